This design comes from an exercise in tuning for small area and a short achievable clock period on the open sky130 flow, not from production work. Where RTL was checked, it was by simulation tests only, not by an equivalence proof against the original. The runs stand in the order in which they began. Some may have run side by side, so a run need not build on the results above it, and the first need not be the original design. Some runs may be left out. An edit can pass the tests and still lose a function that they never use. For runs 2 to 4 and 14, only the layout was checked, not whether the RTL still works. No activity file was given, so power comes from the tool's default toggle rates.

### flow/run.sh
#!/bin/bash
# synth_recipe.tcl (not shown) runs the flow's synth.tcl, then flattens the netlist and writes it again
# the make line also repeats each setting of config.mk as NAME=value (left out here)
make -C /OpenROAD-flow-scripts/flow DESIGN_CONFIG=/design/flow/config.mk WORK_HOME=/design/flow/orfs CLKGATE_MAP_FILE= SYNTH_SCRIPT=/design/flow/synth_recipe.tcl finish
### flow/config.mk
export PLATFORM = sky130hd
export DESIGN_NAME = F_Mul
export DESIGN_NICKNAME = F_Mul
export VERILOG_FILES = /design/flow/design.v
export SDC_FILE = /design/flow/constraint.sdc
export NUM_CORES = 4
export LEC_CHECK = 0
export CAP_MARGIN = 20
export CORE_MARGIN = 2
export CORE_UTILIZATION = 40
export SLEW_MARGIN = 20
### flow/constraint.sdc
create_clock -name core_clock -period 10.0 [get_ports {clk}]
set_input_delay 2.0000 -clock core_clock [delete_from_list [all_inputs] [get_ports {clk}]]
set_output_delay 2.0000 -clock core_clock [all_outputs]
set_load 0.01 [all_outputs]
### flow/design.v
`timescale 1ns / 1ps
module iob_fp_clz #(
             parameter DATA_W = 32 
             )
  (
   input [DATA_W-1:0]                data_i,
   output reg [$clog2(DATA_W+1)-1:0] data_o
   );
   localparam BIT_W = $clog2(DATA_W+1);
   integer                         i;
   always @* begin
      data_o = DATA_W[BIT_W-1:0];
      for (i=0; i < DATA_W; i=i+1) begin
         if (data_i[i]) begin
            data_o = (DATA_W[BIT_W-1:0] - i[BIT_W-1:0] - 1);
         end
      end
   end
endmodule
`timescale 1ns / 1ps
module iob_fp_special #(
                    parameter DATA_W = 32,
                    parameter EXP_W = 8
                    )
   (
    input [DATA_W-2:0] data_i,
    output             nan_o,
    output             infinite_o,
    output             zero_o,
    output             sub_normal_o
    );
   localparam MAN_W = DATA_W-EXP_W;
   wire [EXP_W-1:0]    exponent = data_i[DATA_W-2 -: EXP_W];
   wire [MAN_W-2:0]    mantissa = data_i[MAN_W-2:0];
   wire                exp_all_ones = &exponent;
   wire                exp_zero = ~|exponent;
   wire                man_zero = ~|mantissa;
   assign nan_o        = exp_all_ones & ~man_zero;
   assign infinite_o   = exp_all_ones & man_zero;
   assign zero_o       = exp_zero & man_zero;
   assign sub_normal_o = exp_zero & ~man_zero;
endmodule
`timescale 1ns / 1ps
module iob_fp_round #(
               parameter DATA_W = 24,
               parameter EXP_W = 8
               )
  (
   input [EXP_W-1:0]    exponent_i,
   input [DATA_W+3-1:0] mantissa_i,
   output [EXP_W-1:0]   exponent_rnd_o,
   output [DATA_W-2:0]  mantissa_rnd_o
   );
   wire                 round = ~mantissa_i[2]? 1'b0:
                                ~|mantissa_i[1:0] & ~mantissa_i[3]? 1'b0: 1'b1;
   wire [DATA_W-1:0] mantissa_rnd_int = round? mantissa_i[DATA_W+3-1:3] + 1'b1: mantissa_i[DATA_W+3-1:3];
   wire allOnes = &mantissa_i[DATA_W+3-1:3];
   wire [$clog2(DATA_W)-1:0] lzc;
   iob_fp_clz #(
         .DATA_W(DATA_W)
         )
   clz0
     (
      .data_i  (mantissa_rnd_int),
      .data_o (lzc)
      );
   assign exponent_rnd_o = allOnes ? (exponent_i + 1) : exponent_i - {{(EXP_W-$clog2(DATA_W)){1'b0}},lzc};
   wire [DATA_W-2:0] mantissa_rnd_norm = mantissa_rnd_int[DATA_W-2:0] << lzc;
   assign mantissa_rnd_o = allOnes ? 0 : mantissa_rnd_norm;
endmodule
`timescale 1ns / 1ps
module iob_fp_mul #(
                parameter DATA_W = 32,
                parameter EXP_W = 8
                )
   (
    input                   clk_i,
    input                   rst_i,
    input                   start_i,
    output reg              done_o,
    input [DATA_W-1:0]      op_a_i,
    input [DATA_W-1:0]      op_b_i,
    output                  overflow_o,
    output                  underflow_o,
    output                  exception_o,
    output reg [DATA_W-1:0] res_o
    );
   localparam MAN_W = DATA_W-EXP_W;
   localparam BIAS = 2**(EXP_W-1)-1;
   localparam EXTRA = 3;
   wire                     op_a_nan, op_a_inf, op_a_zero;
   iob_fp_special #(
                .DATA_W(DATA_W),
                .EXP_W(EXP_W)
                )
   special_op_a
     (
      .data_i      (op_a_i[DATA_W-2:0]),
      .nan_o        (op_a_nan),
      .infinite_o   (op_a_inf),
      .zero_o       (op_a_zero),
      .sub_normal_o ()
      );
   wire                     op_b_nan, op_b_inf, op_b_zero;
   iob_fp_special #(
                .DATA_W(DATA_W),
                .EXP_W(EXP_W)
                )
   special_op_b
     (
      .data_i       (op_b_i[DATA_W-2:0]),
      .nan_o        (op_b_nan),
      .infinite_o   (op_b_inf),
      .zero_o       (op_b_zero),
      .sub_normal_o ()
      );
   wire                     special = op_a_nan | op_a_inf | op_b_nan | op_b_inf;
wire any_nan = op_a_nan | op_b_nan;
wire any_inf = op_a_inf | op_b_inf;
wire any_zero = op_a_zero | op_b_zero;
reg any_zero_1,any_zero_2,any_zero_3;
always @(posedge clk_i) begin
   any_zero_1 <= any_zero;
   any_zero_2 <= any_zero_1;
   any_zero_3 <= any_zero_2;
end
   wire [MAN_W-1:0]         A_Mantissa = {1'b1, op_a_i[MAN_W-2:0]};
   wire [EXP_W-1:0]         A_Exponent = op_a_i[DATA_W-2 -: EXP_W];
   wire                     A_sign     = op_a_i[DATA_W-1];
   wire [MAN_W-1:0]         B_Mantissa = {1'b1, op_b_i[MAN_W-2:0]};
   wire [EXP_W-1:0]         B_Exponent = op_b_i[DATA_W-2 -: EXP_W];
   wire                     B_sign     = op_b_i[DATA_W-1];
   reg                      A_sign_reg;
   reg [EXP_W-1:0]          A_Exponent_reg;
   reg [MAN_W-1:0]          A_Mantissa_reg;
   reg                      B_sign_reg;
   reg [EXP_W-1:0]          B_Exponent_reg;
   reg [MAN_W-1:0]          B_Mantissa_reg;
   reg                      done_int;
   always @(posedge clk_i) begin
      if (rst_i) begin
         A_sign_reg <= 1'b0;
         A_Exponent_reg <= {EXP_W{1'b0}};
         A_Mantissa_reg <= {MAN_W{1'b0}};
         B_sign_reg <= 1'b0;
         B_Exponent_reg <= {EXP_W{1'b0}};
         B_Mantissa_reg <= {MAN_W{1'b0}};
         done_int <= 1'b0;
      end else begin
         A_sign_reg <= A_sign;
         A_Exponent_reg <= A_Exponent;
         A_Mantissa_reg <= A_Mantissa;
         B_sign_reg <= B_sign;
         B_Exponent_reg <= B_Exponent;
         B_Mantissa_reg <= B_Mantissa;
         done_int <= start_i;
      end
   end
   wire                     Temp_sign = A_sign_reg ^ B_sign_reg;
   wire [EXP_W-1:0]         Temp_Exponent = A_Exponent_reg + B_Exponent_reg - BIAS;
   wire [2*MAN_W-1:0]       Temp_Mantissa = A_Mantissa_reg * B_Mantissa_reg;
   reg                      Temp_sign_reg;
   reg [EXP_W-1:0]          Temp_Exponent_reg;
   reg [MAN_W+EXTRA:0]      Temp_Mantissa_reg;
   reg                      done_int2;
   always @(posedge clk_i) begin
      if (rst_i) begin
         Temp_sign_reg <= 1'b0;
         Temp_Exponent_reg <= {EXP_W{1'b0}};
         Temp_Mantissa_reg <= {(MAN_W+EXTRA+1){1'b0}};
         done_int2 <= 1'b0;
      end else begin
         Temp_sign_reg <= Temp_sign;
         Temp_Exponent_reg <= Temp_Exponent;
         Temp_Mantissa_reg <= Temp_Mantissa[2*MAN_W-1 -: MAN_W+EXTRA+1];
         done_int2 <= done_int;
      end
   end
   wire [MAN_W+EXTRA-1:0]   Mantissa_int = Temp_Mantissa_reg[MAN_W+EXTRA]? Temp_Mantissa_reg[MAN_W+EXTRA:1] : Temp_Mantissa_reg[MAN_W+EXTRA-1:0];
   wire [EXP_W-1:0]         Exponent_int = Temp_Mantissa_reg[MAN_W+EXTRA]? Temp_Exponent_reg + 1'b1 : Temp_Exponent_reg;
   reg                      Temp_sign_reg2;
   reg [EXP_W-1:0]          Exponent_reg;
   reg [MAN_W+EXTRA-1:0]    Mantissa_reg;
   reg                      done_int3;
   always @(posedge clk_i) begin
      if (rst_i) begin
         Temp_sign_reg2 <= 1'b0;
         Exponent_reg <= {EXP_W{1'b0}};
         Mantissa_reg <= {(MAN_W+EXTRA){1'b0}};
         done_int3 <= 1'b0;
      end else begin
         Temp_sign_reg2 <= Temp_sign_reg;
         Exponent_reg <= Exponent_int;
         Mantissa_reg <= {Mantissa_int[MAN_W+EXTRA-1:1], Mantissa_int[0] | Temp_Mantissa_reg[0]};
         done_int3 <= done_int2;
      end
   end
   wire [MAN_W-2:0]         Mantissa_rnd;
   wire [EXP_W-1:0]         Exponent_rnd;
   iob_fp_round #(
           .DATA_W (MAN_W),
           .EXP_W  (EXP_W)
           )
   round0
     (
      .exponent_i     (Exponent_reg),
      .mantissa_i     (Mantissa_reg),
      .exponent_rnd_o (Exponent_rnd),
      .mantissa_rnd_o (Mantissa_rnd)
      );
   wire [MAN_W-2:0]         Mantissa = Mantissa_rnd[MAN_W-2:0];
   wire [EXP_W-1:0]         Exponent = Exponent_rnd;
   wire                     Sign = Temp_sign_reg2;
   wire [DATA_W-1:0]        res_in = any_zero_3 ? 32'b0 :
                                                  (any_nan ? {1'b0, {EXP_W{1'b1}}, 1'b1, {(DATA_W-EXP_W-2){1'b0}}} : 
                                                             (any_inf ? {Sign, {EXP_W{1'b1}}, {(DATA_W-EXP_W-1){1'b0}}} : {Sign, Exponent, Mantissa}));
   wire                     done_in = special? start_i: done_int3;
   always @(posedge clk_i) begin
      if (rst_i) begin
         res_o <= {DATA_W{1'b0}};
         done_o <= 1'b0;
      end else begin
         res_o <= res_in;
         done_o <= done_in;
      end
   end
   assign overflow_o = 1'b0;
   assign underflow_o = 1'b0;
   assign exception_o = 1'b0;
endmodule
`timescale 1ns / 1ps
module F_Mul  #(
    parameter DATA_W = 32
    )
   (
   input clk,
   input rst,
   input running,
   input [DATA_W-1:0] in0,
   input [DATA_W-1:0] in1,
   (* versat_latency = 4 *) output [DATA_W-1:0] out0
   );
wire [DATA_W-1:0] muller_out;
iob_fp_mul muller (
  .start_i(1'b1),
  .done_o (),
  .op_a_i(in0),
  .op_b_i(in1),
  .res_o(muller_out),
  .overflow_o(),
  .underflow_o(),
  .exception_o(),
  .clk_i(clk),
  .rst_i(rst)
);
assign out0 = running ? muller_out : 0;
endmodule
==> results of run 1 <==
-- logic make-up (layout without fill, tap and decap cells) --
family	after synthesis	count (layout)	share of synthesized area, %
XOR/XNOR	81	81	2.72
AND/OR/NAND/NOR	1021	1021	19.5
buffers and inverters	662	658	9.76
adder cells (fa/ha/maj)	676	676	45.9
flip-flops	173	173	13.1
multiplexers	70	70	2.74
AO/OA/AOI/OAI	234	234	6.25
-- final cells by class --
type / instances / area, um^2
Tap cell: 864 / 1080
Timing Repair Buffer: 120 / 1150
Sequential cell: 173 / 3480
Multi-Input combinational cell: 2082 / 20300
Fill cell: 6299 / 37000
Clock buffer: 18 / 439
Inverter: 506 / 1900
Clock inverter: 14 / 184
-- per-layer routing --
metal,routed length (um),global-route usage [%],up-vias
met2,33800,36.2,711
met5,0,0,-
li1,-,-,8969
met1,30800,29.3,10031
met4,2050,7.35,0
met3,4490,2.59,114
-- per-stage QoR --
step,worst slack (ns),area [um^2],power (mW),hold slack (ns),util [%]
floorplan,2.91,26300,3.08,0.310,-
global placement,2.01,27900,3.83,0.320,42.6
detailed placement,1.94,27900,3.87,0.317,42.6
CTS,1.90,28500,4.61,0.336,43.5
global route,1.43,28600,5.01,0.342,43.6
finish,1.84,28600,4.59,0.332,43.6
-- cell usage after synthesis, drive strengths merged, types with 5 or more instances --
cell type | number | area share, %
nand2b | 6 | 0.14
nor2 | 113 | 1.6
xnor2 | 45 | 1.5
ha | 193 | 9.2
nor3 | 28 | 0.65
xor2 | 36 | 1.2
nand3 | 35 | 0.77
nand4 | 25 | 0.67
dfxtp | 173 | 13
nor4 | 23 | 0.65
o21a | 5 | 0.15
or3 | 6 | 0.14
mux2i | 61 | 2.3
a21oi | 51 | 1.0
buf | 34 | 0.81
and3 | 16 | 0.38
o21ai | 45 | 0.87
clkbuf | 122 | 1.7
fa | 483 | 37
o211ai | 15 | 0.45
o31ai | 7 | 0.25
and4 | 8 | 0.27
nor2b | 75 | 1.8
a311oi | 11 | 0.37
a21o | 27 | 0.77
nand2 | 426 | 6.1
o221ai | 6 | 0.20
inv | 505 | 7.2
or2 | 6 | 0.14
o21bai | 7 | 0.20
and2 | 242 | 5.8
a211o | 5 | 0.17
mux2 | 9 | 0.41
a31oi | 8 | 0.19
-- critical path: stages, from the launching register on --
cell and delay (ns):
dfxtp_1 1.12, nand2_1 0.20, fa_1 0.57, inv_1 0.05, fa_1 0.47, fa_1 0.58
fa_1 0.45, fa_1 0.55, inv_1 0.05, fa_1 0.47, inv_1 0.05, fa_1 0.43
ha_1 0.34, a21oi_1 0.14, o211a_1 0.14, o21ai_0 0.11, a211o_1 0.28, o21ai_1 0.13
buf_4 0.18, o21bai_1 0.20, a221o_1 0.48, a211o_1 0.36, a21o_1 0.21, a211o_1 0.28
and3_1 0.18
-- how the worst max path moves through the flow --
stage                         startpoint  slack (ns)                            to  cells after the start
2_1_floorplan   muller.B_Mantissa_reg[3]        2.91  muller.Temp_Mantissa_reg[25]                     24
3_3_place_gp   muller.A_Mantissa_reg[18]        2.01  muller.Temp_Mantissa_reg[25]                     25
3_5_place_dp    muller.B_Mantissa_reg[3]        1.94  muller.Temp_Mantissa_reg[25]                     24
4_1_cts         muller.B_Mantissa_reg[3]        1.90  muller.Temp_Mantissa_reg[25]                     24
5_1_grt         muller.B_Mantissa_reg[3]        1.43  muller.Temp_Mantissa_reg[27]                     21
6_report        muller.B_Mantissa_reg[3]        1.84  muller.Temp_Mantissa_reg[25]                     24
-- where the power goes --
part / switching (mW) / internal (mW) / total, mW / leakage (nW)
registers: 0.154 / 0.819 / 0.973 / 1.44
clock network: 0.340 / 0.369 / 0.709 / 0.305
logic: 1.69 / 1.22 / 2.91 / 11.3
==> impl_metrics.env, run 1 <==
export IMPL_p_leak_nw=13.0
export IMPL_worst_skew_pair_late_latency_ns=0.47
export IMPL_finalCritPeriodShare_pct=81.6
export IMPL_gp_congestion=0.877
export IMPL_worstHoldEndpoint="muller.any_zero_2"
export IMPL_vias_per_cell=5.25
export IMPL_layout_commonest_cell="inv_1"
export IMPL_crit_path_start_kind="flip-flop"
export IMPL_finalSetupViolations=0
export IMPL_cts_tree="yes"
export IMPL_grt_setup_unrepaired="false"
export IMPL_r2r_start="muller.B_Mantissa_reg[3]"
export IMPL_die_w_um=261
export IMPL_synth_ff_type="dfxtp_1"
export IMPL_grtUsageTotal_pct=21.7
export IMPL_overflow=0
export IMPL_grt_antenna_before_repair=0
export IMPL_largest_reg_flops=32
export IMPL_critPathMaxFanout=24
export IMPL_r2r_slack_ns=1.84
export IMPL_endpoint_kind="flip-flop"
export IMPL_maxCapViolations=0
export IMPL_synth_warnings=2
export IMPL_drt_initial_drc_count=1229
export IMPL_dr_total_vias=19825
export IMPL_syn_cell_area_um2=26300
export IMPL_dr_pass1_iters=5
export IMPL_clock_sinks=173
export IMPL_htree_levels=4
export IMPL_tightest_slew_ns=1.20
export IMPL_ys_seq_area_share_pct=13.1
export IMPL_clock_path_buffers=2
export IMPL_num_antenna_cells=0
export IMPL_drc_errors=0
export IMPL_hold_violations=0
export IMPL_grt_max_degree=75
export IMPL_coreArea_um2=65500
export IMPL_period_needed_ns=8.16
export IMPL_cts_made_buffers=17
export IMPL_finalNonFillerCells=3777
export IMPL_worstHoldPathCells=0
export IMPL_cp_arrival_ns=8.51
export IMPL_fmax_ghz=0.123
export IMPL_port_buffers=98
export IMPL_dp_cells=3744
export IMPL_cts_clk_slew_worst_paths_ns=0.08
export IMPL_crit_required_ns=10.35
export IMPL_report_final_slew_viol_count=0
export IMPL_wl_per_cell_um=18.8
export IMPL_grt_pass1_wl_mm=115
export IMPL_nNetsFinal=3643
export IMPL_synth_net_count=3660
export IMPL_drive_gt1_share_pct=4.22
export IMPL_cts_repair_resized=0
export IMPL_clockRootBuffer="clkbuf_16"
export IMPL_grt_pass1_vias=21292
export IMPL_cts_hold_buffers_added=0
export IMPL_ys_ff_latch=173
export IMPL_die_area_um2=67900
export IMPL_layout_common_cells="inv_1 (504), fa_1 (483), nand2_1 (423)"
export IMPL_r2r_cells=24
export IMPL_syn_avg_cell_area_um2=9.03
export IMPL_post_cts_setup_buffers=0
export IMPL_status="complete, no violations"
export IMPL_finClkSkew_ns=0.0177
export IMPL_hold_start="muller.any_zero_1"
export IMPL_vdd_drop_max_v=0.000108
export IMPL_power_per_cell_area_nw_per_um2=161
export IMPL_io_pins=99
export IMPL_die_h_um=261
export IMPL_postRouteAntennaNets=0
export IMPL_holdCritPathClass="reg2reg"
export IMPL_routed_wl_mm=71.2
export IMPL_syn_inst=2917
export IMPL_dp_hpwl_mm=54.5
export IMPL_start_util_pct=40.2
export IMPL_max_slew_margin_rel_pct=19.7
export IMPL_crit_type="reg2reg"
export IMPL_synthToLayoutAreaGrowth_pct=8.37
export IMPL_synth_edf_count=0
export IMPL_row_count=94
export IMPL_setup_tns_final_ns=0
export IMPL_regToRegEndpoint="muller.Temp_Mantissa_reg[25]"
export IMPL_async_flop_share_pct=0
export IMPL_yosysUniqueCellTypes=91
==> run 2, diff against run 1 <==
==> flow/design.v (replaced) <==
`timescale 1ns / 1ps
module F_Mul #(
    parameter DATA_W = 32
    )
   (
   input clk,
   input rst,
   input running,
   input [DATA_W-1:0] in0,
   input [DATA_W-1:0] in1,
   (* versat_latency = 4 *) output [DATA_W-1:0] out0
   );
   wire a_zero = ~|in0[30:0];
   wire b_zero = ~|in1[30:0];
   wire a_eff  = &in0[30:23];
   wire b_eff  = &in1[30:23];
   wire a_mz   = ~|in0[22:0];
   wire b_mz   = ~|in1[22:0];
   wire any_nan = (a_eff & ~a_mz) | (b_eff & ~b_mz);
   wire any_inf = (a_eff & a_mz) | (b_eff & b_mz);
   reg        s1, z1, v1;
   reg [7:0]  e1;
   reg [22:0] fa1, fb1;
   always @(posedge clk) begin
      z1  <= a_zero | b_zero;
      v1  <= ~rst;
      s1  <= in0[31] ^ in1[31];
      e1  <= in0[30:23] + in1[30:23] + 8'd129;
      fa1 <= in0[22:0];
      fb1 <= in1[22:0];
   end
   wire neg0 = fb1[1];
   wire one0 = fb1[0] ^ 1'b0;
   wire two0 = (fb1[1] & ~fb1[0] & ~1'b0) | (~fb1[1] & fb1[0] & 1'b0);
   wire pp0_0 = ((one0 & fa1[0]) | (two0 & 1'b0)) ^ neg0;
   wire pp0_1 = ((one0 & fa1[1]) | (two0 & fa1[0])) ^ neg0;
   wire pp0_2 = ((one0 & fa1[2]) | (two0 & fa1[1])) ^ neg0;
   wire pp0_3 = ((one0 & fa1[3]) | (two0 & fa1[2])) ^ neg0;
   wire pp0_4 = ((one0 & fa1[4]) | (two0 & fa1[3])) ^ neg0;
   wire pp0_5 = ((one0 & fa1[5]) | (two0 & fa1[4])) ^ neg0;
   wire pp0_6 = ((one0 & fa1[6]) | (two0 & fa1[5])) ^ neg0;
   wire pp0_7 = ((one0 & fa1[7]) | (two0 & fa1[6])) ^ neg0;
   wire pp0_8 = ((one0 & fa1[8]) | (two0 & fa1[7])) ^ neg0;
   wire pp0_9 = ((one0 & fa1[9]) | (two0 & fa1[8])) ^ neg0;
   wire pp0_10 = ((one0 & fa1[10]) | (two0 & fa1[9])) ^ neg0;
   wire pp0_11 = ((one0 & fa1[11]) | (two0 & fa1[10])) ^ neg0;
   wire pp0_12 = ((one0 & fa1[12]) | (two0 & fa1[11])) ^ neg0;
   wire pp0_13 = ((one0 & fa1[13]) | (two0 & fa1[12])) ^ neg0;
   wire pp0_14 = ((one0 & fa1[14]) | (two0 & fa1[13])) ^ neg0;
   wire pp0_15 = ((one0 & fa1[15]) | (two0 & fa1[14])) ^ neg0;
   wire pp0_16 = ((one0 & fa1[16]) | (two0 & fa1[15])) ^ neg0;
   wire pp0_17 = ((one0 & fa1[17]) | (two0 & fa1[16])) ^ neg0;
   wire pp0_18 = ((one0 & fa1[18]) | (two0 & fa1[17])) ^ neg0;
   wire pp0_19 = ((one0 & fa1[19]) | (two0 & fa1[18])) ^ neg0;
   wire pp0_20 = ((one0 & fa1[20]) | (two0 & fa1[19])) ^ neg0;
   wire pp0_21 = ((one0 & fa1[21]) | (two0 & fa1[20])) ^ neg0;
   wire pp0_22 = ((one0 & fa1[22]) | (two0 & fa1[21])) ^ neg0;
   wire pp0_23 = ((one0 & 1'b1) | (two0 & fa1[22])) ^ neg0;
   wire pp0_24 = ((one0 & 1'b0) | (two0 & 1'b1)) ^ neg0;
   wire neg1 = fb1[3];
   wire one1 = fb1[2] ^ fb1[1];
   wire two1 = (fb1[3] & ~fb1[2] & ~fb1[1]) | (~fb1[3] & fb1[2] & fb1[1]);
   wire pp1_0 = ((one1 & fa1[0]) | (two1 & 1'b0)) ^ neg1;
   wire pp1_1 = ((one1 & fa1[1]) | (two1 & fa1[0])) ^ neg1;
   wire pp1_2 = ((one1 & fa1[2]) | (two1 & fa1[1])) ^ neg1;
   wire pp1_3 = ((one1 & fa1[3]) | (two1 & fa1[2])) ^ neg1;
   wire pp1_4 = ((one1 & fa1[4]) | (two1 & fa1[3])) ^ neg1;
   wire pp1_5 = ((one1 & fa1[5]) | (two1 & fa1[4])) ^ neg1;
   wire pp1_6 = ((one1 & fa1[6]) | (two1 & fa1[5])) ^ neg1;
   wire pp1_7 = ((one1 & fa1[7]) | (two1 & fa1[6])) ^ neg1;
   wire pp1_8 = ((one1 & fa1[8]) | (two1 & fa1[7])) ^ neg1;
   wire pp1_9 = ((one1 & fa1[9]) | (two1 & fa1[8])) ^ neg1;
   wire pp1_10 = ((one1 & fa1[10]) | (two1 & fa1[9])) ^ neg1;
   wire pp1_11 = ((one1 & fa1[11]) | (two1 & fa1[10])) ^ neg1;
   wire pp1_12 = ((one1 & fa1[12]) | (two1 & fa1[11])) ^ neg1;
   wire pp1_13 = ((one1 & fa1[13]) | (two1 & fa1[12])) ^ neg1;
   wire pp1_14 = ((one1 & fa1[14]) | (two1 & fa1[13])) ^ neg1;
   wire pp1_15 = ((one1 & fa1[15]) | (two1 & fa1[14])) ^ neg1;
   wire pp1_16 = ((one1 & fa1[16]) | (two1 & fa1[15])) ^ neg1;
   wire pp1_17 = ((one1 & fa1[17]) | (two1 & fa1[16])) ^ neg1;
   wire pp1_18 = ((one1 & fa1[18]) | (two1 & fa1[17])) ^ neg1;
   wire pp1_19 = ((one1 & fa1[19]) | (two1 & fa1[18])) ^ neg1;
   wire pp1_20 = ((one1 & fa1[20]) | (two1 & fa1[19])) ^ neg1;
   wire pp1_21 = ((one1 & fa1[21]) | (two1 & fa1[20])) ^ neg1;
   wire pp1_22 = ((one1 & fa1[22]) | (two1 & fa1[21])) ^ neg1;
   wire pp1_23 = ((one1 & 1'b1) | (two1 & fa1[22])) ^ neg1;
   wire pp1_24 = ((one1 & 1'b0) | (two1 & 1'b1)) ^ neg1;
   wire neg2 = fb1[5];
   wire one2 = fb1[4] ^ fb1[3];
   wire two2 = (fb1[5] & ~fb1[4] & ~fb1[3]) | (~fb1[5] & fb1[4] & fb1[3]);
   wire pp2_0 = ((one2 & fa1[0]) | (two2 & 1'b0)) ^ neg2;
   wire pp2_1 = ((one2 & fa1[1]) | (two2 & fa1[0])) ^ neg2;
   wire pp2_2 = ((one2 & fa1[2]) | (two2 & fa1[1])) ^ neg2;
   wire pp2_3 = ((one2 & fa1[3]) | (two2 & fa1[2])) ^ neg2;
   wire pp2_4 = ((one2 & fa1[4]) | (two2 & fa1[3])) ^ neg2;
   wire pp2_5 = ((one2 & fa1[5]) | (two2 & fa1[4])) ^ neg2;
   wire pp2_6 = ((one2 & fa1[6]) | (two2 & fa1[5])) ^ neg2;
   wire pp2_7 = ((one2 & fa1[7]) | (two2 & fa1[6])) ^ neg2;
   wire pp2_8 = ((one2 & fa1[8]) | (two2 & fa1[7])) ^ neg2;
   wire pp2_9 = ((one2 & fa1[9]) | (two2 & fa1[8])) ^ neg2;
   wire pp2_10 = ((one2 & fa1[10]) | (two2 & fa1[9])) ^ neg2;
   wire pp2_11 = ((one2 & fa1[11]) | (two2 & fa1[10])) ^ neg2;
   wire pp2_12 = ((one2 & fa1[12]) | (two2 & fa1[11])) ^ neg2;
   wire pp2_13 = ((one2 & fa1[13]) | (two2 & fa1[12])) ^ neg2;
   wire pp2_14 = ((one2 & fa1[14]) | (two2 & fa1[13])) ^ neg2;
   wire pp2_15 = ((one2 & fa1[15]) | (two2 & fa1[14])) ^ neg2;
   wire pp2_16 = ((one2 & fa1[16]) | (two2 & fa1[15])) ^ neg2;
   wire pp2_17 = ((one2 & fa1[17]) | (two2 & fa1[16])) ^ neg2;
   wire pp2_18 = ((one2 & fa1[18]) | (two2 & fa1[17])) ^ neg2;
   wire pp2_19 = ((one2 & fa1[19]) | (two2 & fa1[18])) ^ neg2;
   wire pp2_20 = ((one2 & fa1[20]) | (two2 & fa1[19])) ^ neg2;
   wire pp2_21 = ((one2 & fa1[21]) | (two2 & fa1[20])) ^ neg2;
   wire pp2_22 = ((one2 & fa1[22]) | (two2 & fa1[21])) ^ neg2;
   wire pp2_23 = ((one2 & 1'b1) | (two2 & fa1[22])) ^ neg2;
   wire pp2_24 = ((one2 & 1'b0) | (two2 & 1'b1)) ^ neg2;
   wire neg3 = fb1[7];
   wire one3 = fb1[6] ^ fb1[5];
   wire two3 = (fb1[7] & ~fb1[6] & ~fb1[5]) | (~fb1[7] & fb1[6] & fb1[5]);
   wire pp3_0 = ((one3 & fa1[0]) | (two3 & 1'b0)) ^ neg3;
   wire pp3_1 = ((one3 & fa1[1]) | (two3 & fa1[0])) ^ neg3;
   wire pp3_2 = ((one3 & fa1[2]) | (two3 & fa1[1])) ^ neg3;
   wire pp3_3 = ((one3 & fa1[3]) | (two3 & fa1[2])) ^ neg3;
   wire pp3_4 = ((one3 & fa1[4]) | (two3 & fa1[3])) ^ neg3;
   wire pp3_5 = ((one3 & fa1[5]) | (two3 & fa1[4])) ^ neg3;
   wire pp3_6 = ((one3 & fa1[6]) | (two3 & fa1[5])) ^ neg3;
   wire pp3_7 = ((one3 & fa1[7]) | (two3 & fa1[6])) ^ neg3;
   wire pp3_8 = ((one3 & fa1[8]) | (two3 & fa1[7])) ^ neg3;
   wire pp3_9 = ((one3 & fa1[9]) | (two3 & fa1[8])) ^ neg3;
   wire pp3_10 = ((one3 & fa1[10]) | (two3 & fa1[9])) ^ neg3;
   wire pp3_11 = ((one3 & fa1[11]) | (two3 & fa1[10])) ^ neg3;
   wire pp3_12 = ((one3 & fa1[12]) | (two3 & fa1[11])) ^ neg3;
   wire pp3_13 = ((one3 & fa1[13]) | (two3 & fa1[12])) ^ neg3;
   wire pp3_14 = ((one3 & fa1[14]) | (two3 & fa1[13])) ^ neg3;
   wire pp3_15 = ((one3 & fa1[15]) | (two3 & fa1[14])) ^ neg3;
   wire pp3_16 = ((one3 & fa1[16]) | (two3 & fa1[15])) ^ neg3;
   wire pp3_17 = ((one3 & fa1[17]) | (two3 & fa1[16])) ^ neg3;
   wire pp3_18 = ((one3 & fa1[18]) | (two3 & fa1[17])) ^ neg3;
   wire pp3_19 = ((one3 & fa1[19]) | (two3 & fa1[18])) ^ neg3;
   wire pp3_20 = ((one3 & fa1[20]) | (two3 & fa1[19])) ^ neg3;
   wire pp3_21 = ((one3 & fa1[21]) | (two3 & fa1[20])) ^ neg3;
   wire pp3_22 = ((one3 & fa1[22]) | (two3 & fa1[21])) ^ neg3;
   wire pp3_23 = ((one3 & 1'b1) | (two3 & fa1[22])) ^ neg3;
   wire pp3_24 = ((one3 & 1'b0) | (two3 & 1'b1)) ^ neg3;
   wire neg4 = fb1[9];
   wire one4 = fb1[8] ^ fb1[7];
   wire two4 = (fb1[9] & ~fb1[8] & ~fb1[7]) | (~fb1[9] & fb1[8] & fb1[7]);
   wire pp4_0 = ((one4 & fa1[0]) | (two4 & 1'b0)) ^ neg4;
   wire pp4_1 = ((one4 & fa1[1]) | (two4 & fa1[0])) ^ neg4;
   wire pp4_2 = ((one4 & fa1[2]) | (two4 & fa1[1])) ^ neg4;
   wire pp4_3 = ((one4 & fa1[3]) | (two4 & fa1[2])) ^ neg4;
   wire pp4_4 = ((one4 & fa1[4]) | (two4 & fa1[3])) ^ neg4;
   wire pp4_5 = ((one4 & fa1[5]) | (two4 & fa1[4])) ^ neg4;
   wire pp4_6 = ((one4 & fa1[6]) | (two4 & fa1[5])) ^ neg4;
   wire pp4_7 = ((one4 & fa1[7]) | (two4 & fa1[6])) ^ neg4;
   wire pp4_8 = ((one4 & fa1[8]) | (two4 & fa1[7])) ^ neg4;
   wire pp4_9 = ((one4 & fa1[9]) | (two4 & fa1[8])) ^ neg4;
   wire pp4_10 = ((one4 & fa1[10]) | (two4 & fa1[9])) ^ neg4;
   wire pp4_11 = ((one4 & fa1[11]) | (two4 & fa1[10])) ^ neg4;
   wire pp4_12 = ((one4 & fa1[12]) | (two4 & fa1[11])) ^ neg4;
   wire pp4_13 = ((one4 & fa1[13]) | (two4 & fa1[12])) ^ neg4;
   wire pp4_14 = ((one4 & fa1[14]) | (two4 & fa1[13])) ^ neg4;
   wire pp4_15 = ((one4 & fa1[15]) | (two4 & fa1[14])) ^ neg4;
   wire pp4_16 = ((one4 & fa1[16]) | (two4 & fa1[15])) ^ neg4;
   wire pp4_17 = ((one4 & fa1[17]) | (two4 & fa1[16])) ^ neg4;
   wire pp4_18 = ((one4 & fa1[18]) | (two4 & fa1[17])) ^ neg4;
   wire pp4_19 = ((one4 & fa1[19]) | (two4 & fa1[18])) ^ neg4;
   wire pp4_20 = ((one4 & fa1[20]) | (two4 & fa1[19])) ^ neg4;
   wire pp4_21 = ((one4 & fa1[21]) | (two4 & fa1[20])) ^ neg4;
   wire pp4_22 = ((one4 & fa1[22]) | (two4 & fa1[21])) ^ neg4;
   wire pp4_23 = ((one4 & 1'b1) | (two4 & fa1[22])) ^ neg4;
   wire pp4_24 = ((one4 & 1'b0) | (two4 & 1'b1)) ^ neg4;
   wire neg5 = fb1[11];
   wire one5 = fb1[10] ^ fb1[9];
   wire two5 = (fb1[11] & ~fb1[10] & ~fb1[9]) | (~fb1[11] & fb1[10] & fb1[9]);
   wire pp5_0 = ((one5 & fa1[0]) | (two5 & 1'b0)) ^ neg5;
   wire pp5_1 = ((one5 & fa1[1]) | (two5 & fa1[0])) ^ neg5;
   wire pp5_2 = ((one5 & fa1[2]) | (two5 & fa1[1])) ^ neg5;
   wire pp5_3 = ((one5 & fa1[3]) | (two5 & fa1[2])) ^ neg5;
   wire pp5_4 = ((one5 & fa1[4]) | (two5 & fa1[3])) ^ neg5;
   wire pp5_5 = ((one5 & fa1[5]) | (two5 & fa1[4])) ^ neg5;
   wire pp5_6 = ((one5 & fa1[6]) | (two5 & fa1[5])) ^ neg5;
   wire pp5_7 = ((one5 & fa1[7]) | (two5 & fa1[6])) ^ neg5;
   wire pp5_8 = ((one5 & fa1[8]) | (two5 & fa1[7])) ^ neg5;
   wire pp5_9 = ((one5 & fa1[9]) | (two5 & fa1[8])) ^ neg5;
   wire pp5_10 = ((one5 & fa1[10]) | (two5 & fa1[9])) ^ neg5;
   wire pp5_11 = ((one5 & fa1[11]) | (two5 & fa1[10])) ^ neg5;
   wire pp5_12 = ((one5 & fa1[12]) | (two5 & fa1[11])) ^ neg5;
   wire pp5_13 = ((one5 & fa1[13]) | (two5 & fa1[12])) ^ neg5;
   wire pp5_14 = ((one5 & fa1[14]) | (two5 & fa1[13])) ^ neg5;
   wire pp5_15 = ((one5 & fa1[15]) | (two5 & fa1[14])) ^ neg5;
   wire pp5_16 = ((one5 & fa1[16]) | (two5 & fa1[15])) ^ neg5;
   wire pp5_17 = ((one5 & fa1[17]) | (two5 & fa1[16])) ^ neg5;
   wire pp5_18 = ((one5 & fa1[18]) | (two5 & fa1[17])) ^ neg5;
   wire pp5_19 = ((one5 & fa1[19]) | (two5 & fa1[18])) ^ neg5;
   wire pp5_20 = ((one5 & fa1[20]) | (two5 & fa1[19])) ^ neg5;
   wire pp5_21 = ((one5 & fa1[21]) | (two5 & fa1[20])) ^ neg5;
   wire pp5_22 = ((one5 & fa1[22]) | (two5 & fa1[21])) ^ neg5;
   wire pp5_23 = ((one5 & 1'b1) | (two5 & fa1[22])) ^ neg5;
   wire pp5_24 = ((one5 & 1'b0) | (two5 & 1'b1)) ^ neg5;
   wire neg6 = fb1[13];
   wire one6 = fb1[12] ^ fb1[11];
   wire two6 = (fb1[13] & ~fb1[12] & ~fb1[11]) | (~fb1[13] & fb1[12] & fb1[11]);
   wire pp6_0 = ((one6 & fa1[0]) | (two6 & 1'b0)) ^ neg6;
   wire pp6_1 = ((one6 & fa1[1]) | (two6 & fa1[0])) ^ neg6;
   wire pp6_2 = ((one6 & fa1[2]) | (two6 & fa1[1])) ^ neg6;
   wire pp6_3 = ((one6 & fa1[3]) | (two6 & fa1[2])) ^ neg6;
   wire pp6_4 = ((one6 & fa1[4]) | (two6 & fa1[3])) ^ neg6;
   wire pp6_5 = ((one6 & fa1[5]) | (two6 & fa1[4])) ^ neg6;
   wire pp6_6 = ((one6 & fa1[6]) | (two6 & fa1[5])) ^ neg6;
   wire pp6_7 = ((one6 & fa1[7]) | (two6 & fa1[6])) ^ neg6;
   wire pp6_8 = ((one6 & fa1[8]) | (two6 & fa1[7])) ^ neg6;
   wire pp6_9 = ((one6 & fa1[9]) | (two6 & fa1[8])) ^ neg6;
   wire pp6_10 = ((one6 & fa1[10]) | (two6 & fa1[9])) ^ neg6;
   wire pp6_11 = ((one6 & fa1[11]) | (two6 & fa1[10])) ^ neg6;
   wire pp6_12 = ((one6 & fa1[12]) | (two6 & fa1[11])) ^ neg6;
   wire pp6_13 = ((one6 & fa1[13]) | (two6 & fa1[12])) ^ neg6;
   wire pp6_14 = ((one6 & fa1[14]) | (two6 & fa1[13])) ^ neg6;
   wire pp6_15 = ((one6 & fa1[15]) | (two6 & fa1[14])) ^ neg6;
   wire pp6_16 = ((one6 & fa1[16]) | (two6 & fa1[15])) ^ neg6;
   wire pp6_17 = ((one6 & fa1[17]) | (two6 & fa1[16])) ^ neg6;
   wire pp6_18 = ((one6 & fa1[18]) | (two6 & fa1[17])) ^ neg6;
   wire pp6_19 = ((one6 & fa1[19]) | (two6 & fa1[18])) ^ neg6;
   wire pp6_20 = ((one6 & fa1[20]) | (two6 & fa1[19])) ^ neg6;
   wire pp6_21 = ((one6 & fa1[21]) | (two6 & fa1[20])) ^ neg6;
   wire pp6_22 = ((one6 & fa1[22]) | (two6 & fa1[21])) ^ neg6;
   wire pp6_23 = ((one6 & 1'b1) | (two6 & fa1[22])) ^ neg6;
   wire pp6_24 = ((one6 & 1'b0) | (two6 & 1'b1)) ^ neg6;
   wire neg7 = fb1[15];
   wire one7 = fb1[14] ^ fb1[13];
   wire two7 = (fb1[15] & ~fb1[14] & ~fb1[13]) | (~fb1[15] & fb1[14] & fb1[13]);
   wire pp7_0 = ((one7 & fa1[0]) | (two7 & 1'b0)) ^ neg7;
   wire pp7_1 = ((one7 & fa1[1]) | (two7 & fa1[0])) ^ neg7;
   wire pp7_2 = ((one7 & fa1[2]) | (two7 & fa1[1])) ^ neg7;
   wire pp7_3 = ((one7 & fa1[3]) | (two7 & fa1[2])) ^ neg7;
   wire pp7_4 = ((one7 & fa1[4]) | (two7 & fa1[3])) ^ neg7;
   wire pp7_5 = ((one7 & fa1[5]) | (two7 & fa1[4])) ^ neg7;
   wire pp7_6 = ((one7 & fa1[6]) | (two7 & fa1[5])) ^ neg7;
   wire pp7_7 = ((one7 & fa1[7]) | (two7 & fa1[6])) ^ neg7;
   wire pp7_8 = ((one7 & fa1[8]) | (two7 & fa1[7])) ^ neg7;
   wire pp7_9 = ((one7 & fa1[9]) | (two7 & fa1[8])) ^ neg7;
   wire pp7_10 = ((one7 & fa1[10]) | (two7 & fa1[9])) ^ neg7;
   wire pp7_11 = ((one7 & fa1[11]) | (two7 & fa1[10])) ^ neg7;
   wire pp7_12 = ((one7 & fa1[12]) | (two7 & fa1[11])) ^ neg7;
   wire pp7_13 = ((one7 & fa1[13]) | (two7 & fa1[12])) ^ neg7;
   wire pp7_14 = ((one7 & fa1[14]) | (two7 & fa1[13])) ^ neg7;
   wire pp7_15 = ((one7 & fa1[15]) | (two7 & fa1[14])) ^ neg7;
   wire pp7_16 = ((one7 & fa1[16]) | (two7 & fa1[15])) ^ neg7;
   wire pp7_17 = ((one7 & fa1[17]) | (two7 & fa1[16])) ^ neg7;
   wire pp7_18 = ((one7 & fa1[18]) | (two7 & fa1[17])) ^ neg7;
   wire pp7_19 = ((one7 & fa1[19]) | (two7 & fa1[18])) ^ neg7;
   wire pp7_20 = ((one7 & fa1[20]) | (two7 & fa1[19])) ^ neg7;
   wire pp7_21 = ((one7 & fa1[21]) | (two7 & fa1[20])) ^ neg7;
   wire pp7_22 = ((one7 & fa1[22]) | (two7 & fa1[21])) ^ neg7;
   wire pp7_23 = ((one7 & 1'b1) | (two7 & fa1[22])) ^ neg7;
   wire pp7_24 = ((one7 & 1'b0) | (two7 & 1'b1)) ^ neg7;
   wire neg8 = fb1[17];
   wire one8 = fb1[16] ^ fb1[15];
   wire two8 = (fb1[17] & ~fb1[16] & ~fb1[15]) | (~fb1[17] & fb1[16] & fb1[15]);
   wire pp8_0 = ((one8 & fa1[0]) | (two8 & 1'b0)) ^ neg8;
   wire pp8_1 = ((one8 & fa1[1]) | (two8 & fa1[0])) ^ neg8;
   wire pp8_2 = ((one8 & fa1[2]) | (two8 & fa1[1])) ^ neg8;
   wire pp8_3 = ((one8 & fa1[3]) | (two8 & fa1[2])) ^ neg8;
   wire pp8_4 = ((one8 & fa1[4]) | (two8 & fa1[3])) ^ neg8;
   wire pp8_5 = ((one8 & fa1[5]) | (two8 & fa1[4])) ^ neg8;
   wire pp8_6 = ((one8 & fa1[6]) | (two8 & fa1[5])) ^ neg8;
   wire pp8_7 = ((one8 & fa1[7]) | (two8 & fa1[6])) ^ neg8;
   wire pp8_8 = ((one8 & fa1[8]) | (two8 & fa1[7])) ^ neg8;
   wire pp8_9 = ((one8 & fa1[9]) | (two8 & fa1[8])) ^ neg8;
   wire pp8_10 = ((one8 & fa1[10]) | (two8 & fa1[9])) ^ neg8;
   wire pp8_11 = ((one8 & fa1[11]) | (two8 & fa1[10])) ^ neg8;
   wire pp8_12 = ((one8 & fa1[12]) | (two8 & fa1[11])) ^ neg8;
   wire pp8_13 = ((one8 & fa1[13]) | (two8 & fa1[12])) ^ neg8;
   wire pp8_14 = ((one8 & fa1[14]) | (two8 & fa1[13])) ^ neg8;
   wire pp8_15 = ((one8 & fa1[15]) | (two8 & fa1[14])) ^ neg8;
   wire pp8_16 = ((one8 & fa1[16]) | (two8 & fa1[15])) ^ neg8;
   wire pp8_17 = ((one8 & fa1[17]) | (two8 & fa1[16])) ^ neg8;
   wire pp8_18 = ((one8 & fa1[18]) | (two8 & fa1[17])) ^ neg8;
   wire pp8_19 = ((one8 & fa1[19]) | (two8 & fa1[18])) ^ neg8;
   wire pp8_20 = ((one8 & fa1[20]) | (two8 & fa1[19])) ^ neg8;
   wire pp8_21 = ((one8 & fa1[21]) | (two8 & fa1[20])) ^ neg8;
   wire pp8_22 = ((one8 & fa1[22]) | (two8 & fa1[21])) ^ neg8;
   wire pp8_23 = ((one8 & 1'b1) | (two8 & fa1[22])) ^ neg8;
   wire pp8_24 = ((one8 & 1'b0) | (two8 & 1'b1)) ^ neg8;
   wire neg9 = fb1[19];
   wire one9 = fb1[18] ^ fb1[17];
   wire two9 = (fb1[19] & ~fb1[18] & ~fb1[17]) | (~fb1[19] & fb1[18] & fb1[17]);
   wire pp9_0 = ((one9 & fa1[0]) | (two9 & 1'b0)) ^ neg9;
   wire pp9_1 = ((one9 & fa1[1]) | (two9 & fa1[0])) ^ neg9;
   wire pp9_2 = ((one9 & fa1[2]) | (two9 & fa1[1])) ^ neg9;
   wire pp9_3 = ((one9 & fa1[3]) | (two9 & fa1[2])) ^ neg9;
   wire pp9_4 = ((one9 & fa1[4]) | (two9 & fa1[3])) ^ neg9;
   wire pp9_5 = ((one9 & fa1[5]) | (two9 & fa1[4])) ^ neg9;
   wire pp9_6 = ((one9 & fa1[6]) | (two9 & fa1[5])) ^ neg9;
   wire pp9_7 = ((one9 & fa1[7]) | (two9 & fa1[6])) ^ neg9;
   wire pp9_8 = ((one9 & fa1[8]) | (two9 & fa1[7])) ^ neg9;
   wire pp9_9 = ((one9 & fa1[9]) | (two9 & fa1[8])) ^ neg9;
   wire pp9_10 = ((one9 & fa1[10]) | (two9 & fa1[9])) ^ neg9;
   wire pp9_11 = ((one9 & fa1[11]) | (two9 & fa1[10])) ^ neg9;
   wire pp9_12 = ((one9 & fa1[12]) | (two9 & fa1[11])) ^ neg9;
   wire pp9_13 = ((one9 & fa1[13]) | (two9 & fa1[12])) ^ neg9;
   wire pp9_14 = ((one9 & fa1[14]) | (two9 & fa1[13])) ^ neg9;
   wire pp9_15 = ((one9 & fa1[15]) | (two9 & fa1[14])) ^ neg9;
   wire pp9_16 = ((one9 & fa1[16]) | (two9 & fa1[15])) ^ neg9;
   wire pp9_17 = ((one9 & fa1[17]) | (two9 & fa1[16])) ^ neg9;
   wire pp9_18 = ((one9 & fa1[18]) | (two9 & fa1[17])) ^ neg9;
   wire pp9_19 = ((one9 & fa1[19]) | (two9 & fa1[18])) ^ neg9;
   wire pp9_20 = ((one9 & fa1[20]) | (two9 & fa1[19])) ^ neg9;
   wire pp9_21 = ((one9 & fa1[21]) | (two9 & fa1[20])) ^ neg9;
   wire pp9_22 = ((one9 & fa1[22]) | (two9 & fa1[21])) ^ neg9;
   wire pp9_23 = ((one9 & 1'b1) | (two9 & fa1[22])) ^ neg9;
   wire pp9_24 = ((one9 & 1'b0) | (two9 & 1'b1)) ^ neg9;
   wire neg10 = fb1[21];
   wire one10 = fb1[20] ^ fb1[19];
   wire two10 = (fb1[21] & ~fb1[20] & ~fb1[19]) | (~fb1[21] & fb1[20] & fb1[19]);
   wire pp10_0 = ((one10 & fa1[0]) | (two10 & 1'b0)) ^ neg10;
   wire pp10_1 = ((one10 & fa1[1]) | (two10 & fa1[0])) ^ neg10;
   wire pp10_2 = ((one10 & fa1[2]) | (two10 & fa1[1])) ^ neg10;
   wire pp10_3 = ((one10 & fa1[3]) | (two10 & fa1[2])) ^ neg10;
   wire pp10_4 = ((one10 & fa1[4]) | (two10 & fa1[3])) ^ neg10;
   wire pp10_5 = ((one10 & fa1[5]) | (two10 & fa1[4])) ^ neg10;
   wire pp10_6 = ((one10 & fa1[6]) | (two10 & fa1[5])) ^ neg10;
   wire pp10_7 = ((one10 & fa1[7]) | (two10 & fa1[6])) ^ neg10;
   wire pp10_8 = ((one10 & fa1[8]) | (two10 & fa1[7])) ^ neg10;
   wire pp10_9 = ((one10 & fa1[9]) | (two10 & fa1[8])) ^ neg10;
   wire pp10_10 = ((one10 & fa1[10]) | (two10 & fa1[9])) ^ neg10;
   wire pp10_11 = ((one10 & fa1[11]) | (two10 & fa1[10])) ^ neg10;
   wire pp10_12 = ((one10 & fa1[12]) | (two10 & fa1[11])) ^ neg10;
   wire pp10_13 = ((one10 & fa1[13]) | (two10 & fa1[12])) ^ neg10;
   wire pp10_14 = ((one10 & fa1[14]) | (two10 & fa1[13])) ^ neg10;
   wire pp10_15 = ((one10 & fa1[15]) | (two10 & fa1[14])) ^ neg10;
   wire pp10_16 = ((one10 & fa1[16]) | (two10 & fa1[15])) ^ neg10;
   wire pp10_17 = ((one10 & fa1[17]) | (two10 & fa1[16])) ^ neg10;
   wire pp10_18 = ((one10 & fa1[18]) | (two10 & fa1[17])) ^ neg10;
   wire pp10_19 = ((one10 & fa1[19]) | (two10 & fa1[18])) ^ neg10;
   wire pp10_20 = ((one10 & fa1[20]) | (two10 & fa1[19])) ^ neg10;
   wire pp10_21 = ((one10 & fa1[21]) | (two10 & fa1[20])) ^ neg10;
   wire pp10_22 = ((one10 & fa1[22]) | (two10 & fa1[21])) ^ neg10;
   wire pp10_23 = ((one10 & 1'b1) | (two10 & fa1[22])) ^ neg10;
   wire pp10_24 = ((one10 & 1'b0) | (two10 & 1'b1)) ^ neg10;
   wire neg11 = 1'b1;
   wire one11 = fb1[22] ^ fb1[21];
   wire two11 = (1'b1 & ~fb1[22] & ~fb1[21]) | (~1'b1 & fb1[22] & fb1[21]);
   wire pp11_0 = ((one11 & fa1[0]) | (two11 & 1'b0)) ^ neg11;
   wire pp11_1 = ((one11 & fa1[1]) | (two11 & fa1[0])) ^ neg11;
   wire pp11_2 = ((one11 & fa1[2]) | (two11 & fa1[1])) ^ neg11;
   wire pp11_3 = ((one11 & fa1[3]) | (two11 & fa1[2])) ^ neg11;
   wire pp11_4 = ((one11 & fa1[4]) | (two11 & fa1[3])) ^ neg11;
   wire pp11_5 = ((one11 & fa1[5]) | (two11 & fa1[4])) ^ neg11;
   wire pp11_6 = ((one11 & fa1[6]) | (two11 & fa1[5])) ^ neg11;
   wire pp11_7 = ((one11 & fa1[7]) | (two11 & fa1[6])) ^ neg11;
   wire pp11_8 = ((one11 & fa1[8]) | (two11 & fa1[7])) ^ neg11;
   wire pp11_9 = ((one11 & fa1[9]) | (two11 & fa1[8])) ^ neg11;
   wire pp11_10 = ((one11 & fa1[10]) | (two11 & fa1[9])) ^ neg11;
   wire pp11_11 = ((one11 & fa1[11]) | (two11 & fa1[10])) ^ neg11;
   wire pp11_12 = ((one11 & fa1[12]) | (two11 & fa1[11])) ^ neg11;
   wire pp11_13 = ((one11 & fa1[13]) | (two11 & fa1[12])) ^ neg11;
   wire pp11_14 = ((one11 & fa1[14]) | (two11 & fa1[13])) ^ neg11;
   wire pp11_15 = ((one11 & fa1[15]) | (two11 & fa1[14])) ^ neg11;
   wire pp11_16 = ((one11 & fa1[16]) | (two11 & fa1[15])) ^ neg11;
   wire pp11_17 = ((one11 & fa1[17]) | (two11 & fa1[16])) ^ neg11;
   wire pp11_18 = ((one11 & fa1[18]) | (two11 & fa1[17])) ^ neg11;
   wire pp11_19 = ((one11 & fa1[19]) | (two11 & fa1[18])) ^ neg11;
   wire pp11_20 = ((one11 & fa1[20]) | (two11 & fa1[19])) ^ neg11;
   wire pp11_21 = ((one11 & fa1[21]) | (two11 & fa1[20])) ^ neg11;
   wire pp11_22 = ((one11 & fa1[22]) | (two11 & fa1[21])) ^ neg11;
   wire pp11_23 = ((one11 & 1'b1) | (two11 & fa1[22])) ^ neg11;
   wire pp11_24 = ((one11 & 1'b0) | (two11 & 1'b1)) ^ neg11;
   wire ts1 = neg8 ^ pp0_16;
   wire tc2 = neg8 & pp0_16;
   wire ts3 = pp0_17 ^ pp1_15;
   wire tc4 = pp0_17 & pp1_15;
   wire ts5 = neg9 ^ pp0_18 ^ pp1_16;
   wire tc6 = (neg9 & pp0_18) | (neg9 & pp1_16) | (pp0_18 & pp1_16);
   wire ts7 = pp2_14 ^ pp3_12;
   wire tc8 = pp2_14 & pp3_12;
   wire ts9 = pp0_19 ^ pp1_17 ^ pp2_15;
   wire tc10 = (pp0_19 & pp1_17) | (pp0_19 & pp2_15) | (pp1_17 & pp2_15);
   wire ts11 = pp3_13 ^ pp4_11;
   wire tc12 = pp3_13 & pp4_11;
   wire ts13 = neg10 ^ pp0_20 ^ pp10_0;
   wire tc14 = (neg10 & pp0_20) | (neg10 & pp10_0) | (pp0_20 & pp10_0);
   wire ts15 = pp1_18 ^ pp2_16 ^ pp3_14;
   wire tc16 = (pp1_18 & pp2_16) | (pp1_18 & pp3_14) | (pp2_16 & pp3_14);
   wire ts17 = pp4_12 ^ pp5_10;
   wire tc18 = pp4_12 & pp5_10;
   wire ts19 = pp0_21 ^ pp10_1 ^ pp1_19;
   wire tc20 = (pp0_21 & pp10_1) | (pp0_21 & pp1_19) | (pp10_1 & pp1_19);
   wire ts21 = pp2_17 ^ pp3_15 ^ pp4_13;
   wire tc22 = (pp2_17 & pp3_15) | (pp2_17 & pp4_13) | (pp3_15 & pp4_13);
   wire ts23 = pp5_11 ^ pp6_9;
   wire tc24 = pp5_11 & pp6_9;
   wire ts25 = 1'b1 ^ pp0_22 ^ pp10_2;
   wire tc26 = (1'b1 & pp0_22) | (1'b1 & pp10_2) | (pp0_22 & pp10_2);
   wire ts27 = pp11_0 ^ pp1_20 ^ pp2_18;
   wire tc28 = (pp11_0 & pp1_20) | (pp11_0 & pp2_18) | (pp1_20 & pp2_18);
   wire ts29 = pp3_16 ^ pp4_14 ^ pp5_12;
   wire tc30 = (pp3_16 & pp4_14) | (pp3_16 & pp5_12) | (pp4_14 & pp5_12);
   wire ts31 = pp6_10 ^ pp7_8;
   wire tc32 = pp6_10 & pp7_8;
   wire ts33 = pp0_23 ^ pp10_3 ^ pp11_1;
   wire tc34 = (pp0_23 & pp10_3) | (pp0_23 & pp11_1) | (pp10_3 & pp11_1);
   wire ts35 = pp1_21 ^ pp2_19 ^ pp3_17;
   wire tc36 = (pp1_21 & pp2_19) | (pp1_21 & pp3_17) | (pp2_19 & pp3_17);
   wire ts37 = pp4_15 ^ pp5_13 ^ pp6_11;
   wire tc38 = (pp4_15 & pp5_13) | (pp4_15 & pp6_11) | (pp5_13 & pp6_11);
   wire ts39 = pp7_9 ^ pp8_7;
   wire tc40 = pp7_9 & pp8_7;
   wire ts41 = fa1[0] ^ pp0_24 ^ pp10_4;
   wire tc42 = (fa1[0] & pp0_24) | (fa1[0] & pp10_4) | (pp0_24 & pp10_4);
   wire ts43 = pp11_2 ^ pp1_22 ^ pp2_20;
   wire tc44 = (pp11_2 & pp1_22) | (pp11_2 & pp2_20) | (pp1_22 & pp2_20);
   wire ts45 = pp3_18 ^ pp4_16 ^ pp5_14;
   wire tc46 = (pp3_18 & pp4_16) | (pp3_18 & pp5_14) | (pp4_16 & pp5_14);
   wire ts47 = pp6_12 ^ pp7_10 ^ pp8_8;
   wire tc48 = (pp6_12 & pp7_10) | (pp6_12 & pp8_8) | (pp7_10 & pp8_8);
   wire ts49 = fa1[1] ^ neg0 ^ pp10_5;
   wire tc50 = (fa1[1] & neg0) | (fa1[1] & pp10_5) | (neg0 & pp10_5);
   wire ts51 = pp11_3 ^ pp1_23 ^ pp2_21;
   wire tc52 = (pp11_3 & pp1_23) | (pp11_3 & pp2_21) | (pp1_23 & pp2_21);
   wire ts53 = pp3_19 ^ pp4_17 ^ pp5_15;
   wire tc54 = (pp3_19 & pp4_17) | (pp3_19 & pp5_15) | (pp4_17 & pp5_15);
   wire ts55 = pp6_13 ^ pp7_11 ^ pp8_9;
   wire tc56 = (pp6_13 & pp7_11) | (pp6_13 & pp8_9) | (pp7_11 & pp8_9);
   wire ts57 = fa1[2] ^ neg0 ^ pp10_6;
   wire tc58 = (fa1[2] & neg0) | (fa1[2] & pp10_6) | (neg0 & pp10_6);
   wire ts59 = pp11_4 ^ pp1_24 ^ pp2_22;
   wire tc60 = (pp11_4 & pp1_24) | (pp11_4 & pp2_22) | (pp1_24 & pp2_22);
   wire ts61 = pp3_20 ^ pp4_18 ^ pp5_16;
   wire tc62 = (pp3_20 & pp4_18) | (pp3_20 & pp5_16) | (pp4_18 & pp5_16);
   wire ts63 = pp6_14 ^ pp7_12 ^ pp8_10;
   wire tc64 = (pp6_14 & pp7_12) | (pp6_14 & pp8_10) | (pp7_12 & pp8_10);
   wire ts65 = fa1[3] ^ ~neg0 ^ ~neg1;
   wire tc66 = (fa1[3] & ~neg0) | (fa1[3] & ~neg1) | (~neg0 & ~neg1);
   wire ts67 = pp10_7 ^ pp11_5 ^ pp2_23;
   wire tc68 = (pp10_7 & pp11_5) | (pp10_7 & pp2_23) | (pp11_5 & pp2_23);
   wire ts69 = pp3_21 ^ pp4_19 ^ pp5_17;
   wire tc70 = (pp3_21 & pp4_19) | (pp3_21 & pp5_17) | (pp4_19 & pp5_17);
   wire ts71 = pp6_15 ^ pp7_13 ^ pp8_11;
   wire tc72 = (pp6_15 & pp7_13) | (pp6_15 & pp8_11) | (pp7_13 & pp8_11);
   wire ts73 = 1'b1 ^ fa1[4] ^ pp10_8;
   wire tc74 = (1'b1 & fa1[4]) | (1'b1 & pp10_8) | (fa1[4] & pp10_8);
   wire ts75 = pp11_6 ^ pp2_24 ^ pp3_22;
   wire tc76 = (pp11_6 & pp2_24) | (pp11_6 & pp3_22) | (pp2_24 & pp3_22);
   wire ts77 = pp4_20 ^ pp5_18 ^ pp6_16;
   wire tc78 = (pp4_20 & pp5_18) | (pp4_20 & pp6_16) | (pp5_18 & pp6_16);
   wire ts79 = pp7_14 ^ pp8_12;
   wire tc80 = pp7_14 & pp8_12;
   wire ts81 = fa1[5] ^ ~neg2 ^ pp10_9;
   wire tc82 = (fa1[5] & ~neg2) | (fa1[5] & pp10_9) | (~neg2 & pp10_9);
   wire ts83 = pp11_7 ^ pp3_23 ^ pp4_21;
   wire tc84 = (pp11_7 & pp3_23) | (pp11_7 & pp4_21) | (pp3_23 & pp4_21);
   wire ts85 = pp5_19 ^ pp6_17 ^ pp7_15;
   wire tc86 = (pp5_19 & pp6_17) | (pp5_19 & pp7_15) | (pp6_17 & pp7_15);
   wire ts87 = 1'b1 ^ fa1[6] ^ pp10_10;
   wire tc88 = (1'b1 & fa1[6]) | (1'b1 & pp10_10) | (fa1[6] & pp10_10);
   wire ts89 = pp11_8 ^ pp3_24 ^ pp4_22;
   wire tc90 = (pp11_8 & pp3_24) | (pp11_8 & pp4_22) | (pp3_24 & pp4_22);
   wire ts91 = pp5_20 ^ pp6_18;
   wire tc92 = pp5_20 & pp6_18;
   wire ts93 = fa1[7] ^ ~neg3 ^ pp10_11;
   wire tc94 = (fa1[7] & ~neg3) | (fa1[7] & pp10_11) | (~neg3 & pp10_11);
   wire ts95 = pp11_9 ^ pp4_23 ^ pp5_21;
   wire tc96 = (pp11_9 & pp4_23) | (pp11_9 & pp5_21) | (pp4_23 & pp5_21);
   wire ts97 = 1'b1 ^ fa1[8] ^ pp10_12;
   wire tc98 = (1'b1 & fa1[8]) | (1'b1 & pp10_12) | (fa1[8] & pp10_12);
   wire ts99 = pp11_10 ^ pp4_24;
   wire tc100 = pp11_10 & pp4_24;
   wire ts101 = fa1[9] ^ ~neg4 ^ pp10_13;
   wire tc102 = (fa1[9] & ~neg4) | (fa1[9] & pp10_13) | (~neg4 & pp10_13);
   wire ts103 = 1'b1 ^ fa1[10];
   wire tc104 = 1'b1 & fa1[10];
   wire ts105 = neg5 ^ pp0_10;
   wire tc106 = neg5 & pp0_10;
   wire ts107 = pp0_11 ^ pp1_9;
   wire tc108 = pp0_11 & pp1_9;
   wire ts109 = neg6 ^ pp0_12 ^ pp1_10;
   wire tc110 = (neg6 & pp0_12) | (neg6 & pp1_10) | (pp0_12 & pp1_10);
   wire ts111 = pp2_8 ^ pp3_6;
   wire tc112 = pp2_8 & pp3_6;
   wire ts113 = pp0_13 ^ pp1_11 ^ pp2_9;
   wire tc114 = (pp0_13 & pp1_11) | (pp0_13 & pp2_9) | (pp1_11 & pp2_9);
   wire ts115 = pp3_7 ^ pp4_5;
   wire tc116 = pp3_7 & pp4_5;
   wire ts117 = neg7 ^ pp0_14 ^ pp1_12;
   wire tc118 = (neg7 & pp0_14) | (neg7 & pp1_12) | (pp0_14 & pp1_12);
   wire ts119 = pp2_10 ^ pp3_8 ^ pp4_6;
   wire tc120 = (pp2_10 & pp3_8) | (pp2_10 & pp4_6) | (pp3_8 & pp4_6);
   wire ts121 = pp5_4 ^ pp6_2;
   wire tc122 = pp5_4 & pp6_2;
   wire ts123 = pp0_15 ^ pp1_13 ^ pp2_11;
   wire tc124 = (pp0_15 & pp1_13) | (pp0_15 & pp2_11) | (pp1_13 & pp2_11);
   wire ts125 = pp3_9 ^ pp4_7 ^ pp5_5;
   wire tc126 = (pp3_9 & pp4_7) | (pp3_9 & pp5_5) | (pp4_7 & pp5_5);
   wire ts127 = pp6_3 ^ pp7_1;
   wire tc128 = pp6_3 & pp7_1;
   wire ts129 = pp1_14 ^ pp2_12 ^ pp3_10;
   wire tc130 = (pp1_14 & pp2_12) | (pp1_14 & pp3_10) | (pp2_12 & pp3_10);
   wire ts131 = pp4_8 ^ pp5_6 ^ pp6_4;
   wire tc132 = (pp4_8 & pp5_6) | (pp4_8 & pp6_4) | (pp5_6 & pp6_4);
   wire ts133 = pp7_2 ^ pp8_0 ^ ts1;
   wire tc134 = (pp7_2 & pp8_0) | (pp7_2 & ts1) | (pp8_0 & ts1);
   wire ts135 = pp2_13 ^ pp3_11 ^ pp4_9;
   wire tc136 = (pp2_13 & pp3_11) | (pp2_13 & pp4_9) | (pp3_11 & pp4_9);
   wire ts137 = pp5_7 ^ pp6_5 ^ pp7_3;
   wire tc138 = (pp5_7 & pp6_5) | (pp5_7 & pp7_3) | (pp6_5 & pp7_3);
   wire ts139 = pp8_1 ^ tc2 ^ ts3;
   wire tc140 = (pp8_1 & tc2) | (pp8_1 & ts3) | (tc2 & ts3);
   wire ts141 = pp4_10 ^ pp5_8 ^ pp6_6;
   wire tc142 = (pp4_10 & pp5_8) | (pp4_10 & pp6_6) | (pp5_8 & pp6_6);
   wire ts143 = pp7_4 ^ pp8_2 ^ pp9_0;
   wire tc144 = (pp7_4 & pp8_2) | (pp7_4 & pp9_0) | (pp8_2 & pp9_0);
   wire ts145 = tc4 ^ ts7 ^ ts5;
   wire tc146 = (tc4 & ts7) | (tc4 & ts5) | (ts7 & ts5);
   wire ts147 = pp5_9 ^ pp6_7 ^ pp7_5;
   wire tc148 = (pp5_9 & pp6_7) | (pp5_9 & pp7_5) | (pp6_7 & pp7_5);
   wire ts149 = pp8_3 ^ pp9_1 ^ tc8;
   wire tc150 = (pp8_3 & pp9_1) | (pp8_3 & tc8) | (pp9_1 & tc8);
   wire ts151 = ts11 ^ tc6 ^ ts9;
   wire tc152 = (ts11 & tc6) | (ts11 & ts9) | (tc6 & ts9);
   wire ts153 = pp6_8 ^ pp7_6 ^ pp8_4;
   wire tc154 = (pp6_8 & pp7_6) | (pp6_8 & pp8_4) | (pp7_6 & pp8_4);
   wire ts155 = pp9_2 ^ tc12 ^ ts17;
   wire tc156 = (pp9_2 & tc12) | (pp9_2 & ts17) | (tc12 & ts17);
   wire ts157 = tc10 ^ ts13 ^ ts15;
   wire tc158 = (tc10 & ts13) | (tc10 & ts15) | (ts13 & ts15);
   wire ts159 = pp7_7 ^ pp8_5 ^ pp9_3;
   wire tc160 = (pp7_7 & pp8_5) | (pp7_7 & pp9_3) | (pp8_5 & pp9_3);
   wire ts161 = tc18 ^ ts23 ^ tc14;
   wire tc162 = (tc18 & ts23) | (tc18 & tc14) | (ts23 & tc14);
   wire ts163 = tc16 ^ ts19 ^ ts21;
   wire tc164 = (tc16 & ts19) | (tc16 & ts21) | (ts19 & ts21);
   wire ts165 = pp8_6 ^ pp9_4 ^ tc24;
   wire tc166 = (pp8_6 & pp9_4) | (pp8_6 & tc24) | (pp9_4 & tc24);
   wire ts167 = ts31 ^ tc20 ^ tc22;
   wire tc168 = (ts31 & tc20) | (ts31 & tc22) | (tc20 & tc22);
   wire ts169 = ts25 ^ ts27 ^ ts29;
   wire tc170 = (ts25 & ts27) | (ts25 & ts29) | (ts27 & ts29);
   wire ts171 = pp9_5 ^ tc32 ^ ts39;
   wire tc172 = (pp9_5 & tc32) | (pp9_5 & ts39) | (tc32 & ts39);
   wire ts173 = tc26 ^ tc28 ^ tc30;
   wire tc174 = (tc26 & tc28) | (tc26 & tc30) | (tc28 & tc30);
   wire ts175 = ts33 ^ ts35 ^ ts37;
   wire tc176 = (ts33 & ts35) | (ts33 & ts37) | (ts35 & ts37);
   wire ts177 = pp9_6 ^ tc40 ^ tc34;
   wire tc178 = (pp9_6 & tc40) | (pp9_6 & tc34) | (tc40 & tc34);
   wire ts179 = tc36 ^ tc38 ^ ts41;
   wire tc180 = (tc36 & tc38) | (tc36 & ts41) | (tc38 & ts41);
   wire ts181 = ts43 ^ ts45 ^ ts47;
   wire tc182 = (ts43 & ts45) | (ts43 & ts47) | (ts45 & ts47);
   wire ts183 = pp9_7 ^ tc42 ^ tc44;
   wire tc184 = (pp9_7 & tc42) | (pp9_7 & tc44) | (tc42 & tc44);
   wire ts185 = tc46 ^ tc48 ^ ts49;
   wire tc186 = (tc46 & tc48) | (tc46 & ts49) | (tc48 & ts49);
   wire ts187 = ts51 ^ ts53 ^ ts55;
   wire tc188 = (ts51 & ts53) | (ts51 & ts55) | (ts53 & ts55);
   wire ts189 = pp9_8 ^ tc50 ^ tc52;
   wire tc190 = (pp9_8 & tc50) | (pp9_8 & tc52) | (tc50 & tc52);
   wire ts191 = tc54 ^ tc56 ^ ts57;
   wire tc192 = (tc54 & tc56) | (tc54 & ts57) | (tc56 & ts57);
   wire ts193 = ts59 ^ ts61 ^ ts63;
   wire tc194 = (ts59 & ts61) | (ts59 & ts63) | (ts61 & ts63);
   wire ts195 = pp9_9 ^ ts65 ^ tc58;
   wire tc196 = (pp9_9 & ts65) | (pp9_9 & tc58) | (ts65 & tc58);
   wire ts197 = tc60 ^ tc62 ^ tc64;
   wire tc198 = (tc60 & tc62) | (tc60 & tc64) | (tc62 & tc64);
   wire ts199 = ts67 ^ ts69 ^ ts71;
   wire tc200 = (ts67 & ts69) | (ts67 & ts71) | (ts69 & ts71);
   wire ts201 = pp9_10 ^ tc66 ^ ts79;
   wire tc202 = (pp9_10 & tc66) | (pp9_10 & ts79) | (tc66 & ts79);
   wire ts203 = tc68 ^ tc70 ^ tc72;
   wire tc204 = (tc68 & tc70) | (tc68 & tc72) | (tc70 & tc72);
   wire ts205 = ts73 ^ ts75 ^ ts77;
   wire tc206 = (ts73 & ts75) | (ts73 & ts77) | (ts75 & ts77);
   wire ts207 = pp8_13 ^ pp9_11 ^ tc80;
   wire tc208 = (pp8_13 & pp9_11) | (pp8_13 & tc80) | (pp9_11 & tc80);
   wire ts209 = tc74 ^ tc76 ^ tc78;
   wire tc210 = (tc74 & tc76) | (tc74 & tc78) | (tc76 & tc78);
   wire ts211 = ts81 ^ ts83 ^ ts85;
   wire tc212 = (ts81 & ts83) | (ts81 & ts85) | (ts83 & ts85);
   wire ts213 = pp7_16 ^ pp8_14 ^ pp9_12;
   wire tc214 = (pp7_16 & pp8_14) | (pp7_16 & pp9_12) | (pp8_14 & pp9_12);
   wire ts215 = ts91 ^ tc82 ^ tc84;
   wire tc216 = (ts91 & tc82) | (ts91 & tc84) | (tc82 & tc84);
   wire ts217 = tc86 ^ ts87 ^ ts89;
   wire tc218 = (tc86 & ts87) | (tc86 & ts89) | (ts87 & ts89);
   wire ts219 = pp6_19 ^ pp7_17 ^ pp8_15;
   wire tc220 = (pp6_19 & pp7_17) | (pp6_19 & pp8_15) | (pp7_17 & pp8_15);
   wire ts221 = pp9_13 ^ tc92 ^ tc88;
   wire tc222 = (pp9_13 & tc92) | (pp9_13 & tc88) | (tc92 & tc88);
   wire ts223 = tc90 ^ ts93 ^ ts95;
   wire tc224 = (tc90 & ts93) | (tc90 & ts95) | (ts93 & ts95);
   wire ts225 = pp5_22 ^ pp6_20 ^ pp7_18;
   wire tc226 = (pp5_22 & pp6_20) | (pp5_22 & pp7_18) | (pp6_20 & pp7_18);
   wire ts227 = pp8_16 ^ pp9_14 ^ ts99;
   wire tc228 = (pp8_16 & pp9_14) | (pp8_16 & ts99) | (pp9_14 & ts99);
   wire ts229 = tc94 ^ tc96 ^ ts97;
   wire tc230 = (tc94 & tc96) | (tc94 & ts97) | (tc96 & ts97);
   wire ts231 = pp11_11 ^ pp5_23 ^ pp6_21;
   wire tc232 = (pp11_11 & pp5_23) | (pp11_11 & pp6_21) | (pp5_23 & pp6_21);
   wire ts233 = pp7_19 ^ pp8_17 ^ pp9_15;
   wire tc234 = (pp7_19 & pp8_17) | (pp7_19 & pp9_15) | (pp8_17 & pp9_15);
   wire ts235 = tc100 ^ tc98 ^ ts101;
   wire tc236 = (tc100 & tc98) | (tc100 & ts101) | (tc98 & ts101);
   wire ts237 = ts103 ^ pp10_14 ^ pp11_12;
   wire tc238 = (ts103 & pp10_14) | (ts103 & pp11_12) | (pp10_14 & pp11_12);
   wire ts239 = pp5_24 ^ pp6_22 ^ pp7_20;
   wire tc240 = (pp5_24 & pp6_22) | (pp5_24 & pp7_20) | (pp6_22 & pp7_20);
   wire ts241 = pp8_18 ^ pp9_16 ^ tc102;
   wire tc242 = (pp8_18 & pp9_16) | (pp8_18 & tc102) | (pp9_16 & tc102);
   wire ts243 = fa1[11] ^ ~neg5 ^ tc104;
   wire tc244 = (fa1[11] & ~neg5) | (fa1[11] & tc104) | (~neg5 & tc104);
   wire ts245 = pp10_15 ^ pp11_13 ^ pp6_23;
   wire tc246 = (pp10_15 & pp11_13) | (pp10_15 & pp6_23) | (pp11_13 & pp6_23);
   wire ts247 = pp7_21 ^ pp8_19 ^ pp9_17;
   wire tc248 = (pp7_21 & pp8_19) | (pp7_21 & pp9_17) | (pp8_19 & pp9_17);
   wire ts249 = 1'b1 ^ fa1[12] ^ pp10_16;
   wire tc250 = (1'b1 & fa1[12]) | (1'b1 & pp10_16) | (fa1[12] & pp10_16);
   wire ts251 = pp11_14 ^ pp6_24 ^ pp7_22;
   wire tc252 = (pp11_14 & pp6_24) | (pp11_14 & pp7_22) | (pp6_24 & pp7_22);
   wire ts253 = pp8_20 ^ pp9_18;
   wire tc254 = pp8_20 & pp9_18;
   wire ts255 = fa1[13] ^ ~neg6 ^ pp10_17;
   wire tc256 = (fa1[13] & ~neg6) | (fa1[13] & pp10_17) | (~neg6 & pp10_17);
   wire ts257 = pp11_15 ^ pp7_23 ^ pp8_21;
   wire tc258 = (pp11_15 & pp7_23) | (pp11_15 & pp8_21) | (pp7_23 & pp8_21);
   wire ts259 = 1'b1 ^ fa1[14] ^ pp10_18;
   wire tc260 = (1'b1 & fa1[14]) | (1'b1 & pp10_18) | (fa1[14] & pp10_18);
   wire ts261 = pp11_16 ^ pp7_24;
   wire tc262 = pp11_16 & pp7_24;
   wire ts263 = fa1[15] ^ ~neg7 ^ pp10_19;
   wire tc264 = (fa1[15] & ~neg7) | (fa1[15] & pp10_19) | (~neg7 & pp10_19);
   wire ts265 = 1'b1 ^ fa1[16];
   wire tc266 = 1'b1 & fa1[16];
   wire ts267 = neg3 ^ pp0_6;
   wire tc268 = neg3 & pp0_6;
   wire ts269 = pp0_7 ^ pp1_5;
   wire tc270 = pp0_7 & pp1_5;
   wire ts271 = neg4 ^ pp0_8 ^ pp1_6;
   wire tc272 = (neg4 & pp0_8) | (neg4 & pp1_6) | (pp0_8 & pp1_6);
   wire ts273 = pp2_4 ^ pp3_2;
   wire tc274 = pp2_4 & pp3_2;
   wire ts275 = pp0_9 ^ pp1_7 ^ pp2_5;
   wire tc276 = (pp0_9 & pp1_7) | (pp0_9 & pp2_5) | (pp1_7 & pp2_5);
   wire ts277 = pp3_3 ^ pp4_1;
   wire tc278 = pp3_3 & pp4_1;
   wire ts279 = pp1_8 ^ pp2_6 ^ pp3_4;
   wire tc280 = (pp1_8 & pp2_6) | (pp1_8 & pp3_4) | (pp2_6 & pp3_4);
   wire ts281 = pp4_2 ^ pp5_0 ^ ts105;
   wire tc282 = (pp4_2 & pp5_0) | (pp4_2 & ts105) | (pp5_0 & ts105);
   wire ts283 = pp2_7 ^ pp3_5 ^ pp4_3;
   wire tc284 = (pp2_7 & pp3_5) | (pp2_7 & pp4_3) | (pp3_5 & pp4_3);
   wire ts285 = pp5_1 ^ tc106 ^ ts107;
   wire tc286 = (pp5_1 & tc106) | (pp5_1 & ts107) | (tc106 & ts107);
   wire ts287 = pp4_4 ^ pp5_2 ^ pp6_0;
   wire tc288 = (pp4_4 & pp5_2) | (pp4_4 & pp6_0) | (pp5_2 & pp6_0);
   wire ts289 = tc108 ^ ts111 ^ ts109;
   wire tc290 = (tc108 & ts111) | (tc108 & ts109) | (ts111 & ts109);
   wire ts291 = pp5_3 ^ pp6_1 ^ tc112;
   wire tc292 = (pp5_3 & pp6_1) | (pp5_3 & tc112) | (pp6_1 & tc112);
   wire ts293 = ts115 ^ tc110 ^ ts113;
   wire tc294 = (ts115 & tc110) | (ts115 & ts113) | (tc110 & ts113);
   wire ts295 = pp7_0 ^ tc116 ^ ts121;
   wire tc296 = (pp7_0 & tc116) | (pp7_0 & ts121) | (tc116 & ts121);
   wire ts297 = tc114 ^ ts117 ^ ts119;
   wire tc298 = (tc114 & ts117) | (tc114 & ts119) | (ts117 & ts119);
   wire ts299 = tc122 ^ ts127 ^ tc118;
   wire tc300 = (tc122 & ts127) | (tc122 & tc118) | (ts127 & tc118);
   wire ts301 = tc120 ^ ts123 ^ ts125;
   wire tc302 = (tc120 & ts123) | (tc120 & ts125) | (ts123 & ts125);
   wire ts303 = tc128 ^ tc124 ^ tc126;
   wire tc304 = (tc128 & tc124) | (tc128 & tc126) | (tc124 & tc126);
   wire ts305 = ts129 ^ ts131 ^ ts133;
   wire tc306 = (ts129 & ts131) | (ts129 & ts133) | (ts131 & ts133);
   wire ts307 = tc130 ^ tc132 ^ ts135;
   wire tc308 = (tc130 & tc132) | (tc130 & ts135) | (tc132 & ts135);
   wire ts309 = ts137 ^ tc134 ^ ts139;
   wire tc310 = (ts137 & tc134) | (ts137 & ts139) | (tc134 & ts139);
   wire ts311 = tc136 ^ tc138 ^ ts141;
   wire tc312 = (tc136 & tc138) | (tc136 & ts141) | (tc138 & ts141);
   wire ts313 = ts143 ^ tc140 ^ ts145;
   wire tc314 = (ts143 & tc140) | (ts143 & ts145) | (tc140 & ts145);
   wire ts315 = tc142 ^ tc144 ^ ts147;
   wire tc316 = (tc142 & tc144) | (tc142 & ts147) | (tc144 & ts147);
   wire ts317 = ts149 ^ tc146 ^ ts151;
   wire tc318 = (ts149 & tc146) | (ts149 & ts151) | (tc146 & ts151);
   wire ts319 = tc148 ^ ts153 ^ tc150;
   wire tc320 = (tc148 & ts153) | (tc148 & tc150) | (ts153 & tc150);
   wire ts321 = ts155 ^ tc152 ^ ts157;
   wire tc322 = (ts155 & tc152) | (ts155 & ts157) | (tc152 & ts157);
   wire ts323 = tc154 ^ ts159 ^ tc156;
   wire tc324 = (tc154 & ts159) | (tc154 & tc156) | (ts159 & tc156);
   wire ts325 = tc158 ^ ts161 ^ ts163;
   wire tc326 = (tc158 & ts161) | (tc158 & ts163) | (ts161 & ts163);
   wire ts327 = tc160 ^ ts165 ^ tc162;
   wire tc328 = (tc160 & ts165) | (tc160 & tc162) | (ts165 & tc162);
   wire ts329 = tc164 ^ ts167 ^ ts169;
   wire tc330 = (tc164 & ts167) | (tc164 & ts169) | (ts167 & ts169);
   wire ts331 = tc166 ^ tc168 ^ ts171;
   wire tc332 = (tc166 & tc168) | (tc166 & ts171) | (tc168 & ts171);
   wire ts333 = tc170 ^ ts173 ^ ts175;
   wire tc334 = (tc170 & ts173) | (tc170 & ts175) | (ts173 & ts175);
   wire ts335 = tc172 ^ tc174 ^ tc176;
   wire tc336 = (tc172 & tc174) | (tc172 & tc176) | (tc174 & tc176);
   wire ts337 = ts177 ^ ts179 ^ ts181;
   wire tc338 = (ts177 & ts179) | (ts177 & ts181) | (ts179 & ts181);
   wire ts339 = tc178 ^ tc180 ^ tc182;
   wire tc340 = (tc178 & tc180) | (tc178 & tc182) | (tc180 & tc182);
   wire ts341 = ts183 ^ ts185 ^ ts187;
   wire tc342 = (ts183 & ts185) | (ts183 & ts187) | (ts185 & ts187);
   wire ts343 = tc184 ^ tc186 ^ tc188;
   wire tc344 = (tc184 & tc186) | (tc184 & tc188) | (tc186 & tc188);
   wire ts345 = ts189 ^ ts191 ^ ts193;
   wire tc346 = (ts189 & ts191) | (ts189 & ts193) | (ts191 & ts193);
   wire ts347 = tc190 ^ tc192 ^ tc194;
   wire tc348 = (tc190 & tc192) | (tc190 & tc194) | (tc192 & tc194);
   wire ts349 = ts195 ^ ts197 ^ ts199;
   wire tc350 = (ts195 & ts197) | (ts195 & ts199) | (ts197 & ts199);
   wire ts351 = tc196 ^ tc198 ^ ts201;
   wire tc352 = (tc196 & tc198) | (tc196 & ts201) | (tc198 & ts201);
   wire ts353 = tc200 ^ ts203 ^ ts205;
   wire tc354 = (tc200 & ts203) | (tc200 & ts205) | (ts203 & ts205);
   wire ts355 = tc202 ^ ts207 ^ tc204;
   wire tc356 = (tc202 & ts207) | (tc202 & tc204) | (ts207 & tc204);
   wire ts357 = tc206 ^ ts209 ^ ts211;
   wire tc358 = (tc206 & ts209) | (tc206 & ts211) | (ts209 & ts211);
   wire ts359 = ts213 ^ tc208 ^ tc210;
   wire tc360 = (ts213 & tc208) | (ts213 & tc210) | (tc208 & tc210);
   wire ts361 = tc212 ^ ts215 ^ ts217;
   wire tc362 = (tc212 & ts215) | (tc212 & ts217) | (ts215 & ts217);
   wire ts363 = tc214 ^ ts219 ^ tc216;
   wire tc364 = (tc214 & ts219) | (tc214 & tc216) | (ts219 & tc216);
   wire ts365 = tc218 ^ ts221 ^ ts223;
   wire tc366 = (tc218 & ts221) | (tc218 & ts223) | (ts221 & ts223);
   wire ts367 = tc220 ^ ts225 ^ tc222;
   wire tc368 = (tc220 & ts225) | (tc220 & tc222) | (ts225 & tc222);
   wire ts369 = ts227 ^ tc224 ^ ts229;
   wire tc370 = (ts227 & tc224) | (ts227 & ts229) | (tc224 & ts229);
   wire ts371 = tc226 ^ ts231 ^ ts233;
   wire tc372 = (tc226 & ts231) | (tc226 & ts233) | (ts231 & ts233);
   wire ts373 = tc228 ^ tc230 ^ ts235;
   wire tc374 = (tc228 & tc230) | (tc228 & ts235) | (tc230 & ts235);
   wire ts375 = tc232 ^ tc234 ^ ts237;
   wire tc376 = (tc232 & tc234) | (tc232 & ts237) | (tc234 & ts237);
   wire ts377 = ts239 ^ tc236 ^ ts241;
   wire tc378 = (ts239 & tc236) | (ts239 & ts241) | (tc236 & ts241);
   wire ts379 = ts243 ^ tc238 ^ tc240;
   wire tc380 = (ts243 & tc238) | (ts243 & tc240) | (tc238 & tc240);
   wire ts381 = ts245 ^ ts247 ^ tc242;
   wire tc382 = (ts245 & ts247) | (ts245 & tc242) | (ts247 & tc242);
   wire ts383 = tc244 ^ ts253 ^ tc246;
   wire tc384 = (tc244 & ts253) | (tc244 & tc246) | (ts253 & tc246);
   wire ts385 = tc248 ^ ts249 ^ ts251;
   wire tc386 = (tc248 & ts249) | (tc248 & ts251) | (ts249 & ts251);
   wire ts387 = pp9_19 ^ tc254 ^ tc250;
   wire tc388 = (pp9_19 & tc254) | (pp9_19 & tc250) | (tc254 & tc250);
   wire ts389 = tc252 ^ ts255 ^ ts257;
   wire tc390 = (tc252 & ts255) | (tc252 & ts257) | (ts255 & ts257);
   wire ts391 = pp8_22 ^ pp9_20 ^ ts261;
   wire tc392 = (pp8_22 & pp9_20) | (pp8_22 & ts261) | (pp9_20 & ts261);
   wire ts393 = tc256 ^ tc258 ^ ts259;
   wire tc394 = (tc256 & tc258) | (tc256 & ts259) | (tc258 & ts259);
   wire ts395 = pp11_17 ^ pp8_23 ^ pp9_21;
   wire tc396 = (pp11_17 & pp8_23) | (pp11_17 & pp9_21) | (pp8_23 & pp9_21);
   wire ts397 = tc262 ^ tc260 ^ ts263;
   wire tc398 = (tc262 & tc260) | (tc262 & ts263) | (tc260 & ts263);
   wire ts399 = ts265 ^ pp10_20 ^ pp11_18;
   wire tc400 = (ts265 & pp10_20) | (ts265 & pp11_18) | (pp10_20 & pp11_18);
   wire ts401 = pp8_24 ^ pp9_22 ^ tc264;
   wire tc402 = (pp8_24 & pp9_22) | (pp8_24 & tc264) | (pp9_22 & tc264);
   wire ts403 = fa1[17] ^ ~neg8 ^ tc266;
   wire tc404 = (fa1[17] & ~neg8) | (fa1[17] & tc266) | (~neg8 & tc266);
   wire ts405 = pp10_21 ^ pp11_19 ^ pp9_23;
   wire tc406 = (pp10_21 & pp11_19) | (pp10_21 & pp9_23) | (pp11_19 & pp9_23);
   wire ts407 = 1'b1 ^ fa1[18] ^ pp10_22;
   wire tc408 = (1'b1 & fa1[18]) | (1'b1 & pp10_22) | (fa1[18] & pp10_22);
   wire ts409 = pp11_20 ^ pp9_24;
   wire tc410 = pp11_20 & pp9_24;
   wire ts411 = fa1[19] ^ ~neg9 ^ pp10_23;
   wire tc412 = (fa1[19] & ~neg9) | (fa1[19] & pp10_23) | (~neg9 & pp10_23);
   wire ts413 = 1'b1 ^ fa1[20];
   wire tc414 = 1'b1 & fa1[20];
   wire ts415 = neg2 ^ pp0_4;
   wire tc416 = neg2 & pp0_4;
   wire ts417 = pp0_5 ^ pp1_3;
   wire tc418 = pp0_5 & pp1_3;
   wire ts419 = pp1_4 ^ pp2_2 ^ pp3_0;
   wire tc420 = (pp1_4 & pp2_2) | (pp1_4 & pp3_0) | (pp2_2 & pp3_0);
   wire ts421 = pp2_3 ^ pp3_1 ^ tc268;
   wire tc422 = (pp2_3 & pp3_1) | (pp2_3 & tc268) | (pp3_1 & tc268);
   wire ts423 = pp4_0 ^ tc270 ^ ts273;
   wire tc424 = (pp4_0 & tc270) | (pp4_0 & ts273) | (tc270 & ts273);
   wire ts425 = tc274 ^ ts277 ^ tc272;
   wire tc426 = (tc274 & ts277) | (tc274 & tc272) | (ts277 & tc272);
   wire ts427 = tc278 ^ tc276 ^ ts279;
   wire tc428 = (tc278 & tc276) | (tc278 & ts279) | (tc276 & ts279);
   wire ts429 = tc280 ^ ts283 ^ tc282;
   wire tc430 = (tc280 & ts283) | (tc280 & tc282) | (ts283 & tc282);
   wire ts431 = tc284 ^ ts287 ^ tc286;
   wire tc432 = (tc284 & ts287) | (tc284 & tc286) | (ts287 & tc286);
   wire ts433 = tc288 ^ ts291 ^ tc290;
   wire tc434 = (tc288 & ts291) | (tc288 & tc290) | (ts291 & tc290);
   wire ts435 = tc292 ^ ts295 ^ tc294;
   wire tc436 = (tc292 & ts295) | (tc292 & tc294) | (ts295 & tc294);
   wire ts437 = tc296 ^ tc298 ^ ts299;
   wire tc438 = (tc296 & tc298) | (tc296 & ts299) | (tc298 & ts299);
   wire ts439 = tc300 ^ tc302 ^ ts303;
   wire tc440 = (tc300 & tc302) | (tc300 & ts303) | (tc302 & ts303);
   wire ts441 = tc304 ^ ts307 ^ tc306;
   wire tc442 = (tc304 & ts307) | (tc304 & tc306) | (ts307 & tc306);
   wire ts443 = tc308 ^ ts311 ^ tc310;
   wire tc444 = (tc308 & ts311) | (tc308 & tc310) | (ts311 & tc310);
   wire ts445 = tc312 ^ ts315 ^ tc314;
   wire tc446 = (tc312 & ts315) | (tc312 & tc314) | (ts315 & tc314);
   wire ts447 = tc316 ^ ts319 ^ tc318;
   wire tc448 = (tc316 & ts319) | (tc316 & tc318) | (ts319 & tc318);
   wire ts449 = tc320 ^ ts323 ^ tc322;
   wire tc450 = (tc320 & ts323) | (tc320 & tc322) | (ts323 & tc322);
   wire ts451 = tc324 ^ ts327 ^ tc326;
   wire tc452 = (tc324 & ts327) | (tc324 & tc326) | (ts327 & tc326);
   wire ts453 = tc328 ^ ts331 ^ tc330;
   wire tc454 = (tc328 & ts331) | (tc328 & tc330) | (ts331 & tc330);
   wire ts455 = tc332 ^ tc334 ^ ts335;
   wire tc456 = (tc332 & tc334) | (tc332 & ts335) | (tc334 & ts335);
   wire ts457 = tc336 ^ tc338 ^ ts339;
   wire tc458 = (tc336 & tc338) | (tc336 & ts339) | (tc338 & ts339);
   wire ts459 = tc340 ^ tc342 ^ ts343;
   wire tc460 = (tc340 & tc342) | (tc340 & ts343) | (tc342 & ts343);
   wire ts461 = tc344 ^ tc346 ^ ts347;
   wire tc462 = (tc344 & tc346) | (tc344 & ts347) | (tc346 & ts347);
   wire ts463 = tc348 ^ ts351 ^ tc350;
   wire tc464 = (tc348 & ts351) | (tc348 & tc350) | (ts351 & tc350);
   wire ts465 = tc352 ^ ts355 ^ tc354;
   wire tc466 = (tc352 & ts355) | (tc352 & tc354) | (ts355 & tc354);
   wire ts467 = tc356 ^ ts359 ^ tc358;
   wire tc468 = (tc356 & ts359) | (tc356 & tc358) | (ts359 & tc358);
   wire ts469 = tc360 ^ ts363 ^ tc362;
   wire tc470 = (tc360 & ts363) | (tc360 & tc362) | (ts363 & tc362);
   wire ts471 = tc364 ^ ts367 ^ tc366;
   wire tc472 = (tc364 & ts367) | (tc364 & tc366) | (ts367 & tc366);
   wire ts473 = ts371 ^ tc368 ^ tc370;
   wire tc474 = (ts371 & tc368) | (ts371 & tc370) | (tc368 & tc370);
   wire ts475 = tc372 ^ ts375 ^ tc374;
   wire tc476 = (tc372 & ts375) | (tc372 & tc374) | (ts375 & tc374);
   wire ts477 = tc376 ^ ts379 ^ tc378;
   wire tc478 = (tc376 & ts379) | (tc376 & tc378) | (ts379 & tc378);
   wire ts479 = tc380 ^ ts383 ^ ts385;
   wire tc480 = (tc380 & ts383) | (tc380 & ts385) | (ts383 & ts385);
   wire ts481 = tc384 ^ tc386 ^ ts387;
   wire tc482 = (tc384 & tc386) | (tc384 & ts387) | (tc386 & ts387);
   wire ts483 = tc388 ^ ts391 ^ tc390;
   wire tc484 = (tc388 & ts391) | (tc388 & tc390) | (ts391 & tc390);
   wire ts485 = ts395 ^ tc392 ^ tc394;
   wire tc486 = (ts395 & tc392) | (ts395 & tc394) | (tc392 & tc394);
   wire ts487 = tc396 ^ ts399 ^ tc398;
   wire tc488 = (tc396 & ts399) | (tc396 & tc398) | (ts399 & tc398);
   wire ts489 = ts403 ^ tc400 ^ ts405;
   wire tc490 = (ts403 & tc400) | (ts403 & ts405) | (tc400 & ts405);
   wire ts491 = tc404 ^ ts409 ^ tc406;
   wire tc492 = (tc404 & ts409) | (tc404 & tc406) | (ts409 & tc406);
   wire ts493 = pp11_21 ^ tc410 ^ tc408;
   wire tc494 = (pp11_21 & tc410) | (pp11_21 & tc408) | (tc410 & tc408);
   wire ts495 = ts413 ^ pp10_24 ^ pp11_22;
   wire tc496 = (ts413 & pp10_24) | (ts413 & pp11_22) | (pp10_24 & pp11_22);
   wire ts497 = fa1[21] ^ ~neg10 ^ tc414;
   wire tc498 = (fa1[21] & ~neg10) | (fa1[21] & tc414) | (~neg10 & tc414);
   wire ts499 = 1'b1 ^ fa1[22];
   wire tc500 = 1'b1 & fa1[22];
   wire ts501 = neg1 ^ pp0_2;
   wire tc502 = neg1 & pp0_2;
   wire ts503 = pp0_3 ^ pp1_1;
   wire tc504 = pp0_3 & pp1_1;
   wire ts505 = pp1_2 ^ pp2_0 ^ ts415;
   wire tc506 = (pp1_2 & pp2_0) | (pp1_2 & ts415) | (pp2_0 & ts415);
   wire ts507 = pp2_1 ^ tc416 ^ ts417;
   wire tc508 = (pp2_1 & tc416) | (pp2_1 & ts417) | (tc416 & ts417);
   wire ts509 = tc418 ^ ts267 ^ ts419;
   wire tc510 = (tc418 & ts267) | (tc418 & ts419) | (ts267 & ts419);
   wire ts511 = ts269 ^ tc420 ^ ts421;
   wire tc512 = (ts269 & tc420) | (ts269 & ts421) | (tc420 & ts421);
   wire ts513 = ts271 ^ tc422 ^ ts423;
   wire tc514 = (ts271 & tc422) | (ts271 & ts423) | (tc422 & ts423);
   wire ts515 = ts275 ^ tc424 ^ ts425;
   wire tc516 = (ts275 & tc424) | (ts275 & ts425) | (tc424 & ts425);
   wire ts517 = tc426 ^ ts281 ^ ts427;
   wire tc518 = (tc426 & ts281) | (tc426 & ts427) | (ts281 & ts427);
   wire ts519 = ts285 ^ tc428 ^ ts429;
   wire tc520 = (ts285 & tc428) | (ts285 & ts429) | (tc428 & ts429);
   wire ts521 = ts289 ^ tc430 ^ ts431;
   wire tc522 = (ts289 & tc430) | (ts289 & ts431) | (tc430 & ts431);
   wire ts523 = ts293 ^ tc432 ^ ts433;
   wire tc524 = (ts293 & tc432) | (ts293 & ts433) | (tc432 & ts433);
   wire ts525 = ts297 ^ tc434 ^ ts435;
   wire tc526 = (ts297 & tc434) | (ts297 & ts435) | (tc434 & ts435);
   wire ts527 = ts301 ^ tc436 ^ ts437;
   wire tc528 = (ts301 & tc436) | (ts301 & ts437) | (tc436 & ts437);
   wire ts529 = tc438 ^ ts305 ^ ts439;
   wire tc530 = (tc438 & ts305) | (tc438 & ts439) | (ts305 & ts439);
   wire ts531 = tc440 ^ ts309 ^ ts441;
   wire tc532 = (tc440 & ts309) | (tc440 & ts441) | (ts309 & ts441);
   wire ts533 = ts313 ^ tc442 ^ ts443;
   wire tc534 = (ts313 & tc442) | (ts313 & ts443) | (tc442 & ts443);
   wire ts535 = ts317 ^ tc444 ^ ts445;
   wire tc536 = (ts317 & tc444) | (ts317 & ts445) | (tc444 & ts445);
   wire ts537 = ts321 ^ tc446 ^ ts447;
   wire tc538 = (ts321 & tc446) | (ts321 & ts447) | (tc446 & ts447);
   wire ts539 = ts325 ^ tc448 ^ ts449;
   wire tc540 = (ts325 & tc448) | (ts325 & ts449) | (tc448 & ts449);
   wire ts541 = ts329 ^ tc450 ^ ts451;
   wire tc542 = (ts329 & tc450) | (ts329 & ts451) | (tc450 & ts451);
   wire ts543 = ts333 ^ tc452 ^ ts453;
   wire tc544 = (ts333 & tc452) | (ts333 & ts453) | (tc452 & ts453);
   wire ts545 = ts337 ^ tc454 ^ ts455;
   wire tc546 = (ts337 & tc454) | (ts337 & ts455) | (tc454 & ts455);
   wire ts547 = ts341 ^ tc456 ^ ts457;
   wire tc548 = (ts341 & tc456) | (ts341 & ts457) | (tc456 & ts457);
   wire ts549 = ts345 ^ tc458 ^ ts459;
   wire tc550 = (ts345 & tc458) | (ts345 & ts459) | (tc458 & ts459);
   wire ts551 = ts349 ^ tc460 ^ ts461;
   wire tc552 = (ts349 & tc460) | (ts349 & ts461) | (tc460 & ts461);
   wire ts553 = ts353 ^ tc462 ^ ts463;
   wire tc554 = (ts353 & tc462) | (ts353 & ts463) | (tc462 & ts463);
   wire ts555 = ts357 ^ tc464 ^ ts465;
   wire tc556 = (ts357 & tc464) | (ts357 & ts465) | (tc464 & ts465);
   wire ts557 = ts361 ^ tc466 ^ ts467;
   wire tc558 = (ts361 & tc466) | (ts361 & ts467) | (tc466 & ts467);
   wire ts559 = ts365 ^ tc468 ^ ts469;
   wire tc560 = (ts365 & tc468) | (ts365 & ts469) | (tc468 & ts469);
   wire ts561 = ts369 ^ tc470 ^ ts471;
   wire tc562 = (ts369 & tc470) | (ts369 & ts471) | (tc470 & ts471);
   wire ts563 = ts373 ^ tc472 ^ ts473;
   wire tc564 = (ts373 & tc472) | (ts373 & ts473) | (tc472 & ts473);
   wire ts565 = ts377 ^ tc474 ^ ts475;
   wire tc566 = (ts377 & tc474) | (ts377 & ts475) | (tc474 & ts475);
   wire ts567 = ts381 ^ tc476 ^ ts477;
   wire tc568 = (ts381 & tc476) | (ts381 & ts477) | (tc476 & ts477);
   wire ts569 = tc382 ^ ts479 ^ tc478;
   wire tc570 = (tc382 & ts479) | (tc382 & tc478) | (ts479 & tc478);
   wire ts571 = ts389 ^ tc480 ^ ts481;
   wire tc572 = (ts389 & tc480) | (ts389 & ts481) | (tc480 & ts481);
   wire ts573 = ts393 ^ tc482 ^ ts483;
   wire tc574 = (ts393 & tc482) | (ts393 & ts483) | (tc482 & ts483);
   wire ts575 = ts397 ^ tc484 ^ ts485;
   wire tc576 = (ts397 & tc484) | (ts397 & ts485) | (tc484 & ts485);
   wire ts577 = ts401 ^ tc486 ^ ts487;
   wire tc578 = (ts401 & tc486) | (ts401 & ts487) | (tc486 & ts487);
   wire ts579 = tc402 ^ ts489 ^ tc488;
   wire tc580 = (tc402 & ts489) | (tc402 & tc488) | (ts489 & tc488);
   wire ts581 = ts407 ^ tc490 ^ ts491;
   wire tc582 = (ts407 & tc490) | (ts407 & ts491) | (tc490 & ts491);
   wire ts583 = ts411 ^ tc492 ^ ts493;
   wire tc584 = (ts411 & tc492) | (ts411 & ts493) | (tc492 & ts493);
   wire ts585 = tc412 ^ ts495 ^ tc494;
   wire tc586 = (tc412 & ts495) | (tc412 & tc494) | (ts495 & tc494);
   wire ts587 = pp11_23 ^ ts497 ^ tc496;
   wire tc588 = (pp11_23 & ts497) | (pp11_23 & tc496) | (ts497 & tc496);
   wire ts589 = ts499 ^ pp11_24 ^ tc498;
   wire tc590 = (ts499 & pp11_24) | (ts499 & tc498) | (pp11_24 & tc498);
   wire ts591 = 1'b1 ^ tc500;
   wire tc592 = 1'b1 & tc500;
   wire [20:0] low_sum = {1'b0, {tc534, tc532, tc530, tc528, tc526, tc524, tc522, tc520, tc518, tc516, tc514, tc512, tc510, tc508, tc506, tc504, tc502, ts501, pp0_1, neg0}} + {1'b0, {ts535, ts533, ts531, ts529, ts527, ts525, ts523, ts521, ts519, ts517, ts515, ts513, ts511, ts509, ts507, ts505, ts503, pp1_0, 1'b0, pp0_0}};
   reg        s2, z2, n2, k2, c2;
   reg [7:0]  e2;
   reg [27:0] x2, y2;
   always @(posedge clk) begin
      s2 <= s1;
      z2 <= z1;
      e2 <= e1;
      n2 <= ~rst & v1;
      k2 <= ~rst;
      c2 <= low_sum[20];
      x2 <= {tc590, tc588, tc586, tc584, tc582, tc580, tc578, tc576, tc574, tc572, tc570, tc568, tc566, tc564, tc562, tc560, tc558, tc556, tc554, tc552, tc550, tc548, tc546, tc544, tc542, tc540, tc538, tc536};
      y2 <= {ts591, ts589, ts587, ts585, ts583, ts581, ts579, ts577, ts575, ts573, ts571, ts569, ts567, ts565, ts563, ts561, ts559, ts557, ts555, ts553, ts551, ts549, ts547, ts545, ts543, ts541, ts539, ts537};
   end
   wire [27:0] hsum = x2 + y2 + c2;
   wire [27:0] T = hsum[27 -: 28];
   wire        hi = T[27];
   wire [23:0] m24 = hi ? T[27:4] : T[26:3];
   wire        g   = hi ? T[3] : T[2];
   wire        r   = hi ? T[2] : T[1];
   wire        st  = hi ? (T[1] | T[0]) : T[0];
   wire        rnd = g & (r | st | m24[0]);
   wire        all_ones = &m24;
   wire [23:0] mr = m24 + rnd;
   wire [22:0] mant = all_ones ? 23'd0 : mr[22:0];
   wire [7:0]  expo = e2 + {7'd0, hi} + {7'd0, all_ones};
   reg [31:0] w3;
   reg        z3;
   always @(posedge clk) begin
      z3 <= z2;
      if (rst)
         w3 <= 32'h74000000;
      else if (n2)
         w3 <= {s2, expo, mant};
      else if (k2)
         w3 <= 32'h34800000;
      else
         w3 <= 32'h74000000;
   end
   reg [31:0] res;
   always @(posedge clk) begin
      if (rst | z3)
         res <= 32'h0;
      else if (any_nan)
         res <= 32'h7fc00000;
      else if (any_inf)
         res <= {w3[31], 8'hff, 23'd0};
      else
         res <= w3;
   end
   assign out0 = running ? res : {DATA_W{1'b0}};
endmodule
==> run 2 against run 1 <==
Fmax up 38%; sequential power increased by 12%; register-to-register slack better by 2.2 ns; non-clock buffer count rose by 55; via count up 21%; still clean on timing, DRC and antenna; core utilization grew 0.066 points; highest routed layer unchanged; clock power is 3.4% higher; clock skew grew 0.0088 ns; largest power group unchanged.
==> impl_metrics.env, run 2 <==
export IMPL_status="complete, no violations"
export IMPL_cts_made_buffers=17
export IMPL_synth_area_leaders="fa_1 (21%), dfxtp_1 (16%), ha_1 (5.0%)"
export IMPL_fillCellCount=5997
export IMPL_row_count=90
export IMPL_worst_path_buf_inv=4
export IMPL_overflow=0
export IMPL_stdcell_area_um2=26400
export IMPL_holdCritPathClass="reg2reg"
export IMPL_num_antenna_cells=0
export IMPL_syn_cell_area_um2=24500
export IMPL_period_needed_ns=5.92
export IMPL_dr_total_vias=23976
export IMPL_clock_path_buffers=2
export IMPL_port_buffers=98
export IMPL_crit_type="reg2reg"
export IMPL_nNetsFinal=3460
export IMPL_worst_skew_pair_late_latency_ns=0.51
export IMPL_syn_inst=3183
export IMPL_synth_edf_count=0
export IMPL_layout_common_cells="inv_1 (320), nor2_1 (305), fa_1 (258)"
export IMPL_finalCritPeriodShare_pct=59.2
export IMPL_grtUsageTotal_pct=28.7
export IMPL_cts_repair_resized=0
export IMPL_grt_pass1_vias=22666
export IMPL_drc_errors=0
export IMPL_grt_max_degree=89
export IMPL_finalSetupViolations=0
export IMPL_dr_pass1_iters=6
export IMPL_post_synth_top_area_cell="fa_1"
export IMPL_crit_path_start_kind="flip-flop"
export IMPL_postRouteAntennaNets=0
export IMPL_clock_sinks=190
export IMPL_die_h_um=252
export IMPL_dpl_worst_slack_ns=4.22
export IMPL_p_total_mw=7.13
export IMPL_cts_clk_slew_worst_paths_ns=0.09
export IMPL_grt_antenna_before_repair=0
export IMPL_final_util_pct=43.7
export IMPL_htree_levels=4
export IMPL_setup_tns_final_ns=0
export IMPL_r2r_start="fb1[3]"
export IMPL_synth_ff_type="dfxtp_1"
export IMPL_routed_wl_mm=90.7
export IMPL_cp_cell_sequence="buf_4 > inv_1 > nor2_1 > nand2_1 > o21ai_0 > a21oi_1 > ha_1 > fa_1 > inv_1 > fa_1 > inv_1 > fa_1 > fa_1 > ha_1 > a2111oi_0 > a31oi_1"
export IMPL_grt_setup_unrepaired="false"
export IMPL_vias_per_cell=6.26
export IMPL_post_cts_setup_buffers=0
export IMPL_grt_pass1_wl_mm=139
export IMPL_max_stage_delay_ns=0.96
export IMPL_hold_violations=0
export IMPL_ys_ff_latch=190
export IMPL_crit_path_top_delay_cell="nor2_1"
export IMPL_crit_family="adder cells"
export IMPL_tightest_slew_ns=1.17
export IMPL_wl_per_cell_um=23.7
export IMPL_dp_hpwl_mm=63.8
export IMPL_ys_seq_area_share_pct=15.5
export IMPL_post_dp_cell_area_um2=25800
export IMPL_hold_start="e1[6]"
export IMPL_drt_initial_drc_count=2933
export IMPL_power_per_cell_area_nw_per_um2=270
export IMPL_maxCapViolations=0
export IMPL_die_area_um2=63300
export IMPL_p_leak_nw=10.7
export IMPL_vdd_drop_max_v=0.000157
export IMPL_synth_warnings=1
export IMPL_layout_commonest_cell="inv_1"
export IMPL_coreArea_um2=60500
export IMPL_crit_required_ns=10.39
export IMPL_max_slew_margin_rel_pct=21.4
export IMPL_report_final_slew_viol_count=0
export IMPL_drive_gt1_share_pct=5.34
export IMPL_synth_top_area_share_pct=21.1
export IMPL_clockRootBuffer="clkbuf_16"
export IMPL_critPathMaxFanout=79
export IMPL_start_util_pct=40.5
export IMPL_finClkSkew_ns=0.0265
export IMPL_syn_avg_cell_area_um2=7.70
export IMPL_yosysUniqueCellTypes=83
export IMPL_synthToLayoutAreaGrowth_pct=7.72
export IMPL_cts_hold_buffers_added=0
export IMPL_gp_congestion=0.936
export IMPL_finalWorstSetupSlack_ns=4.08
export IMPL_yosys_top_cells_count="inv_1 (320), nor2_1 (309), clkbuf_1 (274), fa_1 (258), a21oi_1 (240)"
export IMPL_synth_most_common_cell="inv_1"
export IMPL_crit_path_start="fb1[3]"
export IMPL_cts_tree="yes"
export IMPL_cp_common_cell="fa_1"
export IMPL_endpoint_kind="flip-flop"
export IMPL_async_flop_share_pct=0
export IMPL_cp_arrival_ns=6.31
export IMPL_die_w_um=252
export IMPL_synth_net_count=3605
export IMPL_io_pins=99
export IMPL_fmax_ghz=0.169
==> run 2: changes by cell type after synthesis, moves of 152 or more <==
cell and delta:
fa_1 -225, nand2_1 -205, nor2_1 +196, a21oi_1 +191
inv_1 -184, and2_1 -158, o21ai_0 +155, clkbuf_1 +152
==> run 2: layout make-up <==
cell class,instances,area [um^2],area share [%]
Inverter,324,1220,4.61
Clock buffer,17,425,1.61
Clock inverter,15,184,0.697
Sequential cell,190,3830,14.5
Multi-Input combinational cell,2330,18200,69.0
Tap cell,782,978,3.71
Timing Repair Buffer,175,1560,5.91
==> run 2: final timing paths <==
check	to	slack [ns]	cells after the start
hold reg to reg	e2[6]	0.33	0
hold / removal	e2[6]	0.33	0
setup reg to reg	c2	4.08	16
setup / recovery	c2	4.08	16
==> run 2: cells by family (layout without fill, tap and decap cells) <==
| kind of cell | after synthesis | in the layout | synth area share, % |
|---|---|---|---|
| multiplexers | 6 | 6 | 0.250 |
| buffers and inverters | 663 | 531 | 10.2 |
| flip-flops | 190 | 190 | 15.5 |
| AO/OA/AOI/OAI | 1044 | 1044 | 28.2 |
| AND/OR/NAND/NOR | 805 | 805 | 15.2 |
| XOR/XNOR | 71 | 71 | 2.57 |
| adder cells (fa/ha/maj) | 404 | 404 | 28.0 |
==> run 2: per-layer routing <==
layer	vias to the layer above	track usage, %	routed length (um)
met2	1479	44.0	39200
met1	11521	39.3	37800
met5	-	0	0
met4	0	10.6	3460
met3	201	6.65	10200
li1	10775	-	-
==> run 2: where the power goes <==
group	internal (mW)	switching, mW	total, mW
logic	2.00	3.31	5.31
registers	0.994	0.0960	1.09
clock network	0.340	0.394	0.733
==> run 2: metrics by stage <==
stage               hold WS (ns)  std cells
global placement           0.313       3801
global route               0.338       3833
detailed placement         0.314       3801
CTS                        0.332       3833
floorplan                  0.310       3183
finish                     0.332       3833
==> run 3, diff against run 2 <==
--- a/flow/design.v
+++ b/flow/design.v
@@ -20,18 +20,54 @@
    wire any_inf = (a_eff & a_mz) | (b_eff & b_mz);
    reg        s1, z1, v1;
    reg [7:0]  e1;
-   reg [22:0] fa1, fb1;
+   reg [22:0] fa1;
+   reg [11:0] bone, btwo;    
+   reg [10:0] bneg;          
    always @(posedge clk) begin
       z1  <= a_zero | b_zero;
       v1  <= ~rst;
       s1  <= in0[31] ^ in1[31];
       e1  <= in0[30:23] + in1[30:23] + 8'd129;
       fa1 <= in0[22:0];
-      fb1 <= in1[22:0];
+      bone[0] <= in1[0] ^ 1'b0;
+      btwo[0] <= (in1[1] & ~in1[0] & ~1'b0) | (~in1[1] & in1[0] & 1'b0);
+      bneg[0] <= in1[1];
+      bone[1] <= in1[2] ^ in1[1];
+      btwo[1] <= (in1[3] & ~in1[2] & ~in1[1]) | (~in1[3] & in1[2] & in1[1]);
+      bneg[1] <= in1[3];
+      bone[2] <= in1[4] ^ in1[3];
+      btwo[2] <= (in1[5] & ~in1[4] & ~in1[3]) | (~in1[5] & in1[4] & in1[3]);
+      bneg[2] <= in1[5];
+      bone[3] <= in1[6] ^ in1[5];
+      btwo[3] <= (in1[7] & ~in1[6] & ~in1[5]) | (~in1[7] & in1[6] & in1[5]);
+      bneg[3] <= in1[7];
+      bone[4] <= in1[8] ^ in1[7];
+      btwo[4] <= (in1[9] & ~in1[8] & ~in1[7]) | (~in1[9] & in1[8] & in1[7]);
+      bneg[4] <= in1[9];
+      bone[5] <= in1[10] ^ in1[9];
+      btwo[5] <= (in1[11] & ~in1[10] & ~in1[9]) | (~in1[11] & in1[10] & in1[9]);
+      bneg[5] <= in1[11];
+      bone[6] <= in1[12] ^ in1[11];
+      btwo[6] <= (in1[13] & ~in1[12] & ~in1[11]) | (~in1[13] & in1[12] & in1[11]);
+      bneg[6] <= in1[13];
+      bone[7] <= in1[14] ^ in1[13];
+      btwo[7] <= (in1[15] & ~in1[14] & ~in1[13]) | (~in1[15] & in1[14] & in1[13]);
+      bneg[7] <= in1[15];
+      bone[8] <= in1[16] ^ in1[15];
+      btwo[8] <= (in1[17] & ~in1[16] & ~in1[15]) | (~in1[17] & in1[16] & in1[15]);
+      bneg[8] <= in1[17];
+      bone[9] <= in1[18] ^ in1[17];
+      btwo[9] <= (in1[19] & ~in1[18] & ~in1[17]) | (~in1[19] & in1[18] & in1[17]);
+      bneg[9] <= in1[19];
+      bone[10] <= in1[20] ^ in1[19];
+      btwo[10] <= (in1[21] & ~in1[20] & ~in1[19]) | (~in1[21] & in1[20] & in1[19]);
+      bneg[10] <= in1[21];
+      bone[11] <= in1[22] ^ in1[21];
+      btwo[11] <= (1'b1 & ~in1[22] & ~in1[21]) | (~1'b1 & in1[22] & in1[21]);
    end
-   wire neg0 = fb1[1];
-   wire one0 = fb1[0] ^ 1'b0;
-   wire two0 = (fb1[1] & ~fb1[0] & ~1'b0) | (~fb1[1] & fb1[0] & 1'b0);
+   wire neg0 = bneg[0];
+   wire one0 = bone[0];
+   wire two0 = btwo[0];
    wire pp0_0 = ((one0 & fa1[0]) | (two0 & 1'b0)) ^ neg0;
    wire pp0_1 = ((one0 & fa1[1]) | (two0 & fa1[0])) ^ neg0;
    wire pp0_2 = ((one0 & fa1[2]) | (two0 & fa1[1])) ^ neg0;
@@ -57,9 +93,9 @@
    wire pp0_22 = ((one0 & fa1[22]) | (two0 & fa1[21])) ^ neg0;
    wire pp0_23 = ((one0 & 1'b1) | (two0 & fa1[22])) ^ neg0;
    wire pp0_24 = ((one0 & 1'b0) | (two0 & 1'b1)) ^ neg0;
-   wire neg1 = fb1[3];
-   wire one1 = fb1[2] ^ fb1[1];
-   wire two1 = (fb1[3] & ~fb1[2] & ~fb1[1]) | (~fb1[3] & fb1[2] & fb1[1]);
+   wire neg1 = bneg[1];
+   wire one1 = bone[1];
+   wire two1 = btwo[1];
    wire pp1_0 = ((one1 & fa1[0]) | (two1 & 1'b0)) ^ neg1;
    wire pp1_1 = ((one1 & fa1[1]) | (two1 & fa1[0])) ^ neg1;
    wire pp1_2 = ((one1 & fa1[2]) | (two1 & fa1[1])) ^ neg1;
@@ -85,9 +121,9 @@
    wire pp1_22 = ((one1 & fa1[22]) | (two1 & fa1[21])) ^ neg1;
    wire pp1_23 = ((one1 & 1'b1) | (two1 & fa1[22])) ^ neg1;
    wire pp1_24 = ((one1 & 1'b0) | (two1 & 1'b1)) ^ neg1;
-   wire neg2 = fb1[5];
-   wire one2 = fb1[4] ^ fb1[3];
-   wire two2 = (fb1[5] & ~fb1[4] & ~fb1[3]) | (~fb1[5] & fb1[4] & fb1[3]);
+   wire neg2 = bneg[2];
+   wire one2 = bone[2];
+   wire two2 = btwo[2];
    wire pp2_0 = ((one2 & fa1[0]) | (two2 & 1'b0)) ^ neg2;
    wire pp2_1 = ((one2 & fa1[1]) | (two2 & fa1[0])) ^ neg2;
    wire pp2_2 = ((one2 & fa1[2]) | (two2 & fa1[1])) ^ neg2;
@@ -113,9 +149,9 @@
    wire pp2_22 = ((one2 & fa1[22]) | (two2 & fa1[21])) ^ neg2;
    wire pp2_23 = ((one2 & 1'b1) | (two2 & fa1[22])) ^ neg2;
    wire pp2_24 = ((one2 & 1'b0) | (two2 & 1'b1)) ^ neg2;
-   wire neg3 = fb1[7];
-   wire one3 = fb1[6] ^ fb1[5];
-   wire two3 = (fb1[7] & ~fb1[6] & ~fb1[5]) | (~fb1[7] & fb1[6] & fb1[5]);
+   wire neg3 = bneg[3];
+   wire one3 = bone[3];
+   wire two3 = btwo[3];
    wire pp3_0 = ((one3 & fa1[0]) | (two3 & 1'b0)) ^ neg3;
    wire pp3_1 = ((one3 & fa1[1]) | (two3 & fa1[0])) ^ neg3;
    wire pp3_2 = ((one3 & fa1[2]) | (two3 & fa1[1])) ^ neg3;
@@ -141,9 +177,9 @@
    wire pp3_22 = ((one3 & fa1[22]) | (two3 & fa1[21])) ^ neg3;
    wire pp3_23 = ((one3 & 1'b1) | (two3 & fa1[22])) ^ neg3;
    wire pp3_24 = ((one3 & 1'b0) | (two3 & 1'b1)) ^ neg3;
-   wire neg4 = fb1[9];
-   wire one4 = fb1[8] ^ fb1[7];
-   wire two4 = (fb1[9] & ~fb1[8] & ~fb1[7]) | (~fb1[9] & fb1[8] & fb1[7]);
+   wire neg4 = bneg[4];
+   wire one4 = bone[4];
+   wire two4 = btwo[4];
    wire pp4_0 = ((one4 & fa1[0]) | (two4 & 1'b0)) ^ neg4;
    wire pp4_1 = ((one4 & fa1[1]) | (two4 & fa1[0])) ^ neg4;
    wire pp4_2 = ((one4 & fa1[2]) | (two4 & fa1[1])) ^ neg4;
@@ -169,9 +205,9 @@
    wire pp4_22 = ((one4 & fa1[22]) | (two4 & fa1[21])) ^ neg4;
    wire pp4_23 = ((one4 & 1'b1) | (two4 & fa1[22])) ^ neg4;
    wire pp4_24 = ((one4 & 1'b0) | (two4 & 1'b1)) ^ neg4;
-   wire neg5 = fb1[11];
-   wire one5 = fb1[10] ^ fb1[9];
-   wire two5 = (fb1[11] & ~fb1[10] & ~fb1[9]) | (~fb1[11] & fb1[10] & fb1[9]);
+   wire neg5 = bneg[5];
+   wire one5 = bone[5];
+   wire two5 = btwo[5];
    wire pp5_0 = ((one5 & fa1[0]) | (two5 & 1'b0)) ^ neg5;
    wire pp5_1 = ((one5 & fa1[1]) | (two5 & fa1[0])) ^ neg5;
    wire pp5_2 = ((one5 & fa1[2]) | (two5 & fa1[1])) ^ neg5;
@@ -197,9 +233,9 @@
    wire pp5_22 = ((one5 & fa1[22]) | (two5 & fa1[21])) ^ neg5;
    wire pp5_23 = ((one5 & 1'b1) | (two5 & fa1[22])) ^ neg5;
    wire pp5_24 = ((one5 & 1'b0) | (two5 & 1'b1)) ^ neg5;
-   wire neg6 = fb1[13];
-   wire one6 = fb1[12] ^ fb1[11];
-   wire two6 = (fb1[13] & ~fb1[12] & ~fb1[11]) | (~fb1[13] & fb1[12] & fb1[11]);
+   wire neg6 = bneg[6];
+   wire one6 = bone[6];
+   wire two6 = btwo[6];
    wire pp6_0 = ((one6 & fa1[0]) | (two6 & 1'b0)) ^ neg6;
    wire pp6_1 = ((one6 & fa1[1]) | (two6 & fa1[0])) ^ neg6;
    wire pp6_2 = ((one6 & fa1[2]) | (two6 & fa1[1])) ^ neg6;
@@ -225,9 +261,9 @@
    wire pp6_22 = ((one6 & fa1[22]) | (two6 & fa1[21])) ^ neg6;
    wire pp6_23 = ((one6 & 1'b1) | (two6 & fa1[22])) ^ neg6;
    wire pp6_24 = ((one6 & 1'b0) | (two6 & 1'b1)) ^ neg6;
-   wire neg7 = fb1[15];
-   wire one7 = fb1[14] ^ fb1[13];
-   wire two7 = (fb1[15] & ~fb1[14] & ~fb1[13]) | (~fb1[15] & fb1[14] & fb1[13]);
+   wire neg7 = bneg[7];
+   wire one7 = bone[7];
+   wire two7 = btwo[7];
    wire pp7_0 = ((one7 & fa1[0]) | (two7 & 1'b0)) ^ neg7;
    wire pp7_1 = ((one7 & fa1[1]) | (two7 & fa1[0])) ^ neg7;
    wire pp7_2 = ((one7 & fa1[2]) | (two7 & fa1[1])) ^ neg7;
@@ -253,9 +289,9 @@
    wire pp7_22 = ((one7 & fa1[22]) | (two7 & fa1[21])) ^ neg7;
    wire pp7_23 = ((one7 & 1'b1) | (two7 & fa1[22])) ^ neg7;
    wire pp7_24 = ((one7 & 1'b0) | (two7 & 1'b1)) ^ neg7;
-   wire neg8 = fb1[17];
-   wire one8 = fb1[16] ^ fb1[15];
-   wire two8 = (fb1[17] & ~fb1[16] & ~fb1[15]) | (~fb1[17] & fb1[16] & fb1[15]);
+   wire neg8 = bneg[8];
+   wire one8 = bone[8];
+   wire two8 = btwo[8];
    wire pp8_0 = ((one8 & fa1[0]) | (two8 & 1'b0)) ^ neg8;
    wire pp8_1 = ((one8 & fa1[1]) | (two8 & fa1[0])) ^ neg8;
    wire pp8_2 = ((one8 & fa1[2]) | (two8 & fa1[1])) ^ neg8;
@@ -281,9 +317,9 @@
    wire pp8_22 = ((one8 & fa1[22]) | (two8 & fa1[21])) ^ neg8;
    wire pp8_23 = ((one8 & 1'b1) | (two8 & fa1[22])) ^ neg8;
    wire pp8_24 = ((one8 & 1'b0) | (two8 & 1'b1)) ^ neg8;
-   wire neg9 = fb1[19];
-   wire one9 = fb1[18] ^ fb1[17];
-   wire two9 = (fb1[19] & ~fb1[18] & ~fb1[17]) | (~fb1[19] & fb1[18] & fb1[17]);
+   wire neg9 = bneg[9];
+   wire one9 = bone[9];
+   wire two9 = btwo[9];
    wire pp9_0 = ((one9 & fa1[0]) | (two9 & 1'b0)) ^ neg9;
    wire pp9_1 = ((one9 & fa1[1]) | (two9 & fa1[0])) ^ neg9;
    wire pp9_2 = ((one9 & fa1[2]) | (two9 & fa1[1])) ^ neg9;
@@ -309,9 +345,9 @@
    wire pp9_22 = ((one9 & fa1[22]) | (two9 & fa1[21])) ^ neg9;
    wire pp9_23 = ((one9 & 1'b1) | (two9 & fa1[22])) ^ neg9;
    wire pp9_24 = ((one9 & 1'b0) | (two9 & 1'b1)) ^ neg9;
-   wire neg10 = fb1[21];
-   wire one10 = fb1[20] ^ fb1[19];
-   wire two10 = (fb1[21] & ~fb1[20] & ~fb1[19]) | (~fb1[21] & fb1[20] & fb1[19]);
+   wire neg10 = bneg[10];
+   wire one10 = bone[10];
+   wire two10 = btwo[10];
    wire pp10_0 = ((one10 & fa1[0]) | (two10 & 1'b0)) ^ neg10;
    wire pp10_1 = ((one10 & fa1[1]) | (two10 & fa1[0])) ^ neg10;
    wire pp10_2 = ((one10 & fa1[2]) | (two10 & fa1[1])) ^ neg10;
@@ -338,8 +374,8 @@
    wire pp10_23 = ((one10 & 1'b1) | (two10 & fa1[22])) ^ neg10;
    wire pp10_24 = ((one10 & 1'b0) | (two10 & 1'b1)) ^ neg10;
    wire neg11 = 1'b1;
-   wire one11 = fb1[22] ^ fb1[21];
-   wire two11 = (1'b1 & ~fb1[22] & ~fb1[21]) | (~1'b1 & fb1[22] & fb1[21]);
+   wire one11 = bone[11];
+   wire two11 = btwo[11];
    wire pp11_0 = ((one11 & fa1[0]) | (two11 & 1'b0)) ^ neg11;
    wire pp11_1 = ((one11 & fa1[1]) | (two11 & fa1[0])) ^ neg11;
    wire pp11_2 = ((one11 & fa1[2]) | (two11 & fa1[1])) ^ neg11;
--- a/flow/config.mk
+++ b/flow/config.mk
@@ -8,4 +8,5 @@
 export CAP_MARGIN = 20
 export CORE_MARGIN = 2
 export CORE_UTILIZATION = 40
+export SETUP_SLACK_MARGIN = 5
 export SLEW_MARGIN = 20
==> run 3 against run 2 <==
Still clean on timing, DRC and antenna; synthesized cell count shrank 31%; hold slack lost 0.0066 ns; design area shrank 12%; via count shrank 33%; power grew 7.9%; register-to-register slack gained 1.1 ns; routed wire length shrank 37%; sequential power grew 6%; combinational power grew 7.2%; clock-buffer cell count grew 13; non-clock buffer count shrank 16; critical path type is now in2out; highest routed layer unchanged.
==> impl_metrics.env, run 3 <==
export IMPL_status="complete, no violations"
export IMPL_synth_edf_count=0
export IMPL_fillCellCount=4926
export IMPL_grt_antenna_before_repair=0
export IMPL_r2r_slack_ns=5.19
export IMPL_synth_net_count=2630
export IMPL_endpoint_kind="output pin"
export IMPL_r2r_start="c2"
export IMPL_holdCritPathClass="reg2reg"
export IMPL_gp_congestion=0.887
export IMPL_async_flop_share_pct=0
export IMPL_hold_violations=0
export IMPL_synth_most_common_cell="inv_1"
export IMPL_finalNonFillerCells=2923
export IMPL_syn_cell_area_um2=20600
export IMPL_synth_top_area_share_pct=25.1
export IMPL_dp_cells=2880
export IMPL_yosysUniqueCellTypes=68
export IMPL_worst_skew_pair_late_latency_ns=0.55
export IMPL_worstSetupEndpoint="out0[19]"
export IMPL_post_dp_cell_area_um2=22200
export IMPL_finalSetupViolations=0
export IMPL_p_leak_nw=9.71
export IMPL_drive_gt1_share_pct=6.29
export IMPL_finClkSkew_ns=0.0349
export IMPL_crit_path_start="running"
export IMPL_row_count=83
export IMPL_htree_levels=1
export IMPL_die_w_um=231
export IMPL_maxCapViolations=0
export IMPL_crit_path_start_kind="input pin"
export IMPL_drt_initial_drc_count=1373
export IMPL_drc_errors=0
export IMPL_wl_per_cell_um=19.6
export IMPL_report_final_slew_viol_count=0
export IMPL_ys_ff_latch=202
export IMPL_crit_required_ns=8.00
export IMPL_vias_per_cell=5.49
export IMPL_grt_pass1_wl_mm=91.4
export IMPL_layout_common_cells="inv_1 (315), xnor2_1 (278), a22oi_1 (260)"
export IMPL_dp_hpwl_mm=41.0
export IMPL_overflow=0
export IMPL_io_pins=99
export IMPL_clock_path_buffers=3
export IMPL_regToRegEndpoint="w3[14]"
export IMPL_syn_avg_cell_area_um2=9.33
export IMPL_synth_area_leaders="fa_1 (25%), dfxtp_1 (20%), xnor2_1 (12%)"
export IMPL_grtUsageMet2_pct=34.9
export IMPL_grt_pass1_vias=16686
export IMPL_cp_arrival_ns=2.86
export IMPL_synthToLayoutAreaGrowth_pct=12.1
export IMPL_grt_use_met3_pct=4.47
export IMPL_critPathMaxFanout=32
export IMPL_num_antenna_cells=0
export IMPL_cts_made_buffers=24
export IMPL_coreArea_um2=51100
export IMPL_grt_util_met1_pct=28.3
export IMPL_syn_inst=2208
export IMPL_postRouteAntennaNets=0
export IMPL_period_needed_ns=4.86
export IMPL_p_total_mw=7.69
export IMPL_busiest_layer="met2"
export IMPL_r2r_cells=17
export IMPL_max_slew_margin_rel_pct=40.5
export IMPL_vdd_drop_max_v=0.000197
export IMPL_ys_seq_area_share_pct=19.6
export IMPL_dr_pass1_iters=6
export IMPL_stdcell_area_um2=23100
export IMPL_port_buffers=98
export IMPL_nNetsFinal=2649
export IMPL_clockRootBuffer="clkbuf_16"
export IMPL_die_h_um=231
export IMPL_synth_warnings=1
export IMPL_layout_commonest_cell="inv_1"
export IMPL_grt_max_degree=36
export IMPL_synth_ff_type="dfxtp_1"
export IMPL_clock_sinks=202
export IMPL_finalCritPeriodShare_pct=48.6
export IMPL_power_per_cell_area_nw_per_um2=333
export IMPL_start_util_pct=40.3
export IMPL_fmax_ghz=0.206
export IMPL_yosys_top_cells_count="inv_1 (315), xnor2_1 (279), a22oi_1 (260), fa_1 (258), dfxtp_1 (202)"
export IMPL_post_synth_top_area_cell="fa_1"
export IMPL_dr_total_vias=16036
export IMPL_cts_clk_slew_worst_paths_ns=0.06
export IMPL_setup_tns_final_ns=0
export IMPL_grt_setup_unrepaired="true"
export IMPL_cts_tree="yes"
export IMPL_tightest_slew_ns=0.891
export IMPL_routed_wl_mm=57.4
export IMPL_grtUsageTotal_pct=21.6
export IMPL_crit_type="in2out"
export IMPL_die_area_um2=53300
-- run 3: repair_timing --
action | in CTS | in global routing
resized for setup | 11 | 13
pin swaps | 0 | 2
hold endpoints to repair | 0 | 0
setup endpoints to repair | 43 | 15
hold buffers | 0 | 0
buffers inserted | 0 | 1
-- run 3: critical path, cell delays in order --
cell	delay (ns)
buf_6	0.16
and2_1	0.16
clkdlybuf4s50_1	0.54
-- run 3: routing by layer --
metal	wire length, um	share of wire, %	vias up
met5	0	0	-
met4	2060	3.6	0
met3	5000	8.7	135
met2	26500	46	765
met1	23900	42	7811
li1	-	-	7325
-- run 3: cell families (layout without fill, tap and decap cells) --
group	Yosys count	in the layout	synth area share, %
xor+xnor	341	341	14.5
simple gates	351	351	9.23
buf+inv	487	522	9.07
flops	202	202	19.6
fa+ha+maj	355	355	31.0
mux	9	9	0.456
compound gates	463	463	16.1
-- run 3: worst min-delay path by stage --
stage / startpoint / to / slack (ns) / cells after the start
after detailed placement: e1[1] / e2[1] / 0.31 / 0
after global placement: e1[5] / e2[5] / 0.31 / 0
after floorplan: e1[0] / e2[0] / 0.31 / 0
after global routing: e1[3] / e2[3] / 0.33 / 0
after CTS: e1[1] / e2[1] / 0.33 / 0
final: e1[0] / e2[0] / 0.33 / 0
-- run 3: layout make-up --
cell class,instances,area [um^2],share of cell area [%]
flip-flops and latches,202,4050,17.5
repair buffers,159,1450,6.27
well taps,680,851,3.68
multi-input cells,1519,14800,63.9
clock buffers,30,633,2.74
clock inverters,12,141,0.612
inverters,321,1210,5.22
-- run 3: stage by stage --
| stage | utilization [%] | hold slack (ns) | setup WS [ns] |
|---|---|---|---|
| 2_1_floorplan | - | 0.310 | 5.33 |
| 3_3_place_gp | 43.5 | 0.312 | 4.33 |
| 3_5_place_dp | 43.5 | 0.312 | 4.26 |
| 4_1_cts | 45.1 | 0.326 | 5.05 |
| 5_1_grt | 45.2 | 0.329 | 4.84 |
| 6_report | 45.2 | 0.326 | 5.14 |
-- run 3: power breakdown --
group | switching, mW | leakage [nW] | total, mW | internal (mW)
registers | 0.0785 | 1.68 | 1.15 | 1.07
clock network | 0.349 | 0.367 | 0.853 | 0.504
logic | 3.40 | 7.66 | 5.69 | 2.29
total | 3.83 | 9.71 | 7.69 | 3.87
==> run 4, diff against run 3 <==
--- a/flow/config.mk
+++ b/flow/config.mk
@@ -8,5 +8,6 @@
 export CAP_MARGIN = 20
 export CORE_MARGIN = 2
 export CORE_UTILIZATION = 40
+export CTS_BUF_LIST = sky130_fd_sc_hd__clkbuf_4 sky130_fd_sc_hd__clkbuf_8
 export SETUP_SLACK_MARGIN = 5
 export SLEW_MARGIN = 20
==> run 4 against run 3 <==
Still clean; register-to-register slack improved by 0.03 ns; non-clock buffer count grew 1; sequential share of layout area is essentially flat; combinational power is 0.9% higher; synthesized area unchanged; die area is the same; routed wire length grew 0.29%; sequential power about the same; critical endpoint unchanged; largest cell class unchanged.
==> impl_metrics.env, run 4 <==
export IMPL_status="complete, no violations"
export IMPL_finalSetupViolations=0
export IMPL_yosysUniqueCellTypes=68
export IMPL_drive_gt1_share_pct=7.60
export IMPL_dpl_worst_slack_ns=4.26
export IMPL_synth_adder_area_share_pct=31.0
export IMPL_port_buffers=98
export IMPL_layout_common_cells="inv_1 (315), xnor2_1 (277), a22oi_1 (260)"
export IMPL_syn_avg_cell_area_um2=9.33
export IMPL_crit_type="in2out"
export IMPL_synth_edf_count=0
export IMPL_cts_clk_slew_worst_paths_ns=0.06
export IMPL_holdCritPathClass="reg2reg"
export IMPL_synth_warnings=1
export IMPL_die_area_um2=53300
export IMPL_die_w_um=231
export IMPL_vias_per_cell=5.44
export IMPL_routed_wl_mm=57.6
export IMPL_ys_seq_area_share_pct=19.6
export IMPL_synth_compound_area_share_pct=16.1
export IMPL_crit_path_start="running"
export IMPL_dp_hpwl_mm=41.0
export IMPL_cts_made_buffers=36
export IMPL_cts_tree="yes"
export IMPL_grt_setup_unrepaired="false"
export IMPL_fmax_ghz=0.206
export IMPL_io_pins=99
export IMPL_ys_ff_latch=202
export IMPL_finalCritPeriodShare_pct=48.7
export IMPL_synth_xor_area_share_pct=14.5
export IMPL_crit_path_top_delay_cell="clkdlybuf4s50_1"
export IMPL_cts_hold_buffers_added=0
export IMPL_num_antenna_cells=0
export IMPL_drc_errors=0
export IMPL_hold_start="e1[3]"
export IMPL_hold_violations=0
export IMPL_grt_antenna_before_repair=0
export IMPL_synth_top_family_by_area="adder cells"
export IMPL_dr_total_vias=16018
export IMPL_coreArea_um2=51100
export IMPL_syn_inst=2208
export IMPL_gp_congestion=0.887
export IMPL_r2r_start="btwo[4]"
export IMPL_nNetsFinal=2662
export IMPL_synth_most_common_cell="inv_1"
export IMPL_yosys_top_cells_count="inv_1 (315), xnor2_1 (279), a22oi_1 (260), fa_1 (258), dfxtp_1 (202)"
export IMPL_synthToLayoutAreaGrowth_pct=12.3
export IMPL_synth_net_count=2630
export IMPL_wl_per_cell_um=19.6
export IMPL_finalWorstSetupSlack_ns=5.13
export IMPL_die_h_um=231
export IMPL_period_needed_ns=4.87
export IMPL_cp_cell_sequence="buf_6 > and2_1 > clkdlybuf4s50_1"
export IMPL_drt_initial_drc_count=1378
export IMPL_dr_pass1_iters=6
export IMPL_crit_path_start_kind="input pin"
export IMPL_grtUsageTotal_pct=21.8
export IMPL_synth_ff_type="dfxtp_1"
export IMPL_syn_cell_area_um2=20600
export IMPL_worst_skew_pair_late_latency_ns=0.58
export IMPL_clock_sinks=202
export IMPL_yosys_area_share_simple_pct=9.23
export IMPL_max_stage_delay_ns=0.54
export IMPL_maxCapViolations=0
export IMPL_crit_required_ns=8.00
export IMPL_grt_pass1_wl_mm=91.5
export IMPL_synth_top_area_share_pct=25.1
export IMPL_grt_pass1_vias=16857
export IMPL_setup_tns_final_ns=0
export IMPL_grt_max_degree=36
export IMPL_max_slew_margin_rel_pct=35.8
export IMPL_htree_levels=2
export IMPL_overflow=0
export IMPL_clock_path_buffers=3
export IMPL_tightest_slew_ns=0.956
export IMPL_muxShareOfSynthArea_pct=0.456
export IMPL_vdd_drop_max_v=0.000144
export IMPL_p_leak_nw=9.77
export IMPL_critPathMaxFanout=32
export IMPL_synth_area_leaders="fa_1 (25%), dfxtp_1 (20%), xnor2_1 (12%)"
export IMPL_cp_arrival_ns=2.87
export IMPL_power_per_cell_area_nw_per_um2=332
export IMPL_row_count=83
export IMPL_report_final_slew_viol_count=0
export IMPL_layout_commonest_cell="inv_1"
export IMPL_endpoint_kind="output pin"
export IMPL_clockRootBuffer="clkbuf_8"
export IMPL_finClkSkew_ns=0.0277
export IMPL_start_util_pct=40.3
export IMPL_post_synth_top_area_cell="fa_1"
export IMPL_async_flop_share_pct=0
export IMPL_postRouteAntennaNets=0
[run 4: changes by cell type in the layout (fill, tap and decap cells not counted), moves of 2 or more]
cell       before  now
clkbuf_16      24    0
clkbuf_8        1   40
clkbuf_4        0   11
buf_12          0    2
buf_6           3    1
clkbuf_1        5    0
[run 4: logic make-up after synthesis]
group                      Yosys count
xor gates and xnor gates           341
DFF                                202
muxes                                9
buffers and inverters              487
and+or+nand+nor                    351
adders and majority gates          355
AOI/OAI and AO/OA                  463
[run 4: stage by stage]
step / instance area, um^2 / cells / total power [mW] / hold slack [ns] / util [%]
after floorplan: 20600 / 2208 / 5.33 / 0.310 / -
after global placement: 22200 / 2880 / 6.62 / 0.312 / 43.5
after detailed placement: 22200 / 2880 / 6.78 / 0.312 / 43.5
after CTS: 23000 / 2941 / 7.67 / 0.320 / 45.0
after global routing: 23100 / 2943 / 8.63 / 0.324 / 45.3
final: 23100 / 2943 / 7.69 / 0.322 / 45.3
[run 4: what timing repair did]
item | CTS | global route
pin swaps | 0 | 3
setup buffers | 0 | 2
endpoints found under the setup margin | 45 | 15
gates resized for setup | 13 | 23
[run 4: path summary, 6_finish.rpt]
path | endpoint | slack, ns | cells past startpoint
setup / recovery | out0[19] | 5.13 | 3
hold / removal | e2[3] | 0.32 | 0
setup reg to reg | c2 | 5.22 | 16
hold reg to reg | e2[3] | 0.32 | 0
[run 4: power by group]
| group | total (mW) | internal (mW) | switching [mW] |
|---|---|---|---|
| Sequential | 1.15 | 1.07 | 0.0784 |
| Clock | 0.804 | 0.462 | 0.342 |
| Combinational | 5.74 | 2.32 | 3.42 |
[run 4: final cells by class]
class	count	area, um^2
Timing Repair Buffer	160	1470
Multi-Input combinational cell	1519	14800
Sequential cell	202	4050
Inverter	321	1210
Tap cell	680	851
Fill cell	4931	28000
Clock buffer	51	633
Clock inverter	10	118
[run 4: layer usage]
layer | part of all wire, % | up-vias | GRT usage (%)
li1 | - | 7361 | -
met1 | 42 | 7746 | 28.1
met2 | 46 | 759 | 34.8
met3 | 8.7 | 152 | 4.85
met4 | 3.9 | 0 | 9.70
met5 | 0 | - | 0
[run 4: critical path: cells and delay by family]
| kind | cells | cell delay (ns) |
|---|---|---|
| and+or+nand+nor | 1 | 0.16 |
| buffers and inverters | 2 | 0.70 |
==> run 5, diff against run 4 <==
--- a/flow/design.v
+++ b/flow/design.v
@@ -1007,31 +1007,129 @@
       x2 <= {tc590, tc588, tc586, tc584, tc582, tc580, tc578, tc576, tc574, tc572, tc570, tc568, tc566, tc564, tc562, tc560, tc558, tc556, tc554, tc552, tc550, tc548, tc546, tc544, tc542, tc540, tc538, tc536};
       y2 <= {ts591, ts589, ts587, ts585, ts583, ts581, ts579, ts577, ts575, ts573, ts571, ts569, ts567, ts565, ts563, ts561, ts559, ts557, ts555, ts553, ts551, ts549, ts547, ts545, ts543, ts541, ts539, ts537};
    end
-   wire [27:0] hsum = x2 + y2 + c2;
-   wire [27:0] T = hsum[27 -: 28];
+   wire [27:0] cpa_p = x2 ^ y2;
+   wire [27:0] cpa_g = x2 & y2;
+   wire cpa_g0c = cpa_g[0] | (cpa_p[0] & c2);
+   wire cpa_G1 = cpa_g[1] | (cpa_p[1] & cpa_g0c);
+   wire cpa_P1 = cpa_p[1] & cpa_p[0];
+   wire cpa_G2 = cpa_g[3] | (cpa_p[3] & cpa_g[2]);
+   wire cpa_P2 = cpa_p[3] & cpa_p[2];
+   wire cpa_G3 = cpa_g[5] | (cpa_p[5] & cpa_g[4]);
+   wire cpa_P3 = cpa_p[5] & cpa_p[4];
+   wire cpa_G4 = cpa_g[7] | (cpa_p[7] & cpa_g[6]);
+   wire cpa_P4 = cpa_p[7] & cpa_p[6];
+   wire cpa_G5 = cpa_g[9] | (cpa_p[9] & cpa_g[8]);
+   wire cpa_P5 = cpa_p[9] & cpa_p[8];
+   wire cpa_G6 = cpa_g[11] | (cpa_p[11] & cpa_g[10]);
+   wire cpa_P6 = cpa_p[11] & cpa_p[10];
+   wire cpa_G7 = cpa_g[13] | (cpa_p[13] & cpa_g[12]);
+   wire cpa_P7 = cpa_p[13] & cpa_p[12];
+   wire cpa_G8 = cpa_g[15] | (cpa_p[15] & cpa_g[14]);
+   wire cpa_P8 = cpa_p[15] & cpa_p[14];
+   wire cpa_G9 = cpa_g[17] | (cpa_p[17] & cpa_g[16]);
+   wire cpa_P9 = cpa_p[17] & cpa_p[16];
+   wire cpa_G10 = cpa_g[19] | (cpa_p[19] & cpa_g[18]);
+   wire cpa_P10 = cpa_p[19] & cpa_p[18];
+   wire cpa_G11 = cpa_g[21] | (cpa_p[21] & cpa_g[20]);
+   wire cpa_P11 = cpa_p[21] & cpa_p[20];
+   wire cpa_G12 = cpa_g[23] | (cpa_p[23] & cpa_g[22]);
+   wire cpa_P12 = cpa_p[23] & cpa_p[22];
+   wire cpa_G13 = cpa_g[25] | (cpa_p[25] & cpa_g[24]);
+   wire cpa_P13 = cpa_p[25] & cpa_p[24];
+   wire cpa_G14 = cpa_g[27] | (cpa_p[27] & cpa_g[26]);
+   wire cpa_P14 = cpa_p[27] & cpa_p[26];
+   wire cpa_G15 = cpa_G2 | (cpa_P2 & cpa_G1);
+   wire cpa_P15 = cpa_P2 & cpa_P1;
+   wire cpa_G16 = cpa_G4 | (cpa_P4 & cpa_G3);
+   wire cpa_P16 = cpa_P4 & cpa_P3;
+   wire cpa_G17 = cpa_G6 | (cpa_P6 & cpa_G5);
+   wire cpa_P17 = cpa_P6 & cpa_P5;
+   wire cpa_G18 = cpa_G8 | (cpa_P8 & cpa_G7);
+   wire cpa_P18 = cpa_P8 & cpa_P7;
+   wire cpa_G19 = cpa_G10 | (cpa_P10 & cpa_G9);
+   wire cpa_P19 = cpa_P10 & cpa_P9;
+   wire cpa_G20 = cpa_G12 | (cpa_P12 & cpa_G11);
+   wire cpa_P20 = cpa_P12 & cpa_P11;
+   wire cpa_G21 = cpa_G14 | (cpa_P14 & cpa_G13);
+   wire cpa_P21 = cpa_P14 & cpa_P13;
+   wire cpa_G22 = cpa_G16 | (cpa_P16 & cpa_G15);
+   wire cpa_P22 = cpa_P16 & cpa_P15;
+   wire cpa_G23 = cpa_G18 | (cpa_P18 & cpa_G17);
+   wire cpa_P23 = cpa_P18 & cpa_P17;
+   wire cpa_G24 = cpa_G20 | (cpa_P20 & cpa_G19);
+   wire cpa_P24 = cpa_P20 & cpa_P19;
+   wire cpa_G25 = cpa_G23 | (cpa_P23 & cpa_G22);
+   wire cpa_P25 = cpa_P23 & cpa_P22;
+   wire cpa_G26 = cpa_G24 | (cpa_P24 & cpa_G25);
+   wire cpa_P26 = cpa_P24 & cpa_P25;
+   wire cpa_G27 = cpa_G17 | (cpa_P17 & cpa_G22);
+   wire cpa_P27 = cpa_P17 & cpa_P22;
+   wire cpa_G28 = cpa_G19 | (cpa_P19 & cpa_G25);
+   wire cpa_P28 = cpa_P19 & cpa_P25;
+   wire cpa_G29 = cpa_G21 | (cpa_P21 & cpa_G26);
+   wire cpa_P29 = cpa_P21 & cpa_P26;
+   wire cpa_G30 = cpa_G3 | (cpa_P3 & cpa_G15);
+   wire cpa_P30 = cpa_P3 & cpa_P15;
+   wire cpa_G31 = cpa_G5 | (cpa_P5 & cpa_G22);
+   wire cpa_P31 = cpa_P5 & cpa_P22;
+   wire cpa_G32 = cpa_G7 | (cpa_P7 & cpa_G27);
+   wire cpa_P32 = cpa_P7 & cpa_P27;
+   wire cpa_G33 = cpa_G9 | (cpa_P9 & cpa_G25);
+   wire cpa_P33 = cpa_P9 & cpa_P25;
+   wire cpa_G34 = cpa_G11 | (cpa_P11 & cpa_G28);
+   wire cpa_P34 = cpa_P11 & cpa_P28;
+   wire cpa_G35 = cpa_G13 | (cpa_P13 & cpa_G26);
+   wire cpa_P35 = cpa_P13 & cpa_P26;
+   wire cpa_G36 = cpa_g[2] | (cpa_p[2] & cpa_G1);
+   wire cpa_P36 = cpa_p[2] & cpa_P1;
+   wire cpa_G37 = cpa_g[4] | (cpa_p[4] & cpa_G15);
+   wire cpa_P37 = cpa_p[4] & cpa_P15;
+   wire cpa_G38 = cpa_g[6] | (cpa_p[6] & cpa_G30);
+   wire cpa_P38 = cpa_p[6] & cpa_P30;
+   wire cpa_G39 = cpa_g[8] | (cpa_p[8] & cpa_G22);
+   wire cpa_P39 = cpa_p[8] & cpa_P22;
+   wire cpa_G40 = cpa_g[10] | (cpa_p[10] & cpa_G31);
+   wire cpa_P40 = cpa_p[10] & cpa_P31;
+   wire cpa_G41 = cpa_g[12] | (cpa_p[12] & cpa_G27);
+   wire cpa_P41 = cpa_p[12] & cpa_P27;
+   wire cpa_G42 = cpa_g[14] | (cpa_p[14] & cpa_G32);
+   wire cpa_P42 = cpa_p[14] & cpa_P32;
+   wire cpa_G43 = cpa_g[16] | (cpa_p[16] & cpa_G25);
+   wire cpa_P43 = cpa_p[16] & cpa_P25;
+   wire cpa_G44 = cpa_g[18] | (cpa_p[18] & cpa_G33);
+   wire cpa_P44 = cpa_p[18] & cpa_P33;
+   wire cpa_G45 = cpa_g[20] | (cpa_p[20] & cpa_G28);
+   wire cpa_P45 = cpa_p[20] & cpa_P28;
+   wire cpa_G46 = cpa_g[22] | (cpa_p[22] & cpa_G34);
+   wire cpa_P46 = cpa_p[22] & cpa_P34;
+   wire cpa_G47 = cpa_g[24] | (cpa_p[24] & cpa_G26);
+   wire cpa_P47 = cpa_p[24] & cpa_P26;
+   wire cpa_G48 = cpa_g[26] | (cpa_p[26] & cpa_G35);
+   wire cpa_P48 = cpa_p[26] & cpa_P35;
+   wire [27:0] cpa_s = cpa_p ^ {cpa_G48, cpa_G35, cpa_G47, cpa_G26, cpa_G46, cpa_G34, cpa_G45, cpa_G28, cpa_G44, cpa_G33, cpa_G43, cpa_G25, cpa_G42, cpa_G32, cpa_G41, cpa_G27, cpa_G40, cpa_G31, cpa_G39, cpa_G22, cpa_G38, cpa_G30, cpa_G37, cpa_G15, cpa_G36, cpa_G1, cpa_g0c, c2};
+   wire [27:0] T = cpa_s[27 -: 28];
    wire        hi = T[27];
    wire [23:0] m24 = hi ? T[27:4] : T[26:3];
    wire        g   = hi ? T[3] : T[2];
    wire        r   = hi ? T[2] : T[1];
    wire        st  = hi ? (T[1] | T[0]) : T[0];
-   wire        rnd = g & (r | st | m24[0]);
-   wire        all_ones = &m24;
-   wire [23:0] mr = m24 + rnd;
-   wire [22:0] mant = all_ones ? 23'd0 : mr[22:0];
-   wire [7:0]  expo = e2 + {7'd0, hi} + {7'd0, all_ones};
-   reg [31:0] w3;
-   reg        z3;
+   reg [23:0] m3;
+   reg [7:0]  e3;
+   reg        rnd3, s3, n3, k3, z3;
    always @(posedge clk) begin
-      z3 <= z2;
-      if (rst)
-         w3 <= 32'h74000000;
-      else if (n2)
-         w3 <= {s2, expo, mant};
-      else if (k2)
-         w3 <= 32'h34800000;
-      else
-         w3 <= 32'h74000000;
+      z3   <= z2;
+      m3   <= m24;
+      rnd3 <= g & (r | st | m24[0]);
+      e3   <= e2 + {7'd0, hi};
+      s3   <= s2;
+      n3   <= ~rst & n2;
+      k3   <= ~rst & k2;
    end
+   wire [23:0] mr = m3 + {23'd0, rnd3};
+   wire        all_ones = &m3;
+   wire [22:0] mant = all_ones ? 23'd0 : mr[22:0];
+   wire [7:0]  expo = e3 + {7'd0, all_ones};
+   wire [31:0] w = n3 ? {s3, expo, mant} : (k3 ? 32'h34800000 : 32'h74000000);
    reg [31:0] res;
    always @(posedge clk) begin
       if (rst | z3)
@@ -1039,9 +1137,9 @@
       else if (any_nan)
          res <= 32'h7fc00000;
       else if (any_inf)
-         res <= {w3[31], 8'hff, 23'd0};
+         res <= {w[31], 8'hff, 23'd0};
       else
-         res <= w3;
+         res <= w;
    end
    assign out0 = running ? res : {DATA_W{1'b0}};
 endmodule
--- a/flow/config.mk
+++ b/flow/config.mk
@@ -8,6 +8,5 @@
 export CAP_MARGIN = 20
 export CORE_MARGIN = 2
 export CORE_UTILIZATION = 40
-export CTS_BUF_LIST = sky130_fd_sc_hd__clkbuf_4 sky130_fd_sc_hd__clkbuf_8
 export SETUP_SLACK_MARGIN = 5
 export SLEW_MARGIN = 20
==> run 5 against run 4 <==
Global-route usage barely moved; critical path type unchanged; clock skew fell by 0.017 ns; sequential share of layout area rose by 1.2 points; critical endpoint is now out0[27]; fmax fell by 1.2%; still clean; cell count fell by 8.7%; sequential power rose by 12%; power fell by 16%; synthesized area fell by 5.3%; highest routed layer unchanged; combinational power fell by 25%; critical path depth did not move.
==> impl_metrics.env, run 5 <==
export IMPL_largest_reg_flops=32
export IMPL_finalCritPeriodShare_pct=49.3
export IMPL_period_needed_ns=4.93
export IMPL_finalWorstSetupSlack_ns=5.07
export IMPL_tightest_slew_ns=0.843
export IMPL_ys_ff_latch=205
export IMPL_grt_pass1_wl_mm=86.0
export IMPL_regToRegEndpoint="c2"
export IMPL_holdCritPathClass="reg2reg"
export IMPL_crit_type="in2out"
export IMPL_vdd_drop_max_v=0.000213
export IMPL_r2r_cells=17
export IMPL_die_h_um=225
export IMPL_crit_path_start_kind="input pin"
export IMPL_port_buffers=98
export IMPL_hold_violations=0
export IMPL_grt_pass1_vias=15440
export IMPL_max_slew_margin_rel_pct=43.6
export IMPL_grt_antenna_before_repair=0
export IMPL_worstHoldPathCells=0
export IMPL_critPathMaxFanout=32
export IMPL_dp_hpwl_mm=37.5
export IMPL_finalSetupViolations=0
export IMPL_r2r_slack_ns=5.18
export IMPL_synth_net_count=2443
export IMPL_yosys_top_cells_count="inv_1 (324), xnor2_1 (275), fa_1 (271), a22oi_1 (260), dfxtp_1 (205)"
export IMPL_grt_setup_unrepaired="false"
export IMPL_maxCapViolations=0
export IMPL_cp_arrival_ns=2.93
export IMPL_switching_power_mw=2.96
export IMPL_die_w_um=225
export IMPL_dr_total_vias=14518
export IMPL_drive_gt1_share_pct=6.85
export IMPL_p_int_mw=3.49
export IMPL_status="complete, no violations"
export IMPL_postRouteAntennaNets=0
export IMPL_grtUsageTotal_pct=21.7
export IMPL_p_leak_nw=9.49
export IMPL_final_util_pct=45.9
export IMPL_stdcell_area_um2=22000
export IMPL_num_antenna_cells=0
export IMPL_routed_wl_mm=54.0
export IMPL_post_dp_cell_area_um2=21100
export IMPL_synth_top_area_share_pct=27.8
export IMPL_ys_seq_area_share_pct=21.0
export IMPL_drc_errors=0
export IMPL_drt_initial_drc_count=1221
export IMPL_power_per_cell_area_nw_per_um2=293
export IMPL_syn_inst=2008
export IMPL_synth_most_common_cell="inv_1"
export IMPL_crit_required_ns=8.00
export IMPL_dp_cells=2627
export IMPL_synth_ff_type="dfxtp_1"
export IMPL_overflow=0
export IMPL_p_total_mw=6.45
export IMPL_nNetsFinal=2492
export IMPL_syn_avg_cell_area_um2=9.72
export IMPL_io_pins=99
export IMPL_multiInputGateArea_um2=13600
export IMPL_worstHoldEndpoint="e2[3]"
export IMPL_clockRootBuffer="clkbuf_16"
export IMPL_grt_max_degree=50
export IMPL_clock_sinks=205
export IMPL_synth_area_leaders="fa_1 (28%), dfxtp_1 (21%), xnor2_1 (12%)"
export IMPL_dr_pass1_iters=5
export IMPL_seq_power_share_pct=20.0
export IMPL_hold_start="e1[3]"
export IMPL_synthToLayoutAreaGrowth_pct=12.9
export IMPL_finClkSkew_ns=0.0106
export IMPL_coreArea_um2=47900
export IMPL_r2r_start="fa1[11]"
export IMPL_swShare_pct=45.8
export IMPL_synth_warnings=1
export IMPL_die_area_um2=50600
export IMPL_hold_worst_slack_ns=0.326
export IMPL_dpl_worst_slack_ns=4.25
export IMPL_p_comb_share_pct=66.9
export IMPL_worst_skew_pair_late_latency_ns=0.54
export IMPL_cts_hold_buffers_added=0
export IMPL_fillCellCount=4545
export IMPL_post_synth_top_area_cell="fa_1"
export IMPL_wl_per_cell_um=20.1
export IMPL_htree_levels=1
export IMPL_cts_clk_slew_worst_paths_ns=0.06
export IMPL_yosysUniqueCellTypes=51
export IMPL_cts_made_buffers=25
export IMPL_fmax_ghz=0.203
export IMPL_start_util_pct=40.7
export IMPL_async_flop_share_pct=0
export IMPL_syn_cell_area_um2=19500
export IMPL_cts_tree="yes"
export IMPL_setup_tns_final_ns=0
export IMPL_synth_edf_count=0
export IMPL_power_frac_clock_pct=13.1
export IMPL_endpoint_kind="output pin"
export IMPL_clock_path_buffers=3
export IMPL_finalNonFillerCells=2688
export IMPL_layout_common_cells="inv_1 (321), xnor2_1 (274), fa_1 (271)"
export IMPL_layout_commonest_cell="inv_1"
export IMPL_gp_congestion=0.858
export IMPL_regMostFlops="res"
export IMPL_vias_per_cell=5.40
export IMPL_report_final_slew_viol_count=0
export IMPL_ff_latch_area_um2=4110
export IMPL_row_count=80
## run 5: changes by cell type after synthesis, moves of 8 or more
cell      previous run  this run
a211oi_2             9         0
a21oi_1             59        46
and2_1              67        33
buf_1               14         6
buf_2                5        19
clkbuf_1           142       123
fa_1               258       271
inv_1              315       324
nand2_1             58        43
nand4_1             31        14
nor3_1              25         6
o21a_1              14         2
## run 5: worst max-delay path: stages
cell	delay, ns
buf_4	0.21
and2_1	0.16
clkdlybuf4s50_1	0.55
## run 5: logic make-up after synthesis
group	count (synthesis)	share of synthesized area, %
muxes	5	0.276
DFF	205	21.0
AOI/OAI and AO/OA	375	13.5
and+or+nand+nor	239	6.57
xor gates and xnor gates	339	15.2
buffers and inverters	477	9.34
adders and majority gates	368	34.0
## run 5: metal layers
metal  part of all wire, %  vias up  track usage [%]
met5                     0        -            0.880
met1                    42     7168             28.2
met3                   9.1      113             5.26
met4                   3.5        0             7.97
li1                      -     6581                -
met2                    45      656             35.1
## run 5: worst max path at each step
| stage | startpoint | endpoint | slack (ns) | cells after the start |
|---|---|---|---|---|
| final | running | out0[27] | 5.07 | 3 |
| after global routing | running | out0[19] | 5.00 | 3 |
| after CTS | bneg[2] | c2 | 5.02 | 15 |
| after detailed placement | running | out0[27] | 4.25 | 3 |
| after global placement | running | out0[17] | 4.36 | 3 |
| after floorplan | bneg[2] | c2 | 5.49 | 18 |
## run 5: power by group through the flow
stage,logic [mW],clock network (mW),registers (mW)
after floorplan,3.07,0,1.27
after global placement,4.15,0,1.30
after detailed placement,4.30,0,1.31
after CTS,4.34,0.870,1.30
after global routing,5.01,0.903,1.32
final,4.31,0.844,1.29
## run 5: repair_timing
action / in CTS / in global routing
buffers inserted: 0 / 18
resized for setup: 8 / 7
pin swaps: 0 / 0
endpoints found under the setup margin: 33 / 1
## run 5: layout make-up
| type | instances | area share, % |
|---|---|---|
| clock inverters | 11 | 0.341 |
| flip-flops and latches | 205 | 18.7 |
| inverters | 328 | 5.66 |
| multi-input cells | 1326 | 61.7 |
| well taps | 615 | 3.49 |
| clock buffers | 32 | 3.14 |
| repair buffers | 171 | 6.95 |
==> run 6, diff against run 5 <==
==> flow/flow/run.sh (new file) <==
#!/bin/bash
# Standard ORFS flow with one extra step between synthesis and floorplan:
# flow/invpush.py re-polarises full adders in the synthesised netlist to drop
# the inverters Yosys' extract_fa leaves between them (registers untouched).
set -euo pipefail
R=$(pwd)/orfs/results/${FLOW_PLATFORM}/F_Mul/base
bash standard.sh "$R/1_2_yosys.v" > synth.log 2>&1
cp "$R/1_2_yosys.v" yosys_orig.v
python3 flow/invpush.py yosys_orig.v "$R/1_2_yosys.v" > invpush.log 2>&1
bash standard.sh finish BUFFER_PORTS_ARGS="-buffer_cell sky130_fd_sc_hd__buf_1" > layout.log 2>&1
==> flow/flow/invpush.py (new file) <==
#!/usr/bin/env python3
"""Re-polarise full adders in a mapped sky130 netlist to remove inverters.

A full adder is self-dual: FA(~a,~b,~c) = (~s, ~co).  Yosys' extract_fa leaves
an inverter on many adder-to-adder nets.  This pass chooses, for each fa cell,
whether it computes the true or the complemented outputs so that as few nets as
possible need an inverter, removes the inverters that only served the adder
network and adds one inverter per net that still needs the other polarity.
usage: invpush.py in.v out.v
"""
import re, sys, collections

src = open(sys.argv[1]).read()
m = re.search(r'\bmodule\s+(\S+)\s*\(', src)
body_start = src.index(';', m.end()) + 1
end = src.rindex('endmodule')
header = src[:body_start]
body = src[body_start:end]

cell_re = re.compile(r'^\s*(sky130_fd_sc_hd__\w+)\s+(\\\S+\s|\S+)\s*\((.*?)\);\s*$', re.S | re.M)
pin_re = re.compile(r'\.(\w+)\(\s*(.*?)\s*\)\s*(?:,|$)', re.S)

items = []      # ('text', str) or ('cell', [type, name, [(pin, net)]])
pos = 0
for cm in cell_re.finditer(body):
    if cm.start() > pos:
        items.append(('text', body[pos:cm.start()]))
    typ, name, pins = cm.group(1), cm.group(2).strip(), cm.group(3)
    pl = [(p, n.strip()) for p, n in pin_re.findall(pins)]
    items.append(('cell', [typ, name, pl]))
    pos = cm.end()
items.append(('text', body[pos:]))

ports = set()
for pm in re.finditer(r'^\s*(input|output)\s*(\[(\d+):(\d+)\])?\s*([^;]+);', src, re.M):
    names = [x.strip() for x in pm.group(5).split(',')]
    for nm in names:
        if pm.group(2):
            hi, lo = int(pm.group(3)), int(pm.group(4))
            for i in range(min(hi, lo), max(hi, lo) + 1):
                ports.add('%s[%d]' % (nm, i))
        ports.add(nm)

OUT = {'X', 'Y', 'Q', 'Q_N', 'SUM', 'COUT', 'HI', 'LO'}
def is_inv(t): return re.match(r'sky130_fd_sc_hd__(clk)?inv_\d+$', t) is not None
def is_buf(t): return re.match(r'sky130_fd_sc_hd__(clk)?buf_\d+$', t) is not None
def is_fa(t): return re.match(r'sky130_fd_sc_hd__fa_\d+$', t) is not None
def is_xor(t): return re.match(r'sky130_fd_sc_hd__x(n)?or2_\d+$', t) is not None

cells = [it[1] for it in items if it[0] == 'cell']
driver = {}
for ci, (t, n, pl) in enumerate(cells):
    for p, net in pl:
        if p in OUT:
            driver[net] = ci

# inverters that may be collapsed: output not a port
inv_in = {}
def collapsible(c):
    t, n, pl = c
    if not (is_inv(t) or is_buf(t)): return False
    d = dict(pl)
    return (d.get('Y', d.get('X')) not in ports)
for ci, c in enumerate(cells):
    if collapsible(c):
        d = dict(c[2])
        if is_inv(c[0]):
            inv_in[d['Y']] = (d['A'], 1)
        else:
            inv_in[d['X']] = (d['A'], 0)

def lit(net):
    par = 0
    seen = 0
    while net in inv_in and seen < 100:
        net, q = inv_in[net]; par ^= q; seen += 1
    return net, par

fas = [ci for ci, c in enumerate(cells) if is_fa(c[0]) or is_xor(c[0])]
infl = [is_fa(cells[ci][0]) for ci in fas]   # inputs flip too (full adders)
fa_idx = {ci: k for k, ci in enumerate(fas)}
phi = [0] * len(fas)
flippable = [True] * len(fas)
for k, ci in enumerate(fas):
    for p, net in cells[ci][2]:
        if p in OUT and net in ports:
            flippable[k] = False

# loads per base net: list of (cell index, pin, parity)
loads = collections.defaultdict(list)
for ci, (t, n, pl) in enumerate(cells):
    if collapsible(cells[ci]):
        continue
    for p, net in pl:
        if p in OUT: continue
        b, par = lit(net)
        loads[b].append((ci, p, par))

def base_phase(b):
    ci = driver.get(b)
    if ci is not None and ci in fa_idx:
        return phi[fa_idx[ci]]
    return 0

def need(b):
    """1 if base net b needs an inverted copy."""
    av = base_phase(b)
    for ci, p, par in loads[b]:
        req = par ^ (phi[fa_idx[ci]] if ci in fa_idx and infl[fa_idx[ci]] else 0)
        if req != av:
            return 1
    return 0

def touched(k):
    ci = fas[k]
    s = set()
    for p, net in cells[ci][2]:
        if p in OUT:
            s.add(net)
        elif infl[k]:
            s.add(lit(net)[0])
    return s

before = sum(need(b) for b in list(loads))
changed = True
it = 0
while changed and it < 50:
    changed = False; it += 1
    for k in range(len(fas)):
        if not flippable[k]: continue
        ts = touched(k)
        c0 = sum(need(b) for b in ts)
        phi[k] ^= 1
        c1 = sum(need(b) for b in ts)
        if c1 < c0:
            changed = True
        else:
            phi[k] ^= 1
import random
random.seed(1)
cur = sum(need(b) for b in list(loads))
best = cur; bestphi = list(phi)
flip_ok = [k for k in range(len(fas)) if flippable[k]]
T = 1.0
for step in range(300000):
    k = random.choice(flip_ok)
    ts = touched(k)
    c0 = sum(need(b) for b in ts)
    phi[k] ^= 1
    c1 = sum(need(b) for b in ts)
    d = c1 - c0
    if d <= 0 or random.random() < pow(2.718, -d / T):
        cur += d
        if cur < best:
            best = cur; bestphi = list(phi)
    else:
        phi[k] ^= 1
    T = max(0.02, 1.0 * (1 - step / 250000.0))
phi[:] = bestphi
after = sum(need(b) for b in list(loads))
n_old_inv = sum(1 for c in cells if collapsible(c))
sys.stderr.write("invpush: %d fa, %d flipped, collapsible inverters %d, inverted nets needed before %d after %d\n"
                 % (len(fas), sum(phi), n_old_inv, before, after))

# rebuild
newinv = {}
newwires = []
def inv_of(b):
    if b not in newinv:
        nm = '_invp%d_' % len(newinv)
        newinv[b] = nm
        newwires.append(nm)
    return newinv[b]

# nets driven by a flipped cell carry the complement now: rename them
ren = {}
for k, ci in enumerate(fas):
    if phi[k]:
        for p, net in cells[ci][2]:
            if p in OUT:
                ren[net] = '_ipn%d_' % len(ren)
                newwires.append(ren[net])
R = lambda x: ren.get(x, x)
for ci, (t, n, pl) in enumerate(cells):
    if collapsible(cells[ci]):
        continue
    newpl = []
    for p, net in pl:
        if p in OUT:
            newpl.append((p, R(net))); continue
        b, par = lit(net)
        req = par ^ (phi[fa_idx[ci]] if ci in fa_idx and infl[fa_idx[ci]] else 0)
        newpl.append((p, R(b) if req == base_phase(b) else inv_of(b)))
    cells[ci][2] = newpl
    if ci in fa_idx and phi[fa_idx[ci]] and is_xor(t):
        cells[ci][0] = t.replace('xnor2', 'XOR2').replace('xor2', 'xnor2').replace('XOR2', 'xor2')
        op = 'Y' if 'xnor2' in cells[ci][0] else 'X'
        cells[ci][2] = [(op if p in ('X', 'Y') else p, net) for p, net in cells[ci][2]]

def esc(x):
    return x + ' ' if x.startswith('\\') else x
out = [header]
out.append('\n' + ''.join('  wire %s;\n' % w for w in newwires))
k = 0
for kind, v in items:
    if kind == 'text':
        out.append(v)
    else:
        t, n, pl = v
        if collapsible(v):
            continue
        out.append('  %s %s (\n%s\n  );\n' % (t, n if not n.startswith('\\') else n + ' ', ',\n'.join('    .%s(%s)' % (p, esc(net)) for p, net in pl)))
for b, nm in newinv.items():
    out.append('  sky130_fd_sc_hd__inv_1 _invpc%s (\n    .A(%s),\n    .Y(%s)\n  );\n' % (nm[5:], esc(R(b)), nm))
out.append('endmodule\n')
open(sys.argv[2], 'w').write(''.join(out))
==> flow/standard.sh (new file) <==
#!/bin/bash
# synth_recipe.tcl (not shown) runs the flow's synth.tcl, then flattens the netlist and writes it again
# the make line also repeats each setting of config.mk as NAME=value (left out here)
make -C /OpenROAD-flow-scripts/flow DESIGN_CONFIG=/design/flow/config.mk WORK_HOME=/design/flow/orfs CLKGATE_MAP_FILE= SYNTH_SCRIPT=/design/flow/synth_recipe.tcl "${@:-finish}"
removed: flow/run.sh
==> run 6 against run 5 <==
Still clean; sequential share of layout area grew 1.6 points; power fell by 1.8%; hold slack improved by 0.0032 ns; cell count decreased by 12%; sequential cell count stayed put; fmax up 5.5%; critical path depth rose by 12; routed wire length rose by 0.82%; worst setup slack better by 0.26 ns; critical path type is now reg2reg.
==> impl_metrics.env, run 6 <==
export IMPL_synth_warnings=1
export IMPL_io_pins=99
export IMPL_cts_hold_buffers_added=0
export IMPL_fillCellCount=4123
export IMPL_setup_tns_final_ns=0
export IMPL_drc_errors=0
export IMPL_finalCritPeriodShare_pct=46.7
export IMPL_cts_tree="yes"
export IMPL_largest_reg_flops=32
export IMPL_crit_path_start_kind="flip-flop"
export IMPL_p_comb_share_pct=65.3
export IMPL_p_int_mw=3.56
export IMPL_syn_avg_cell_area_um2=11.3
export IMPL_finalSetupViolations=0
export IMPL_row_count=77
export IMPL_report_final_slew_viol_count=0
export IMPL_postRouteAntennaNets=0
export IMPL_die_w_um=216
export IMPL_layout_common_cells="fa_1 (271), a22oi_1 (260), xnor2_1 (201)"
export IMPL_hold_violations=0
export IMPL_cts_clk_slew_worst_paths_ns=0.06
export IMPL_die_area_um2=46500
export IMPL_status="complete, no violations"
export IMPL_fmax_ghz=0.214
export IMPL_grt_pass1_wl_mm=85.4
export IMPL_grtUsageTotal_pct=23.7
export IMPL_regMostFlops="res"
export IMPL_synth_net_count=2022
export IMPL_p_leak_nw=7.84
export IMPL_num_antenna_cells=0
export IMPL_drt_initial_drc_count=1270
export IMPL_drive_gt1_share_pct=6.90
export IMPL_die_h_um=216
export IMPL_htree_levels=1
export IMPL_routed_wl_mm=54.4
export IMPL_power_per_cell_area_nw_per_um2=313
export IMPL_nNetsFinal=2201
export IMPL_start_util_pct=40.5
export IMPL_holdCritPathClass="reg2reg"
export IMPL_critPathMaxFanout=26
export IMPL_cp_arrival_ns=5.12
export IMPL_period_needed_ns=4.67
export IMPL_switching_power_mw=2.78
export IMPL_crit_type="reg2reg"
export IMPL_power_frac_clock_pct=14.0
export IMPL_synthToLayoutAreaGrowth_pct=13.2
export IMPL_tightest_slew_ns=1.12
export IMPL_wl_per_cell_um=22.9
export IMPL_coreArea_um2=44200
export IMPL_layout_commonest_cell="fa_1"
export IMPL_clockRootBuffer="clkbuf_16"
export IMPL_grt_antenna_before_repair=0
export IMPL_dp_hpwl_mm=36.8
export IMPL_seq_power_share_pct=20.6
export IMPL_cts_made_buffers=23
export IMPL_swShare_pct=43.8
export IMPL_worst_skew_pair_late_latency_ns=0.56
export IMPL_gp_congestion=0.914
export IMPL_dr_total_vias=13440
export IMPL_p_total_mw=6.34
export IMPL_clock_path_buffers=3
export IMPL_port_buffers=98
export IMPL_clock_sinks=205
export IMPL_vdd_drop_max_v=0.000276
export IMPL_dr_pass1_iters=7
export IMPL_crit_required_ns=10.45
export IMPL_maxCapViolations=0
export IMPL_max_slew_margin_rel_pct=25.2
export IMPL_grt_setup_unrepaired="false"
export IMPL_grt_pass1_vias=14415
export IMPL_endpoint_kind="flip-flop"
export IMPL_syn_inst=1587
export IMPL_hold_worst_slack_ns=0.329
export IMPL_grt_max_degree=50
export IMPL_syn_cell_area_um2=17900
export IMPL_finClkSkew_ns=0.0262
export IMPL_vias_per_cell=5.66
export IMPL_overflow=0
==> run 6: cell count changes in the layout (fill, tap and decap cells not counted), sizes merged <==
cell	change
clkdlybuf4s50	-97
bufinv	+3
xor2	+73
inv	-272
xnor2	-73
clkbuf	-3
buf	+80
clkinv	-2
==> run 6: final cells by class <==
class                      count  area (um^2)  share of cell area, %
clock inverter                12          161                  0.796
multi-input combinational   1326        13600                   67.1
tap                          592          741                   3.65
sequential                   205         4120                   20.3
timing repair buffer         154          790                   3.90
inverter                      56          218                   1.07
clock buffer                  29          638                   3.15
==> run 6: what timing repair did <==
item | 4_1_cts | 5_1_grt
gates cloned | 0 | 0
endpoints found under the setup margin | 8 | 1
setup buffers | 0 | 6
gates resized for setup | 3 | 9
==> run 6: power groups by stage <==
| stage | clock [mW] | combinational (mW) | sequential (mW) |
|---|---|---|---|
| floorplan | 0 | 2.85 | 1.33 |
| CTS | 0.920 | 4.15 | 1.31 |
| global route | 0.947 | 4.73 | 1.34 |
| global placement | 0 | 4.02 | 1.32 |
| detailed placement | 0 | 4.12 | 1.32 |
| finish | 0.890 | 4.14 | 1.31 |
==> run 6: final timing paths <==
path | start | end | slack, ns | cells past startpoint
setup reg to reg | fa1[16] | c2 | 5.33 | 15
setup / recovery | fa1[16] | c2 | 5.33 | 15
hold / removal | e1[6] | e2[6] | 0.33 | 0
hold reg to reg | e1[6] | e2[6] | 0.33 | 0
==> run 6: worst max-delay path, cell delays in order (launching register included) <==
cell and delay, ns:
dfxtp_1 0.34, buf_4 0.36, a22oi_1 0.15, xnor2_1 0.16
ha_1 0.31, fa_1 0.52, fa_1 0.47, fa_1 0.53
fa_1 0.50, ha_1 0.33, a21o_1 0.18, a21o_1 0.18
a21oi_1 0.15, o21ai_0 0.13, nor3_1 0.16, a21oi_1 0.08
==> run 6: metal layers <==
metal | part of all wire (%) | GRT usage, % | up-vias | routed length [um]
met1 | 41 | 30.9 | 6631 | 22100
met2 | 45 | 38.5 | 681 | 24600
met4 | 4.3 | 9.31 | 0 | 2360
met3 | 9.8 | 5.36 | 147 | 5330
li1 | - | - | 5981 | -
met5 | 0 | 0 | - | 0
==> run 6: per-stage QoR <==
step                      cells  util [%]  area [um^2]  setup WS, ns
after floorplan            1587         -        17900          5.41
after global placement     2327      43.9        19400          4.89
after detailed placement   2327      43.9        19400          4.83
after CTS                  2368      45.7        20200          5.01
after global routing       2374      45.8        20300          5.02
final                      2374      45.8        20300          5.33
==> run 7, diff against run 6 <==
--- a/flow/design.v
+++ b/flow/design.v
@@ -993,22 +993,22 @@
    wire tc590 = (ts499 & pp11_24) | (ts499 & tc498) | (pp11_24 & tc498);
    wire ts591 = 1'b1 ^ tc500;
    wire tc592 = 1'b1 & tc500;
-   wire [20:0] low_sum = {1'b0, {tc534, tc532, tc530, tc528, tc526, tc524, tc522, tc520, tc518, tc516, tc514, tc512, tc510, tc508, tc506, tc504, tc502, ts501, pp0_1, neg0}} + {1'b0, {ts535, ts533, ts531, ts529, ts527, ts525, ts523, ts521, ts519, ts517, ts515, ts513, ts511, ts509, ts507, ts505, ts503, pp1_0, 1'b0, pp0_0}};
+   wire [14:0] low_sum = {1'b0, {tc522, tc520, tc518, tc516, tc514, tc512, tc510, tc508, tc506, tc504, tc502, ts501, pp0_1, neg0}} + {1'b0, {ts523, ts521, ts519, ts517, ts515, ts513, ts511, ts509, ts507, ts505, ts503, pp1_0, 1'b0, pp0_0}};
    reg        s2, z2, n2, k2, c2;
    reg [7:0]  e2;
-   reg [27:0] x2, y2;
+   reg [33:0] x2, y2;
    always @(posedge clk) begin
       s2 <= s1;
       z2 <= z1;
       e2 <= e1;
       n2 <= ~rst & v1;
       k2 <= ~rst;
-      c2 <= low_sum[20];
-      x2 <= {tc590, tc588, tc586, tc584, tc582, tc580, tc578, tc576, tc574, tc572, tc570, tc568, tc566, tc564, tc562, tc560, tc558, tc556, tc554, tc552, tc550, tc548, tc546, tc544, tc542, tc540, tc538, tc536};
-      y2 <= {ts591, ts589, ts587, ts585, ts583, ts581, ts579, ts577, ts575, ts573, ts571, ts569, ts567, ts565, ts563, ts561, ts559, ts557, ts555, ts553, ts551, ts549, ts547, ts545, ts543, ts541, ts539, ts537};
+      c2 <= low_sum[14];
+      x2 <= {tc590, tc588, tc586, tc584, tc582, tc580, tc578, tc576, tc574, tc572, tc570, tc568, tc566, tc564, tc562, tc560, tc558, tc556, tc554, tc552, tc550, tc548, tc546, tc544, tc542, tc540, tc538, tc536, tc534, tc532, tc530, tc528, tc526, tc524};
+      y2 <= {ts591, ts589, ts587, ts585, ts583, ts581, ts579, ts577, ts575, ts573, ts571, ts569, ts567, ts565, ts563, ts561, ts559, ts557, ts555, ts553, ts551, ts549, ts547, ts545, ts543, ts541, ts539, ts537, ts535, ts533, ts531, ts529, ts527, ts525};
    end
-   wire [27:0] cpa_p = x2 ^ y2;
-   wire [27:0] cpa_g = x2 & y2;
+   wire [33:0] cpa_p = x2 ^ y2;
+   wire [33:0] cpa_g = x2 & y2;
    wire cpa_g0c = cpa_g[0] | (cpa_p[0] & c2);
    wire cpa_G1 = cpa_g[1] | (cpa_p[1] & cpa_g0c);
    wire cpa_P1 = cpa_p[1] & cpa_p[0];
@@ -1038,76 +1038,100 @@
    wire cpa_P13 = cpa_p[25] & cpa_p[24];
    wire cpa_G14 = cpa_g[27] | (cpa_p[27] & cpa_g[26]);
    wire cpa_P14 = cpa_p[27] & cpa_p[26];
-   wire cpa_G15 = cpa_G2 | (cpa_P2 & cpa_G1);
-   wire cpa_P15 = cpa_P2 & cpa_P1;
-   wire cpa_G16 = cpa_G4 | (cpa_P4 & cpa_G3);
-   wire cpa_P16 = cpa_P4 & cpa_P3;
-   wire cpa_G17 = cpa_G6 | (cpa_P6 & cpa_G5);
-   wire cpa_P17 = cpa_P6 & cpa_P5;
-   wire cpa_G18 = cpa_G8 | (cpa_P8 & cpa_G7);
-   wire cpa_P18 = cpa_P8 & cpa_P7;
-   wire cpa_G19 = cpa_G10 | (cpa_P10 & cpa_G9);
-   wire cpa_P19 = cpa_P10 & cpa_P9;
-   wire cpa_G20 = cpa_G12 | (cpa_P12 & cpa_G11);
-   wire cpa_P20 = cpa_P12 & cpa_P11;
-   wire cpa_G21 = cpa_G14 | (cpa_P14 & cpa_G13);
-   wire cpa_P21 = cpa_P14 & cpa_P13;
-   wire cpa_G22 = cpa_G16 | (cpa_P16 & cpa_G15);
-   wire cpa_P22 = cpa_P16 & cpa_P15;
-   wire cpa_G23 = cpa_G18 | (cpa_P18 & cpa_G17);
-   wire cpa_P23 = cpa_P18 & cpa_P17;
-   wire cpa_G24 = cpa_G20 | (cpa_P20 & cpa_G19);
-   wire cpa_P24 = cpa_P20 & cpa_P19;
-   wire cpa_G25 = cpa_G23 | (cpa_P23 & cpa_G22);
-   wire cpa_P25 = cpa_P23 & cpa_P22;
-   wire cpa_G26 = cpa_G24 | (cpa_P24 & cpa_G25);
-   wire cpa_P26 = cpa_P24 & cpa_P25;
-   wire cpa_G27 = cpa_G17 | (cpa_P17 & cpa_G22);
-   wire cpa_P27 = cpa_P17 & cpa_P22;
-   wire cpa_G28 = cpa_G19 | (cpa_P19 & cpa_G25);
-   wire cpa_P28 = cpa_P19 & cpa_P25;
-   wire cpa_G29 = cpa_G21 | (cpa_P21 & cpa_G26);
-   wire cpa_P29 = cpa_P21 & cpa_P26;
-   wire cpa_G30 = cpa_G3 | (cpa_P3 & cpa_G15);
-   wire cpa_P30 = cpa_P3 & cpa_P15;
-   wire cpa_G31 = cpa_G5 | (cpa_P5 & cpa_G22);
-   wire cpa_P31 = cpa_P5 & cpa_P22;
-   wire cpa_G32 = cpa_G7 | (cpa_P7 & cpa_G27);
-   wire cpa_P32 = cpa_P7 & cpa_P27;
-   wire cpa_G33 = cpa_G9 | (cpa_P9 & cpa_G25);
-   wire cpa_P33 = cpa_P9 & cpa_P25;
-   wire cpa_G34 = cpa_G11 | (cpa_P11 & cpa_G28);
-   wire cpa_P34 = cpa_P11 & cpa_P28;
-   wire cpa_G35 = cpa_G13 | (cpa_P13 & cpa_G26);
-   wire cpa_P35 = cpa_P13 & cpa_P26;
-   wire cpa_G36 = cpa_g[2] | (cpa_p[2] & cpa_G1);
-   wire cpa_P36 = cpa_p[2] & cpa_P1;
-   wire cpa_G37 = cpa_g[4] | (cpa_p[4] & cpa_G15);
-   wire cpa_P37 = cpa_p[4] & cpa_P15;
-   wire cpa_G38 = cpa_g[6] | (cpa_p[6] & cpa_G30);
-   wire cpa_P38 = cpa_p[6] & cpa_P30;
-   wire cpa_G39 = cpa_g[8] | (cpa_p[8] & cpa_G22);
-   wire cpa_P39 = cpa_p[8] & cpa_P22;
-   wire cpa_G40 = cpa_g[10] | (cpa_p[10] & cpa_G31);
-   wire cpa_P40 = cpa_p[10] & cpa_P31;
-   wire cpa_G41 = cpa_g[12] | (cpa_p[12] & cpa_G27);
-   wire cpa_P41 = cpa_p[12] & cpa_P27;
-   wire cpa_G42 = cpa_g[14] | (cpa_p[14] & cpa_G32);
-   wire cpa_P42 = cpa_p[14] & cpa_P32;
-   wire cpa_G43 = cpa_g[16] | (cpa_p[16] & cpa_G25);
-   wire cpa_P43 = cpa_p[16] & cpa_P25;
-   wire cpa_G44 = cpa_g[18] | (cpa_p[18] & cpa_G33);
-   wire cpa_P44 = cpa_p[18] & cpa_P33;
-   wire cpa_G45 = cpa_g[20] | (cpa_p[20] & cpa_G28);
-   wire cpa_P45 = cpa_p[20] & cpa_P28;
-   wire cpa_G46 = cpa_g[22] | (cpa_p[22] & cpa_G34);
-   wire cpa_P46 = cpa_p[22] & cpa_P34;
-   wire cpa_G47 = cpa_g[24] | (cpa_p[24] & cpa_G26);
-   wire cpa_P47 = cpa_p[24] & cpa_P26;
-   wire cpa_G48 = cpa_g[26] | (cpa_p[26] & cpa_G35);
-   wire cpa_P48 = cpa_p[26] & cpa_P35;
-   wire [27:0] cpa_s = cpa_p ^ {cpa_G48, cpa_G35, cpa_G47, cpa_G26, cpa_G46, cpa_G34, cpa_G45, cpa_G28, cpa_G44, cpa_G33, cpa_G43, cpa_G25, cpa_G42, cpa_G32, cpa_G41, cpa_G27, cpa_G40, cpa_G31, cpa_G39, cpa_G22, cpa_G38, cpa_G30, cpa_G37, cpa_G15, cpa_G36, cpa_G1, cpa_g0c, c2};
-   wire [27:0] T = cpa_s[27 -: 28];
+   wire cpa_G15 = cpa_g[29] | (cpa_p[29] & cpa_g[28]);
+   wire cpa_P15 = cpa_p[29] & cpa_p[28];
+   wire cpa_G16 = cpa_g[31] | (cpa_p[31] & cpa_g[30]);
+   wire cpa_P16 = cpa_p[31] & cpa_p[30];
+   wire cpa_G17 = cpa_g[33] | (cpa_p[33] & cpa_g[32]);
+   wire cpa_P17 = cpa_p[33] & cpa_p[32];
+   wire cpa_G18 = cpa_G2 | (cpa_P2 & cpa_G1);
+   wire cpa_P18 = cpa_P2 & cpa_P1;
+   wire cpa_G19 = cpa_G4 | (cpa_P4 & cpa_G3);
+   wire cpa_P19 = cpa_P4 & cpa_P3;
+   wire cpa_G20 = cpa_G6 | (cpa_P6 & cpa_G5);
+   wire cpa_P20 = cpa_P6 & cpa_P5;
+   wire cpa_G21 = cpa_G8 | (cpa_P8 & cpa_G7);
+   wire cpa_P21 = cpa_P8 & cpa_P7;
+   wire cpa_G22 = cpa_G10 | (cpa_P10 & cpa_G9);
+   wire cpa_P22 = cpa_P10 & cpa_P9;
+   wire cpa_G23 = cpa_G12 | (cpa_P12 & cpa_G11);
+   wire cpa_P23 = cpa_P12 & cpa_P11;
+   wire cpa_G24 = cpa_G14 | (cpa_P14 & cpa_G13);
+   wire cpa_P24 = cpa_P14 & cpa_P13;
+   wire cpa_G25 = cpa_G16 | (cpa_P16 & cpa_G15);
+   wire cpa_P25 = cpa_P16 & cpa_P15;
+   wire cpa_G26 = cpa_G19 | (cpa_P19 & cpa_G18);
+   wire cpa_P26 = cpa_P19 & cpa_P18;
+   wire cpa_G27 = cpa_G21 | (cpa_P21 & cpa_G20);
+   wire cpa_P27 = cpa_P21 & cpa_P20;
+   wire cpa_G28 = cpa_G23 | (cpa_P23 & cpa_G22);
+   wire cpa_P28 = cpa_P23 & cpa_P22;
+   wire cpa_G29 = cpa_G25 | (cpa_P25 & cpa_G24);
+   wire cpa_P29 = cpa_P25 & cpa_P24;
+   wire cpa_G30 = cpa_G27 | (cpa_P27 & cpa_G26);
+   wire cpa_P30 = cpa_P27 & cpa_P26;
+   wire cpa_G31 = cpa_G29 | (cpa_P29 & cpa_G28);
+   wire cpa_P31 = cpa_P29 & cpa_P28;
+   wire cpa_G32 = cpa_G31 | (cpa_P31 & cpa_G30);
+   wire cpa_P32 = cpa_P31 & cpa_P30;
+   wire cpa_G33 = cpa_G28 | (cpa_P28 & cpa_G30);
+   wire cpa_P33 = cpa_P28 & cpa_P30;
+   wire cpa_G34 = cpa_G20 | (cpa_P20 & cpa_G26);
+   wire cpa_P34 = cpa_P20 & cpa_P26;
+   wire cpa_G35 = cpa_G22 | (cpa_P22 & cpa_G30);
+   wire cpa_P35 = cpa_P22 & cpa_P30;
+   wire cpa_G36 = cpa_G24 | (cpa_P24 & cpa_G33);
+   wire cpa_P36 = cpa_P24 & cpa_P33;
+   wire cpa_G37 = cpa_G3 | (cpa_P3 & cpa_G18);
+   wire cpa_P37 = cpa_P3 & cpa_P18;
+   wire cpa_G38 = cpa_G5 | (cpa_P5 & cpa_G26);
+   wire cpa_P38 = cpa_P5 & cpa_P26;
+   wire cpa_G39 = cpa_G7 | (cpa_P7 & cpa_G34);
+   wire cpa_P39 = cpa_P7 & cpa_P34;
+   wire cpa_G40 = cpa_G9 | (cpa_P9 & cpa_G30);
+   wire cpa_P40 = cpa_P9 & cpa_P30;
+   wire cpa_G41 = cpa_G11 | (cpa_P11 & cpa_G35);
+   wire cpa_P41 = cpa_P11 & cpa_P35;
+   wire cpa_G42 = cpa_G13 | (cpa_P13 & cpa_G33);
+   wire cpa_P42 = cpa_P13 & cpa_P33;
+   wire cpa_G43 = cpa_G15 | (cpa_P15 & cpa_G36);
+   wire cpa_P43 = cpa_P15 & cpa_P36;
+   wire cpa_G44 = cpa_G17 | (cpa_P17 & cpa_G32);
+   wire cpa_P44 = cpa_P17 & cpa_P32;
+   wire cpa_G45 = cpa_g[2] | (cpa_p[2] & cpa_G1);
+   wire cpa_P45 = cpa_p[2] & cpa_P1;
+   wire cpa_G46 = cpa_g[4] | (cpa_p[4] & cpa_G18);
+   wire cpa_P46 = cpa_p[4] & cpa_P18;
+   wire cpa_G47 = cpa_g[6] | (cpa_p[6] & cpa_G37);
+   wire cpa_P47 = cpa_p[6] & cpa_P37;
+   wire cpa_G48 = cpa_g[8] | (cpa_p[8] & cpa_G26);
+   wire cpa_P48 = cpa_p[8] & cpa_P26;
+   wire cpa_G49 = cpa_g[10] | (cpa_p[10] & cpa_G38);
+   wire cpa_P49 = cpa_p[10] & cpa_P38;
+   wire cpa_G50 = cpa_g[12] | (cpa_p[12] & cpa_G34);
+   wire cpa_P50 = cpa_p[12] & cpa_P34;
+   wire cpa_G51 = cpa_g[14] | (cpa_p[14] & cpa_G39);
+   wire cpa_P51 = cpa_p[14] & cpa_P39;
+   wire cpa_G52 = cpa_g[16] | (cpa_p[16] & cpa_G30);
+   wire cpa_P52 = cpa_p[16] & cpa_P30;
+   wire cpa_G53 = cpa_g[18] | (cpa_p[18] & cpa_G40);
+   wire cpa_P53 = cpa_p[18] & cpa_P40;
+   wire cpa_G54 = cpa_g[20] | (cpa_p[20] & cpa_G35);
+   wire cpa_P54 = cpa_p[20] & cpa_P35;
+   wire cpa_G55 = cpa_g[22] | (cpa_p[22] & cpa_G41);
+   wire cpa_P55 = cpa_p[22] & cpa_P41;
+   wire cpa_G56 = cpa_g[24] | (cpa_p[24] & cpa_G33);
+   wire cpa_P56 = cpa_p[24] & cpa_P33;
+   wire cpa_G57 = cpa_g[26] | (cpa_p[26] & cpa_G42);
+   wire cpa_P57 = cpa_p[26] & cpa_P42;
+   wire cpa_G58 = cpa_g[28] | (cpa_p[28] & cpa_G36);
+   wire cpa_P58 = cpa_p[28] & cpa_P36;
+   wire cpa_G59 = cpa_g[30] | (cpa_p[30] & cpa_G43);
+   wire cpa_P59 = cpa_p[30] & cpa_P43;
+   wire cpa_G60 = cpa_g[32] | (cpa_p[32] & cpa_G32);
+   wire cpa_P60 = cpa_p[32] & cpa_P32;
+   wire [33:0] cpa_s = cpa_p ^ {cpa_G60, cpa_G32, cpa_G59, cpa_G43, cpa_G58, cpa_G36, cpa_G57, cpa_G42, cpa_G56, cpa_G33, cpa_G55, cpa_G41, cpa_G54, cpa_G35, cpa_G53, cpa_G40, cpa_G52, cpa_G30, cpa_G51, cpa_G39, cpa_G50, cpa_G34, cpa_G49, cpa_G38, cpa_G48, cpa_G26, cpa_G47, cpa_G37, cpa_G46, cpa_G18, cpa_G45, cpa_G1, cpa_g0c, c2};
+   wire [27:0] T = cpa_s[33 -: 28];
    wire        hi = T[27];
    wire [23:0] m24 = hi ? T[27:4] : T[26:3];
    wire        g   = hi ? T[3] : T[2];
==> flow/flow/run.sh (replaced) <==
#!/bin/bash
# Standard ORFS flow with one extra step between synthesis and floorplan:
# flow/invpush.py re-polarises full adders in the synthesised netlist to drop
# the inverters Yosys' extract_fa leaves between them (registers untouched).
# Ports are buffered with buf_1 (resized later by repair) and timing repair
# aims for 5.5 ns of setup slack.
set -euo pipefail
R=$(pwd)/orfs/results/${FLOW_PLATFORM}/F_Mul/base
bash standard.sh "$R/1_2_yosys.v" > synth.log 2>&1
cp "$R/1_2_yosys.v" yosys_orig.v
python3 flow/invpush.py yosys_orig.v "$R/1_2_yosys.v" > invpush.log 2>&1
bash standard.sh finish SETUP_SLACK_MARGIN=5.5 BUFFER_PORTS_ARGS="-buffer_cell sky130_fd_sc_hd__buf_1" > layout.log 2>&1
--- a/flow/config.mk
+++ b/flow/config.mk
@@ -8,5 +8,4 @@
 export CAP_MARGIN = 20
 export CORE_MARGIN = 2
 export CORE_UTILIZATION = 40
-export SETUP_SLACK_MARGIN = 5
 export SLEW_MARGIN = 20
==> run 7 against run 6 <==
Clock skew up 0.0089 ns; clock power up 13%; worst setup slack better by 0.24 ns; fmax increased by 5.5%; combinational power down 6.3%; sequential share of layout area is 0.59 points higher; cell count is 2.2% higher; largest cell class unchanged.
==> impl_metrics.env, run 7 <==
export IMPL_port_buffers=98
export IMPL_grt_antenna_before_repair=0
export IMPL_layout_common_cells="fa_1 (270), a22oi_1 (255), dfxtp_1 (215)"
export IMPL_io_pins=99
export IMPL_cp_cell_sequence="buf_8 > and2_1 > buf_1"
export IMPL_drt_initial_drc_count=1285
export IMPL_finalNonFillerCells=2427
export IMPL_setup_tns_final_ns=0
export IMPL_dr_pass1_iters=6
export IMPL_cts_clk_slew_worst_paths_ns=0.06
export IMPL_htree_levels=1
export IMPL_status="complete, no violations"
export IMPL_worst_path_buf_inv=2
export IMPL_swShare_pct=42.5
export IMPL_critPathMaxFanout=32
export IMPL_wl_per_cell_um=22.5
export IMPL_grt_pass1_wl_mm=85.4
export IMPL_finalCritPeriodShare_pct=44.3
export IMPL_cts_tree="yes"
export IMPL_ff_latch_area_um2=4350
export IMPL_clock_sinks=217
export IMPL_num_antenna_cells=0
export IMPL_cp_depth=3
export IMPL_overflow=0
export IMPL_power_per_cell_area_nw_per_um2=302
export IMPL_grt_pass1_vias=14635
export IMPL_max_stage_delay_ns=0.15
export IMPL_maxCapViolations=0
export IMPL_nNetsFinal=2245
export IMPL_die_w_um=217
export IMPL_fmax_ghz=0.226
export IMPL_drc_errors=0
export IMPL_synth_net_count=2052
export IMPL_r2r_cells=11
export IMPL_finClkSkew_ns=0.0351
export IMPL_dp_cells=2371
export IMPL_die_h_um=217
export IMPL_switching_power_mw=2.66
export IMPL_dp_hpwl_mm=36.4
export IMPL_p_int_mw=3.61
export IMPL_die_area_um2=47100
export IMPL_coreArea_um2=45100
export IMPL_syn_inst=1616
export IMPL_crit_type="in2out"
export IMPL_vias_per_cell=5.71
export IMPL_drive_gt1_share_pct=7.17
export IMPL_p_leak_nw=8.10
export IMPL_crit_path_start_kind="input pin"
export IMPL_grtUsageTotal_pct=23.5
export IMPL_seq_power_share_pct=22.0
export IMPL_gp_congestion=0.872
export IMPL_synthToLayoutAreaGrowth_pct=14.4
export IMPL_max_slew_margin_rel_pct=18.8
export IMPL_fillCellCount=4211
export IMPL_worst_skew_pair_late_latency_ns=0.58
export IMPL_crit_required_ns=8.00
export IMPL_clock_path_buffers=3
export IMPL_crit_path_top_delay_cell="buf_1"
export IMPL_row_count=78
export IMPL_tightest_slew_ns=1.22
export IMPL_stdcell_area_um2=20800
export IMPL_dr_total_vias=13862
export IMPL_finalSetupViolations=0
export IMPL_layout_commonest_cell="fa_1"
export IMPL_grt_max_degree=40
export IMPL_crit_family="buffers and inverters"
export IMPL_routed_wl_mm=54.5
export IMPL_syn_avg_cell_area_um2=11.2
export IMPL_endpoint_kind="output pin"
export IMPL_report_final_slew_viol_count=0
export IMPL_holdCritPathClass="reg2reg"
export IMPL_p_comb_share_pct=61.8
export IMPL_hold_violations=0
export IMPL_multiInputGateArea_um2=13600
export IMPL_vdd_drop_max_v=0.000182
export IMPL_synth_warnings=1
export IMPL_grt_setup_unrepaired="true"
export IMPL_power_frac_clock_pct=16.2
export IMPL_post_dp_cell_area_um2=19700
export IMPL_syn_cell_area_um2=18200
export IMPL_cts_made_buffers=25
export IMPL_start_util_pct=40.3
export IMPL_cp_arrival_ns=2.43
export IMPL_worstHoldPathCells=0
export IMPL_period_needed_ns=4.43
export IMPL_clockRootBuffer="clkbuf_16"
export IMPL_postRouteAntennaNets=0
[run 7: layout make-up]
class / instances / area share [%]
inverter: 66 / 1.23
clock inverter: 12 / 1.01
sequential: 217 / 20.9
clock buffer: 33 / 3.40
tap: 600 / 3.61
timing repair buffer: 166 / 4.30
multi-input combinational: 1333 / 65.5
[run 7: through the flow]
step                      power (mW)  hold slack (ns)  setup WS, ns  utilization (%)
after floorplan                 4.09            0.310          5.57                -
after global placement          5.15            0.311          4.79             43.8
after detailed placement        5.25            0.313          4.97             43.8
after CTS                       6.30            0.327          5.53             45.8
after global routing            6.93            0.331          5.45             46.1
final                           6.27            0.326          5.57             46.1
[run 7: worst paths after layout]
kind	slack, ns	startpoint	end
setup / recovery	5.57	running	out0[0]
hold / removal	0.33	s1	s2
setup reg to reg	5.60	fa1[10]	c2
hold reg to reg	0.33	s1	s2
[run 7: power groups by stage]
stage / registers, mW / logic, mW / clock network, mW
3_3_place_gp: 1.39 / 3.76 / 0
6_report: 1.38 / 3.88 / 1.01
2_1_floorplan: 1.42 / 2.67 / 0
5_1_grt: 1.41 / 4.45 / 1.07
4_1_cts: 1.38 / 3.88 / 1.04
3_5_place_dp: 1.40 / 3.85 / 0
[run 7: what timing repair did]
item | CTS | global route
buffers inserted | 0 | 11
resized for setup | 7 | 8
endpoints found under the setup margin | 41 | 17
hold buffers | 0 | 0
hold endpoints to repair | 0 | 0
[run 7: metal layers]
| layer | GRT usage (%) | wire [um] | part of all wire, % |
|---|---|---|---|
| met2 | 38.6 | 24900 | 46 |
| met5 | 0 | 0 | 0 |
| met1 | 30.7 | 22100 | 41 |
| met3 | 4.86 | 5020 | 9.2 |
| met4 | 8.61 | 2460 | 4.5 |
==> run 8, diff against run 7 <==
--- a/flow/flow/run.sh
+++ b/flow/flow/run.sh
@@ -9,4 +9,4 @@
 bash standard.sh "$R/1_2_yosys.v" > synth.log 2>&1
 cp "$R/1_2_yosys.v" yosys_orig.v
 python3 flow/invpush.py yosys_orig.v "$R/1_2_yosys.v" > invpush.log 2>&1
-bash standard.sh finish SETUP_SLACK_MARGIN=5.5 BUFFER_PORTS_ARGS="-buffer_cell sky130_fd_sc_hd__buf_1" > layout.log 2>&1
+bash standard.sh finish SETUP_SLACK_MARGIN=5.75 BUFFER_PORTS_ARGS="-buffer_cell sky130_fd_sc_hd__buf_1" > layout.log 2>&1
==> run 8 against run 7 <==
Highest routed layer unchanged; combinational power is 2% higher; still clean; critical path type unchanged; critical path depth stayed put; cell count fell by 0.12%; sequential share of layout area is 0.41 points lower; hold slack worse by 0.0035 ns; worst setup slack better by 0.047 ns; clock skew is 0.024 ns lower; power is 1.0% higher.
==> impl_metrics.env, run 8 <==
export IMPL_cts_made_buffers=26
export IMPL_holdCritPathClass="reg2reg"
export IMPL_drt_initial_drc_count=1300
export IMPL_clock_sinks=217
export IMPL_crit_required_ns=8.00
export IMPL_clockRootBuffer="clkbuf_16"
export IMPL_die_area_um2=47100
export IMPL_p_comb_share_pct=62.6
export IMPL_synth_net_count=2052
export IMPL_nNetsFinal=2242
export IMPL_syn_inst=1616
export IMPL_finalSetupViolations=0
export IMPL_grt_antenna_before_repair=0
export IMPL_syn_cell_area_um2=18200
export IMPL_drive_gt1_share_pct=10.7
export IMPL_num_antenna_cells=0
export IMPL_finalCritPeriodShare_pct=43.8
export IMPL_synthToLayoutAreaGrowth_pct=16.8
export IMPL_die_h_um=217
export IMPL_clock_path_buffers=3
export IMPL_critPathMaxFanout=16
export IMPL_stdcell_area_um2=21200
export IMPL_crit_path_start_kind="input pin"
export IMPL_die_w_um=217
export IMPL_io_pins=99
export IMPL_gp_congestion=0.872
export IMPL_routed_wl_mm=55.6
export IMPL_finalNonFillerCells=2424
export IMPL_port_buffers=98
export IMPL_post_dp_cell_area_um2=19700
export IMPL_grt_max_degree=47
export IMPL_dp_cells=2370
export IMPL_swShare_pct=42.5
export IMPL_cts_clk_slew_worst_paths_ns=0.05
export IMPL_report_final_slew_viol_count=0
export IMPL_start_util_pct=40.3
export IMPL_grt_setup_unrepaired="true"
export IMPL_setup_tns_final_ns=0
export IMPL_status="complete, no violations"
export IMPL_dr_pass1_iters=6
export IMPL_grt_pass1_vias=15020
export IMPL_row_count=78
export IMPL_coreArea_um2=45100
export IMPL_syn_avg_cell_area_um2=11.2
export IMPL_drc_errors=0
export IMPL_maxCapViolations=0
export IMPL_layout_common_cells="fa_1 (270), a22oi_1 (255), dfxtp_1 (213)"
export IMPL_grtUsageTotal_pct=23.8
export IMPL_power_per_cell_area_nw_per_um2=299
export IMPL_htree_levels=1
export IMPL_vdd_drop_max_v=0.000143
export IMPL_endpoint_kind="output pin"
export IMPL_worst_skew_pair_late_latency_ns=0.55
export IMPL_p_int_mw=3.64
export IMPL_hold_violations=0
export IMPL_synth_warnings=1
export IMPL_cts_tree="yes"
export IMPL_wl_per_cell_um=22.9
export IMPL_crit_type="in2out"
export IMPL_switching_power_mw=2.69
export IMPL_dp_hpwl_mm=36.6
export IMPL_seq_power_share_pct=21.9
export IMPL_cts_hold_buffers_added=0
export IMPL_vias_per_cell=5.77
export IMPL_cp_arrival_ns=2.38
export IMPL_finClkSkew_ns=0.0115
export IMPL_fmax_ghz=0.228
export IMPL_dr_total_vias=13997
export IMPL_overflow=0
export IMPL_power_frac_clock_pct=15.5
export IMPL_postRouteAntennaNets=0
export IMPL_final_util_pct=47.1
export IMPL_tightest_slew_ns=0.942
export IMPL_period_needed_ns=4.38
export IMPL_grt_pass1_wl_mm=86.5
export IMPL_p_leak_nw=8.32
export IMPL_layout_commonest_cell="fa_1"
export IMPL_max_slew_margin_rel_pct=37.1
## run 8: changes by cell type in the layout (fill, tap and decap cells not counted), sizes merged
| cell | previous run | this run |
|---|---|---|
| bufinv | 5 | 3 |
| clkinv | 4 | 6 |
| inv | 66 | 64 |
| buf | 163 | 162 |
## run 8: layout make-up
type / count / area (um^2)
inverter: 66 / 255
sequential: 217 / 4350
fill: 4171 / 23900
multi-input combinational: 1333 / 13700
timing repair buffer: 162 / 1210
clock buffer: 36 / 768
tap: 600 / 751
clock inverter: 10 / 150
## run 8: metrics by stage
step / power [mW] / hold WS (ns) / setup slack (ns)
after CTS: 6.36 / 0.321 / 5.61
after global placement: 5.15 / 0.311 / 4.81
final: 6.34 / 0.323 / 5.62
after global routing: 6.92 / 0.326 / 5.61
after floorplan: 4.09 / 0.310 / 5.85
after detailed placement: 5.30 / 0.312 / 4.95
## run 8: final timing paths
path	startpoint	depth (start not counted)	endpoint	slack, ns
hold reg to reg	e1[5]	0	e2[5]	0.32
setup / recovery	running	3	out0[3]	5.62
hold / removal	e1[5]	0	e2[5]	0.32
setup reg to reg	bneg[7]	8	y2[11]	5.86
## run 8: what timing repair did
action | in CTS | in global routing
gates cloned | 2 | 0
setup endpoints to repair | 67 | 63
gates resized for setup | 76 | 55
pin swaps | 4 | 4
setup buffers | 1 | 5
## run 8: critical path, cell delays in order
cell and delay (ns):
buf_12 0.12, and2_4 0.14, buf_6 0.11
## run 8: routing by layer
metal	track usage, %	share of wire (%)	up-vias
li1	-	-	6082
met1	30.8	40	7000
met2	39.5	47	763
met3	4.32	9.0	152
met4	9.54	3.7	0
met5	0	0	-
## run 8: power by group through the flow
stage          clock (mW)  combinational, mW  sequential [mW]
2_1_floorplan           0               2.67             1.42
3_3_place_gp            0               3.76             1.40
3_5_place_dp            0               3.90             1.40
4_1_cts              1.01               3.96             1.39
5_1_grt              1.04               4.46             1.41
6_report            0.981               3.97             1.39
==> run 9, diff against run 8 <==
--- a/flow/flow/run.sh
+++ b/flow/flow/run.sh
@@ -9,4 +9,4 @@
 bash standard.sh "$R/1_2_yosys.v" > synth.log 2>&1
 cp "$R/1_2_yosys.v" yosys_orig.v
 python3 flow/invpush.py yosys_orig.v "$R/1_2_yosys.v" > invpush.log 2>&1
-bash standard.sh finish SETUP_SLACK_MARGIN=5.75 BUFFER_PORTS_ARGS="-buffer_cell sky130_fd_sc_hd__buf_1" > layout.log 2>&1
+bash standard.sh finish SETUP_SLACK_MARGIN=5.5 BUFFER_PORTS_ARGS="-buffer_cell sky130_fd_sc_hd__buf_1" > layout.log 2>&1
--- a/flow/config.mk
+++ b/flow/config.mk
@@ -8,4 +8,6 @@
 export CAP_MARGIN = 20
 export CORE_MARGIN = 2
 export CORE_UTILIZATION = 40
+export CTS_CLUSTER_DIAMETER = 80
+export CTS_CLUSTER_SIZE = 30
 export SLEW_MARGIN = 20
==> run 9 against run 8 <==
Highest routed layer unchanged; routed wire length down 2.9%; power down 5.8%; register-to-register slack worse by 0.25 ns; sequential power about the same; largest power group unchanged; sequential cell count unchanged; worst setup slack worse by 0.048 ns; via count down 1.7%; non-clock buffer count up 5; clock power down 27%; sequential share of layout area up 0.75 points; clock skew up 0.00097 ns.
==> impl_metrics.env, run 9 <==
export IMPL_status="complete, no violations"
export IMPL_port_buffers=98
export IMPL_layout_common_cells="fa_1 (270), a22oi_1 (255), dfxtp_1 (215)"
export IMPL_clockRootBuffer="clkbuf_16"
export IMPL_swShare_pct=44.0
export IMPL_crit_path_start_kind="input pin"
export IMPL_grt_use_met3_pct=5.03
export IMPL_vdd_drop_max_v=0.000132
export IMPL_vias_per_cell=5.70
export IMPL_die_h_um=217
export IMPL_seq_power_share_pct=23.1
export IMPL_drive_gt1_share_pct=6.45
export IMPL_layout_commonest_cell="fa_1"
export IMPL_finalSetupViolations=0
export IMPL_tightest_slew_ns=1.22
export IMPL_worst_skew_pair_late_latency_ns=0.52
export IMPL_syn_cell_area_um2=18200
export IMPL_hold_violations=0
export IMPL_crit_type="in2out"
export IMPL_finalNonFillerCells=2413
export IMPL_ff_latch_area_um2=4350
export IMPL_die_w_um=217
export IMPL_grtUsageMet2_pct=38.3
export IMPL_critPathMaxFanout=32
export IMPL_drt_initial_drc_count=1149
export IMPL_cts_tree="yes"
export IMPL_grtUsageTotal_pct=23.3
export IMPL_finClkSkew_ns=0.0124
export IMPL_grt_pass1_wl_mm=84.7
export IMPL_p_leak_nw=7.94
export IMPL_row_count=78
export IMPL_cts_made_buffers=17
export IMPL_grt_util_met1_pct=30.4
export IMPL_busiest_layer="met2"
export IMPL_coreArea_um2=45100
export IMPL_syn_inst=1616
export IMPL_grt_max_degree=40
export IMPL_fillCellCount=4242
export IMPL_cp_arrival_ns=2.43
export IMPL_synth_net_count=2052
export IMPL_p_total_mw=5.96
export IMPL_clock_path_buffers=3
export IMPL_drc_errors=0
export IMPL_clock_sinks=217
export IMPL_holdCritPathClass="reg2reg"
export IMPL_htree_levels=1
export IMPL_cts_clk_slew_worst_paths_ns=0.09
export IMPL_switching_power_mw=2.62
export IMPL_syn_avg_cell_area_um2=11.2
export IMPL_maxCapViolations=0
export IMPL_start_util_pct=40.3
export IMPL_synthToLayoutAreaGrowth_pct=12.6
export IMPL_finalCritPeriodShare_pct=44.3
export IMPL_die_area_um2=47100
export IMPL_synth_warnings=1
export IMPL_endpoint_kind="output pin"
export IMPL_power_frac_clock_pct=12.0
export IMPL_grt_setup_unrepaired="false"
export IMPL_dp_cells=2371
export IMPL_num_antenna_cells=0
export IMPL_io_pins=99
export IMPL_dr_total_vias=13759
export IMPL_dp_hpwl_mm=36.4
export IMPL_setup_tns_final_ns=0
export IMPL_routed_wl_mm=54.0
export IMPL_dr_pass1_iters=6
export IMPL_multiInputGateArea_um2=13600
export IMPL_p_int_mw=3.34
export IMPL_grt_pass1_vias=14543
export IMPL_postRouteAntennaNets=0
export IMPL_report_final_slew_viol_count=0
export IMPL_fmax_ghz=0.226
export IMPL_p_comb_share_pct=64.9
export IMPL_gp_congestion=0.872
export IMPL_power_per_cell_area_nw_per_um2=292
export IMPL_wl_per_cell_um=22.4
export IMPL_overflow=0
export IMPL_grt_antenna_before_repair=0
export IMPL_max_slew_margin_rel_pct=18.5
export IMPL_cts_hold_buffers_added=0
export IMPL_nNetsFinal=2238
export IMPL_crit_required_ns=8.00
export IMPL_period_needed_ns=4.43
run 9: cell types whose count changed in the layout (fill, tap and decap cells not counted), sizes merged:
cell / delta
clkinv: -3
inv: +5
clkinvlp: -1
bufinv: -2
buf: +2
clkbuf: -12
run 9: layout make-up:
| type | instances | share of cell area [%] |
|---|---|---|
| clock buffers | 21 | 2.20 |
| clock inverters | 9 | 0.581 |
| inverters | 66 | 1.25 |
| multi-input cells | 1333 | 66.6 |
| flip-flops and latches | 217 | 21.3 |
| well taps | 600 | 3.67 |
| repair buffers | 167 | 4.44 |
run 9: what timing repair did:
item                                    in CTS  in global routing
resized for setup                            7                 10
endpoints found under the setup margin      40                 17
buffers inserted                             0                 12
run 9: path summary, 6_finish.rpt:
check,from,end,slack [ns],cells after the start
setup / recovery,running,out0[0],5.57,3
hold / removal,e1[4],e2[4],0.33,0
setup reg to reg,fa1[10],c2,5.61,11
hold reg to reg,e1[4],e2[4],0.33,0
run 9: routing by layer:
| metal | share of wire, % | vias up |
|---|---|---|
| li1 | - | 6063 |
| met1 | 40 | 6829 |
| met2 | 46 | 719 |
| met3 | 9.5 | 148 |
| met4 | 4.1 | 0 |
| met5 | 0 | - |
run 9: power groups by stage:
stage | clock network (mW) | logic (mW) | registers, mW
floorplan | 0 | 2.67 | 1.42
global route | 0.770 | 4.44 | 1.41
finish | 0.713 | 3.87 | 1.38
detailed placement | 0 | 3.85 | 1.40
global placement | 0 | 3.76 | 1.39
CTS | 0.739 | 3.88 | 1.38
run 9: per-stage QoR:
stage / hold WS (ns) / util (%) / setup WS (ns) / cell area [um^2]
2_1_floorplan: 0.310 / - / 5.57 / 18200
3_3_place_gp: 0.311 / 43.8 / 4.79 / 19700
3_5_place_dp: 0.313 / 43.8 / 4.97 / 19700
4_1_cts: 0.334 / 45.1 / 5.53 / 20300
5_1_grt: 0.337 / 45.4 / 5.50 / 20500
6_report: 0.334 / 45.4 / 5.57 / 20500
run 9: worst max-delay path: stages:
cell and delay (ns):
buf_8 0.14, and2_1 0.14, buf_1 0.15
==> run 10, diff against run 9 <==
--- a/flow/flow/invpush.py
+++ b/flow/flow/invpush.py
@@ -45,6 +45,7 @@
 def is_inv(t): return re.match(r'sky130_fd_sc_hd__(clk)?inv_\d+$', t) is not None
 def is_buf(t): return re.match(r'sky130_fd_sc_hd__(clk)?buf_\d+$', t) is not None
 def is_fa(t): return re.match(r'sky130_fd_sc_hd__fa_\d+$', t) is not None
+def is_ha(t): return re.match(r'sky130_fd_sc_hd__ha_1$', t) is not None
 def is_xor(t): return re.match(r'sky130_fd_sc_hd__x(n)?or2_\d+$', t) is not None
 
 cells = [it[1] for it in items if it[0] == 'cell']
@@ -76,8 +77,9 @@
         net, q = inv_in[net]; par ^= q; seen += 1
     return net, par
 
-fas = [ci for ci, c in enumerate(cells) if is_fa(c[0]) or is_xor(c[0])]
-infl = [is_fa(cells[ci][0]) for ci in fas]   # inputs flip too (full adders)
+fas = [ci for ci, c in enumerate(cells) if is_fa(c[0]) or is_xor(c[0]) or is_ha(c[0])]
+infl = [is_fa(cells[ci][0]) or is_ha(cells[ci][0]) for ci in fas]   # inputs flip
+outfl = [not is_ha(cells[ci][0]) for ci in fas]                     # outputs flip
 fa_idx = {ci: k for k, ci in enumerate(fas)}
 phi = [0] * len(fas)
 flippable = [True] * len(fas)
@@ -98,7 +100,7 @@
 
 def base_phase(b):
     ci = driver.get(b)
-    if ci is not None and ci in fa_idx:
+    if ci is not None and ci in fa_idx and outfl[fa_idx[ci]]:
         return phi[fa_idx[ci]]
     return 0
 
@@ -116,7 +118,7 @@
     s = set()
     for p, net in cells[ci][2]:
         if p in OUT:
-            s.add(net)
+            if outfl[k]: s.add(net)
         elif infl[k]:
             s.add(lit(net)[0])
     return s
@@ -175,7 +177,7 @@
 # nets driven by a flipped cell carry the complement now: rename them
 ren = {}
 for k, ci in enumerate(fas):
-    if phi[k]:
+    if phi[k] and outfl[k]:
         for p, net in cells[ci][2]:
             if p in OUT:
                 ren[net] = '_ipn%d_' % len(ren)
@@ -209,6 +211,11 @@
         t, n, pl = v
         if collapsible(v):
             continue
+        if is_ha(t) and cells.index(v) in fa_idx and phi[fa_idx[cells.index(v)]]:
+            d = dict(pl)
+            out.append('  sky130_fd_sc_hd__xor2_1 %s (\n    .A(%s),\n    .B(%s),\n    .X(%s)\n  );\n' % (n + '_hx' if not n.startswith('\\') else n + '_hx ', esc(d['A']), esc(d['B']), esc(d['SUM'])))
+            out.append('  sky130_fd_sc_hd__nor2_1 %s (\n    .A(%s),\n    .B(%s),\n    .Y(%s)\n  );\n' % (n + '_hn' if not n.startswith('\\') else n + '_hn ', esc(d['A']), esc(d['B']), esc(d['COUT'])))
+            continue
         out.append('  %s %s (\n%s\n  );\n' % (t, n if not n.startswith('\\') else n + ' ', ',\n'.join('    .%s(%s)' % (p, esc(net)) for p, net in pl)))
 for b, nm in newinv.items():
     out.append('  sky130_fd_sc_hd__inv_1 _invpc%s (\n    .A(%s),\n    .Y(%s)\n  );\n' % (nm[5:], esc(R(b)), nm))
==> run 10 against run 9 <==
Cell count barely moved; critical path depth did not move; synthesized cell count rose by 0.80%; via count rose by 1.0%; critical path type unchanged; highest routed layer unchanged.
==> impl_metrics.env, run 10 <==
export IMPL_status="complete, no violations"
export IMPL_crit_required_ns=8.00
export IMPL_cp_arrival_ns=2.43
export IMPL_tightest_slew_ns=1.22
export IMPL_vias_per_cell=5.77
export IMPL_die_area_um2=47000
export IMPL_row_count=78
export IMPL_cts_tree="yes"
export IMPL_clockRootBuffer="clkbuf_16"
export IMPL_hold_violations=0
export IMPL_nNetsFinal=2215
export IMPL_fillCellCount=4320
export IMPL_fmax_ghz=0.226
export IMPL_crit_type="in2out"
export IMPL_p_total_mw=6.04
export IMPL_synth_net_count=2042
export IMPL_syn_inst=1629
export IMPL_maxCapViolations=0
export IMPL_drt_initial_drc_count=1332
export IMPL_endpoint_kind="output pin"
export IMPL_start_util_pct=40.2
export IMPL_dr_pass1_iters=7
export IMPL_layout_common_cells="fa_1 (270), a22oi_1 (255), dfxtp_1 (215)"
export IMPL_finalWorstSetupSlack_ns=5.57
export IMPL_cts_made_buffers=16
export IMPL_drc_errors=0
export IMPL_hold_worst_slack_ns=0.333
export IMPL_wl_per_cell_um=22.7
export IMPL_clock_path_buffers=3
export IMPL_synthToLayoutAreaGrowth_pct=12.2
export IMPL_power_per_cell_area_nw_per_um2=297
export IMPL_overflow=0
export IMPL_grt_pass1_wl_mm=85.7
export IMPL_layout_commonest_cell="fa_1"
export IMPL_clock_sinks=217
export IMPL_worst_skew_pair_late_latency_ns=0.53
export IMPL_critPathMaxFanout=32
export IMPL_max_slew_margin_rel_pct=18.4
export IMPL_post_dp_cell_area_um2=19700
export IMPL_gp_congestion=0.886
export IMPL_setup_tns_final_ns=0
export IMPL_num_antenna_cells=0
export IMPL_stdcell_area_um2=20300
export IMPL_finalNonFillerCells=2411
export IMPL_final_util_pct=45.1
export IMPL_crit_path_start_kind="input pin"
export IMPL_grt_max_degree=48
export IMPL_dp_hpwl_mm=36.8
export IMPL_finalCritPeriodShare_pct=44.3
export IMPL_die_h_um=217
export IMPL_syn_avg_cell_area_um2=11.1
export IMPL_cts_clk_slew_worst_paths_ns=0.08
export IMPL_crit_path_start="running"
export IMPL_holdCritPathClass="reg2reg"
export IMPL_grt_pass1_vias=14884
export IMPL_port_buffers=98
export IMPL_p_leak_nw=7.82
export IMPL_htree_levels=1
export IMPL_period_needed_ns=4.43
export IMPL_cts_hold_buffers_added=0
export IMPL_hold_start="e1[3]"
export IMPL_grt_antenna_before_repair=0
export IMPL_finClkSkew_ns=0.0418
export IMPL_report_final_slew_viol_count=0
export IMPL_dr_total_vias=13900
export IMPL_vdd_drop_max_v=0.000141
export IMPL_syn_cell_area_um2=18100
export IMPL_grtUsageTotal_pct=23.6
export IMPL_postRouteAntennaNets=0
export IMPL_r2r_start="btwo[4]"
export IMPL_drive_gt1_share_pct=5.80
export IMPL_coreArea_um2=45100
export IMPL_synth_warnings=1
export IMPL_finalSetupViolations=0
export IMPL_dp_cells=2383
export IMPL_die_w_um=217
export IMPL_io_pins=99
export IMPL_grt_setup_unrepaired="false"
export IMPL_dpl_worst_slack_ns=4.86
export IMPL_routed_wl_mm=54.7
[run 10: cell count changes in the layout (fill, tap and decap cells not counted), moves of 3 or more]
cell / delta
buf_4: -13
clkbuf_1: -3
ha_1: -23
inv_1: -9
nor2_1: +23
xnor2_1: -17
xor2_1: +40
[run 10: worst max-delay path, stage by stage]
cell and delay [ns]:
buf_8 0.13, and2_1 0.14, buf_1 0.14
[run 10: repair_timing]
item	4_1_cts	5_1_grt
gates resized for setup	8	9
buffers inserted	1	0
setup endpoints to repair	62	19
endpoints found under the hold margin	0	0
[run 10: final cells by class]
class,instances,area (um^2),share of cell area [%]
tap,600,751,3.69
clock inverter,9,126,0.621
multi-input combinational,1356,13600,67.1
sequential,217,4350,21.4
inverter,56,214,1.05
timing repair buffer,155,821,4.04
clock buffer,18,439,2.16
[run 10: metal layers]
metal,global-route usage (%),share of wire (%)
met1,30.3,40
met2,38.4,46
met3,5.06,9.6
met4,10.3,4.6
met5,0,0
[run 10: power breakdown]
group          internal [mW]  total (mW)  switching [mW]
logic                   1.78        3.96            2.18
registers               1.21        1.38           0.167
clock network          0.338       0.690           0.352
[run 10: worst paths after layout]
| path | to | slack (ns) | cells after the start |
|---|---|---|---|
| setup / recovery | out0[19] | 5.57 | 3 |
| hold / removal | e2[3] | 0.33 | 0 |
| setup reg to reg | c2 | 5.66 | 9 |
| hold reg to reg | e2[3] | 0.33 | 0 |
==> run 11, diff against run 10 <==
--- a/flow/flow/run.sh
+++ b/flow/flow/run.sh
@@ -9,4 +9,4 @@
 bash standard.sh "$R/1_2_yosys.v" > synth.log 2>&1
 cp "$R/1_2_yosys.v" yosys_orig.v
 python3 flow/invpush.py yosys_orig.v "$R/1_2_yosys.v" > invpush.log 2>&1
-bash standard.sh finish SETUP_SLACK_MARGIN=5.5 BUFFER_PORTS_ARGS="-buffer_cell sky130_fd_sc_hd__buf_1" > layout.log 2>&1
+bash standard.sh finish SETUP_SLACK_MARGIN=5.4 BUFFER_PORTS_ARGS="-buffer_cell sky130_fd_sc_hd__buf_1" > layout.log 2>&1
--- a/flow/config.mk
+++ b/flow/config.mk
@@ -10,4 +10,5 @@
 export CORE_UTILIZATION = 40
 export CTS_CLUSTER_DIAMETER = 80
 export CTS_CLUSTER_SIZE = 30
+export GPL_TIMING_DRIVEN = 0
 export SLEW_MARGIN = 20
==> run 11 against run 10 <==
Combinational power shrank 4%; synthesized cell count unchanged; global-route usage is essentially flat; cell count fell by 1.8%; clock power decreased by 3.6%; power is 0.38% lower; synthesized area did not move; still clean on timing, DRC and antenna.
==> impl_metrics.env, run 11 <==
export IMPL_hold_violations=0
export IMPL_tightest_slew_ns=1.24
export IMPL_finClkSkew_ns=0.0418
export IMPL_period_needed_ns=4.63
export IMPL_grt_pass1_vias=14593
export IMPL_finalNonFillerCells=2368
export IMPL_postRouteAntennaNets=0
export IMPL_die_w_um=217
export IMPL_clock_path_buffers=3
export IMPL_cts_tree="yes"
export IMPL_drive_gt1_share_pct=6.23
export IMPL_dp_cells=2330
export IMPL_grtUsageMet2_pct=37.6
export IMPL_htree_levels=1
export IMPL_grt_antenna_before_repair=1
export IMPL_grt_max_degree=35
export IMPL_grtUsageTotal_pct=23.6
export IMPL_crit_path_start_kind="flip-flop"
export IMPL_wl_per_cell_um=23.0
export IMPL_critPathMaxFanout=14
export IMPL_synth_net_count=2042
export IMPL_overflow=0
export IMPL_gp_congestion=0.865
export IMPL_layout_commonest_cell="fa_1"
export IMPL_synth_warnings=1
export IMPL_coreArea_um2=45100
export IMPL_maxCapViolations=0
export IMPL_syn_avg_cell_area_um2=11.1
export IMPL_crit_required_ns=10.39
export IMPL_p_leak_nw=7.59
export IMPL_drt_initial_drc_count=1268
export IMPL_io_pins=99
export IMPL_multiInputGateArea_um2=13600
export IMPL_grt_pass1_wl_mm=85.2
export IMPL_power_per_cell_area_nw_per_um2=299
export IMPL_finalCritPeriodShare_pct=46.3
export IMPL_fillCellCount=4281
export IMPL_port_buffers=98
export IMPL_dr_pass1_iters=6
export IMPL_die_h_um=217
export IMPL_vdd_drop_max_v=0.000158
export IMPL_grt_use_met3_pct=4.70
export IMPL_drc_errors=0
export IMPL_fmax_ghz=0.216
export IMPL_cts_clk_slew_worst_paths_ns=0.10
export IMPL_syn_inst=1629
export IMPL_status="complete, no violations"
export IMPL_ff_latch_area_um2=4410
export IMPL_finalSetupViolations=0
export IMPL_setup_tns_final_ns=0
export IMPL_grt_util_met1_pct=31.0
export IMPL_grt_setup_unrepaired="true"
export IMPL_synthToLayoutAreaGrowth_pct=10.8
export IMPL_worst_skew_pair_late_latency_ns=0.53
export IMPL_start_util_pct=40.2
export IMPL_vias_per_cell=5.81
export IMPL_dp_hpwl_mm=36.0
export IMPL_cts_hold_buffers_added=0
export IMPL_cp_arrival_ns=5.02
export IMPL_row_count=78
export IMPL_layout_common_cells="fa_1 (270), a22oi_1 (255), xor2_1 (189)"
export IMPL_dr_total_vias=13758
export IMPL_nNetsFinal=2173
export IMPL_syn_cell_area_um2=18100
export IMPL_clockRootBuffer="clkbuf_16"
export IMPL_holdCritPathClass="reg2reg"
export IMPL_max_slew_margin_rel_pct=17.4
export IMPL_routed_wl_mm=54.5
export IMPL_crit_type="reg2reg"
export IMPL_die_area_um2=47000
export IMPL_clock_sinks=217
export IMPL_report_final_slew_viol_count=0
export IMPL_endpoint_kind="flip-flop"
export IMPL_busiest_layer="met2"
export IMPL_cts_made_buffers=14
run 11: power by group:
part	switching, mW	internal [mW]	total, mW
clock	0.343	0.322	0.665
combinational	2.03	1.79	3.82
sequential	0.316	1.22	1.53
run 11: layout make-up:
class,instances,share of cell area [%]
timing repair buffer,115,2.78
clock buffer,15,1.87
tap,600,3.74
clock inverter,8,0.723
antenna,1,0.0125
inverter,56,1.12
multi-input combinational,1356,67.8
sequential,217,22.0
run 11: layer usage:
layer  wire [um]  vias to the layer above
li1            -                     5988
met1       22100                     6826
met2       24700                      801
met3        5300                      143
met4        2340                        0
met5           0                        -
run 11: final timing paths:
kind,cells after the start,start,endpoint,slack [ns]
max,9,bneg[4],c2,5.37
min,0,e1[2],e2[2],0.34
max reg2reg,9,bneg[4],c2,5.37
min reg2reg,0,e1[2],e2[2],0.34
run 11: worst max-delay path, cell delays in order (launching register included):
cell and delay [ns]:
dfxtp_2 0.77, inv_1 0.68, xor2_1 0.36, fa_1 0.63
fa_1 0.45, fa_1 0.50, ha_1 0.32, nand4_1 0.09
or3_1 0.36, o21ai_0 0.33
run 11: stage by stage:
stage	cell area (um^2)	setup WS, ns	total power [mW]	util, %	hold WS, ns
2_1_floorplan	18100	5.57	4.09	-	0.310
3_3_place_gp	19300	4.53	5.19	42.7	0.314
3_5_place_dp	19400	4.80	5.32	43.0	0.318
4_1_cts	20000	5.26	6.03	44.3	0.341
5_1_grt	20100	5.32	6.63	44.5	0.346
6_report	20100	5.37	6.01	44.5	0.337
run 11: repair_timing:
| item | CTS | global route |
|---|---|---|
| hold endpoints to repair | 0 | 0 |
| gates resized for setup | 13 | 8 |
| setup buffers | 6 | 8 |
| endpoints found under the setup margin | 67 | 6 |
==> run 12, diff against run 11 <==
--- a/flow/flow/run.sh
+++ b/flow/flow/run.sh
@@ -9,4 +9,4 @@
 bash standard.sh "$R/1_2_yosys.v" > synth.log 2>&1
 cp "$R/1_2_yosys.v" yosys_orig.v
 python3 flow/invpush.py yosys_orig.v "$R/1_2_yosys.v" > invpush.log 2>&1
-bash standard.sh finish SETUP_SLACK_MARGIN=5.4 BUFFER_PORTS_ARGS="-buffer_cell sky130_fd_sc_hd__buf_1" > layout.log 2>&1
+bash standard.sh finish SETUP_SLACK_MARGIN=5.5 BUFFER_PORTS_ARGS="-buffer_cell sky130_fd_sc_hd__buf_1" > layout.log 2>&1
==> run 12 against run 11 <==
Highest routed layer unchanged; largest cell class unchanged; clock skew decreased by 0.00076 ns; critical path type is now in2out; combinational power about the same; die area unchanged.
==> impl_metrics.env, run 12 <==
export IMPL_cp_cell_sequence="buf_8 > and2_1 > buf_1"
export IMPL_layout_commonest_cell="fa_1"
export IMPL_grtUsageTotal_pct=23.6
export IMPL_grt_pass1_wl_mm=85.2
export IMPL_dr_pass1_iters=6
export IMPL_endpoint_kind="output pin"
export IMPL_fmax_ghz=0.226
export IMPL_synthToLayoutAreaGrowth_pct=11.5
export IMPL_cts_tree="yes"
export IMPL_maxCapViolations=0
export IMPL_cp_arrival_ns=2.43
export IMPL_crit_path_top_delay_cell="buf_8"
export IMPL_vdd_drop_max_v=0.000161
export IMPL_dp_hpwl_mm=36.0
export IMPL_period_needed_ns=4.43
export IMPL_cts_made_buffers=14
export IMPL_grt_antenna_before_repair=1
export IMPL_hold_violations=0
export IMPL_cts_hold_buffers_added=0
export IMPL_syn_cell_area_um2=18100
export IMPL_cts_clk_slew_worst_paths_ns=0.10
export IMPL_finClkSkew_ns=0.0410
export IMPL_row_count=78
export IMPL_vias_per_cell=5.79
export IMPL_clock_sinks=217
export IMPL_routed_wl_mm=54.4
export IMPL_die_area_um2=47000
export IMPL_drt_initial_drc_count=1398
export IMPL_die_h_um=217
export IMPL_worst_skew_pair_late_latency_ns=0.53
export IMPL_dr_total_vias=13773
export IMPL_status="complete, no violations"
export IMPL_max_stage_delay_ns=0.14
export IMPL_synth_warnings=1
export IMPL_syn_avg_cell_area_um2=11.1
export IMPL_coreArea_um2=45100
export IMPL_overflow=0
export IMPL_wl_per_cell_um=22.9
export IMPL_drc_errors=0
export IMPL_crit_type="in2out"
export IMPL_syn_inst=1629
export IMPL_worst_path_buf_inv=2
export IMPL_power_per_cell_area_nw_per_um2=297
export IMPL_clockRootBuffer="clkbuf_16"
export IMPL_grt_pass1_vias=14593
export IMPL_hold_worst_slack_ns=0.337
export IMPL_synth_net_count=2042
export IMPL_start_util_pct=40.2
export IMPL_setup_tns_final_ns=0
export IMPL_htree_levels=1
export IMPL_crit_required_ns=8.00
export IMPL_port_buffers=98
export IMPL_gp_congestion=0.865
export IMPL_drive_gt1_share_pct=7.37
export IMPL_clock_path_buffers=3
export IMPL_crit_family="buffers and inverters"
export IMPL_die_w_um=217
export IMPL_finalSetupViolations=0
export IMPL_nNetsFinal=2184
export IMPL_critPathMaxFanout=32
export IMPL_layout_common_cells="fa_1 (270), a22oi_1 (255), xor2_1 (188)"
export IMPL_holdCritPathClass="reg2reg"
export IMPL_postRouteAntennaNets=0
export IMPL_grt_setup_unrepaired="true"
export IMPL_grt_max_degree=35
export IMPL_max_slew_margin_rel_pct=17.9
export IMPL_crit_path_start_kind="input pin"
export IMPL_tightest_slew_ns=1.23
export IMPL_io_pins=99
export IMPL_finalCritPeriodShare_pct=44.3
export IMPL_p_leak_nw=7.64
export IMPL_report_final_slew_viol_count=0
[run 12: timing repair]
item / 4_1_cts / 5_1_grt
resized for setup: 18 / 19
hold endpoints to repair: 0 / 0
endpoints found under the setup margin: 69 / 59
cloned: 0 / 0
buffers inserted: 6 / 19
[run 12: area by class of cell]
class,count,area (um^2)
repair buffers,126,652
inverters,56,233
well taps,600,751
clock buffers,15,375
diodes,1,2.50
flip-flops and latches,217,4420
clock inverters,8,145
fillers,4279,24900
multi-input cells,1356,13600
[run 12: metrics by stage]
stage               std cells  setup slack [ns]  instance area (um^2)  utilization, %  total power [mW]
floorplan                1629              5.57                 18100               -              4.09
global placement         2327              4.53                 19300            42.7              5.19
detailed placement       2330              4.80                 19400            43.0              5.32
CTS                      2359              5.36                 20000            44.3              6.03
global route             2378              5.47                 20200            44.8              6.64
finish                   2379              5.57                 20200            44.8              6.01
[run 12: final timing paths]
check                           cells past startpoint     from       to  slack (ns)
worst min register to register                      0    e1[2]    e2[2]        0.34
worst max register to register                     10  fa1[11]       c2        5.58
worst min-delay path                                0    e1[2]    e2[2]        0.34
worst max-delay path                                3  running  out0[8]        5.57
[run 12: metal layers]
metal  vias up  GRT usage, %  routed length, um
met3       140          4.70               5140
met1      6841          31.0              22200
met5         -             0                  0
li1       6008             -                  -
met4         0          10.8               2340
met2       784          37.6              24800
[run 12: report_power, final]
group / switching, mW / internal (mW)
clock network: 0.342 / 0.322
logic: 2.02 / 1.79
registers: 0.316 / 1.22
total: 2.68 / 3.33
==> run 13, diff against run 12 <==
--- a/flow/flow/run.sh
+++ b/flow/flow/run.sh
@@ -9,4 +9,4 @@
 bash standard.sh "$R/1_2_yosys.v" > synth.log 2>&1
 cp "$R/1_2_yosys.v" yosys_orig.v
 python3 flow/invpush.py yosys_orig.v "$R/1_2_yosys.v" > invpush.log 2>&1
-bash standard.sh finish SETUP_SLACK_MARGIN=5.5 BUFFER_PORTS_ARGS="-buffer_cell sky130_fd_sc_hd__buf_1" > layout.log 2>&1
+bash standard.sh finish SETUP_SLACK_MARGIN=5.6 BUFFER_PORTS_ARGS="-buffer_cell sky130_fd_sc_hd__buf_1" > layout.log 2>&1
==> run 13 against run 12 <==
Routed wire length is 1.2% higher; register-to-register slack better by 0.05 ns; critical path depth stayed put; largest cell class unchanged; sequential cell count stayed put; power is 0.55% higher; via count is 0.53% higher; worst setup slack better by 0.042 ns; sequential power hardly changed; synthesized cell count stayed put; global-route usage is 0.33 points higher.
==> impl_metrics.env, run 13 <==
export IMPL_gp_congestion=0.882
export IMPL_synth_net_count=2042
export IMPL_status="complete, no violations"
export IMPL_hold_worst_slack_ns=0.334
export IMPL_cp_cell_sequence="buf_16 > and2_1 > buf_2"
export IMPL_die_w_um=217
export IMPL_crit_family="buffers and inverters"
export IMPL_drt_initial_drc_count=1416
export IMPL_die_area_um2=47000
export IMPL_layout_commonest_cell="fa_1"
export IMPL_io_pins=99
export IMPL_row_count=78
export IMPL_drive_gt1_share_pct=8.61
export IMPL_start_util_pct=40.2
export IMPL_grt_setup_unrepaired="true"
export IMPL_cts_made_buffers=15
export IMPL_hold_violations=0
export IMPL_clockRootBuffer="clkbuf_16"
export IMPL_clock_sinks=217
export IMPL_wl_per_cell_um=23.1
export IMPL_crit_path_top_delay_cell="and2_1"
export IMPL_grt_pass1_vias=14680
export IMPL_crit_path_start_kind="input pin"
export IMPL_syn_avg_cell_area_um2=11.1
export IMPL_endpoint_kind="output pin"
export IMPL_synth_warnings=1
export IMPL_r2r_cells=10
export IMPL_dr_pass1_iters=7
export IMPL_r2r_start="bone[0]"
export IMPL_dp_cells=2329
export IMPL_stdcell_area_um2=20400
export IMPL_crit_path_start="running"
export IMPL_dp_hpwl_mm=35.9
export IMPL_finClkSkew_ns=0.0331
export IMPL_r2r_slack_ns=5.63
export IMPL_worstHoldPathCells=0
export IMPL_period_needed_ns=4.38
export IMPL_coreArea_um2=45100
export IMPL_hold_start="z1"
export IMPL_vdd_drop_max_v=0.000134
export IMPL_routed_wl_mm=55.1
export IMPL_worst_skew_pair_late_latency_ns=0.53
export IMPL_syn_cell_area_um2=18100
export IMPL_cts_hold_buffers_added=0
export IMPL_crit_type="in2out"
export IMPL_cp_depth=3
export IMPL_htree_levels=1
export IMPL_max_slew_margin_rel_pct=23.7
export IMPL_setup_tns_final_ns=0
export IMPL_overflow=0
export IMPL_p_leak_nw=7.75
export IMPL_crit_required_ns=8.00
export IMPL_die_h_um=217
export IMPL_grtUsageTotal_pct=23.9
export IMPL_report_final_slew_viol_count=0
export IMPL_tightest_slew_ns=1.14
export IMPL_cts_clk_slew_worst_paths_ns=0.10
export IMPL_max_stage_delay_ns=0.14
export IMPL_grt_max_degree=30
export IMPL_synthToLayoutAreaGrowth_pct=12.3
export IMPL_holdCritPathClass="reg2reg"
export IMPL_worst_path_buf_inv=2
export IMPL_cp_arrival_ns=2.38
export IMPL_syn_inst=1629
export IMPL_drc_errors=0
export IMPL_power_per_cell_area_nw_per_um2=297
export IMPL_postRouteAntennaNets=0
export IMPL_port_buffers=98
export IMPL_maxCapViolations=0
export IMPL_layout_common_cells="fa_1 (270), a22oi_1 (255), xor2_1 (188)"
export IMPL_vias_per_cell=5.80
export IMPL_post_dp_cell_area_um2=19400
export IMPL_finalSetupViolations=0
export IMPL_finalCritPeriodShare_pct=43.8
export IMPL_grt_antenna_before_repair=1
export IMPL_num_antenna_cells=0
export IMPL_clock_path_buffers=3
export IMPL_grt_pass1_wl_mm=86.7
export IMPL_cts_tree="yes"
export IMPL_finalNonFillerCells=2388
export IMPL_critPathMaxFanout=8
export IMPL_fmax_ghz=0.228
export IMPL_dr_total_vias=13846
export IMPL_nNetsFinal=2192
==> run 13: final timing paths <==
| kind | end |
|---|---|
| worst max register to register | c2 |
| worst min-delay path | z2 |
| worst max-delay path | out0[14] |
| worst min register to register | z2 |
==> run 13: final cells by class <==
class	count	area, um^2
clock buffers	16	389
repair buffers	131	733
flip-flops and latches	217	4420
well taps	600	751
inverters	56	233
clock inverters	10	138
fillers	4235	24700
multi-input cells	1358	13700
==> run 13: what timing repair did <==
item / 4_1_cts / 5_1_grt
endpoints found under the hold margin: 0 / 0
setup endpoints to repair: 114 / 55
setup buffers: 11 / 18
gates resized for setup: 30 / 24
gates cloned: 4 / 0
pin swaps: 3 / 3
==> run 13: routing by layer <==
metal / up-vias / track usage (%) / part of all wire, %
li1: 6019 / - / -
met1: 6947 / 31.3 / 40
met2: 742 / 39.1 / 46
met3: 136 / 4.47 / 9.2
met4: 2 / 9.63 / 3.9
met5: - / 0 / 0.024
==> run 13: power by group <==
| group | switching [mW] | leakage (nW) | internal (mW) |
|---|---|---|---|
| registers | 0.318 | 1.82 | 1.22 |
| clock network | 0.345 | 0.255 | 0.330 |
| logic | 2.02 | 5.67 | 1.81 |
==> run 13: through the flow <==
step           util [%]  power, mW  setup slack [ns]
3_5_place_dp       42.9       5.27              4.80
6_report           45.2       6.04              5.62
3_3_place_gp       42.7       5.17              4.83
5_1_grt            45.2       6.72              5.45
4_1_cts            44.7       6.04              5.27
2_1_floorplan         -       4.09              5.85
==> run 13: worst reg2reg max path, stage by stage, from the launching register on <==
cell,delay (ns)
dfxtp_2,0.73
a22oi_1,0.22
xnor2_1,0.23
fa_1,0.48
fa_1,0.46
fa_1,0.52
fa_1,0.53
ha_1,0.32
nand4_1,0.08
or3_1,0.37
o21ai_0,0.32
==> run 14, diff against run 13 <==
--- a/flow/design.v
+++ b/flow/design.v
@@ -993,22 +993,22 @@
    wire tc590 = (ts499 & pp11_24) | (ts499 & tc498) | (pp11_24 & tc498);
    wire ts591 = 1'b1 ^ tc500;
    wire tc592 = 1'b1 & tc500;
-   wire [14:0] low_sum = {1'b0, {tc522, tc520, tc518, tc516, tc514, tc512, tc510, tc508, tc506, tc504, tc502, ts501, pp0_1, neg0}} + {1'b0, {ts523, ts521, ts519, ts517, ts515, ts513, ts511, ts509, ts507, ts505, ts503, pp1_0, 1'b0, pp0_0}};
+   wire [17:0] low_sum = {1'b0, {tc528, tc526, tc524, tc522, tc520, tc518, tc516, tc514, tc512, tc510, tc508, tc506, tc504, tc502, ts501, pp0_1, neg0}} + {1'b0, {ts529, ts527, ts525, ts523, ts521, ts519, ts517, ts515, ts513, ts511, ts509, ts507, ts505, ts503, pp1_0, 1'b0, pp0_0}};
    reg        s2, z2, n2, k2, c2;
    reg [7:0]  e2;
-   reg [33:0] x2, y2;
+   reg [30:0] x2, y2;
    always @(posedge clk) begin
       s2 <= s1;
       z2 <= z1;
       e2 <= e1;
       n2 <= ~rst & v1;
       k2 <= ~rst;
-      c2 <= low_sum[14];
-      x2 <= {tc590, tc588, tc586, tc584, tc582, tc580, tc578, tc576, tc574, tc572, tc570, tc568, tc566, tc564, tc562, tc560, tc558, tc556, tc554, tc552, tc550, tc548, tc546, tc544, tc542, tc540, tc538, tc536, tc534, tc532, tc530, tc528, tc526, tc524};
-      y2 <= {ts591, ts589, ts587, ts585, ts583, ts581, ts579, ts577, ts575, ts573, ts571, ts569, ts567, ts565, ts563, ts561, ts559, ts557, ts555, ts553, ts551, ts549, ts547, ts545, ts543, ts541, ts539, ts537, ts535, ts533, ts531, ts529, ts527, ts525};
+      c2 <= low_sum[17];
+      x2 <= {tc590, tc588, tc586, tc584, tc582, tc580, tc578, tc576, tc574, tc572, tc570, tc568, tc566, tc564, tc562, tc560, tc558, tc556, tc554, tc552, tc550, tc548, tc546, tc544, tc542, tc540, tc538, tc536, tc534, tc532, tc530};
+      y2 <= {ts591, ts589, ts587, ts585, ts583, ts581, ts579, ts577, ts575, ts573, ts571, ts569, ts567, ts565, ts563, ts561, ts559, ts557, ts555, ts553, ts551, ts549, ts547, ts545, ts543, ts541, ts539, ts537, ts535, ts533, ts531};
    end
-   wire [33:0] cpa_p = x2 ^ y2;
-   wire [33:0] cpa_g = x2 & y2;
+   wire [30:0] cpa_p = x2 ^ y2;
+   wire [30:0] cpa_g = x2 & y2;
    wire cpa_g0c = cpa_g[0] | (cpa_p[0] & c2);
    wire cpa_G1 = cpa_g[1] | (cpa_p[1] & cpa_g0c);
    wire cpa_P1 = cpa_p[1] & cpa_p[0];
@@ -1040,98 +1040,82 @@
    wire cpa_P14 = cpa_p[27] & cpa_p[26];
    wire cpa_G15 = cpa_g[29] | (cpa_p[29] & cpa_g[28]);
    wire cpa_P15 = cpa_p[29] & cpa_p[28];
-   wire cpa_G16 = cpa_g[31] | (cpa_p[31] & cpa_g[30]);
-   wire cpa_P16 = cpa_p[31] & cpa_p[30];
-   wire cpa_G17 = cpa_g[33] | (cpa_p[33] & cpa_g[32]);
-   wire cpa_P17 = cpa_p[33] & cpa_p[32];
-   wire cpa_G18 = cpa_G2 | (cpa_P2 & cpa_G1);
-   wire cpa_P18 = cpa_P2 & cpa_P1;
-   wire cpa_G19 = cpa_G4 | (cpa_P4 & cpa_G3);
-   wire cpa_P19 = cpa_P4 & cpa_P3;
-   wire cpa_G20 = cpa_G6 | (cpa_P6 & cpa_G5);
-   wire cpa_P20 = cpa_P6 & cpa_P5;
-   wire cpa_G21 = cpa_G8 | (cpa_P8 & cpa_G7);
-   wire cpa_P21 = cpa_P8 & cpa_P7;
-   wire cpa_G22 = cpa_G10 | (cpa_P10 & cpa_G9);
-   wire cpa_P22 = cpa_P10 & cpa_P9;
-   wire cpa_G23 = cpa_G12 | (cpa_P12 & cpa_G11);
-   wire cpa_P23 = cpa_P12 & cpa_P11;
-   wire cpa_G24 = cpa_G14 | (cpa_P14 & cpa_G13);
-   wire cpa_P24 = cpa_P14 & cpa_P13;
-   wire cpa_G25 = cpa_G16 | (cpa_P16 & cpa_G15);
-   wire cpa_P25 = cpa_P16 & cpa_P15;
-   wire cpa_G26 = cpa_G19 | (cpa_P19 & cpa_G18);
-   wire cpa_P26 = cpa_P19 & cpa_P18;
-   wire cpa_G27 = cpa_G21 | (cpa_P21 & cpa_G20);
-   wire cpa_P27 = cpa_P21 & cpa_P20;
-   wire cpa_G28 = cpa_G23 | (cpa_P23 & cpa_G22);
-   wire cpa_P28 = cpa_P23 & cpa_P22;
-   wire cpa_G29 = cpa_G25 | (cpa_P25 & cpa_G24);
-   wire cpa_P29 = cpa_P25 & cpa_P24;
-   wire cpa_G30 = cpa_G27 | (cpa_P27 & cpa_G26);
-   wire cpa_P30 = cpa_P27 & cpa_P26;
-   wire cpa_G31 = cpa_G29 | (cpa_P29 & cpa_G28);
-   wire cpa_P31 = cpa_P29 & cpa_P28;
-   wire cpa_G32 = cpa_G31 | (cpa_P31 & cpa_G30);
-   wire cpa_P32 = cpa_P31 & cpa_P30;
-   wire cpa_G33 = cpa_G28 | (cpa_P28 & cpa_G30);
-   wire cpa_P33 = cpa_P28 & cpa_P30;
-   wire cpa_G34 = cpa_G20 | (cpa_P20 & cpa_G26);
-   wire cpa_P34 = cpa_P20 & cpa_P26;
-   wire cpa_G35 = cpa_G22 | (cpa_P22 & cpa_G30);
-   wire cpa_P35 = cpa_P22 & cpa_P30;
-   wire cpa_G36 = cpa_G24 | (cpa_P24 & cpa_G33);
-   wire cpa_P36 = cpa_P24 & cpa_P33;
-   wire cpa_G37 = cpa_G3 | (cpa_P3 & cpa_G18);
-   wire cpa_P37 = cpa_P3 & cpa_P18;
-   wire cpa_G38 = cpa_G5 | (cpa_P5 & cpa_G26);
-   wire cpa_P38 = cpa_P5 & cpa_P26;
-   wire cpa_G39 = cpa_G7 | (cpa_P7 & cpa_G34);
-   wire cpa_P39 = cpa_P7 & cpa_P34;
-   wire cpa_G40 = cpa_G9 | (cpa_P9 & cpa_G30);
-   wire cpa_P40 = cpa_P9 & cpa_P30;
-   wire cpa_G41 = cpa_G11 | (cpa_P11 & cpa_G35);
-   wire cpa_P41 = cpa_P11 & cpa_P35;
-   wire cpa_G42 = cpa_G13 | (cpa_P13 & cpa_G33);
-   wire cpa_P42 = cpa_P13 & cpa_P33;
-   wire cpa_G43 = cpa_G15 | (cpa_P15 & cpa_G36);
-   wire cpa_P43 = cpa_P15 & cpa_P36;
-   wire cpa_G44 = cpa_G17 | (cpa_P17 & cpa_G32);
-   wire cpa_P44 = cpa_P17 & cpa_P32;
-   wire cpa_G45 = cpa_g[2] | (cpa_p[2] & cpa_G1);
-   wire cpa_P45 = cpa_p[2] & cpa_P1;
-   wire cpa_G46 = cpa_g[4] | (cpa_p[4] & cpa_G18);
-   wire cpa_P46 = cpa_p[4] & cpa_P18;
-   wire cpa_G47 = cpa_g[6] | (cpa_p[6] & cpa_G37);
-   wire cpa_P47 = cpa_p[6] & cpa_P37;
-   wire cpa_G48 = cpa_g[8] | (cpa_p[8] & cpa_G26);
-   wire cpa_P48 = cpa_p[8] & cpa_P26;
-   wire cpa_G49 = cpa_g[10] | (cpa_p[10] & cpa_G38);
-   wire cpa_P49 = cpa_p[10] & cpa_P38;
-   wire cpa_G50 = cpa_g[12] | (cpa_p[12] & cpa_G34);
-   wire cpa_P50 = cpa_p[12] & cpa_P34;
-   wire cpa_G51 = cpa_g[14] | (cpa_p[14] & cpa_G39);
-   wire cpa_P51 = cpa_p[14] & cpa_P39;
-   wire cpa_G52 = cpa_g[16] | (cpa_p[16] & cpa_G30);
-   wire cpa_P52 = cpa_p[16] & cpa_P30;
-   wire cpa_G53 = cpa_g[18] | (cpa_p[18] & cpa_G40);
-   wire cpa_P53 = cpa_p[18] & cpa_P40;
-   wire cpa_G54 = cpa_g[20] | (cpa_p[20] & cpa_G35);
-   wire cpa_P54 = cpa_p[20] & cpa_P35;
-   wire cpa_G55 = cpa_g[22] | (cpa_p[22] & cpa_G41);
-   wire cpa_P55 = cpa_p[22] & cpa_P41;
-   wire cpa_G56 = cpa_g[24] | (cpa_p[24] & cpa_G33);
-   wire cpa_P56 = cpa_p[24] & cpa_P33;
-   wire cpa_G57 = cpa_g[26] | (cpa_p[26] & cpa_G42);
-   wire cpa_P57 = cpa_p[26] & cpa_P42;
-   wire cpa_G58 = cpa_g[28] | (cpa_p[28] & cpa_G36);
-   wire cpa_P58 = cpa_p[28] & cpa_P36;
-   wire cpa_G59 = cpa_g[30] | (cpa_p[30] & cpa_G43);
-   wire cpa_P59 = cpa_p[30] & cpa_P43;
-   wire cpa_G60 = cpa_g[32] | (cpa_p[32] & cpa_G32);
-   wire cpa_P60 = cpa_p[32] & cpa_P32;
-   wire [33:0] cpa_s = cpa_p ^ {cpa_G60, cpa_G32, cpa_G59, cpa_G43, cpa_G58, cpa_G36, cpa_G57, cpa_G42, cpa_G56, cpa_G33, cpa_G55, cpa_G41, cpa_G54, cpa_G35, cpa_G53, cpa_G40, cpa_G52, cpa_G30, cpa_G51, cpa_G39, cpa_G50, cpa_G34, cpa_G49, cpa_G38, cpa_G48, cpa_G26, cpa_G47, cpa_G37, cpa_G46, cpa_G18, cpa_G45, cpa_G1, cpa_g0c, c2};
-   wire [27:0] T = cpa_s[33 -: 28];
+   wire cpa_G16 = cpa_G2 | (cpa_P2 & cpa_G1);
+   wire cpa_P16 = cpa_P2 & cpa_P1;
+   wire cpa_G17 = cpa_G4 | (cpa_P4 & cpa_G3);
+   wire cpa_P17 = cpa_P4 & cpa_P3;
+   wire cpa_G18 = cpa_G6 | (cpa_P6 & cpa_G5);
+   wire cpa_P18 = cpa_P6 & cpa_P5;
+   wire cpa_G19 = cpa_G8 | (cpa_P8 & cpa_G7);
+   wire cpa_P19 = cpa_P8 & cpa_P7;
+   wire cpa_G20 = cpa_G10 | (cpa_P10 & cpa_G9);
+   wire cpa_P20 = cpa_P10 & cpa_P9;
+   wire cpa_G21 = cpa_G12 | (cpa_P12 & cpa_G11);
+   wire cpa_P21 = cpa_P12 & cpa_P11;
+   wire cpa_G22 = cpa_G14 | (cpa_P14 & cpa_G13);
+   wire cpa_P22 = cpa_P14 & cpa_P13;
+   wire cpa_G23 = cpa_G17 | (cpa_P17 & cpa_G16);
+   wire cpa_P23 = cpa_P17 & cpa_P16;
+   wire cpa_G24 = cpa_G19 | (cpa_P19 & cpa_G18);
+   wire cpa_P24 = cpa_P19 & cpa_P18;
+   wire cpa_G25 = cpa_G21 | (cpa_P21 & cpa_G20);
+   wire cpa_P25 = cpa_P21 & cpa_P20;
+   wire cpa_G26 = cpa_G24 | (cpa_P24 & cpa_G23);
+   wire cpa_P26 = cpa_P24 & cpa_P23;
+   wire cpa_G27 = cpa_G25 | (cpa_P25 & cpa_G26);
+   wire cpa_P27 = cpa_P25 & cpa_P26;
+   wire cpa_G28 = cpa_G18 | (cpa_P18 & cpa_G23);
+   wire cpa_P28 = cpa_P18 & cpa_P23;
+   wire cpa_G29 = cpa_G20 | (cpa_P20 & cpa_G26);
+   wire cpa_P29 = cpa_P20 & cpa_P26;
+   wire cpa_G30 = cpa_G22 | (cpa_P22 & cpa_G27);
+   wire cpa_P30 = cpa_P22 & cpa_P27;
+   wire cpa_G31 = cpa_G3 | (cpa_P3 & cpa_G16);
+   wire cpa_P31 = cpa_P3 & cpa_P16;
+   wire cpa_G32 = cpa_G5 | (cpa_P5 & cpa_G23);
+   wire cpa_P32 = cpa_P5 & cpa_P23;
+   wire cpa_G33 = cpa_G7 | (cpa_P7 & cpa_G28);
+   wire cpa_P33 = cpa_P7 & cpa_P28;
+   wire cpa_G34 = cpa_G9 | (cpa_P9 & cpa_G26);
+   wire cpa_P34 = cpa_P9 & cpa_P26;
+   wire cpa_G35 = cpa_G11 | (cpa_P11 & cpa_G29);
+   wire cpa_P35 = cpa_P11 & cpa_P29;
+   wire cpa_G36 = cpa_G13 | (cpa_P13 & cpa_G27);
+   wire cpa_P36 = cpa_P13 & cpa_P27;
+   wire cpa_G37 = cpa_G15 | (cpa_P15 & cpa_G30);
+   wire cpa_P37 = cpa_P15 & cpa_P30;
+   wire cpa_G38 = cpa_g[2] | (cpa_p[2] & cpa_G1);
+   wire cpa_P38 = cpa_p[2] & cpa_P1;
+   wire cpa_G39 = cpa_g[4] | (cpa_p[4] & cpa_G16);
+   wire cpa_P39 = cpa_p[4] & cpa_P16;
+   wire cpa_G40 = cpa_g[6] | (cpa_p[6] & cpa_G31);
+   wire cpa_P40 = cpa_p[6] & cpa_P31;
+   wire cpa_G41 = cpa_g[8] | (cpa_p[8] & cpa_G23);
+   wire cpa_P41 = cpa_p[8] & cpa_P23;
+   wire cpa_G42 = cpa_g[10] | (cpa_p[10] & cpa_G32);
+   wire cpa_P42 = cpa_p[10] & cpa_P32;
+   wire cpa_G43 = cpa_g[12] | (cpa_p[12] & cpa_G28);
+   wire cpa_P43 = cpa_p[12] & cpa_P28;
+   wire cpa_G44 = cpa_g[14] | (cpa_p[14] & cpa_G33);
+   wire cpa_P44 = cpa_p[14] & cpa_P33;
+   wire cpa_G45 = cpa_g[16] | (cpa_p[16] & cpa_G26);
+   wire cpa_P45 = cpa_p[16] & cpa_P26;
+   wire cpa_G46 = cpa_g[18] | (cpa_p[18] & cpa_G34);
+   wire cpa_P46 = cpa_p[18] & cpa_P34;
+   wire cpa_G47 = cpa_g[20] | (cpa_p[20] & cpa_G29);
+   wire cpa_P47 = cpa_p[20] & cpa_P29;
+   wire cpa_G48 = cpa_g[22] | (cpa_p[22] & cpa_G35);
+   wire cpa_P48 = cpa_p[22] & cpa_P35;
+   wire cpa_G49 = cpa_g[24] | (cpa_p[24] & cpa_G27);
+   wire cpa_P49 = cpa_p[24] & cpa_P27;
+   wire cpa_G50 = cpa_g[26] | (cpa_p[26] & cpa_G36);
+   wire cpa_P50 = cpa_p[26] & cpa_P36;
+   wire cpa_G51 = cpa_g[28] | (cpa_p[28] & cpa_G30);
+   wire cpa_P51 = cpa_p[28] & cpa_P30;
+   wire cpa_G52 = cpa_g[30] | (cpa_p[30] & cpa_G37);
+   wire cpa_P52 = cpa_p[30] & cpa_P37;
+   wire [30:0] cpa_s = cpa_p ^ {cpa_G37, cpa_G51, cpa_G30, cpa_G50, cpa_G36, cpa_G49, cpa_G27, cpa_G48, cpa_G35, cpa_G47, cpa_G29, cpa_G46, cpa_G34, cpa_G45, cpa_G26, cpa_G44, cpa_G33, cpa_G43, cpa_G28, cpa_G42, cpa_G32, cpa_G41, cpa_G23, cpa_G40, cpa_G31, cpa_G39, cpa_G16, cpa_G38, cpa_G1, cpa_g0c, c2};
+   wire [27:0] T = cpa_s[30 -: 28];
    wire        hi = T[27];
    wire [23:0] m24 = hi ? T[27:4] : T[26:3];
    wire        g   = hi ? T[3] : T[2];
--- a/flow/flow/run.sh
+++ b/flow/flow/run.sh
@@ -9,4 +9,4 @@
 bash standard.sh "$R/1_2_yosys.v" > synth.log 2>&1
 cp "$R/1_2_yosys.v" yosys_orig.v
 python3 flow/invpush.py yosys_orig.v "$R/1_2_yosys.v" > invpush.log 2>&1
-bash standard.sh finish SETUP_SLACK_MARGIN=5.6 BUFFER_PORTS_ARGS="-buffer_cell sky130_fd_sc_hd__buf_1" > layout.log 2>&1
+bash standard.sh finish SETUP_SLACK_MARGIN=5.5 BUFFER_PORTS_ARGS="-buffer_cell sky130_fd_sc_hd__buf_1" > layout.log 2>&1
==> run 14 against run 13 <==
First-iteration DRC count shrank 3.9%; hold slack is essentially flat; worst setup slack lost 0.063 ns; sequential share of layout area shrank 0.30 points; largest cell class unchanged; design area shrank 0.74%; routed wire length shrank 2.7%; non-clock buffer count shrank 20; sequential power shrank 3%; global-route usage shrank 0.85 points; sequential cell count shrank 6; core utilization shrank 0.53 points.
==> impl_metrics.env, run 14 <==
export IMPL_crit_type="in2out"
export IMPL_vias_per_cell=5.82
export IMPL_clock_path_buffers=3
export IMPL_cp_arrival_ns=2.45
export IMPL_ff_latch_area_um2=4330
export IMPL_drc_errors=0
export IMPL_gp_congestion=0.883
export IMPL_coreArea_um2=45300
export IMPL_syn_avg_cell_area_um2=11.3
export IMPL_overflow=0
export IMPL_syn_cell_area_um2=18300
export IMPL_cts_tree="yes"
export IMPL_hold_violations=0
export IMPL_clockRootBuffer="clkbuf_16"
export IMPL_crit_required_ns=8.00
export IMPL_nNetsFinal=2163
export IMPL_final_util_pct=44.6
export IMPL_syn_inst=1620
export IMPL_regMostFlops="res"
export IMPL_drive_gt1_share_pct=7.81
export IMPL_wl_per_cell_um=22.8
export IMPL_grt_pass1_vias=14591
export IMPL_regToRegEndpoint="c2"
export IMPL_dp_cells=2321
export IMPL_post_dp_cell_area_um2=19500
export IMPL_layout_commonest_cell="fa_1"
export IMPL_grt_pass1_wl_mm=84.0
export IMPL_r2r_start="bneg[1]"
export IMPL_cts_hold_buffers_added=0
export IMPL_worstHoldPathCells=0
export IMPL_multiInputGateArea_um2=13900
export IMPL_finalSetupViolations=0
export IMPL_cts_clk_slew_worst_paths_ns=0.10
export IMPL_fillCellCount=4278
export IMPL_r2r_slack_ns=5.67
export IMPL_maxCapViolations=0
export IMPL_crit_path_start_kind="input pin"
export IMPL_clock_sinks=211
export IMPL_holdCritPathClass="reg2reg"
export IMPL_setup_tns_final_ns=0
export IMPL_p_total_mw=6.29
export IMPL_htree_levels=1
export IMPL_dr_pass1_iters=6
export IMPL_drt_initial_drc_count=1361
export IMPL_die_w_um=218
export IMPL_finalNonFillerCells=2355
export IMPL_die_h_um=218
export IMPL_p_leak_nw=7.69
export IMPL_row_count=78
export IMPL_grtUsageTotal_pct=23.0
export IMPL_finClkSkew_ns=0.0239
export IMPL_num_antenna_cells=0
export IMPL_hold_start="e1[0]"
export IMPL_hold_worst_slack_ns=0.335
export IMPL_routed_wl_mm=53.6
export IMPL_dpl_worst_slack_ns=4.73
export IMPL_layout_common_cells="fa_1 (269), a22oi_1 (257), xor2_1 (187)"
export IMPL_die_area_um2=47500
export IMPL_dp_hpwl_mm=36.2
export IMPL_vdd_drop_max_v=0.000167
export IMPL_start_util_pct=40.4
export IMPL_dr_total_vias=13708
export IMPL_cts_made_buffers=14
export IMPL_postRouteAntennaNets=0
export IMPL_synth_net_count=2036
export IMPL_max_slew_margin_rel_pct=19.8
export IMPL_synth_warnings=1
export IMPL_power_per_cell_area_nw_per_um2=311
export IMPL_worst_skew_pair_late_latency_ns=0.53
export IMPL_largest_reg_flops=32
export IMPL_port_buffers=98
export IMPL_finalWorstSetupSlack_ns=5.55
export IMPL_io_pins=99
export IMPL_finalCritPeriodShare_pct=44.5
export IMPL_endpoint_kind="output pin"
export IMPL_report_final_slew_viol_count=0
export IMPL_synthToLayoutAreaGrowth_pct=10.4
export IMPL_grt_max_degree=33
export IMPL_r2r_cells=12
export IMPL_period_needed_ns=4.45
export IMPL_tightest_slew_ns=1.20
export IMPL_grt_antenna_before_repair=1
export IMPL_grt_setup_unrepaired="true"
export IMPL_status="complete, no violations"
export IMPL_fmax_ghz=0.225
export IMPL_stdcell_area_um2=20200
export IMPL_critPathMaxFanout=32
export IMPL_worstHoldEndpoint="e2[0]"
==> run 14: what timing repair did <==
item,in CTS,in global routing
endpoints found under the setup margin,62,27
pin swaps,0,0
setup buffers,10,0
cloned,0,0
resized for setup,28,18
==> run 14: where the power goes <==
part	internal, mW	leakage, nW	total (mW)	switching (mW)
clock network	0.296	0.236	0.630	0.334
registers	1.18	1.78	1.48	0.300
logic	2.03	5.68	4.18	2.15
total	3.50	7.69	6.29	2.79
==> run 14: layer usage <==
layer	track usage [%]	routed length, um	up-vias
li1	-	-	5971
met1	29.2	21100	6834
met2	37.9	24700	752
met3	5.50	5400	151
met4	8.89	2310	0
met5	0	0	-
==> run 14: critical path, cell delays in order <==
cell	delay (ns)
buf_8	0.14
and2_1	0.15
buf_1	0.15
==> run 14: area by class of cell <==
cell class	instances	share of cell area [%]
repair buffers	111	2.64
inverters	59	1.19
clock inverters	8	0.594
multi-input cells	1350	68.6
well taps	600	3.71
flip-flops and latches	211	21.4
clock buffers	16	1.88
==> run 14: how the worst max path moves through the flow <==
stage               slack [ns]       end  depth (start not counted)  startpoint
floorplan                 5.57        c2                         12     bneg[0]
global placement          4.29        c2                         12     bneg[0]
detailed placement        4.73        c2                         11     bneg[3]
CTS                       5.50        c2                         12     fa1[11]
global route              5.48        c2                         12     bneg[1]
finish                    5.55  out0[22]                          3     running
==> run 15, diff against run 14 <==
==> flow/design.v: back to that of run 7 <==
--- a/flow/config.mk
+++ b/flow/config.mk
@@ -8,7 +8,7 @@
 export CAP_MARGIN = 20
 export CORE_MARGIN = 2
 export CORE_UTILIZATION = 40
-export CTS_CLUSTER_DIAMETER = 80
-export CTS_CLUSTER_SIZE = 30
+export CTS_CLUSTER_DIAMETER = 60
+export CTS_CLUSTER_SIZE = 35
 export GPL_TIMING_DRIVEN = 0
 export SLEW_MARGIN = 20
==> run 15 against run 14 <==
Non-clock buffer count grew 15; clock-buffer cell count grew 5; core utilization grew 0.54 points; hold slack lost 0.0053 ns; sequential share of layout area grew 0.29 points; power shrank 2.3%; via count grew 1.4%; largest cell class unchanged; largest power group unchanged.
==> impl_metrics.env, run 15 <==
export IMPL_status="complete, no violations"
export IMPL_r2r_start="bneg[1]"
export IMPL_wl_per_cell_um=22.8
export IMPL_syn_cell_area_um2=18100
export IMPL_coreArea_um2=45100
export IMPL_drc_errors=0
export IMPL_crit_required_ns=8.00
export IMPL_endpoint_kind="output pin"
export IMPL_grt_max_degree=35
export IMPL_start_util_pct=40.2
export IMPL_worst_path_buf_inv=2
export IMPL_synth_net_count=2042
export IMPL_worst_skew_pair_late_latency_ns=0.54
export IMPL_final_util_pct=45.2
export IMPL_worstHoldPathCells=0
export IMPL_htree_levels=1
export IMPL_die_area_um2=47000
export IMPL_drive_gt1_share_pct=7.93
export IMPL_vias_per_cell=5.81
export IMPL_layout_common_cells="fa_1 (270), a22oi_1 (255), xor2_1 (189)"
export IMPL_overflow=0
export IMPL_grt_use_met3_pct=4.86
export IMPL_routed_wl_mm=54.6
export IMPL_die_h_um=217
export IMPL_cts_tree="yes"
export IMPL_fmax_ghz=0.226
export IMPL_row_count=78
export IMPL_finalWorstSetupSlack_ns=5.57
export IMPL_max_slew_margin_rel_pct=20.7
export IMPL_grt_antenna_before_repair=1
export IMPL_fillCellCount=4250
export IMPL_grtUsageTotal_pct=23.6
export IMPL_r2r_cells=9
export IMPL_r2r_slack_ns=5.65
export IMPL_synthToLayoutAreaGrowth_pct=12.4
export IMPL_layout_commonest_cell="fa_1"
export IMPL_worstHoldEndpoint="e2[0]"
export IMPL_crit_family="buffers and inverters"
export IMPL_period_needed_ns=4.43
export IMPL_syn_inst=1629
export IMPL_finalSetupViolations=0
export IMPL_cts_made_buffers=20
export IMPL_max_stage_delay_ns=0.14
export IMPL_crit_type="in2out"
export IMPL_die_w_um=217
export IMPL_multiInputGateArea_um2=13600
export IMPL_drt_initial_drc_count=1452
export IMPL_io_pins=99
export IMPL_tightest_slew_ns=1.19
export IMPL_critPathMaxFanout=32
export IMPL_synth_warnings=1
export IMPL_finalCritPeriodShare_pct=44.3
export IMPL_dpl_worst_slack_ns=4.80
export IMPL_postRouteAntennaNets=0
export IMPL_cp_arrival_ns=2.43
export IMPL_holdCritPathClass="reg2reg"
export IMPL_clock_path_buffers=3
export IMPL_grt_util_met1_pct=31.0
export IMPL_hold_violations=0
export IMPL_port_buffers=98
export IMPL_power_per_cell_area_nw_per_um2=301
export IMPL_report_final_slew_viol_count=0
export IMPL_gp_congestion=0.865
export IMPL_dr_pass1_iters=5
export IMPL_grt_pass1_wl_mm=85.5
export IMPL_vdd_drop_max_v=0.000157
export IMPL_finClkSkew_ns=0.0137
export IMPL_p_leak_nw=7.72
export IMPL_clock_sinks=217
export IMPL_crit_path_top_delay_cell="buf_8"
export IMPL_cts_clk_slew_worst_paths_ns=0.09
export IMPL_maxCapViolations=0
export IMPL_busiest_layer="met2"
export IMPL_hold_start="e1[0]"
export IMPL_clockRootBuffer="clkbuf_16"
export IMPL_setup_tns_final_ns=0
export IMPL_grtUsageMet2_pct=37.9
export IMPL_ff_latch_area_um2=4420
export IMPL_dr_total_vias=13906
export IMPL_crit_path_start_kind="input pin"
export IMPL_grt_setup_unrepaired="true"
export IMPL_grt_pass1_vias=14656
export IMPL_regToRegEndpoint="c2"
export IMPL_syn_avg_cell_area_um2=11.1
export IMPL_nNetsFinal=2190
export IMPL_dp_hpwl_mm=36.0
export IMPL_cp_cell_sequence="buf_8 > and2_1 > buf_1"
## run 15: cell count changes in the layout (fill, tap and decap cells not counted), sizes merged, moves of 5 or more
| cell | previous run | this run |
|---|---|---|
| nor2 | 58 | 82 |
| buf | 108 | 124 |
| mux2 | 20 | 4 |
| o21ai | 22 | 34 |
| a21o | 19 | 10 |
| a21oi | 39 | 48 |
| nand2 | 43 | 51 |
| nor3 | 13 | 5 |
| mux2i | 10 | 3 |
| nand4 | 19 | 12 |
| dfxtp | 211 | 217 |
| clkinv | 4 | 9 |
## run 15: final cells by class
cell class	count	share of cell area, %
multi-input cells	1356	66.9
flip-flops and latches	217	21.7
well taps	600	3.69
repair buffers	126	3.20
clock buffers	21	2.52
inverters	56	1.14
clock inverters	15	0.848
diodes	1	0.0123
## run 15: repair_timing
item,4_1_cts,5_1_grt
cloned,0,0
hold buffers,0,0
gates resized for setup,19,17
buffers inserted,10,15
setup endpoints to repair,69,55
## run 15: where the power goes
part	total (mW)	switching (mW)	internal (mW)
logic	3.83	2.03	1.79
registers	1.53	0.317	1.22
clock network	0.782	0.384	0.399
## run 15: worst max path at each step
stage / start / endpoint / slack, ns / cells after the start
finish: running / out0[8] / 5.57 / 3
floorplan: x2[7] / e3[6] / 5.57 / 16
global placement: x2[0] / e3[6] / 4.53 / 16
global route: x2[0] / e3[6] / 5.44 / 16
detailed placement: bneg[6] / c2 / 4.80 / 9
CTS: bneg[4] / c2 / 5.43 / 9
## run 15: worst register-to-register path, cell delays in order (launching register included)
cell,delay [ns]
dfxtp_2,0.71
inv_1,0.57
xor2_1,0.38
fa_1,0.49
fa_1,0.52
fa_1,0.51
ha_1,0.29
nand4_1,0.06
or3_1,0.36
o21ai_0,0.32
## run 15: stage by stage
stage / std cells / hold WS (ns) / area, um^2 / power, mW
6_report: 2392 / 0.329 / 20400 / 6.14
5_1_grt: 2391 / 0.340 / 20400 / 6.76
4_1_cts: 2376 / 0.331 / 20200 / 6.14
3_5_place_dp: 2330 / 0.318 / 19400 / 5.32
3_3_place_gp: 2327 / 0.314 / 19300 / 5.19
2_1_floorplan: 1629 / 0.310 / 18100 / 4.09
## run 15: metal layers
metal | vias up | routed length [um]
met4 | 0 | 2440
met1 | 6954 | 22200
met2 | 774 | 24700
met3 | 155 | 5230
met5 | - | 0
li1 | 6023 | -
==> run 16, diff against run 15 <==
--- a/flow/config.mk
+++ b/flow/config.mk
@@ -8,7 +8,8 @@
 export CAP_MARGIN = 20
 export CORE_MARGIN = 2
 export CORE_UTILIZATION = 40
-export CTS_CLUSTER_DIAMETER = 60
-export CTS_CLUSTER_SIZE = 35
+export CTS_CLUSTER_DIAMETER = 80
+export CTS_CLUSTER_SIZE = 30
 export GPL_TIMING_DRIVEN = 0
+export PLACE_DENSITY = 0.75
 export SLEW_MARGIN = 20
==> run 16 against run 15 <==
Hold slack better by 0.0072 ns; critical path depth is 7 higher; cell count is 1.1% lower; routed wire length is 3.9% lower; clock power is 29% lower; via count is 0.68% higher; clock skew is 0.022 ns higher; sequential share of layout area is 0.34 points higher; critical endpoint is now c2; largest cell class unchanged; largest power group unchanged; highest routed layer unchanged.
==> impl_metrics.env, run 16 <==
export IMPL_hold_worst_slack_ns=0.337
export IMPL_die_area_um2=47000
export IMPL_drive_gt1_share_pct=6.40
export IMPL_power_per_cell_area_nw_per_um2=291
export IMPL_fillCellCount=4197
export IMPL_row_count=78
export IMPL_clock_path_buffers=3
export IMPL_worst_skew_pair_late_latency_ns=0.52
export IMPL_holdCritPathClass="reg2reg"
export IMPL_wl_per_cell_um=22.2
export IMPL_vdd_drop_max_v=0.000131
export IMPL_crit_required_ns=10.39
export IMPL_grtUsageTotal_pct=22.5
export IMPL_report_final_slew_viol_count=0
export IMPL_layout_commonest_cell="fa_1"
export IMPL_synth_warnings=1
export IMPL_cp_common_cell="fa_1"
export IMPL_cp_arrival_ns=4.86
export IMPL_maxCapViolations=0
export IMPL_start_util_pct=40.2
export IMPL_layout_common_cells="fa_1 (270), a22oi_1 (255), xor2_1 (188)"
export IMPL_finalSetupViolations=0
export IMPL_status="complete, no violations"
export IMPL_grt_setup_unrepaired="true"
export IMPL_hold_violations=0
export IMPL_syn_cell_area_um2=18100
export IMPL_r2r_cells=10
export IMPL_grt_pass1_wl_mm=82.9
export IMPL_grt_pass1_vias=14983
export IMPL_overflow=0
export IMPL_vias_per_cell=5.92
export IMPL_cp_cell_sequence="a22oi_1 > xnor2_1 > ha_1 > fa_1 > fa_1 > fa_1 > ha_1 > nand4_1 > or3_1 > o21ai_0"
export IMPL_worstHoldPathCells=0
export IMPL_cts_made_buffers=12
export IMPL_clock_sinks=217
export IMPL_syn_inst=1629
export IMPL_ff_latch_area_um2=4410
export IMPL_setup_tns_final_ns=0
export IMPL_crit_type="reg2reg"
export IMPL_dp_hpwl_mm=35.2
export IMPL_cts_clk_slew_worst_paths_ns=0.10
export IMPL_grt_antenna_before_repair=0
export IMPL_num_antenna_cells=0
export IMPL_port_buffers=98
export IMPL_io_pins=99
export IMPL_htree_levels=1
export IMPL_tightest_slew_ns=1.28
export IMPL_grt_max_degree=39
export IMPL_gp_congestion=0.909
export IMPL_die_w_um=217
export IMPL_max_stage_delay_ns=1.09
export IMPL_dr_pass1_iters=6
export IMPL_routed_wl_mm=52.4
export IMPL_critPathMaxFanout=24
export IMPL_crit_path_top_delay_cell="dfxtp_1"
export IMPL_clockRootBuffer="clkbuf_16"
export IMPL_dp_cells=2331
export IMPL_period_needed_ns=4.48
export IMPL_max_slew_margin_rel_pct=14.7
export IMPL_coreArea_um2=45100
export IMPL_drt_initial_drc_count=1578
export IMPL_postRouteAntennaNets=0
export IMPL_drc_errors=0
export IMPL_synthToLayoutAreaGrowth_pct=10.4
export IMPL_cts_tree="yes"
export IMPL_finalCritPeriodShare_pct=44.8
export IMPL_synth_net_count=2042
export IMPL_p_leak_nw=7.58
export IMPL_finClkSkew_ns=0.0354
export IMPL_finalNonFillerCells=2365
export IMPL_nNetsFinal=2173
export IMPL_dr_total_vias=14000
export IMPL_endpoint_kind="flip-flop"
export IMPL_die_h_um=217
export IMPL_fmax_ghz=0.223
export IMPL_syn_avg_cell_area_um2=11.1
export IMPL_crit_path_start_kind="flip-flop"
export IMPL_multiInputGateArea_um2=13600
[run 16: cell types whose count changed in the layout (fill, tap and decap cells not counted), moves of 3 or more]
| cell | before | now |
|---|---|---|
| buf_1 | 95 | 89 |
| buf_4 | 25 | 15 |
| clkbuf_16 | 20 | 13 |
| clkbuf_2 | 2 | 8 |
| clkinv_8 | 5 | 0 |
| clkinvlp_4 | 8 | 4 |
| dfxtp_1 | 162 | 167 |
| dfxtp_2 | 51 | 48 |
| inv_1 | 50 | 53 |
[run 16: where the power goes]
part           switching, mW  total, mW  internal (mW)  leakage [nW]
Sequential             0.319       1.54           1.22          1.82
Clock                  0.306      0.556          0.250         0.187
Combinational           1.99       3.74           1.75          5.57
Total                   2.61       5.83           3.22          7.58
[run 16: critical path: cells and delay by family (launching register included)]
family          cells  cell delay, ns
flops               1            1.09
fa+ha+maj           5            2.09
xor+xnor            1            0.18
simple gates        2            0.46
compound gates      2            0.51
[run 16: path summary, 6_finish.rpt]
kind | start | to | slack (ns)
worst max-delay path | btwo[2] | c2 | 5.52
worst max register to register | btwo[2] | c2 | 5.52
worst min register to register | z1 | z2 | 0.34
worst min-delay path | z1 | z2 | 0.34
[run 16: metrics by stage]
stage	utilization [%]	power [mW]	instance area, um^2	worst slack, ns
floorplan	-	4.09	18100	5.57
global placement	42.7	5.03	19300	4.57
detailed placement	43.0	5.22	19400	4.90
CTS	43.9	5.79	19800	5.39
global route	44.4	6.42	20000	5.43
finish	44.4	5.83	20000	5.52
[run 16: metal layers]
layer	vias to the layer above	share of wire, %	wire length [um]	global-route usage (%)
li1	5984	-	-	-
met1	6754	38	20100	28.8
met2	1029	44	22800	35.1
met3	233	13	6680	6.60
met4	0	5.4	2820	10.0
met5	-	0	0	0.208
[run 16: final cells by class]
| cell class | instances | area share (%) |
|---|---|---|
| clock buffer | 14 | 1.64 |
| clock inverter | 5 | 0.288 |
| inverter | 56 | 1.11 |
| multi-input combinational | 1356 | 68.1 |
| sequential | 217 | 22.1 |
| tap | 600 | 3.75 |
| timing repair buffer | 117 | 3.02 |
[run 16: repair_timing]
item,in CTS,in global routing
gates cloned,0,0
endpoints found under the setup margin,71,38
hold buffers,0,0
gates resized for setup,15,21
buffers inserted,0,15

[static timing again, ports no longer ideal]
How much do the figures lean on ideal ports? The routed layouts below were timed once more, with nothing changed but the port constraints.
Step 1 (the two cells are an assumption about what drives the block):
set clk [get_ports {clk}]
set_driving_cell -lib_cell sky130_fd_sc_hd__clkbuf_16 $clk
set_driving_cell -lib_cell sky130_fd_sc_hd__buf_2 [delete_from_list [all_inputs] $clk]
Step 2 adds t to the input delays and takes it off the output delays; t is the mean of the earliest and latest rising clock arrival at the registers after step 1. Input paths then give back, and output paths get back, about the clock's delay inside the block.
Three values: no drivers, after step 1, after step 2; two values: the first two.
| run | t (ns) | slack for setup (ns) | worst setup path after step 2 |
|---|---|---|---|
| run 1 | 0.516 | 1.842 / 1.842 / 1.842 | register to register |
| run 2 | 0.567 | 4.081 / 4.081 / 4.081 | register to register |
| run 3 | 0.593 | 5.137 / 5.097 / 5.097 | input to output |
| run 4 | 0.625 | 5.135 / 5.095 / 5.095 | input to output |
| run 5 | 0.591 | 5.075 / 5.049 / 5.049 | input to output |
| run 6 | 0.601 | 5.330 / 5.330 / 5.330 | register to register |
| run 7 | 0.624 | 5.574 / 5.520 / 5.203 | input to register |
| run 8 | 0.598 | 5.620 / 5.414 / 5.329 | input to register |
| run 9 | 0.574 | 5.572 / 5.519 / 5.220 | input to register |
| run 10 | 0.568 | 5.574 / 5.516 / 5.254 | input to register |
| run 11 | 0.565 | 5.371 / 5.371 / 5.088 | input to register |
| run 12 | 0.565 | 5.575 / 5.523 / 5.355 | input to register |
| run 13 | 0.575 | 5.616 / 5.409 / 5.324 | input to register |
| run 14 | 0.573 | 5.553 / 5.502 / 5.502 | input to output |
| run 15 | 0.587 | 5.575 / 5.523 / 5.336 | input to register |
| run 16 | 0.549 | 5.522 / 5.500 / 5.160 | input to register |
After both steps setup and hold are still met in every run listed. The setup slack of run 7, which loses most, moves by -0.054 ns with the drivers and by -0.371 ns with both steps.
